This is an optimization exercise on Yosys and OpenROAD, whose aim is small area, not a production implementation.
Where RTL was checked, it was by simulation tests only, not by an equivalence proof against the original.
Runs are listed by start time; runs that overlapped did not see each other's results, and the first one shown may already differ from the original design.
Some runs may be left out. An edit can pass the tests and still lose a function that they never use.
Function not checked in runs 1, 2, 5, 6, 17, 21 and 24: the RTL went through the layout flow alone.
Power is estimated from default activity; no workload was simulated.

### flow/run.sh
#!/bin/bash
# synth_recipe.tcl (not shown) runs the flow's synth.tcl, then flattens the netlist and writes it again
# the make line also repeats each setting of config.mk as NAME=value (left out here)
make -C /OpenROAD-flow-scripts/flow DESIGN_CONFIG=/design/flow/config.mk WORK_HOME=/design/flow/orfs CLKGATE_MAP_FILE= SYNTH_SCRIPT=/design/flow/synth_recipe.tcl finish
### flow/config.mk
export PLATFORM = sky130hd
export DESIGN_NAME = Segway
export DESIGN_NICKNAME = Segway
export VERILOG_FILES = /design/flow/design.v
export SDC_FILE = /design/flow/constraint.sdc
export NUM_CORES = 4
export LEC_CHECK = 0
export CAP_MARGIN = 20
export CORE_MARGIN = 2
export CORE_UTILIZATION = 40
export PLACE_DENSITY = 0.6
export SLEW_MARGIN = 20
### flow/constraint.sdc
create_clock -name core_clock -period 16.0 [get_ports {clk}]
set_input_delay 3.2000 -clock core_clock [delete_from_list [all_inputs] [get_ports {clk}]]
set_output_delay 3.2000 -clock core_clock [all_outputs]
set_load 0.01 [all_outputs]
### flow/design.v
module UART_rcv(clk,rst_n,RX,rdy,rx_data,clr_rdy);
input clk,rst_n;			 
input RX;					 
input clr_rdy;			 
output rdy;				 
output [7:0] rx_data;		 
typedef enum reg {IDLE, RX_STATE} state_t;
state_t state, nxt_state;
reg [8:0] shift_reg;		 
reg [3:0] bit_cnt;			 
reg [11:0] baud_cnt;			 
reg rdy;					 
reg rx_ff1, rx_ff2;			 
logic start, set_rdy, receiving;		 
wire shift;
always_ff @(posedge clk or negedge rst_n)
  if (!rst_n)
    state <= IDLE;
  else
    state <= nxt_state;
always_ff @(posedge clk or negedge rst_n)
  if (!rst_n)
    bit_cnt <= 4'b0000;
  else if (start)
    bit_cnt <= 4'b0000;
  else if (shift)
    bit_cnt <= bit_cnt+1;
always_ff @(posedge clk or negedge rst_n)
  if (!rst_n)
    baud_cnt <= 1302;			 
  else if (start)
    baud_cnt <= 1302;			 
  else if (shift)
    baud_cnt <= 2604;			 
  else if (receiving)
    baud_cnt <= baud_cnt-1;		 
always_ff @(posedge clk)
  if (shift)
    shift_reg <= {rx_ff2,shift_reg[8:1]};    
always @(posedge clk or negedge rst_n)
  if (!rst_n)
    rdy <= 1'b0;
  else if (start || clr_rdy)
    rdy <= 1'b0;			 
  else if (set_rdy)
    rdy <= 1'b1;
always_ff @(posedge clk or negedge rst_n)
  if (!rst_n)
    begin
      rx_ff1 <= 1'b1;			 
      rx_ff2 <= 1'b1;
    end
  else
    begin
      rx_ff1 <= RX;
      rx_ff2 <= rx_ff1;
    end
always_comb
  begin
    start         = 0;
    set_rdy    = 0;
    receiving     = 0;
    nxt_state     = IDLE;	 
    case (state)
      IDLE : begin
        if (!rx_ff2)		 
          begin
            nxt_state = RX_STATE;
            start = 1;
          end
        else nxt_state = IDLE;
      end
      default : begin		 
        if (bit_cnt==4'b1010)
          begin
            set_rdy = 1;
            nxt_state = IDLE;
          end
        else
          nxt_state = RX_STATE;
        receiving = 1;
      end
    endcase
  end
assign shift = ~|baud_cnt; 						 
assign rx_data = shift_reg[7:0];				 
endmodule
module Auth_blk (clk,rst_n,RX,rider_off,pwr_up);
  input rider_off;
  input RX;
  input clk;
  input rst_n;
  output logic pwr_up;
  logic [7:0] rx_data;
  logic rx_rdy;
  logic clr_rx_rdy;
	UART_rcv receiver(.clk(clk), .rst_n(rst_n), .RX(RX), .rdy(rx_rdy), .rx_data(rx_data), .clr_rdy(clr_rx_rdy));
typedef enum reg [1:0] {OFF, PWR1, PWR2} state_t;
  state_t state, nxt_state;
always_ff @(posedge clk, negedge rst_n) 
  if (!rst_n)    
    state <= OFF;
  else    
    state <= nxt_state;
always_comb  begin 
  pwr_up = 0;
  clr_rx_rdy = 0;
  nxt_state = OFF; 
  case(state)
    OFF: if (rx_data == 8'h67 && rx_rdy) begin 
	   clr_rx_rdy = 1; 
           nxt_state = PWR1;
         end 
    PWR1: begin 
 	pwr_up = 1;
	if (rider_off) begin
            clr_rx_rdy = 1; 
            nxt_state = OFF;
        end
        else if (!rider_off && rx_data == 8'h73 && rx_rdy) begin  
          clr_rx_rdy = 1; 
          nxt_state = PWR2;
        end
	else nxt_state = PWR1;
        end         
  PWR2: begin 
 	pwr_up = 1;
	if (!rider_off && rx_data == 8'h67 && rx_rdy) begin
            clr_rx_rdy = 1; 
            nxt_state = PWR1;
        end 
        else if (rider_off) begin 
                clr_rx_rdy = 1; 
                nxt_state = OFF;
        end
	else nxt_state = PWR2;         
        end 
 default : begin        
  nxt_state = OFF;
 end 
 endcase
end
endmodule 
module SPI_mstr16(rst_n,clk,SS_n,SCLK,MOSI,MISO,cmd,done,rd_data,wrt);
input clk, rst_n, wrt, MISO;
input [15:0] cmd;
output logic done, SS_n, MOSI;
output SCLK;
output [15:0] rd_data;
logic [4:0] sclk_div; 
logic smpl, MISO_smpl, shft; 
logic [15:0] shft_reg;
logic rst_cnt; 
logic set_done, clr_done; 
logic [4:0]count; 
logic add;  
logic init;  
typedef enum logic[1:0]{IDLE, FRONT, SHIFT, BACK} state_t; 
state_t state, nxt_state;
always_ff@(posedge clk)
if(rst_cnt)
  sclk_div <= 5'b10111; 
else
  sclk_div <= sclk_div + 1'b1; 
assign SCLK = sclk_div[4]; 
always_ff@(posedge clk)
  if(smpl) 
    MISO_smpl <= MISO;
always_ff@(posedge clk)
  if(wrt)
    shft_reg <= cmd; 
  else if(shft)
    shft_reg <= {shft_reg[14:0], MISO_smpl}; 
assign MOSI = shft_reg[15]; 
assign rd_data = shft_reg;
always_ff@(posedge clk, negedge rst_n)
  if(!rst_n)
    state <= IDLE;
  else
    state <= nxt_state;
always_comb begin
  nxt_state = IDLE;
  rst_cnt = 0;
  smpl = 0;
  shft = 0;
  add = 0;
  init = 0;
  set_done = 0;
  clr_done = 0;
  case(state)
    IDLE: 
      begin
	rst_cnt = 1;
	if(wrt) begin 
	  nxt_state = FRONT;
	  clr_done = 1;  
	end
      end
    FRONT:  
      begin
	if(sclk_div == 5'b11111)begin
	  nxt_state = SHIFT;
	  init = 1; 
        end
        else
          nxt_state = FRONT;
      end
    SHIFT: 
      begin
        if(count == 16)
          nxt_state = BACK;
        else if(sclk_div == 5'b11111)begin 
	  nxt_state = SHIFT;
	  shft = 1; 
   	end
	else if(sclk_div == 5'b01111)begin 
	  nxt_state = SHIFT;
	  add = 1;
	  smpl = 1;  
 	end
        else
          nxt_state = SHIFT;
      end
    BACK: 
      begin
	if(sclk_div == 5'b11111)begin
	  nxt_state = IDLE;
	  shft = 1; 
	  set_done = 1;
	end
	else
	  nxt_state = BACK;
      end
    default:
	nxt_state = IDLE;
  endcase
end
always_ff@(posedge clk, negedge rst_n)
  if(!rst_n)
    count <= 1'b0;
  else if(init)
    count <= 1'b0; 
  else if(add)
    count <= count + 1; 
always_ff@(posedge clk, negedge rst_n)
  if(!rst_n)begin
    SS_n <= 1'b1; 
    done <= 1'b0; 
  end
  else if(set_done)
    begin
    SS_n <= 1'b1;
    done <= 1'b1;
  end
  else if(clr_done)
    begin
    SS_n <= 1'b0;
    done <= 1'b0;
  end
endmodule
module inertial_integrator(clk,rst_n,vld,ptch_rt,AZ,ptch);
  input clk,rst_n,vld;
  input logic signed [15:0] ptch_rt, AZ;
  output logic signed [15:0] ptch;
  logic signed [26:0] ptch_int;
  logic signed [15:0] ptch_rt_comp;
  logic signed [15:0] AZ_comp;
  logic signed [25:0] ptch_acc_product;
  logic signed [15:0] ptch_acc;
  logic signed [26:0] fusion_ptch_offset;
  localparam signed PTCH_RT_OFFSET = 16'h03C2;
  localparam signed AZ_OFFSET = 16'hFE80; 
  assign AZ_comp = AZ - AZ_OFFSET;
  assign ptch = ptch_int[26:11];
  assign ptch_rt_comp = ptch_rt - PTCH_RT_OFFSET;
  assign ptch_acc_product = AZ_comp*$signed(327);
  assign ptch_acc = {{3{ptch_acc_product[25]}},ptch_acc_product[25:13]};
  assign fusion_ptch_offset = (ptch_acc > ptch) ? 512: -512;  
  always_ff @(posedge clk, negedge rst_n) begin
    if(!rst_n) 
      ptch_int <= 27'h0000000;
    else if(vld)
      ptch_int <= ptch_int - {{11{ptch_rt_comp[15]}},ptch_rt_comp} + fusion_ptch_offset;
  end
endmodule 
module inert_intf(clk,rst_n,vld,ptch,SS_n,SCLK,MOSI,MISO,INT);
  input clk,rst_n;
  input MISO,INT;
  output logic vld;
  output SS_n,SCLK,MOSI;
  output [15:0] ptch;
  logic [7:0] hold_pitchL;
  logic [7:0] hold_pitchH;
  logic [7:0] hold_AZL;
  logic [7:0] hold_AZH;
  logic INT_ff1;
  logic INT_ff2;
  logic [15:0] timer;  
  logic [15:0] cmd;  
  logic wrt;
  logic done;
  logic [7:0] rd_data; 
  logic [15:0] AZ;
  logic [15:0] ptch_rt;
  logic clr_tmr;  
  logic rd_ptchL;
  logic rd_ptchH;
  logic rd_AZL;
  logic rd_AZH;
  typedef enum logic [3:0] {INIT1,INIT2,INIT3,INIT4,WAIT,READ1,READ2,READ3,READ4} state_t;
  state_t state, nextState;
  always_ff @(posedge clk) begin
    INT_ff1 <= INT;
    INT_ff2 <= INT_ff1;
  end
  always_ff @(posedge clk,negedge rst_n) begin
    if(!rst_n) begin
      hold_pitchL <= 8'h00;
      hold_pitchH <= 8'h00;
      hold_AZL <= 8'h00;
      hold_AZH <= 8'h00;
    end
    else if(rd_ptchL) hold_pitchL <= rd_data;
    else if(rd_ptchH) hold_pitchH <= rd_data;
    else if(rd_AZL) hold_AZL <= rd_data;
    else if(rd_AZH) hold_AZH <= rd_data;
  end
  always_ff @(posedge clk, negedge rst_n) begin
    if(!rst_n)
      timer <= 16'h0000;
    else if(clr_tmr)
      timer <= 16'h0000;
    else
      timer <= timer + 1;
  end
  always_ff @(posedge clk, negedge rst_n) begin
    if(!rst_n)
      state <= INIT1;
    else
      state <= nextState;
  end
  always_comb begin
    wrt = 0;
    cmd = 16'h0000;
    vld = 0;
    rd_ptchL = 0;
    rd_ptchH = 0;
    rd_AZL = 0;
    rd_AZH = 0;
    clr_tmr = 0;
	 nextState = INIT1;
    case (state)
      INIT1: begin
        cmd = 16'h0D02;
	if(&timer) begin
	  nextState = INIT2;
	  clr_tmr = 1;
	  wrt = 1;
	end
      end
      INIT2: begin
	cmd = 16'h1053;
	if(&timer[9:0]) begin 
          nextState = INIT3;
	  clr_tmr = 1;
	  wrt = 1;
	end
	else nextState = INIT2;
      end
      INIT3: begin
	cmd = 16'h1150;
	if(&timer[9:0]) begin
	  nextState = INIT4;
	  clr_tmr = 1;
	  wrt = 1;
	end
	else nextState = INIT3;
      end
      INIT4: begin
	cmd = 16'h1460;
	if(&timer[9:0]) begin
	  nextState = WAIT;
	  clr_tmr = 1;
	  wrt = 1;
	end
	else nextState = INIT4;
      end
      WAIT: begin
	if(INT_ff2) begin
	  nextState = READ1;
	  cmd = 16'hA200;
	  wrt = 1;
	end
	else
	  nextState = WAIT;
      end
      READ1: begin
	if(done) begin
	  rd_ptchL = 1;
	  cmd = 16'hA300;
	  wrt = 1;
	  nextState = READ2;
	end
	else nextState = READ1;
      end
      READ2: begin
	if(done) begin
	  cmd = 16'hAC00;
	  wrt = 1;
	  rd_ptchH = 1;
	  nextState = READ3;
	end
	else nextState = READ2;
      end
      READ3: begin
	if(done) begin
	  wrt = 1;
 	  cmd = 16'hAD00;
	  rd_AZL = 1;
	  nextState = READ4;
	end
	else nextState = READ3;
      end
      READ4: begin
	if(done) begin
	  rd_AZH = 1;
	  nextState = WAIT;
	  vld = 1;
	end
	else nextState = READ4;
      end
      default: nextState = INIT1;
    endcase
  end
  assign ptch_rt = {hold_pitchH,hold_pitchL};
  assign AZ = {hold_AZH,hold_AZL};
  SPI_mstr16 SPI_DUT(.clk(clk),.rst_n(rst_n),.SS_n(SS_n),.SCLK(SCLK),.MOSI(MOSI),.MISO(MISO),.wrt(wrt),.cmd(cmd),.done(done),.rd_data(rd_data));
  inertial_integrator integrator_DUT(.clk(clk),.rst_n(rst_n),.vld(vld),.ptch_rt(ptch_rt),.AZ(AZ),.ptch(ptch));  
endmodule
module balance_cntrl(clk,rst_n,vld,ptch,ld_cell_diff,lft_spd,lft_rev,
                     rght_spd,rght_rev,rider_off, en_steer,pwr_up,too_fast);
  input clk,rst_n;
  input vld;						 
  input signed [15:0] ptch;			 
  input signed [11:0] ld_cell_diff;	 
  input rider_off;					 
  input en_steer;
  input pwr_up;
  output too_fast;
  output [10:0] lft_spd;			 
  output lft_rev;					 
  output [10:0] rght_spd;			 
  output rght_rev;					 
  parameter fast_sim = 0;
  logic signed [14:0] ptch_P_term;
  logic signed [17:0] integrator;
  logic signed [12:0] ptch_D_term;
  logic signed [15:0] lft_torque;
  logic signed [15:0] rght_torque;
  logic signed [9:0] ptch_err_sat;
  logic signed [17:0] ptch_err_sat_SE;
  logic signed [17:0] sum_intgtr_ptcherr;
  logic signed [9:0] prev_ptch_err;
  logic signed [9:0] tempI;
  logic signed [9:0] ptch_D_diff;
  logic signed [6:0] ptch_D_diff_SE;
  logic signed [15:0] PID_cntrl;
  logic unsigned [15:0] lft_torque_abs;
  logic unsigned [15:0] rght_torque_abs;
  logic signed [15:0] leftSum;
  logic signed [15:0] rightSum; 
  logic compareLeft;
  logic compareRight;
  logic signed [15:0] lft_shaped;
  logic unsigned [15:0] lft_shaped_abs;
  logic signed [15:0] rght_shaped;
  logic unsigned [15:0] rght_shaped_abs;
  logic ov;
  localparam P_COEFF = 5'h0E;
  localparam D_COEFF = 6'h14;				 
  localparam LOW_TORQUE_BAND = 8'h46;	 
  localparam GAIN_MULTIPLIER = 6'h0F;	 
  localparam MIN_DUTY = 15'h03D4;		 
  always_comb begin
    ptch_err_sat = ptch[15] ? (&ptch[15:9] ? ptch[9:0] : 10'b1000000000) : (|ptch[15:9] ? 10'b0111111111 : ptch[9:0]);
    ptch_P_term = ptch_err_sat * ($signed(P_COEFF));
    ptch_err_sat_SE = {{8{ptch_err_sat[9]}},ptch_err_sat};
    sum_intgtr_ptcherr = ptch_err_sat_SE + integrator;
    ov = ((ptch_err_sat_SE[17] == integrator[17]) && (ptch_err_sat_SE[17] !== sum_intgtr_ptcherr[17]));
  end
  always_ff @(posedge clk, negedge rst_n) begin
    if(!rst_n)
      integrator <= 18'h00000;
    else begin
      if(rider_off)
        integrator <= 18'h00000;
			else if(!pwr_up)
				integrator <= 18'h00000;
      else begin
        if(vld && !ov)
   	  integrator <= sum_intgtr_ptcherr;
	else
	  integrator <= integrator;
      end
    end
  end
  always_ff @(posedge clk, negedge rst_n) begin
    if(!rst_n) begin
      tempI <= 10'h000; 
      prev_ptch_err <= 10'h000;
    end
    else begin
      if(vld) begin
        tempI <= ptch_err_sat;
	prev_ptch_err <= tempI;
      end
    end
  end
  assign ptch_D_diff = ptch_err_sat - prev_ptch_err;
  assign ptch_D_diff_SE = (ptch_D_diff[9] && ~&ptch_D_diff[8:6]) ? 7'h40 : (~ptch_D_diff[9] && |ptch_D_diff[8:6]) ? 7'h3F : ptch_D_diff[6:0];
  assign ptch_D_term = ($signed(D_COEFF)) * ptch_D_diff_SE;
  assign PID_cntrl = (fast_sim) ? {ptch_P_term[14],ptch_P_term} + integrator[17:2] + {{3{ptch_D_term[12]}},ptch_D_term} : {{1{ptch_P_term[14]}},ptch_P_term[14:0]} + {{3{ptch_D_term[12]}},ptch_D_term[12:0]} + {{4{integrator[17]}},integrator[17:6]};
  assign lft_torque = en_steer ? (PID_cntrl - {{7{ld_cell_diff[11]}}, ld_cell_diff[11:3]}) : PID_cntrl;
  assign rght_torque = en_steer ? (PID_cntrl + {{7{ld_cell_diff[11]}}, ld_cell_diff[11:3]}) : PID_cntrl;
  assign leftSum = lft_torque[15] ? lft_torque -($signed(MIN_DUTY)) : lft_torque + ($signed(MIN_DUTY));
  assign rightSum = rght_torque[15] ? rght_torque - ($signed(MIN_DUTY)) : rght_torque + ($signed(MIN_DUTY));
  assign lft_torque_abs = lft_torque[15] ? ~lft_torque + 1 : lft_torque;
  assign rght_torque_abs = rght_torque[15] ? -rght_torque : rght_torque;
  assign compareLeft = (lft_torque_abs >= LOW_TORQUE_BAND);
  assign compareRight = (rght_torque_abs >= LOW_TORQUE_BAND);
  assign lft_shaped = compareLeft ? leftSum : lft_torque * ($signed(GAIN_MULTIPLIER));
  assign lft_shaped_abs = lft_shaped[15] ? -lft_shaped : lft_shaped;
  assign lft_spd = (pwr_up) ? ((|lft_shaped_abs[15:11]) ? 11'h7FF : lft_shaped_abs[10:0]) : 11'h000;
  assign lft_rev = lft_shaped[15];
  assign rght_shaped = compareRight ? rightSum : rght_torque * ($signed(GAIN_MULTIPLIER));
  assign rght_shaped_abs = rght_shaped[15] ? -rght_shaped : rght_shaped;
  assign rght_spd = (pwr_up) ? ((|rght_shaped_abs[15:11]) ? 11'h7FF : rght_shaped_abs[10:0]) : 11'h000;
  assign rght_rev = rght_shaped[15];
  assign too_fast = (lft_spd > 1536 || rght_spd > 1536);
endmodule 
module steer_en(clk,rst_n,en_steer,rider_off,lft_ld,rght_ld,ld_cell_diff);
  input clk;				 
	input rst_n;				 
	input [11:0] lft_ld;
	input [11:0] rght_ld;
	output logic en_steer;	 
	output logic rider_off;	 
	output [11:0] ld_cell_diff;  
	localparam MIN_RIDER_WEIGHT	 = 12'h200;
	logic sum_gt_min; 
	logic diff_gt_15_16;  
	logic diff_gt_1_4;  
  logic clr_tmr;		 
	logic tmr_full; 
	logic [26:0] timer;
	parameter fast_sim = 0;  
	typedef enum logic [1:0] {IDLE, WAIT, STEER} state_t;
		state_t state, nextState;
	always_ff @(posedge clk, negedge rst_n) begin
		if(!rst_n)
			timer <= 26'h0000000;
		else if(clr_tmr)
			timer <= 26'h0000000;
		else
			timer <= timer + 1;
	end
	always_ff @(posedge clk, negedge rst_n) begin
		if(!rst_n)
			state <= IDLE;
		else
			state <= nextState;
	end
	assign sum_gt_min = ((lft_ld + rght_ld) >= MIN_RIDER_WEIGHT);
	assign diff_gt_15_16 = (lft_ld - rght_ld < 0) ? -(lft_ld-rght_ld) > 15*(lft_ld+ rght_ld)/16 : (lft_ld-rght_ld) > 15*(lft_ld+ rght_ld)/16;
	assign diff_gt_1_4 = (lft_ld - rght_ld < 0) ? -(lft_ld - rght_ld) < (lft_ld + rght_ld)/4 : (lft_ld - rght_ld) < (lft_ld + rght_ld)/4;
	assign tmr_full = (fast_sim)? &timer[14:0]: &timer;
	assign ld_cell_diff = lft_ld - rght_ld;
	always_comb begin
		clr_tmr = 0;
		en_steer = 0;
		rider_off = 0;
		nextState = IDLE;
		unique case(state)
			IDLE: 
				if(sum_gt_min) begin
					nextState = WAIT;
					clr_tmr = 1;
					end
			WAIT: begin 
				if(!sum_gt_min) begin
					nextState = IDLE;
					rider_off = 1;
				end
				else if(diff_gt_1_4) begin
					nextState = WAIT;
					clr_tmr = 1;
				end
				else if(tmr_full)
						nextState = STEER;
				else
						nextState = WAIT;
			end
			STEER: begin
				en_steer = 1;
				if(!sum_gt_min) begin
					nextState = IDLE;
					rider_off = 1;
				end
				else if(diff_gt_15_16) begin
					clr_tmr = 1;
					nextState = WAIT;
				end
				else
					nextState = STEER;
			end
			default:
				nextState = IDLE;
		endcase
	end
endmodule
module PWM11(PWM_sig, duty, clk, rst_n);
input clk, rst_n;
input [10:0] duty;
output reg PWM_sig;
reg[10:0] count;
wire set, reset;
reg Q;
always@(posedge clk or negedge rst_n) begin
	if(!rst_n)
		count <= 11'h000;
	else 
		count <= count + 1'b1;
end
always@(posedge clk) begin
	if(reset)
		Q <= 1'b0;
	else if(set)
		Q <= 1'b1;
end
always@(posedge clk or negedge rst_n) begin
	if(!rst_n)
		PWM_sig <= 10'h000;
	else
		PWM_sig <= Q;
end
assign set = (count < duty);
assign reset = (count >= duty);
endmodule
module mtr_drv(input clk,rst_n,lft_rev,rght_rev, input [10:0] lft_spd, input [10:0] rght_spd, output logic PWM_rev_lft,PWM_frwrd_lft,PWM_rev_rght,PWM_frwrd_rght);
  logic PWM_sig_left;  
  logic PWM_sig_right;
    PWM11 pwm_left(.clk(clk), .rst_n(rst_n), .duty(lft_spd), .PWM_sig(PWM_sig_left));
    PWM11 pwm_right(.clk(clk), .rst_n(rst_n) ,.duty(rght_spd), .PWM_sig(PWM_sig_right));
  assign PWM_rev_lft = (lft_rev & PWM_sig_left);
  assign PWM_rev_rght = (rght_rev & PWM_sig_right);
  assign PWM_frwrd_lft = (~lft_rev & PWM_sig_left);
  assign PWM_frwrd_rght = (~rght_rev & PWM_sig_right);
endmodule
module A2D_intf(clk, rst_n, nxt, lft_ld, rght_ld, batt, SS_n, SCLK, MOSI, MISO);
input clk, rst_n, nxt;
input MISO;
output logic [11:0] lft_ld, rght_ld, batt;
output logic SS_n, SCLK, MOSI;
logic wrt, done;
logic [15:0] cmd, rd_data;
logic [1:0] counter;
logic update;
typedef enum logic [1:0]{IDLE, TELL, READ}state_t;
state_t state, nxt_state;
SPI_mstr16 spi(.rst_n(rst_n),.clk(clk),.SS_n(SS_n),.SCLK(SCLK),.MOSI(MOSI),.MISO(MISO),.cmd(cmd),.done(done),.rd_data(rd_data),.wrt(wrt));
always_ff@(posedge clk, negedge rst_n)
	if(!rst_n)
		state <= IDLE;
	else
		state <= nxt_state; 
always_comb begin
	wrt = 0;
	update = 0;
	nxt_state = IDLE;
	case(state)
	IDLE: begin
		if(nxt)begin
			wrt = 1;
			nxt_state = TELL;
		end
	end
	TELL: begin
		if(done)begin
			wrt = 1;
			nxt_state = READ;
		end
		else
			nxt_state = TELL;
	end
	READ: begin
		if(done)begin
			update = 1;
			nxt_state = IDLE;
		end
		else
			nxt_state = READ;
	end
	default:
		nxt_state = IDLE;
	endcase
end
always_ff@(posedge clk, negedge rst_n)
	if(!rst_n)begin
		lft_ld <= 0;
		rght_ld <= 0;
		batt <= 0;
	end
	else if((counter == 2'b00) && update)
		lft_ld <= rd_data[11:0];
	else if((counter == 2'b01) && update)
		rght_ld <= rd_data[11:0];
	else if((counter == 2'b10) && update)
		batt <= rd_data[11:0];
assign cmd = (counter == 2'b00)? 0 : (counter == 2'b01)? 16'h2000 : 16'h2800;
always_ff@(posedge clk, negedge rst_n)
	if(!rst_n)
		counter <= 1'b0;
	else if(update)begin
		counter <= counter + 1;
		if(counter == 2)
			counter <= 1'b0;
        end
endmodule
module reset_synch(RST_n, clk, rst_n);
input RST_n, clk;
output reg rst_n;
reg int_rst;
always @(negedge clk or negedge RST_n) begin
	if(!RST_n)
		int_rst <= 1'b0;
	else
		int_rst <= 1'b1;
end
always @(negedge clk or negedge RST_n) begin
	if(!RST_n)
		rst_n <= 1'b0;
	else
		rst_n <= int_rst;
end
endmodule
module Segway(clk,RST_n,INERT_SS_n,INERT_MOSI,
              INERT_SCLK,INERT_MISO,A2D_SS_n,A2D_MOSI,A2D_SCLK,
			  A2D_MISO,PWM_rev_rght,PWM_frwrd_rght,PWM_rev_lft,
			  PWM_frwrd_lft,INT,RX);
  input clk,RST_n;
  input INERT_MISO;						 
  input A2D_MISO;						 
  input INT;							 
  input RX;								 
  output A2D_SS_n, INERT_SS_n;			 
  output A2D_MOSI, INERT_MOSI;			 
  output A2D_SCLK, INERT_SCLK;			 
  output PWM_rev_rght, PWM_frwrd_rght;   
  output PWM_rev_lft, PWM_frwrd_lft;	 
  localparam fast_sim = 1;	 
  wire rst_n;                            
  wire [11:0] lft_ld;
  wire [11:0] rght_ld;
  wire moving;
  wire ovr_spd;
  wire batt_low;
  wire [10:0] lft_spd;
  wire [10:0] rght_spd;
  wire lft_rev;
  wire rght_rev;
  wire rider_off;
  wire pwr_up;
  wire vld;
  wire [15:0] ptch;
  wire [11:0] ld_cell_diff;
  wire en_steer;
  wire [11:0] batt;
  Auth_blk auth (.RX(RX), .rider_off(rider_off), .pwr_up(pwr_up), .clk(clk), .rst_n(rst_n));
  inert_intf inert(.clk(clk), .rst_n(rst_n), .vld(vld), .ptch(ptch), .SS_n(INERT_SS_n), .SCLK(INERT_SCLK), .MOSI(INERT_MOSI), .MISO(INERT_MISO), .INT(INT));
  balance_cntrl #(fast_sim) blctrl (.clk(clk), .rst_n(rst_n), .ptch(ptch), .ld_cell_diff(ld_cell_diff), .lft_spd(lft_spd), .rght_spd(rght_spd), 
 	.lft_rev(lft_rev), .rght_rev(rght_rev), .rider_off(rider_off), .en_steer(en_steer), .pwr_up(pwr_up), .too_fast(ovr_spd), .vld(vld));
  steer_en #(fast_sim) steer (.clk(clk), .rst_n(rst_n), .en_steer(en_steer), .rider_off(rider_off), .lft_ld(lft_ld), .rght_ld(rght_ld), .ld_cell_diff(ld_cell_diff));
  mtr_drv mtr(.clk(clk), .rst_n(rst_n), .lft_spd(lft_spd), .lft_rev(lft_rev), .PWM_rev_rght(PWM_rev_rght), .PWM_rev_lft(PWM_rev_lft), .PWM_frwrd_lft(PWM_frwrd_lft), .PWM_frwrd_rght(PWM_frwrd_rght), .rght_spd(rght_spd), .rght_rev(rght_rev));
  A2D_intf A2D(.clk(clk), .rst_n(rst_n), .nxt(vld), .lft_ld(lft_ld), .rght_ld(rght_ld), .batt(batt), .SS_n(A2D_SS_n), .SCLK(A2D_SCLK), .MOSI(A2D_MOSI), .MISO(A2D_MISO));
  reset_synch iRST(.clk(clk),.RST_n(RST_n),.rst_n(rst_n));
endmodule
==> metrics.md, run 1 <==
| Metric | Value |
|---|---|
| IO buf count | 15 |
| Max-Cap Viols | 0 |
| Critical path type | reg -> out |
| CP Max Fanout | 9 |
| Via count | 24,300 |
| Status | finished clean |
| Worst Max-Slew Pin Slew | 1110 ps |
| WP data required | 12,800 ps |
| Detail Route Antenna Nets | 0 |
| Post-route insts no fill | 4,701 |
| Clk pwr share | 0.489 |
| Std-Cell Core Area | 0.0787 mm² |
| Yosys warns | 11 |
| GP Congestion | 0.862 |
| Pwr dens | 46.8 mW/mm² |
| Total gr overflow | 0 |
| Logic pwr share | 0.036 |
| Max-slew violations | 0 |
| Fin crit share | 0.951 |
| Max reg flops | 27 |
| Sequential share of the synthesized area | 0.230 |
| Peak supply drop | 0.0000645 V |
| H-tree lvl count | 2 |
| CTS tree | done |
| Syn_area_per_cell | 8.79 µm² |
| Setup-failing EPs final | 0 |
| Cts bufs inserted | 34 |
| Post-synthesis cell type count | 108 |
| WHS | 296 ps |
| Diode count | 0 |
| Synth top area cells | ha_1, dfrtp_1, fa_1 |
| Most common cell in the netlist | inv_1 |
| Worst Hold Class | reg -> reg |
| Total power | 1.63 mW |
| Total wire length | 68.1 mm |
| Net Sw Power | 380 µW |
| Most common cell on crit path | inv_1 |
| CTS Hold Buffers Added | 0 |
| Commonest cells in the netlist | inv_1, ha_1, nor2_1 |
| Die X | 286 µm |
| Worst Path Buf+Inv | 9 |
| Placed cells | 4,635 |
| Critical Path Max Stage Delay | 550 ps |
| Slowest CP cell | clkdlybuf4s50_1 |
| Most used DFF post-synth | dfrtp_1 |
| Post-synth EDFFs | 43 |
| Share of layout cells above drive strength 1 | 0.0748 |
| Largest registers | inert.integrator_DUT.ptch_int x27, blctrl.integrator x18 |
| Biggest area consumer among synthesized cells | ha_1 |
| Leakage power | 17.4 nW |
| Drt initial violations | 1,187 |
| Top reg by flops | inert.integrator_DUT.ptch_int |
| Die area | 0.0815 mm² |
| Initial antenna violation count | 0 |
| Nets | 4,243 |
| Post-synthesis register bit count | 285 |
| Vias per inst | 5.17 |
| Final Hold Viols | 0 |
| WL/cell | 14.5 µm |
| Crit start category | flop |
| P&R area growth vs syn | 9.51% |
| Pin count of the biggest net entering global routing | 159 |
| Internal Power | 1.25 mW |
| Aggregate global-route resource usage | 0.168 |
| Worst rel slew slack | 0.260 |
| Seq pwr share | 0.475 |
| Starting density of the core | 0.403 |
| Syn Nets | 4,221 |
| Filler instances | 7,751 |
| Cell Area, Synth | 0.0317 mm² |
| Detailed placement HPWL | 53.3 mm |
| Worst EP arrival | 12,020 ps |
| Min Tclk post-route | 15,220 ps |
| Crit. End Element | primary output |
| Die Y | 286 µm |
| Family with the most delay on the worst path | adder cells |
| IO Count | 16 |
| FP Rows | 103 |
| Cells after Synth | 3,606 |
| Clk_skew | 36.0 ps |
| Top-area cell type share of the netlist area | 0.178 |
| Final WS setup | 776 ps |
| Reg clk slew, reported paths | 50 ps |
| First-pass GRT wire length | 117 mm |
| CTS root buffer | clkbuf_16 |
| Vias in the first global route | 23,900 |
| Achievable Freq | 65.7 MHz |
| Clock latency on the worst-skew pair | 560 ps |
| CTS Sinks | 285 |
| Async SR Flop Fraction | 0.800 |
| Longest Clk Path Bufs | 3 |
| DRC viols | 0 |
| Number of detailed-route iterations in the first pass | 5 |
| Dpl ws | -30.4 ps |
| Sw frac | 0.234 |
metrics by stage:
| stage | setup TNS, ps | utilization | cell area, µm² |
|---|---|---|---|
| floorplan | 0 | - | 31700 |
| global placement | 0 | 0.422 | 33200 |
| detailed placement | -30.4 | 0.422 | 33200 |
| CTS | 0 | 0.437 | 34400 |
| global route | -110 | 0.441 | 34700 |
| finish | 0 | 0.441 | 34700 |
logic make-up (layout without fill, tap and decap cells):
family,after synthesis,in the layout,share of synthesized area
simple gates,1008,1008,0.156
compound gates,758,758,0.154
fa+ha+maj,609,609,0.278
buf+inv,559,604,0.0670
xor+xnor,295,295,0.0847
flops,285,285,0.230
mux,91,91,0.0308
other cells,1,1,0.000118
worst paths after layout:
check | from | to | slack, ps | depth (start not counted)
max reg2reg | inert.integrator_DUT.ptch_int[21] | mtr.pwm_right.Q | 2150 | 67
min in group asynchronous | iRST.rst_n | inert.SPI_DUT.count[1] | 8490 | 1
max | inert.integrator_DUT.ptch_int[21] | PWM_rev_rght | 780 | 48
min | iRST.int_rst | iRST.rst_n | 300 | 0
max in group asynchronous | RST_n | iRST.rst_n | 5140 | 1
min reg2reg | iRST.int_rst | iRST.rst_n | 300 | 0
cells in the final DEF (no fill, tap or decap), types with 20 or more instances in the layout:
master	instances
fa_1	158
nor2b_1	45
nand3_1	85
nand2_1	234
a211oi_1	28
xor2_1	91
edfxtp_1	43
inv_1	473
mux2_2	53
o21bai_1	33
o211ai_1	22
and3_1	49
nand4_1	31
o21ai_1	31
nor3_1	75
o21a_1	40
xnor2_1	192
clkbuf_16	34
o21ai_0	182
nor4_1	20
o31ai_1	23
nor2_1	281
nand2b_1	36
mux2i_1	37
and2_1	41
buf_4	48
dfrtp_1	217
a21o_1	60
ha_1	445
a21oi_1	168
routing by layer:
metal / vias up / part of all wire / GRT usage
met5: - / 0 / 0
met2: 267 / 0.46 / 0.281
li1: 12400 / - / -
met1: 11500 / 0.49 / 0.236
met3: 63 / 0.028 / 0.0191
met4: 0 / 0.016 / 0.0338
what timing repair did:
action | in CTS | in global routing
setup endpoints to repair | 4 | 5
buffers inserted | 1 | 6
gates resized for setup | 16 | 56
pin swaps | 1 | 10
power groups by stage:
stage / registers, mW / logic [mW] / clock network, mW
6_report: 0.772 / 0.0582 / 0.795
5_1_grt: 0.775 / 0.0696 / 0.850
4_1_cts: 0.772 / 0.0599 / 0.824
3_5_place_dp: 0.785 / 0.0601 / 0
3_3_place_gp: 0.785 / 0.0587 / 0
2_1_floorplan: 0.789 / 0.0401 / 0
final cells by class:
class	count	area [µm²]	share of cell area
Multi-Input combinational cell	2762	22700	0.652
Sequential cell	285	7290	0.210
Inverter	481	1810	0.0522
Tap cell	1050	1310	0.0378
Clock buffer	47	950	0.0274
Timing Repair Buffer	64	531	0.0153
Clock inverter	12	174	0.00501
==> run 2: changes to the inputs <==
--- a/flow/config.mk
+++ b/flow/config.mk
@@ -7,2 +7,3 @@
 export LEC_CHECK = 0
+export ABC_AREA = 1
 export CAP_MARGIN = 20
==> metrics.md, run 2 <==
| Metric | Value |
|---|---|
| Status | finished clean |
| Initial antenna violation count | 0 |
| Async SR Flop Fraction | 0.800 |
| Max reg flops | 27 |
| CTS Hold Buffers Added | 0 |
| WP data required | 12,800 ps |
| Worst Path Buf+Inv | 15 |
| Top-area cell type share of the netlist area | 0.182 |
| Dpl ws | 693 ps |
| Achievable Freq | 67.3 MHz |
| Cts bufs inserted | 35 |
| Die X | 283 µm |
| Min Tclk post-route | 14,850 ps |
| Via count | 24,400 |
| Max-Cap Viols | 0 |
| Most common cell on crit path | inv_1 |
| Post-synth EDFFs | 43 |
| Final core utilization | 0.438 |
| Hold path depth | 0 |
| Detail Route Antenna Nets | 0 |
| GP Congestion | 0.907 |
| P&R area growth vs syn | 8.69% |
| FP Rows | 102 |
| Leakage power | 18.4 nW |
| Total wire length | 64.9 mm |
| Post-synthesis cell type count | 67 |
| Most used DFF post-synth | dfrtp_1 |
| Commonest non-fill, non-tap cells in the layout | inv_1, nand2_1, ha_1 |
| Sequential share of the synthesized area | 0.234 |
| Biggest area consumer among synthesized cells | ha_1 |
| Top reg by flops | inert.integrator_DUT.ptch_int |
| Total gr overflow | 0 |
| WL/cell | 12.7 µm |
| Drt initial violations | 1,009 |
| Longest Clk Path Bufs | 3 |
| Commonest cells in the netlist | inv_1, nand2_1, ha_1 |
| Worst Hold Class | reg -> reg |
| Syn_area_per_cell | 7.78 µm² |
| Aggregate global-route resource usage | 0.168 |
| Post-DP Area | 0.0324 mm² |
| Final WS setup | 1150 ps |
| Synth top area cells | ha_1, dfrtp_1, fa_1 |
| Most common cell after layout, fill and taps aside | inv_1 |
| IO Count | 16 |
| Placed cells | 5,018 |
| Die area | 0.0800 mm² |
| Max-slew violations | 0 |
| WHS | 296 ps |
| Vias per inst | 4.78 |
| Pwr dens | 49.1 mW/mm² |
| Worst EP arrival | 11,650 ps |
| Largest registers | inert.integrator_DUT.ptch_int x27, blctrl.integrator x18 |
| Nets | 4,644 |
| Syn Nets | 4,613 |
| Die Y | 283 µm |
| Cell Area, Synth | 0.0311 mm² |
| CP Max Fanout | 8 |
| Setup-failing EPs final | 0 |
| Post-route insts no fill | 5,096 |
| Family with the most delay on the worst path | adder cells |
| CTS root buffer | clkbuf_16 |
| Clock latency on the worst-skew pair | 570 ps |
| Pin count of the biggest net entering global routing | 161 |
| Post-synthesis register bit count | 285 |
| Number of detailed-route iterations in the first pass | 5 |
| Worst-case reg-to-reg path depth | 82 |
| Detailed placement HPWL | 52.1 mm |
| Final Hold Viols | 0 |
| DRC viols | 0 |
| Crit. End Element | primary output |
| Std-Cell Core Area | 0.0772 mm² |
| Crit start category | flop |
| Final TNS setup | 0 ps |
| Worst Max-Slew Pin Slew | 1030 ps |
| RSZ-0062 raised after global routing | no |
| Clk_skew | 24.9 ps |
| Vias in the first global route | 24,000 |
| CTS Sinks | 285 |
| Share of layout cells above drive strength 1 | 0.0488 |
| First-pass GRT wire length | 113 mm |
| Diode count | 0 |
| CTS tree | done |
| Starting density of the core | 0.403 |
| H-tree lvl count | 2 |
| Fin crit share | 0.928 |
| Critical Path Max Stage Delay | 540 ps |
| Critical path type | reg -> out |
| Number of cells on the critical path | 60 |
| Yosys warns | 11 |
| Reg clk slew, reported paths | 60 ps |
| Worst rel slew slack | 0.307 |
| Total power | 1.66 mW |
| IO buf count | 15 |
| Most common cell in the netlist | inv_1 |
| Cells after Synth | 3,998 |
| Slowest CP cell | fa_1 |
| Peak supply drop | 0.0000667 V |
| Design Area, Final | 0.0338 mm² |
[run 2: cell count changes after synthesis, sizes merged, moves of 54 or more]
cell   delta
nand2   +486
inv     +341
xnor2   -128
xor2    +106
nand3    +90
a21oi    +54
o21ai    +54
[run 2: timing repair]
action | in CTS | in global routing
resized for setup | 0 | 21
buffers inserted | 0 | 13
endpoints found under the setup margin | 0 | 4
[run 2: layer usage]
metal | wire (µm) | vias up | GRT usage | part of all wire
li1 | - | 12800 | - | -
met1 | 30700 | 11200 | 0.220 | 0.47
met3 | 1750 | 74 | 0.0181 | 0.027
met2 | 31300 | 234 | 0.299 | 0.48
met4 | 1080 | 0 | 0.0353 | 0.017
met5 | 0 | - | 0 | 0
[run 2: cell type report]
class                      instances  area [µm²]
clock buffer                      40         915
timing repair buffer              48         418
sequential                       285        7290
multi-input combinational       2835       20500
tap                             1040        1300
inverter                         824        3100
clock inverter                    24         262
fill                            7766       43400
[run 2: worst paths after layout]
kind	to	slack [ps]	from
max	PWM_rev_lft	1150	inert.integrator_DUT.ptch_int[22]
min	iRST.rst_n	300	iRST.int_rst
max reg2reg	mtr.pwm_right.Q	3010	inert.integrator_DUT.ptch_int[22]
min reg2reg	iRST.rst_n	300	iRST.int_rst
max in group asynchronous	iRST.rst_n	5160	RST_n
min in group asynchronous	A2D.spi.count[1]	8500	iRST.rst_n
[run 2: power breakdown]
group	switching [mW]	internal, mW
sequential	0.0158	0.756
combinational	0.0468	0.0223
clock	0.348	0.469
[run 2: cell families (layout without fill, tap and decap cells)]
group	Yosys count	count (layout)	synth area share
buf+inv	878	936	0.109
flops	285	285	0.234
fa+ha+maj	609	609	0.283
compound gates	634	634	0.113
other cells	1	1	0.000121
xor+xnor	270	270	0.0763
simple gates	1321	1321	0.183
[run 2: worst reg2reg max path, delay by kind of cell (launching register included)]
kind,cells,cell delay (ps)
AO/OA/AOI/OAI,18,2520
adder cells (fa/ha/maj),12,4540
flip-flops,1,410
buffers and inverters,17,1370
AND/OR/NAND/NOR,31,3440
XOR/XNOR,4,680
==> run 3: changes to the inputs <==
==> flow/design.v (replaced) <==
module UART_rcv(clk,rst_n,RX,clr_rdy,rdy,is_g,is_s);
  input clk,rst_n;
  input RX;
  input clr_rdy;
  output reg rdy;
  output reg is_g, is_s;
  localparam [11:0] B_HALF = 12'hCEE;    
  localparam [11:0] B_FULL = 12'h000;    
  localparam [11:0] B_ZERO = 12'h1B1;
  localparam [7:0] CH_G = 8'h67, CH_S = 8'h73;
  reg rx_ff1, rx_ff2;
  reg [3:0] bit_cnt;       
  reg [11:0] baud;
  wire idle  = bit_cnt[3] & bit_cnt[1] & bit_cnt[0];
  wire last  = bit_cnt[3] & bit_cnt[1] & ~bit_cnt[0];
  wire recv  = ~(bit_cnt[3] & bit_cnt[1]);
  wire start = idle & ~rx_ff2;
  wire shift = recv & (baud == B_ZERO);
  wire [3:0] bit_inc;
  rc_inc #(4) ibc(.a(bit_cnt), .ci(1'b1), .s(bit_inc), .co());
  always_ff @(posedge clk or negedge rst_n)
    if (!rst_n) begin
      rx_ff1 <= 1'b1;
      rx_ff2 <= 1'b1;
    end else begin
      rx_ff1 <= RX;
      rx_ff2 <= rx_ff1;
    end
  always_ff @(posedge clk or negedge rst_n)
    if (!rst_n)
      bit_cnt <= 4'd11;
    else if (start)
      bit_cnt <= 4'd0;
    else if (shift)
      bit_cnt <= bit_inc;
    else if (last)
      bit_cnt <= 4'd11;
  always_ff @(posedge clk)
    if (start)
      baud <= B_HALF;
    else if (shift)
      baud <= B_FULL;
    else
      baud <= {baud[10:0], ~(baud[11] ^ baud[5] ^ baud[3] ^ baud[0])};
  reg eg, es;
  always_comb
    case (bit_cnt)
      4'd1: begin eg = CH_G[0]; es = CH_S[0]; end
      4'd2: begin eg = CH_G[1]; es = CH_S[1]; end
      4'd3: begin eg = CH_G[2]; es = CH_S[2]; end
      4'd4: begin eg = CH_G[3]; es = CH_S[3]; end
      4'd5: begin eg = CH_G[4]; es = CH_S[4]; end
      4'd6: begin eg = CH_G[5]; es = CH_S[5]; end
      4'd7: begin eg = CH_G[6]; es = CH_S[6]; end
      4'd8: begin eg = CH_G[7]; es = CH_S[7]; end
      default: begin eg = rx_ff2; es = rx_ff2; end    
    endcase
  always_ff @(posedge clk)
    if (start) begin
      is_g <= 1'b1;
      is_s <= 1'b1;
    end else if (shift) begin
      is_g <= is_g & (rx_ff2 == eg);
      is_s <= is_s & (rx_ff2 == es);
    end
  always_ff @(posedge clk or negedge rst_n)
    if (!rst_n)
      rdy <= 1'b0;
    else if (start || clr_rdy)
      rdy <= 1'b0;
    else if (last)
      rdy <= 1'b1;
endmodule
module Auth_blk (clk,rst_n,RX,rider_off,pwr_up);
  input rider_off;
  input RX;
  input clk;
  input rst_n;
  output logic pwr_up;
  logic rx_rdy, is_g, is_s;
  logic clr_rx_rdy;
  UART_rcv receiver(.clk(clk), .rst_n(rst_n), .RX(RX), .clr_rdy(clr_rx_rdy), .rdy(rx_rdy),
                    .is_g(is_g), .is_s(is_s));
  typedef enum reg [1:0] {OFF, PWR1, PWR2} state_t;
  state_t state, nxt_state;
  wire got_g = is_g & rx_rdy;
  wire got_s = is_s & rx_rdy;
  always_ff @(posedge clk, negedge rst_n)
    if (!rst_n)
      state <= OFF;
    else
      state <= nxt_state;
  always_comb begin
    pwr_up = 0;
    clr_rx_rdy = 0;
    nxt_state = OFF;
    case (state)
      OFF: if (got_g) begin
             clr_rx_rdy = 1;
             nxt_state = PWR1;
           end
      PWR1: begin
        pwr_up = 1;
        if (rider_off) begin
          clr_rx_rdy = 1;
          nxt_state = OFF;
        end else if (got_s) begin
          clr_rx_rdy = 1;
          nxt_state = PWR2;
        end else
          nxt_state = PWR1;
      end
      PWR2: begin
        pwr_up = 1;
        if (!rider_off && got_g) begin
          clr_rx_rdy = 1;
          nxt_state = PWR1;
        end else if (rider_off) begin
          clr_rx_rdy = 1;
          nxt_state = OFF;
        end else
          nxt_state = PWR2;
      end
      default: nxt_state = OFF;
    endcase
  end
endmodule
module SPI_mstr16(clk,rst_n,wrt,SS_n,SCLK,p,sc,smpl,shft);
  input clk, rst_n, wrt;
  output logic SS_n;
  output SCLK;
  output [4:0] p, sc;
  output smpl, shft;
  logic [9:0] cnt;
  wire [9:0] cnt_inc;
  rc_inc #(10) inc(.a(cnt), .ci(1'b1), .s(cnt_inc), .co());
  assign SCLK = cnt[4];
  assign p = cnt[9:5];
  assign sc = cnt[4:0];
  wire run = ~SS_n & ~cnt[9];                   
  assign smpl = run & (cnt[4:0] == 5'd15);      
  assign shft = run & (&cnt[4:0]);              
  wire last = ~SS_n & (cnt == 10'h1FF);
  always_ff @(posedge clk)
    if (SS_n)
      cnt <= 10'h3F7;
    else
      cnt <= cnt_inc;
  always_ff @(posedge clk, negedge rst_n)
    if (!rst_n)
      SS_n <= 1'b1;
    else if (SS_n) begin
      if (wrt) SS_n <= 1'b0;
    end else if (last)
      SS_n <= 1'b1;
endmodule
module inertial_integrator(clk,rst_n,vld,ptch_rt,AZ,p,j,fus_go,ptch);
  input clk,rst_n,vld;
  input [15:0] ptch_rt, AZ;
  input [4:0] p, j;
  input fus_go;
  output [15:0] ptch;
  logic [26:0] ptch_int;
  assign ptch = ptch_int[26:11];
  logic [7:0] dl;           
  logic [2:0] cy;           
  logic cx;                 
  logic fus;
  wire init = p[4];                          
  wire az = AZ[j[3:0]];
  wire kb = (j == 5'd7) | (j == 5'd8);
  wire xj = j[4] ? dl[0] : (az ^ kb ^ cx);   
  wire cxn = (az & kb) | (cx & (az ^ kb));
  reg yb;                                    
  always_comb
    if (j < 5'd13)
      yb = 1'b0;
    else if (j > 5'd28)
      yb = ~ptch[15];
    else
      yb = ~ptch[j[3:0] + 4'd3];
  wire s1 = xj ^ dl[0] ^ dl[1];
  wire k1 = (xj & dl[0]) | (dl[1] & (xj ^ dl[0]));
  wire s2 = dl[5] ^ dl[7] ^ yb;
  wire k2 = (dl[5] & dl[7]) | (yb & (dl[5] ^ dl[7]));
  wire ob = s1 ^ s2 ^ cy[0];
  wire k3 = (s1 & s2) | (cy[0] & (s1 ^ s2));
  wire s4 = k1 ^ k2 ^ k3;
  wire k4 = (k1 & k2) | (k3 & (k1 ^ k2));
  wire h0 = s4 ^ cy[1];
  wire k5 = s4 & cy[1];
  wire f1 = k4 ^ k5 ^ cy[2];
  wire k6 = (k4 & k5) | (cy[2] & (k4 ^ k5));
  always_ff @(posedge clk)
    if (init) begin
      dl <= 8'h0;
      cy <= 3'h0;
      cx <= 1'b0;
    end else begin
      dl <= {dl[6:0], xj};
      cy <= {k6, f1, h0};
      cx <= cxn;
    end
  always_ff @(posedge clk)
    if (fus_go & (p == 5'd0) & (&j))
      fus <= ~ob;
  wire [15:0] c;
  rc_add #(16) a5(.a(ptch_rt), .b(16'hFC3E), .ci(1'b0), .s(c), .co());
  wire [16:0] e;
  rc_add #(17) a6(.a(~{c[15], c}), .b(fus ? 17'h00201 : 17'h1FE01), .ci(1'b0), .s(e), .co());
  wire [26:0] nxt;
  rc_add #(27) a7(.a(ptch_int), .b({{10{e[16]}}, e}), .ci(1'b0), .s(nxt), .co());
  always_ff @(posedge clk, negedge rst_n)
    if (!rst_n)
      ptch_int <= 27'h0;
    else if (vld)
      ptch_int <= nxt;
endmodule
module inert_intf(clk,rst_n,tmr,vld,ptch,SS_n,SCLK,MOSI,MISO,INT);
  input clk,rst_n;
  input [15:0] tmr;                
  input MISO,INT;
  output logic vld;
  output SS_n,SCLK,MOSI;
  output [15:0] ptch;
  logic [7:0] hold_pitchL, hold_pitchH, hold_AZH;
  logic INT_ff1, INT_ff2;
  logic wrt, done;
  logic rd_ptchL, rd_ptchH, rd_AZL, rd_AZH;
  logic MISO_smpl;
  logic [7:0] rx;                  
  logic [3:0] txi;                 
  logic smpl, shft;
  logic [15:0] cmd;
  typedef enum logic [3:0] {INIT1,INIT2,INIT3,INIT4,WAIT,READ1,READ2,READ3,READ4} state_t;
  state_t state, nextState;
  always_ff @(posedge clk) begin
    INT_ff1 <= INT;
    INT_ff2 <= INT_ff1;
  end
  logic [4:0] p, sc;
  SPI_mstr16 spi(.clk(clk), .rst_n(rst_n), .wrt(wrt), .SS_n(SS_n), .SCLK(SCLK), .p(p), .sc(sc),
                 .smpl(smpl), .shft(shft));
  assign done = SS_n;
  always_ff @(posedge clk)
    if (smpl) MISO_smpl <= MISO;
  wire [3:0] txi_inc;
  rc_inc #(4) itx(.a(txi), .ci(1'b1), .s(txi_inc), .co());
  always_ff @(posedge clk)
    if (wrt & ~SS_n)
      rx <= 8'h00;
    else if (shft)
      rx <= {rx[6:0], MISO_smpl};
  always_ff @(posedge clk)
    if (wrt)
      txi <= 4'h0;
    else if (shft)
      txi <= txi_inc;
  always_comb
    case (state)
      INIT2: cmd = 16'h0D02;
      INIT3: cmd = 16'h1053;
      INIT4: cmd = 16'h1150;
      WAIT:  cmd = 16'h1460;
      READ1: cmd = 16'hA200;
      READ2: cmd = 16'hA300;
      READ3: cmd = 16'hAC00;
      default: cmd = 16'hAD00;
    endcase
  assign MOSI = cmd[~txi];
  always_ff @(posedge clk) begin
    if (rd_ptchL) hold_pitchL <= rx;
    if (rd_ptchH) hold_pitchH <= rx;
  end
  always_ff @(posedge clk, negedge rst_n)
    if (!rst_n)
      hold_AZH <= 8'h00;
    else if (rd_AZH)
      hold_AZH <= rx;
  always_ff @(posedge clk, negedge rst_n)
    if (!rst_n)
      state <= INIT1;
    else
      state <= nextState;
  wire t10 = &tmr[9:0];
  always_comb begin
    wrt = 0;
    vld = 0;
    rd_ptchL = 0;
    rd_ptchH = 0;
    rd_AZL = 0;
    rd_AZH = 0;
    nextState = state;
    case (state)
      INIT1: if (&tmr[15:10] & t10) begin nextState = INIT2; wrt = 1; end
      INIT2: if (t10) begin nextState = INIT3; wrt = 1; end
      INIT3: if (t10) begin nextState = INIT4; wrt = 1; end
      INIT4: if (t10) begin nextState = WAIT; wrt = 1; end
      WAIT:  if (INT_ff2) begin nextState = READ1; wrt = 1; end
      READ1: if (done) begin rd_ptchL = 1; wrt = 1; nextState = READ2; end
      READ2: if (done) begin rd_ptchH = 1; wrt = 1; nextState = READ3; end
      READ3: if (done) begin rd_AZL = 1; wrt = 1; nextState = READ4; end
      READ4: if (done) begin rd_AZH = 1; vld = 1; nextState = WAIT; end
      default: nextState = INIT1;
    endcase
  end
  wire fus_go = (state == READ4) & ~SS_n;
  inertial_integrator integrator_DUT(.clk(clk), .rst_n(rst_n), .vld(vld),
      .ptch_rt({hold_pitchH,hold_pitchL}), .AZ({hold_AZH,rx}), .p(p), .j(sc), .fus_go(fus_go),
      .ptch(ptch));
endmodule
module balance_cntrl(clk,rst_n,vld,ptch,ld_cell_diff,lft_spd,lft_rev,
                     rght_spd,rght_rev,rider_off,en_steer,pwr_up);
  input clk,rst_n;
  input vld;
  input [15:0] ptch;
  input [8:0] ld_cell_diff;       
  input rider_off;
  input en_steer;
  input pwr_up;
  output [10:0] lft_spd;
  output lft_rev;
  output [10:0] rght_spd;
  output rght_rev;
  logic [17:0] integrator;
  logic [9:0] tempI, prev_ptch_err;
  wire [9:0] err = ptch[15] ? (&ptch[14:9] ? ptch[9:0] : 10'h200)
                            : (|ptch[14:9] ? 10'h1FF : ptch[9:0]);
  wire [17:0] isum;
  rc_add #(18) ai(.a(integrator), .b({{8{err[9]}}, err}), .ci(1'b0), .s(isum), .co());
  wire ov = (err[9] == integrator[17]) & (err[9] != isum[17]);
  always_ff @(posedge clk, negedge rst_n)
    if (!rst_n)
      integrator <= 18'h0;
    else if (rider_off | ~pwr_up)
      integrator <= 18'h0;
    else if (vld & ~ov)
      integrator <= isum;
  always_ff @(posedge clk, negedge rst_n)
    if (!rst_n) begin
      tempI <= 10'h0;
      prev_ptch_err <= 10'h0;
    end else if (vld) begin
      tempI <= err;
      prev_ptch_err <= tempI;
    end
  wire [9:0] dd;
  rc_add #(10) ad(.a(err), .b(~prev_ptch_err), .ci(1'b1), .s(dd), .co());
  wire [6:0] dsat = (dd[9] & ~&dd[8:6]) ? 7'h40 : (~dd[9] & |dd[8:6]) ? 7'h3F : dd[6:0];
  wire [15:0] ds = {{9{dsat[6]}}, dsat};
  wire [15:0] es = {{6{err[9]}}, err};
  wire [15:0] p14, d20, pd, pid;
  rc_add #(16) ap(.a(es << 4), .b(~(es << 1)), .ci(1'b1), .s(p14), .co());
  rc_add #(16) aq(.a(ds << 4), .b(ds << 2), .ci(1'b0), .s(d20), .co());
  rc_add #(16) ar(.a(p14), .b(d20), .ci(1'b0), .s(pd), .co());
  rc_add #(16) as(.a(pd), .b(integrator[17:2]), .ci(1'b0), .s(pid), .co());
  wire [15:0] st = en_steer ? {{7{ld_cell_diff[8]}}, ld_cell_diff} : 16'h0;
  wire [15:0] lt, rt;
  rc_add #(16) al(.a(pid), .b(~st), .ci(1'b1), .s(lt), .co());
  rc_add #(16) ab(.a(pid), .b(st), .ci(1'b0), .s(rt), .co());
  shape shl(.t(lt), .pwr_up(pwr_up), .spd(lft_spd), .rev(lft_rev));
  shape shr(.t(rt), .pwr_up(pwr_up), .spd(rght_spd), .rev(rght_rev));
endmodule
module shape(input [15:0] t, input pwr_up, output [10:0] spd, output rev);
  wire neg = t[15];
  wire [15:0] x = t ^ {16{neg}};
  wire [10:0] a;
  wire co;
  rc_inc #(11) ia(.a(x[10:0]), .ci(neg), .s(a), .co(co));
  wire big = (|x[15:11]) | co;                        
  wire ge70, ge1068, rv_n, rv_p;
  rc_ge #(7) c1(.a(a[6:0]), .b(7'd70), .ge(ge70));
  rc_ge #(11) c2(.a(a), .b(11'd1068), .ge(ge1068));
  rc_ge #(15) c3(.a(t[14:0]), .b(15'h03D4), .ge(rv_n));
  rc_ge #(15) c4(.a(t[14:0]), .b(15'h7C2C), .ge(rv_p));
  wire sml = ~big & ~|a[10:7] & ~ge70;
  wire sat = big | ge1068;
  wire [10:0] m15, m980;
  rc_add #(11) am(.a({a[6:0], 4'h0}), .b(~{4'h0, a[6:0]}), .ci(1'b1), .s(m15), .co());
  rc_add #(11) an(.a(a), .b(11'd980), .ci(1'b0), .s(m980), .co());
  wire [10:0] raw = sat ? 11'h7FF : sml ? m15 : m980;
  assign spd = pwr_up ? raw : 11'h0;
  assign rev = neg ? rv_n : rv_p;
endmodule
module steer_en(clk,rst_n,lft_ld,rght_ld,en_steer,rider_off,ld_cell_diff);
  input clk;
  input rst_n;
  input [11:0] lft_ld;
  input [11:0] rght_ld;
  output logic en_steer;
  output logic rider_off;
  output [8:0] ld_cell_diff;       
  wire [11:0] dif, sum;
  wire nb, sc;
  rc_add #(12) ad(.a(lft_ld), .b(~rght_ld), .ci(1'b1), .s(dif), .co(nb));    
  rc_add #(12) as(.a(lft_ld), .b(rght_ld), .ci(1'b0), .s(sum), .co(sc));
  assign ld_cell_diff = dif[11:3];
  wire sum_gt_min = |sum[11:9];
  wire s_le_32r;
  rc_ge #(13) g1(.a({rght_ld[7:0], 5'h0}), .b({sc, sum}), .ge(s_le_32r));
  wire diff_gt_15_16 = ~nb | (~|rght_ld[11:8] & ~s_le_32r);
  wire d_ge;
  rc_ge #(12) g2(.a(dif), .b({1'b0, sc, sum[11:2]}), .ge(d_ge));
  wire diff_lt_1_4 = nb & ~d_ge;
  localparam [15:0] T_FULL = 16'hD577;
  logic [15:0] timer;
  logic clr_tmr;
  wire tmr_full = (timer == T_FULL);
  always_ff @(posedge clk)
    if (clr_tmr)
      timer <= 16'h0;
    else
      timer <= {timer[14:0], ~(timer[15] ^ timer[14] ^ timer[12] ^ timer[3])};
  typedef enum logic [1:0] {IDLE, WAIT, STEER} state_t;
  state_t state, nextState;
  always_ff @(posedge clk, negedge rst_n)
    if (!rst_n)
      state <= IDLE;
    else
      state <= nextState;
  always_comb begin
    clr_tmr = 0;
    en_steer = 0;
    rider_off = 0;
    nextState = IDLE;
    case (state)
      IDLE:
        if (sum_gt_min) begin
          nextState = WAIT;
          clr_tmr = 1;
        end
      WAIT:
        if (!sum_gt_min) begin
          nextState = IDLE;
          rider_off = 1;
        end else if (diff_lt_1_4) begin
          nextState = WAIT;
          clr_tmr = 1;
        end else if (tmr_full)
          nextState = STEER;
        else
          nextState = WAIT;
      STEER: begin
        en_steer = 1;
        if (!sum_gt_min) begin
          nextState = IDLE;
          rider_off = 1;
        end else if (diff_gt_15_16) begin
          clr_tmr = 1;
          nextState = WAIT;
        end else
          nextState = STEER;
      end
      default:
        nextState = IDLE;
    endcase
  end
endmodule
module PWM11(PWM_sig, duty, cnt, clk, rst_n);
  input clk, rst_n;
  input [10:0] duty;
  input [10:0] cnt;
  output reg PWM_sig;
  reg Q;
  wire ge;
  rc_ge #(11) cmp(.a(cnt), .b(duty), .ge(ge));
  always @(posedge clk)
    Q <= ~ge;
  always @(posedge clk or negedge rst_n)
    if (!rst_n)
      PWM_sig <= 1'b0;
    else
      PWM_sig <= Q;
endmodule
module mtr_drv(input clk, rst_n, lft_rev, rght_rev, input [10:0] lft_spd, input [10:0] rght_spd,
               output [15:0] tmr,
               output logic PWM_rev_lft, PWM_frwrd_lft, PWM_rev_rght, PWM_frwrd_rght);
  logic [15:0] cnt;
  wire [15:0] cnt_inc;
  rc_inc #(16) inc(.a(cnt), .ci(1'b1), .s(cnt_inc), .co());
  always_ff @(posedge clk, negedge rst_n)
    if (!rst_n)
      cnt <= 16'h0;
    else
      cnt <= cnt_inc;
  assign tmr = cnt;
  logic PWM_sig_left, PWM_sig_right;
  PWM11 pwm_left(.clk(clk), .rst_n(rst_n), .duty(lft_spd), .cnt(cnt[10:0]), .PWM_sig(PWM_sig_left));
  PWM11 pwm_right(.clk(clk), .rst_n(rst_n), .duty(rght_spd), .cnt(cnt[10:0]), .PWM_sig(PWM_sig_right));
  assign PWM_rev_lft = lft_rev & PWM_sig_left;
  assign PWM_rev_rght = rght_rev & PWM_sig_right;
  assign PWM_frwrd_lft = ~lft_rev & PWM_sig_left;
  assign PWM_frwrd_rght = ~rght_rev & PWM_sig_right;
endmodule
module A2D_intf(clk, rst_n, nxt, lft_ld, rght_ld, SS_n, SCLK, MOSI, MISO);
  input clk, rst_n, nxt;
  input MISO;
  output logic [11:0] lft_ld, rght_ld;
  output SS_n, SCLK, MOSI;
  logic wrt, done, update;
  logic [1:0] counter;
  logic [11:0] rx;
  logic [4:0] p;
  logic smpl;
  typedef enum logic [1:0] {IDLE, TELL, READ} state_t;
  state_t state, nxt_state;
  SPI_mstr16 spi(.clk(clk), .rst_n(rst_n), .wrt(wrt), .SS_n(SS_n), .SCLK(SCLK), .p(p), .sc(),
                 .smpl(smpl), .shft());
  assign done = SS_n;
  always_ff @(posedge clk)
    if (smpl) rx <= {rx[10:0], MISO};
  assign MOSI = (p == 5'd2) & (counter != 2'd0) | (p == 5'd4) & (counter == 2'd2);
  always_ff @(posedge clk, negedge rst_n)
    if (!rst_n)
      state <= IDLE;
    else
      state <= nxt_state;
  always_comb begin
    wrt = 0;
    update = 0;
    nxt_state = state;
    case (state)
      IDLE: if (nxt) begin wrt = 1; nxt_state = TELL; end
      TELL: if (done) begin wrt = 1; nxt_state = READ; end
      READ: if (done) begin update = 1; nxt_state = IDLE; end
      default: nxt_state = IDLE;
    endcase
  end
  always_ff @(posedge clk, negedge rst_n)
    if (!rst_n) begin
      lft_ld <= 12'h0;
      rght_ld <= 12'h0;
    end else if (update) begin
      if (counter == 2'd0) lft_ld <= rx;
      if (counter == 2'd1) rght_ld <= rx;
    end
  always_ff @(posedge clk, negedge rst_n)
    if (!rst_n)
      counter <= 2'd0;
    else if (update)
      counter <= (counter == 2'd2) ? 2'd0 : {counter[0], ~counter[0] & ~counter[1]};
endmodule
module reset_synch(RST_n, clk, rst_n);
input RST_n, clk;
output reg rst_n;
reg int_rst;
always @(negedge clk or negedge RST_n) begin
	if(!RST_n)
		int_rst <= 1'b0;
	else
		int_rst <= 1'b1;
end
always @(negedge clk or negedge RST_n) begin
	if(!RST_n)
		rst_n <= 1'b0;
	else
		rst_n <= int_rst;
end
endmodule
module Segway(clk,RST_n,INERT_SS_n,INERT_MOSI,
              INERT_SCLK,INERT_MISO,A2D_SS_n,A2D_MOSI,A2D_SCLK,
              A2D_MISO,PWM_rev_rght,PWM_frwrd_rght,PWM_rev_lft,
              PWM_frwrd_lft,INT,RX);
  input clk,RST_n;
  input INERT_MISO;
  input A2D_MISO;
  input INT;
  input RX;
  output A2D_SS_n, INERT_SS_n;
  output A2D_MOSI, INERT_MOSI;
  output A2D_SCLK, INERT_SCLK;
  output PWM_rev_rght, PWM_frwrd_rght;
  output PWM_rev_lft, PWM_frwrd_lft;
  wire rst_n;
  wire [11:0] lft_ld, rght_ld;
  wire [10:0] lft_spd, rght_spd;
  wire lft_rev, rght_rev;
  wire rider_off, pwr_up, en_steer;
  wire vld;
  wire [15:0] ptch;
  wire [8:0] ld_cell_diff;
  wire [15:0] tmr;                       
  reset_synch iRST(.clk(clk),.RST_n(RST_n),.rst_n(rst_n));
  Auth_blk auth(.clk(clk), .rst_n(rst_n), .RX(RX), .rider_off(rider_off), .pwr_up(pwr_up));
  inert_intf inert(.clk(clk), .rst_n(rst_n), .tmr(tmr), .vld(vld), .ptch(ptch),
                   .SS_n(INERT_SS_n), .SCLK(INERT_SCLK), .MOSI(INERT_MOSI), .MISO(INERT_MISO), .INT(INT));
  balance_cntrl blctrl(.clk(clk), .rst_n(rst_n), .vld(vld), .ptch(ptch), .ld_cell_diff(ld_cell_diff),
                       .lft_spd(lft_spd), .lft_rev(lft_rev), .rght_spd(rght_spd), .rght_rev(rght_rev),
                       .rider_off(rider_off), .en_steer(en_steer), .pwr_up(pwr_up));
  steer_en steer(.clk(clk), .rst_n(rst_n), .lft_ld(lft_ld), .rght_ld(rght_ld),
                 .en_steer(en_steer), .rider_off(rider_off), .ld_cell_diff(ld_cell_diff));
  mtr_drv mtr(.clk(clk), .rst_n(rst_n), .tmr(tmr), .lft_spd(lft_spd), .lft_rev(lft_rev),
              .rght_spd(rght_spd), .rght_rev(rght_rev),
              .PWM_rev_lft(PWM_rev_lft), .PWM_frwrd_lft(PWM_frwrd_lft),
              .PWM_rev_rght(PWM_rev_rght), .PWM_frwrd_rght(PWM_frwrd_rght));
  A2D_intf A2D(.clk(clk), .rst_n(rst_n), .nxt(vld), .lft_ld(lft_ld), .rght_ld(rght_ld),
               .SS_n(A2D_SS_n), .SCLK(A2D_SCLK), .MOSI(A2D_MOSI), .MISO(A2D_MISO));
endmodule
module rc_add #(parameter N = 8) (input [N-1:0] a, input [N-1:0] b, input ci,
                                  output [N-1:0] s, output co);
  wire [N:0] c;
  assign c[0] = ci;
  genvar i;
  generate for (i = 0; i < N; i = i + 1) begin : g
    assign s[i] = a[i] ^ b[i] ^ c[i];
    assign c[i+1] = (a[i] & b[i]) | (c[i] & (a[i] ^ b[i]));
  end endgenerate
  assign co = c[N];
endmodule
module rc_inc #(parameter N = 8) (input [N-1:0] a, input ci, output [N-1:0] s, output co);
  wire [N:0] c;
  assign c[0] = ci;
  genvar i;
  generate for (i = 0; i < N; i = i + 1) begin : g
    assign s[i] = a[i] ^ c[i];
    assign c[i+1] = a[i] & c[i];
  end endgenerate
  assign co = c[N];
endmodule
module rc_ge #(parameter N = 8) (input [N-1:0] a, input [N-1:0] b, output ge);
  wire [N:0] c;
  assign c[0] = 1'b1;
  genvar i;
  generate for (i = 0; i < N; i = i + 1) begin : g
    assign c[i+1] = (a[i] & ~b[i]) | (c[i] & ~(a[i] ^ b[i]));
  end endgenerate
  assign ge = c[N];
endmodule
--- a/flow/config.mk
+++ b/flow/config.mk
@@ -7,3 +7,2 @@
 export LEC_CHECK = 0
-export ABC_AREA = 1
 export CAP_MARGIN = 20
==> metrics.md, run 3 <==
| Metric | Value |
|---|---|
| Cell Area, Synth | 0.0165 mm² |
| Setup-failing EPs final | 0 |
| Yosys warns | 11 |
| Biggest area consumer among synthesized cells | dfrtp_1 |
| Post-synth EDFFs | 30 |
| Final TNS setup | 0 ps |
| Crit. End Element | primary output |
| Total gr overflow | 0 |
| Diode count | 0 |
| Critical path type | reg -> out |
| Syn Nets | 1,865 |
| Max reg flops | 27 |
| Number of detailed-route iterations in the first pass | 5 |
| Share of layout cells above drive strength 1 | 0.122 |
| Pin count of the biggest net entering global routing | 71 |
| CTS root buffer | clkbuf_16 |
| FP Rows | 74 |
| Most common cell in the netlist | inv_1 |
| Worst EP arrival | 12,150 ps |
| Total wire length | 31.6 mm |
| Most common cell after layout, fill and taps aside | inv_1 |
| Std-Cell Core Area | 0.0408 mm² |
| Commonest non-fill, non-tap cells in the layout | inv_1, ha_1, nand2_1 |
| Clk_skew | 38.6 ps |
| CTS tree | done |
| Post-route insts no fill | 2,128 |
| Min Tclk post-route | 15,350 ps |
| Die area | 0.0430 mm² |
| Most common cell on crit path | fa_1 |
| H-tree lvl count | 1 |
| Die Y | 207 µm |
| Vias per inst | 5.00 |
| RSZ-0062 raised after global routing | no |
| Commonest cells in the netlist | inv_1, ha_1, fa_1 |
| Clock latency on the worst-skew pair | 590 ps |
| Post-synthesis cell type count | 72 |
| Top reg by flops | inert.integrator_DUT.ptch_int |
| Drt initial violations | 416 |
| Reg clk slew, reported paths | 60 ps |
| Critical Path Max Stage Delay | 570 ps |
| Sequential share of the synthesized area | 0.358 |
| Status | finished clean |
| Longest Clk Path Bufs | 3 |
| CTS Sinks | 246 |
| Via count | 10,600 |
| Async SR Flop Fraction | 0.561 |
| Vias in the first global route | 11,200 |
| Worst rel slew slack | 0.344 |
| Aggregate global-route resource usage | 0.153 |
| DRC viols | 0 |
| First-pass GRT wire length | 55.0 mm |
| Initial antenna violation count | 0 |
| Achievable Freq | 65.1 MHz |
| Largest registers | inert.integrator_DUT.ptch_int x27, blctrl.integrator x18 |
| Placed cells | 2,056 |
| Cts bufs inserted | 29 |
| Cells after Synth | 1,535 |
| Nets | 1,903 |
| CTS Hold Buffers Added | 0 |
| Most used DFF post-synth | dfrtp_1 |
| WP data required | 12,800 ps |
| IO buf count | 15 |
| IO Count | 16 |
| Die X | 207 µm |
| WL/cell | 14.9 µm |
| CP Max Fanout | 4 |
| Syn_area_per_cell | 10.8 µm² |
| Max-slew violations | 0 |
| Synth top area cells | dfrtp_1, fa_1, ha_1 |
| Detailed placement HPWL | 23.6 mm |
| Detail Route Antenna Nets | 0 |
| Top-area cell type share of the netlist area | 0.195 |
| P&R area growth vs syn | 13.1% |
| Fin crit share | 0.959 |
| Post-synthesis register bit count | 246 |
| Worst Max-Slew Pin Slew | 978 ps |
| Crit start category | flop |
| Final Hold Viols | 0 |
| GP Congestion | 0.853 |
| Worst Hold Class | reg -> reg |
| Starting density of the core | 0.405 |
| Slowest CP cell | or4_4 |
| Max-Cap Viols | 0 |
-- run 3: changes by cell type after synthesis, sizes merged, moves of 168 or more --
cell	before	now
a21oi	230	43
ha	451	169
inv	821	216
nand2	723	151
nand3	179	11
nor2	287	72
o21ai	272	104
xor2	202	22
-- run 3: routing by layer --
| layer | track usage | vias to the layer above | wire (µm) |
|---|---|---|---|
| met5 | 0 | - | 0 |
| met4 | 0.0431 | 0 | 788 |
| met3 | 0.0183 | 52 | 846 |
| met2 | 0.261 | 127 | 15300 |
| met1 | 0.205 | 5268 | 14700 |
| li1 | - | 5190 | - |
-- run 3: per-stage QoR --
stage	utilization	setup slack (ps)	hold WS (ps)	instance area, µm²
after detailed placement	0.425	161	297	17300
after floorplan	-	537	292	16500
after global placement	0.425	307	292	17300
after CTS	0.455	-4.80	297	18600
after global routing	0.458	16.1	301	18700
final	0.458	650	295	18700
-- run 3: cells by family (layout without fill, tap and decap cells) --
| group | after synthesis | count (layout) | synth area share |
|---|---|---|---|
| other cells | 1 | 1 | 0.000227 |
| fa+ha+maj | 324 | 324 | 0.315 |
| simple gates | 347 | 347 | 0.0996 |
| buf+inv | 266 | 327 | 0.0619 |
| flops | 246 | 246 | 0.358 |
| xor+xnor | 44 | 44 | 0.0250 |
| compound gates | 242 | 242 | 0.0916 |
| mux | 65 | 65 | 0.0483 |
-- run 3: layout make-up --
cell class,count,area (µm²)
inverters,216,811
multi-input cells,1023,9740
clock inverters,15,210
well taps,532,666
repair buffers,57,472
clock buffers,39,888
flip-flops and latches,246,5920
fillers,3739,22100
-- run 3: critical path, delay by kind of cell, from the launching register on --
family,cells,cell delay [ps]
simple gates,4,1200
fa+ha+maj,23,8310
buf+inv,6,540
compound gates,4,760
flops,1,390
xor+xnor,2,370
-- run 3: repair_timing --
item	4_1_cts	5_1_grt
resized for setup	17	32
pin swaps	10	6
endpoints found under the setup margin	4	6
buffers inserted	10	8
-- run 3: final timing paths --
path / startpoint / end / slack [ps] / depth (start not counted)
max: inert.integrator_DUT.ptch_int[24] / PWM_frwrd_rght / 650 / 39
min reg2reg: iRST.int_rst / iRST.rst_n / 300 / 0
max reg2reg: inert.integrator_DUT.ptch_int[24] / mtr.pwm_right.Q / 750 / 64
min in group asynchronous: iRST.rst_n / inert.integrator_DUT.ptch_int[19] / 8500 / 1
min: iRST.int_rst / iRST.rst_n / 300 / 0
max in group asynchronous: RST_n / iRST.rst_n / 5150 / 1
Power of run 3 is not shown: the default activity estimate is doubtful for this run.
==> run 4: changes to the inputs <==
--- a/flow/config.mk
+++ b/flow/config.mk
@@ -9,4 +9,5 @@
 export CORE_MARGIN = 2
-export CORE_UTILIZATION = 40
-export PLACE_DENSITY = 0.6
+export CORE_UTILIZATION = 60
+export CTS_BUF_LIST = sky130_fd_sc_hd__clkbuf_4
+export PLACE_DENSITY = 0.75
 export SLEW_MARGIN = 20
==> metrics.md, run 4 <==
| Metric | Value |
|---|---|
| Clock latency on the worst-skew pair | 660 ps |
| Biggest area consumer among synthesized cells | dfrtp_1 |
| GP Congestion | 0.858 |
| Die Y | 170 µm |
| First-pass GRT wire length | 54.5 mm |
| FP Rows | 60 |
| DRC viols | 0 |
| Critical path type | reg -> out |
| Most common cell on crit path | fa_1 |
| CTS Hold Buffers Added | 0 |
| P&R area growth vs syn | 11.1% |
| Detail Route Antenna Nets | 0 |
| Cells after Synth | 1,535 |
| Commonest non-fill, non-tap cells in the layout | inv_1, ha_1, nand2_1 |
| Status | finished clean |
| Crit. End Element | primary output |
| Final Hold Viols | 0 |
| Worst Hold Class | reg -> reg |
| Longest Clk Path Bufs | 3 |
| Achievable Freq | 64.3 MHz |
| Total gr overflow | 0 |
| Top reg by flops | inert.integrator_DUT.ptch_int |
| CP Max Fanout | 3 |
| Sequential share of the synthesized area | 0.358 |
| Dpl ws | -93.2 ps |
| Largest registers | inert.integrator_DUT.ptch_int x27, blctrl.integrator x18 |
| Starting density of the core | 0.612 |
| Share of layout cells above drive strength 1 | 0.157 |
| IO Count | 16 |
| Most common cell after layout, fill and taps aside | inv_1 |
| Post-synthesis register bit count | 246 |
| CTS tree | done |
| Worst Max-Slew Pin Slew | 945 ps |
| Post-synthesis cell type count | 72 |
| Std-Cell Core Area | 0.0270 mm² |
| Number of detailed-route iterations in the first pass | 5 |
| Final WS setup | 454 ps |
| Fin crit share | 0.972 |
| Async SR Flop Fraction | 0.561 |
| Vias in the first global route | 11,700 |
| Total wire length | 31.6 mm |
| Detailed placement HPWL | 23.1 mm |
| Filler instances | 2,004 |
| H-tree lvl count | 3 |
| Crit start category | flop |
| Syn Nets | 1,865 |
| Die X | 170 µm |
| Synth top area cells | dfrtp_1, fa_1, ha_1 |
| Cell Area, Synth | 0.0165 mm² |
| WL/cell | 15.7 µm |
| Critical Path Max Stage Delay | 590 ps |
| Pin count of the biggest net entering global routing | 73 |
| Max reg flops | 27 |
| Clk_skew | 85.7 ps |
| Slowest CP cell | or4_4 |
| Cts bufs inserted | 68 |
| Aggregate global-route resource usage | 0.232 |
| Yosys warns | 11 |
| Syn_area_per_cell | 10.8 µm² |
| Min Tclk post-route | 15,550 ps |
| CTS Sinks | 246 |
| Vias per inst | 5.44 |
| Commonest cells in the netlist | inv_1, ha_1, fa_1 |
| IO buf count | 15 |
| Max-Cap Viols | 0 |
| Worst EP arrival | 12,350 ps |
| Via count | 10,900 |
| Reg clk slew, reported paths | 70 ps |
| Initial antenna violation count | 1 |
| Top-area cell type share of the netlist area | 0.195 |
| WP data required | 12,800 ps |
| Post-synth EDFFs | 30 |
| Nets | 1,944 |
| Most common cell in the netlist | inv_1 |
| Die area | 0.0289 mm² |
| Drt initial violations | 678 |
| Setup-failing EPs final | 0 |
| Max-slew violations | 0 |
| Most used DFF post-synth | dfrtp_1 |
| Worst rel slew slack | 0.370 |
| CTS root buffer | clkbuf_4 |
run 4: per-stage QoR:
step                      cells  cell area [µm²]  TNS, ps  hold WS (ps)   util
after floorplan            1535            16500        0           292      -
after global placement     1864            17100        0           296  0.632
after detailed placement   1864            17100    -93.2           301  0.632
after CTS                  2002            18200    -10.7           315  0.674
after global routing       2011            18400     -370           317  0.681
final                      2011            18400        0           315  0.681
run 4: worst paths after layout:
check,start,end,slack [ps],depth (start not counted)
hold / removal,iRST.int_rst,iRST.rst_n,320,0
setup / recovery,inert.integrator_DUT.ptch_int[24],PWM_frwrd_rght,450,39
setup reg to reg,inert.integrator_DUT.ptch_int[24],mtr.pwm_left.Q,610,66
min in group asynchronous,iRST.rst_n,A2D.state[1],8460,1
hold reg to reg,iRST.int_rst,iRST.rst_n,320,0
max in group asynchronous,RST_n,iRST.rst_n,5180,1
run 4: layer usage:
metal	track usage	vias up	wire [µm]
met5	0	-	0
met3	0.0428	46	1270
met2	0.399	187	16100
met1	0.301	5404	13700
li1	-	5306	-
met4	0.0725	0	569
run 4: layout make-up:
| class | instances | area (µm²) | share of cell area |
|---|---|---|---|
| Multi-Input combinational cell | 1023 | 9790 | 0.532 |
| Sequential cell | 246 | 5920 | 0.322 |
| Inverter | 216 | 811 | 0.0441 |
| Clock buffer | 107 | 803 | 0.0437 |
| Timing Repair Buffer | 59 | 483 | 0.0263 |
| Tap cell | 341 | 427 | 0.0232 |
| Clock inverter | 18 | 150 | 0.00816 |
| Antenna cell | 1 | 2.50 | 0.000136 |
run 4: worst max-delay path, delay by kind of cell, from the launching register on:
kind	cells	cell delay [ps]
adders and majority gates	23	8450
xor gates and xnor gates	2	370
DFF	1	380
and+or+nand+nor	4	1240
AOI/OAI and AO/OA	4	760
buffers and inverters	6	510
run 4: cell families after synthesis:
kind of cell | Yosys count | share of synthesized area
buf+inv | 266 | 0.0619
other cells | 1 | 0.000227
simple gates | 347 | 0.0996
fa+ha+maj | 324 | 0.315
compound gates | 242 | 0.0916
flops | 246 | 0.358
xor+xnor | 44 | 0.0250
mux | 65 | 0.0483
run 4: what timing repair did:
item	CTS	global route
gates resized for setup	18	34
pin swaps	11	7
endpoints found under the hold margin	0	0
setup endpoints to repair	5	6
buffers inserted	13	8
Power of run 4 is not shown: the default activity estimate is doubtful for this run.
==> run 5: changes to the inputs <==
--- a/flow/design.v
+++ b/flow/design.v
@@ -156,5 +156,6 @@
 endmodule
-module inertial_integrator(clk,rst_n,vld,ptch_rt,AZ,p,j,fus_go,ptch);
-  input clk,rst_n,vld;
-  input [15:0] ptch_rt, AZ;
+module inertial_integrator(clk,rst_n,vld,rd_lo,n_rt_lo,n_rt_hi,n_AZ,p,j,fus_go,ptch);
+  input clk,rst_n,vld,rd_lo;
+  input [7:0] n_rt_lo, n_rt_hi;
+  input [15:0] n_AZ;
   input [4:0] p, j;
@@ -164,2 +165,17 @@
   assign ptch = ptch_int[26:11];
+  logic k1, k2;
+  wire [7:0] lo, lsum;
+  wire lc, lk;
+  rc_add #(8) a0(.a(n_rt_lo), .b(8'hC2), .ci(1'b0), .s(lo), .co(lc));
+  rc_add #(8) a1(.a(ptch_int[7:0]), .b(lo), .ci(1'b1), .s(lsum), .co(lk));
+  always_ff @(posedge clk)
+    if (rd_lo) begin
+      k1 <= lc;
+      k2 <= lk;
+    end
+  always_ff @(posedge clk, negedge rst_n)
+    if (!rst_n)
+      ptch_int[7:0] <= 8'h0;
+    else if (rd_lo)
+      ptch_int[7:0] <= lsum;
   logic [7:0] dl;           
@@ -169,3 +185,3 @@
   wire init = p[4];                          
-  wire az = AZ[j[3:0]];
+  wire az = ~n_AZ[j[3:0]];
   wire kb = (j == 5'd7) | (j == 5'd8);
@@ -182,9 +198,9 @@
   wire s1 = xj ^ dl[0] ^ dl[1];
-  wire k1 = (xj & dl[0]) | (dl[1] & (xj ^ dl[0]));
+  wire k1s = (xj & dl[0]) | (dl[1] & (xj ^ dl[0]));
   wire s2 = dl[5] ^ dl[7] ^ yb;
-  wire k2 = (dl[5] & dl[7]) | (yb & (dl[5] ^ dl[7]));
+  wire k2s = (dl[5] & dl[7]) | (yb & (dl[5] ^ dl[7]));
   wire ob = s1 ^ s2 ^ cy[0];
   wire k3 = (s1 & s2) | (cy[0] & (s1 ^ s2));
-  wire s4 = k1 ^ k2 ^ k3;
-  wire k4 = (k1 & k2) | (k3 & (k1 ^ k2));
+  wire s4 = k1s ^ k2s ^ k3;
+  wire k4 = (k1s & k2s) | (k3 & (k1s ^ k2s));
   wire h0 = s4 ^ cy[1];
@@ -206,13 +222,13 @@
       fus <= ~ob;
-  wire [15:0] c;
-  rc_add #(16) a5(.a(ptch_rt), .b(16'hFC3E), .ci(1'b0), .s(c), .co());
-  wire [16:0] e;
-  rc_add #(17) a6(.a(~{c[15], c}), .b(fus ? 17'h00201 : 17'h1FE01), .ci(1'b0), .s(e), .co());
-  wire [26:0] nxt;
-  rc_add #(27) a7(.a(ptch_int), .b({{10{e[16]}}, e}), .ci(1'b0), .s(nxt), .co());
+  wire [7:0] nh;
+  rc_add #(8) a5(.a(n_rt_hi), .b(8'h03), .ci(k1), .s(nh), .co());
+  wire [8:0] e;
+  rc_add #(9) a6(.a({nh[7], nh}), .b(fus ? 9'h002 : 9'h1FE), .ci(1'b0), .s(e), .co());
+  wire [18:0] nxt;
+  rc_add #(19) a7(.a(ptch_int[26:8]), .b({{10{e[8]}}, e}), .ci(k2), .s(nxt), .co());
   always_ff @(posedge clk, negedge rst_n)
     if (!rst_n)
-      ptch_int <= 27'h0;
+      ptch_int[26:8] <= 19'h0;
     else if (vld)
-      ptch_int <= nxt;
+      ptch_int[26:8] <= nxt;
 endmodule
@@ -225,3 +241,3 @@
   output [15:0] ptch;
-  logic [7:0] hold_pitchL, hold_pitchH, hold_AZH;
+  logic [7:0] hold_pitchH, hold_AZH;      
   logic INT_ff1, INT_ff2;
@@ -250,5 +266,5 @@
     if (wrt & ~SS_n)
-      rx <= 8'h00;
+      rx <= 8'hFF;
     else if (shft)
-      rx <= {rx[6:0], MISO_smpl};
+      rx <= {rx[6:0], ~MISO_smpl};
   always_ff @(posedge clk)
@@ -270,9 +286,7 @@
   assign MOSI = cmd[~txi];
-  always_ff @(posedge clk) begin
-    if (rd_ptchL) hold_pitchL <= rx;
+  always_ff @(posedge clk)
     if (rd_ptchH) hold_pitchH <= rx;
-  end
   always_ff @(posedge clk, negedge rst_n)
     if (!rst_n)
-      hold_AZH <= 8'h00;
+      hold_AZH <= 8'hFF;
     else if (rd_AZH)
@@ -307,4 +321,4 @@
   wire fus_go = (state == READ4) & ~SS_n;
-  inertial_integrator integrator_DUT(.clk(clk), .rst_n(rst_n), .vld(vld),
-      .ptch_rt({hold_pitchH,hold_pitchL}), .AZ({hold_AZH,rx}), .p(p), .j(sc), .fus_go(fus_go),
+  inertial_integrator integrator_DUT(.clk(clk), .rst_n(rst_n), .vld(vld), .rd_lo(rd_ptchL),
+      .n_rt_lo(rx), .n_rt_hi(hold_pitchH), .n_AZ({hold_AZH,rx}), .p(p), .j(sc), .fus_go(fus_go),
       .ptch(ptch));
--- a/flow/config.mk
+++ b/flow/config.mk
@@ -10,3 +10,4 @@
 export CORE_UTILIZATION = 60
-export CTS_BUF_LIST = sky130_fd_sc_hd__clkbuf_4
+export CTS_BUF_LIST = sky130_fd_sc_hd__clkbuf_8
+export GPL_TIMING_DRIVEN = 0
 export PLACE_DENSITY = 0.75
==> metrics.md, run 5 <==
| Metric | Value |
|---|---|
| Status | finished clean |
| Async SR Flop Fraction | 0.575 |
| Max reg flops | 27 |
| Total wire length | 32.4 mm |
| Most common cell after layout, fill and taps aside | inv_1 |
| Hold EP | iRST.rst_n |
| Total gr overflow | 0 |
| Post-synth EDFFs | 24 |
| Worst Path Buf+Inv | 7 |
| H-tree lvl count | 2 |
| Family with the most delay on the worst path | adder cells |
| IO Count | 16 |
| Diode count | 0 |
| Crit start category | flop |
| Nets | 1,920 |
| Worst rel slew slack | 0.433 |
| Reg2reg end | mtr.pwm_right.Q |
| Achievable Freq | 64.5 MHz |
| Detail Route Antenna Nets | 0 |
| Area share of and/or/nand/nor cells after synthesis | 0.115 |
| Reg clk slew, reported paths | 60 ps |
| Synth Area in Adders | 0.317 |
| P&R area growth vs syn | 12.6% |
| Sequential share of the synthesized area | 0.357 |
| Post-synthesis cell type count | 74 |
| Clock latency on the worst-skew pair | 560 ps |
| Final Hold Viols | 0 |
| Filler instances | 1,939 |
| CTS root buffer | clkbuf_8 |
| Min Tclk post-route | 15,500 ps |
| Xor and xnor area share after synthesis | 0.0269 |
| Worst EP arrival | 12,300 ps |
| Setup-failing EPs final | 0 |
| Yosys warns | 11 |
| Vias per inst | 5.54 |
| Number of detailed-route iterations in the first pass | 5 |
| Pin count of the biggest net entering global routing | 19 |
| Top reg by flops | inert.integrator_DUT.ptch_int |
| Crit. End Element | primary output |
| Std-Cell Core Area | 0.0262 mm² |
| Biggest area consumer among synthesized cells | fa_1 |
| IO buf count | 15 |
| CTS Sinks | 240 |
| Compound-gate portion of the synthesized area | 0.0888 |
| DRC viols | 0 |
| Clk_skew | 39.5 ps |
| Commonest cells in the netlist | inv_1, nand2_1, ha_1 |
| Cells after Synth | 1,502 |
| Worst-case reg-to-reg path depth | 63 |
| Via count | 10,900 |
| Syn_area_per_cell | 10.7 µm² |
| Slowest CP cell | fa_1 |
| Fin crit share | 0.969 |
| Worst Max-Slew Pin Slew | 829 ps |
| Largest registers | inert.integrator_DUT.ptch_int x27, blctrl.integrator x18 |
| Worst Hold Class | reg -> reg |
| Cts bufs inserted | 42 |
| GP Congestion | 0.844 |
| Initial antenna violation count | 0 |
| Max-Cap Viols | 0 |
| Worst R2R Setup Slack | 570 ps |
| Die Y | 168 µm |
| First-pass GRT wire length | 54.7 mm |
| Most common cell on crit path | fa_1 |
| Post-synthesis register bit count | 240 |
| Reg2reg start | inert.integrator_DUT.ptch_int[25] |
| Longest Clk Path Bufs | 3 |
| Most common cell in the netlist | inv_1 |
| Synth top area cells | fa_1, dfrtp_1, ha_1 |
| Top-area cell type share of the netlist area | 0.193 |
| Aggregate global-route resource usage | 0.237 |
| CP Launch Point | inert.integrator_DUT.ptch_int[25] |
| Starting density of the core | 0.615 |
| Critical path type | reg -> out |
| Max-slew violations | 0 |
| WL/cell | 16.5 µm |
| FP Rows | 59 |
| WP data required | 12,800 ps |
| Critical Path Max Stage Delay | 570 ps |
| Cell Area, Synth | 0.0161 mm² |
| Commonest non-fill, non-tap cells in the layout | inv_1, nand2_1, ha_1 |
| Detailed placement HPWL | 24.2 mm |
| Drt initial violations | 518 |
| Share of layout cells above drive strength 1 | 0.138 |
| Most used DFF post-synth | dfrtp_1 |
| Die X | 168 µm |
| Largest family of logic cells by synthesized area | adder cells |
| CTS tree | done |
| Syn Nets | 1,823 |
| Hold path depth | 0 |
| CP Max Fanout | 4 |
| Die area | 0.0282 mm² |
| Vias in the first global route | 11,400 |
| Hold path startpoint | iRST.int_rst |
| Final TNS setup | 0 ps |
| Post-synthesis mux area share | 0.0353 |
[run 5: changes by cell type after synthesis, sizes merged, moves of 9 or more]
cell and change:
mux2i -23, a21boi -17, ha -9, inv -12
nand2 +15, and2 +18, a22o +15, nor2 -18
[run 5: per-stage QoR]
stage                      util  cell area, µm²  instances  hold WS, ps  setup slack (ps)
after floorplan               -           16100       1502          292               673
after global placement    0.637           16700       1852          296              -583
after detailed placement  0.643           16900       1861          307              -861
after CTS                 0.682           17900       1949          308              47.9
after global routing      0.693           18100       1967          311              -114
final                     0.693           18100       1967          309               502
[run 5: logic make-up (layout without fill, tap and decap cells)]
kind of cell,Yosys count,in the layout
compound gates,230,230
xor+xnor,46,46
fa+ha+maj,315,315
buf+inv,251,381
flops,240,240
mux,43,43
other cells,1,1
simple gates,376,376
[run 5: per-layer routing]
metal / global-route usage / up-vias / share of wire
met1: 0.314 / 5458 / 0.44
met3: 0.0336 / 54 / 0.035
li1: - / 5197 / -
met2: 0.409 / 195 / 0.51
met4: 0.0684 / 0 / 0.019
met5: 0 / - / 0
[run 5: worst register-to-register path: cells and delay by family (launching register included)]
kind / cells / cell delay, ps
AO/OA/AOI/OAI: 9 / 1210
multiplexers: 1 / 340
flip-flops: 1 / 400
AND/OR/NAND/NOR: 4 / 680
buffers and inverters: 9 / 930
adder cells (fa/ha/maj): 36 / 11010
XOR/XNOR: 4 / 740
[run 5: timing repair]
action                     4_1_cts  5_1_grt
resized for setup               20       40
cloned                           0        1
setup endpoints to repair        6        6
pin swaps                        3       20
hold buffers                     0        0
buffers inserted                12       17
[run 5: how the worst max path moves through the flow]
stage | end | slack, ps | cells after the start
floorplan | mtr.pwm_right.Q | 670 | 65
global placement | mtr.pwm_right.Q | -580 | 63
detailed placement | mtr.pwm_right.Q | -860 | 65
CTS | PWM_frwrd_rght | 50 | 41
global route | mtr.pwm_right.Q | -110 | 65
finish | PWM_rev_lft | 500 | 42
[run 5: area by class of cell]
| type | count | area (µm²) | share of cell area |
|---|---|---|---|
| timing repair buffer | 54 | 547 | 0.0301 |
| tap | 335 | 419 | 0.0231 |
| clock inverter | 26 | 149 | 0.00820 |
| sequential | 240 | 5750 | 0.317 |
| clock buffer | 51 | 702 | 0.0387 |
| multi-input combinational | 1011 | 9600 | 0.529 |
| buffer | 46 | 208 | 0.0114 |
| inverter | 204 | 766 | 0.0422 |
Power of run 5 is not shown: the default activity estimate is doubtful for this run.
==> run 6: changes to the inputs <==
--- a/flow/config.mk
+++ b/flow/config.mk
@@ -10,3 +10,4 @@
 export CORE_UTILIZATION = 60
-export CTS_BUF_LIST = sky130_fd_sc_hd__clkbuf_8
+export CTS_CLUSTER_DIAMETER = 60
+export CTS_CLUSTER_SIZE = 24
 export GPL_TIMING_DRIVEN = 0
==> metrics.md, run 6 <==
| Metric | Value |
|---|---|
| Status | finished clean |
| Max-Cap Viols | 0 |
| Post-synthesis register bit count | 240 |
| Top reg by flops | inert.integrator_DUT.ptch_int |
| Die Y | 168 µm |
| Family with the most delay on the worst path | adder cells |
| Setup-failing EPs final | 0 |
| Number of detailed-route iterations in the first pass | 5 |
| Cts bufs inserted | 22 |
| Drt initial violations | 608 |
| Worst EP arrival | 12,400 ps |
| Yosys warns | 11 |
| WL/cell | 16.9 µm |
| Total gr overflow | 0 |
| WP data required | 12,800 ps |
| Vias per inst | 5.60 |
| Reg2reg end | mtr.pwm_right.Q |
| Top-area cell type share of the netlist area | 0.193 |
| Aggregate global-route resource usage | 0.236 |
| Worst Hold Class | reg -> reg |
| First-pass GRT wire length | 54.7 mm |
| Vias in the first global route | 11,300 |
| Commonest cells in the netlist | inv_1, nand2_1, ha_1 |
| Critical path type | reg -> out |
| WHS | 306 ps |
| CP Max Fanout | 4 |
| Fin crit share | 0.975 |
| Detailed placement HPWL | 24.2 mm |
| Post-route insts no fill | 1,939 |
| Syn_area_per_cell | 10.7 µm² |
| Hold EP | iRST.rst_n |
| Commonest non-fill, non-tap cells in the layout | inv_1, nand2_1, ha_1 |
| Worst R2R Setup Slack | 620 ps |
| Placed cells | 1,861 |
| CTS root buffer | clkbuf_16 |
| Syn Nets | 1,823 |
| Starting density of the core | 0.615 |
| Die X | 168 µm |
| Most common cell after layout, fill and taps aside | inv_1 |
| Hold path startpoint | iRST.int_rst |
| Via count | 10,900 |
| Slowest CP cell | fa_1 |
| Pin count of the biggest net entering global routing | 25 |
| Post-DP Area | 0.0169 mm² |
| Clock latency on the worst-skew pair | 540 ps |
| Total wire length | 32.7 mm |
| Most used DFF post-synth | dfrtp_1 |
| Nets | 1,909 |
| Final Hold Viols | 0 |
| CTS tree | done |
| Async SR Flop Fraction | 0.575 |
| Detail Route Antenna Nets | 0 |
| Most common cell on crit path | fa_1 |
| DRC viols | 0 |
| Hold path depth | 0 |
| Achievable Freq | 64.1 MHz |
| Sequential share of the synthesized area | 0.357 |
| Min Tclk post-route | 15,600 ps |
| Critical Path Max Stage Delay | 590 ps |
| FP Rows | 59 |
| Crit start category | flop |
| Die area | 0.0282 mm² |
| CTS Sinks | 240 |
| GP Congestion | 0.844 |
| IO Count | 16 |
| Diode count | 0 |
| Max-slew violations | 0 |
| Worst Path Buf+Inv | 7 |
| Post-synthesis cell type count | 74 |
| Biggest area consumer among synthesized cells | fa_1 |
| Synth top area cells | fa_1, dfrtp_1, ha_1 |
| Crit. End Element | primary output |
| H-tree lvl count | 1 |
| Clk_skew | 31.8 ps |
| Cells after Synth | 1,502 |
| Share of layout cells above drive strength 1 | 0.137 |
| Reg2reg start | inert.integrator_DUT.ptch_int[22] |
| IO buf count | 15 |
| Design Area, Final | 0.0182 mm² |
| Worst-case reg-to-reg path depth | 63 |
| Largest registers | inert.integrator_DUT.ptch_int x27, blctrl.integrator x18 |
| Std-Cell Core Area | 0.0262 mm² |
| Initial antenna violation count | 0 |
| P&R area growth vs syn | 12.6% |
| Longest Clk Path Bufs | 3 |
| Worst Max-Slew Pin Slew | 795 ps |
| Worst rel slew slack | 0.466 |
| Cell Area, Synth | 0.0161 mm² |
| Post-synth EDFFs | 24 |
| Reg clk slew, reported paths | 70 ps |
| Most common cell in the netlist | inv_1 |
| Max reg flops | 27 |
[run 6: cell counts after synthesis]
Identical to the previous run, type by type.
[run 6: worst register-to-register path: cells and delay by family (launching register included)]
family                     cells  cell delay (ps)
muxes                          1              340
adders and majority gates     36            10980
buffers and inverters          9              900
xor gates and xnor gates       4              730
AOI/OAI and AO/OA              9             1180
DFF                            1              410
and+or+nand+nor                4              690
[run 6: final cells by class]
class                   instances  area (µm²)
clock inverters                16         190
repair buffers                 63         614
plain buffers                  46         211
inverters                     204         766
fillers                      1921        8060
well taps                     335         419
clock buffers                  24         568
multi-input cells            1011        9630
flip-flops and latches        240        5750
[run 6: layer usage]
metal	vias to the layer above	global-route usage	part of all wire
met1	5471	0.316	0.44
met5	-	0	0
met3	60	0.0268	0.029
li1	5166	-	-
met4	0	0.0567	0.024
met2	168	0.415	0.51
[run 6: cells by family after synthesis]
group | after synthesis | synth area share
adders and majority gates | 315 | 0.317
DFF | 240 | 0.357
and+or+nand+nor | 376 | 0.115
muxes | 43 | 0.0353
buffers and inverters | 251 | 0.0595
AOI/OAI and AO/OA | 230 | 0.0888
xor gates and xnor gates | 46 | 0.0269
other | 1 | 0.000233
[run 6: worst max-delay path by stage]
stage,from,endpoint,slack [ps],cells after the start
after floorplan,inert.integrator_DUT.ptch_int[26],mtr.pwm_right.Q,670,65
after global placement,inert.integrator_DUT.ptch_int[26],mtr.pwm_right.Q,-580,63
after detailed placement,inert.integrator_DUT.ptch_int[26],mtr.pwm_right.Q,-860,65
after CTS,inert.integrator_DUT.ptch_int[24],PWM_frwrd_rght,4,41
after global routing,inert.integrator_DUT.ptch_int[24],PWM_frwrd_lft,-40,42
final,inert.integrator_DUT.ptch_int[22],PWM_frwrd_lft,400,42
[run 6: metrics by stage]
stage,worst slack (ps),util,setup TNS (ps)
2_1_floorplan,673,-,0
3_3_place_gp,-583,0.637,-1330
3_5_place_dp,-861,0.643,-2430
4_1_cts,3.98,0.678,0
5_1_grt,-42.1,0.693,-46.3
6_report,399,0.693,0
[run 6: repair_timing]
item | CTS | global route
setup endpoints to repair | 6 | 6
resized for setup | 19 | 49
gates cloned | 0 | 2
hold buffers | 0 | 0
pin swaps | 4 | 18
buffers inserted | 13 | 24
Power of run 6 is not shown: the default activity estimate is doubtful for this run.
==> run 7: changes to the inputs <==
--- a/flow/design.v
+++ b/flow/design.v
@@ -638,3 +638,3 @@
   generate for (i = 0; i < N; i = i + 1) begin : g
-    assign c[i+1] = (a[i] & ~b[i]) | (c[i] & ~(a[i] ^ b[i]));
+    assign c[i+1] = (a[i] & ~b[i]) | (c[i] & (a[i] | ~b[i]));
   end endgenerate
--- a/flow/config.mk
+++ b/flow/config.mk
@@ -10,4 +10,3 @@
 export CORE_UTILIZATION = 60
-export CTS_CLUSTER_DIAMETER = 60
-export CTS_CLUSTER_SIZE = 24
+export CTS_BUF_LIST = sky130_fd_sc_hd__clkbuf_8
 export GPL_TIMING_DRIVEN = 0
==> metrics.md, run 7 <==
| Metric | Value |
|---|---|
| H-tree lvl count | 2 |
| Final core utilization | 0.691 |
| FP Rows | 60 |
| First-pass GRT wire length | 57.5 mm |
| Critical Path Max Stage Delay | 560 ps |
| Std-Cell Core Area | 0.0267 mm² |
| Vias in the first global route | 11,900 |
| Clk_skew | 56.6 ps |
| Worst Max-Slew Pin Slew | 1130 ps |
| Status | finished clean |
| Sequential share of the synthesized area | 0.355 |
| Commonest cells in the netlist | inv_1, nand2_1, fa_1 |
| Synth top area cells | fa_1, dfrtp_1, dfxtp_1 |
| Number of detailed-route iterations in the first pass | 5 |
| Most common cell on crit path | fa_2 |
| Final TNS setup | 0 ps |
| IO Count | 16 |
| Aggregate global-route resource usage | 0.249 |
| Largest registers | inert.integrator_DUT.ptch_int x27, blctrl.integrator x18 |
| Worst Hold Class | reg -> reg |
| Vias per inst | 5.63 |
| Syn_area_per_cell | 10.4 µm² |
| Worst rel slew slack | 0.241 |
| Worst-case reg-to-reg path depth | 57 |
| Top reg by flops | inert.integrator_DUT.ptch_int |
| Cell Area, Synth | 0.0162 mm² |
| Most used DFF post-synth | dfrtp_1 |
| Clock latency on the worst-skew pair | 570 ps |
| Fin crit share | 0.973 |
| Yosys warns | 11 |
| Min Tclk post-route | 15,570 ps |
| Initial antenna violation count | 0 |
| Diode count | 0 |
| P&R area growth vs syn | 14.0% |
| Post-synthesis cell type count | 85 |
| Most common cell in the netlist | inv_1 |
| Pin count of the biggest net entering global routing | 19 |
| Worst EP arrival | 12,370 ps |
| Post-synthesis register bit count | 240 |
| Topmost layer with routed signal wires | met4 |
| Total gr overflow | 0 |
| Hold EP | iRST.rst_n |
| Achievable Freq | 64.2 MHz |
| Die area | 0.0284 mm² |
| Crit. End Element | primary output |
| Critical path type | reg -> out |
| Reg2reg start | inert.integrator_DUT.ptch_int[23] |
| Final Hold Viols | 0 |
| Detailed placement HPWL | 25.1 mm |
| Worst R2R Setup Slack | 510 ps |
| WL met3 | 1.41 mm |
| CTS tree | done |
| CTS Sinks | 240 |
| IO buf count | 15 |
| Hold path startpoint | iRST.int_rst |
| Design Area, Final | 0.0185 mm² |
| Slowest CP cell | fa_2 |
| Metal2 WL | 16.9 mm |
| Crit start category | flop |
| Cells after Synth | 1,554 |
| Syn Nets | 1,837 |
| CP Launch Point | inert.integrator_DUT.ptch_int[23] |
| Drt initial violations | 605 |
| Most common cell after layout, fill and taps aside | inv_1 |
| Max-Cap Viols | 0 |
| CP Max Fanout | 4 |
| Cts bufs inserted | 42 |
| WL/cell | 16.7 µm |
| Hold path depth | 0 |
| Post-DP Area | 0.0170 mm² |
| CTS root buffer | clkbuf_8 |
| GP Congestion | 0.866 |
| Reg2reg end | mtr.pwm_right.Q |
| Total wire length | 33.9 mm |
| Setup-failing EPs final | 0 |
| Async SR Flop Fraction | 0.575 |
| Share of layout cells above drive strength 1 | 0.146 |
| Starting density of the core | 0.607 |
| DRC viols | 0 |
| Nets | 1,935 |
| Max-slew violations | 0 |
| Die Y | 168 µm |
| Die X | 168 µm |
| Met1 wire length | 14.7 mm |
| Top-area cell type share of the netlist area | 0.191 |
| Commonest non-fill, non-tap cells in the layout | inv_1, nand2_1, fa_1 |
| Post-synth EDFFs | 24 |
| Max reg flops | 27 |
| WP data required | 12,800 ps |
| Detail Route Antenna Nets | 0 |
| Reg clk slew, reported paths | 60 ps |
| Longest Clk Path Bufs | 3 |
| Via count | 11,400 |
| Biggest area consumer among synthesized cells | fa_1 |
-- run 7: cell types whose count changed after synthesis, sizes merged, moves of 15 or more --
cell   change
a21oi     +28
a22o      -15
and2      -17
ha        -38
mux2i     +19
nor2      +42
nor2b     +17
o21ai     -39
-- run 7: critical path: cells and delay by family (launching register included) --
family	cells	cell delay (ps)
compound gates	5	1030
xor+xnor	2	370
fa+ha+maj	23	8360
buf+inv	6	620
flops	1	370
simple gates	3	1010
-- run 7: stage by stage --
step                worst slack, ps  hold WS, ps  cells
floorplan                      95.8          292   1554
global placement              -1030          296   1910
detailed placement            -1320          297   1919
CTS                            21.9          297   2015
global route                  -55.7          302   2026
finish                          427          294   2026
-- run 7: cells by family (layout without fill, tap and decap cells) --
kind of cell,Yosys count,count (layout),share of synthesized area
and+or+nand+nor,429,429,0.128
adders and majority gates,280,280,0.287
buffers and inverters,256,387,0.0599
DFF,240,240,0.355
AOI/OAI and AO/OA,238,238,0.0939
muxes,63,63,0.0483
xor gates and xnor gates,47,47,0.0275
other,1,1,0.000231
-- run 7: worst max-delay path by stage --
stage | endpoint | slack, ps | cells after the start
2_1_floorplan | mtr.pwm_right.Q | 100 | 58
4_1_cts | mtr.pwm_right.Q | 20 | 58
3_5_place_dp | mtr.pwm_right.Q | -1320 | 58
5_1_grt | mtr.pwm_right.Q | -60 | 57
3_3_place_gp | mtr.pwm_left.Q | -1030 | 59
6_report | PWM_rev_rght | 430 | 39
-- run 7: metal layers --
metal,vias to the layer above,global-route usage
met3,78,0.0378
met1,5713,0.333
met2,234,0.425
met5,-,0
li1,5387,-
met4,0,0.0761
-- run 7: repair_timing --
action / CTS / global route
setup endpoints to repair: 6 / 6
setup buffers: 20 / 11
hold endpoints to repair: 0 / 0
pin swaps: 9 / 22
hold buffers: 0 / 0
gates resized for setup: 34 / 53
-- run 7: cell type report --
type                       instances  area [µm²]
multi-input combinational       1058        9850
buffer                            44         193
clock buffer                      52         716
fill                            1957        8250
clock inverter                    25         206
tap                              341         427
inverter                         211         792
timing repair buffer              55         538
sequential                       240        5750
Power of run 7 is not shown: the default activity estimate is doubtful for this run.
==> run 8: changes to the inputs <==
==> flow/flow/run.sh (new file) <==
#!/bin/bash
# Standard layout flow; only the clock tree options differ: no dummy loads
# are added to balance the clock tree, and leaf buffers are clkbuf_8.
set -e
export CTS_ARGS="-sink_clustering_enable -repair_clock_nets -dont_use_dummy_load -buf_list sky130_fd_sc_hd__clkbuf_8"
bash standard.sh > standard.log 2>&1
==> flow/standard.sh (new file) <==
#!/bin/bash
# synth_recipe.tcl (not shown) runs the flow's synth.tcl, then flattens the netlist and writes it again
# the make line also repeats each setting of config.mk as NAME=value (left out here)
make -C /OpenROAD-flow-scripts/flow DESIGN_CONFIG=/design/flow/config.mk WORK_HOME=/design/flow/orfs CLKGATE_MAP_FILE= SYNTH_SCRIPT=/design/flow/synth_recipe.tcl "${@:-finish}"
removed: flow/run.sh
==> metrics.md, run 8 <==
| Metric | Value |
|---|---|
| Drt initial violations | 560 |
| Topmost layer with routed signal wires | met4 |
| Crit. End Element | primary output |
| Commonest non-fill, non-tap cells in the layout | inv_1, nand2_1, fa_1 |
| Diode count | 0 |
| Min Tclk post-route | 15,530 ps |
| Vias per inst | 5.68 |
| Nets | 1,932 |
| WL/cell | 16.6 µm |
| Number of detailed-route iterations in the first pass | 5 |
| Post-synthesis register bit count | 240 |
| Sequential share of the synthesized area | 0.355 |
| Worst rel slew slack | 0.334 |
| Post-route insts no fill | 1,988 |
| Top-area cell type share of the netlist area | 0.191 |
| Die X | 168 µm |
| Starting density of the core | 0.607 |
| FP Rows | 60 |
| Post-synth EDFFs | 24 |
| Std-Cell Core Area | 0.0267 mm² |
| Share of layout cells above drive strength 1 | 0.131 |
| WHS | 294 ps |
| Clock latency on the worst-skew pair | 560 ps |
| Worst Hold Class | reg -> reg |
| Vias in the first global route | 11,800 |
| Longest Clk Path Bufs | 3 |
| Setup-failing EPs final | 0 |
| Crit start category | flop |
| Max-Cap Viols | 0 |
| Largest registers | inert.integrator_DUT.ptch_int x27, blctrl.integrator x18 |
| Metal2 WL | 16.3 mm |
| Die area | 0.0284 mm² |
| Synth top area cells | fa_1, dfrtp_1, dfxtp_1 |
| Max reg flops | 27 |
| IO buf count | 15 |
| Worst Max-Slew Pin Slew | 996 ps |
| Total gr overflow | 0 |
| Cell Area, Synth | 0.0162 mm² |
| Most common cell in the netlist | inv_1 |
| Slowest CP cell | fa_2 |
| Via count | 11,300 |
| Syn_area_per_cell | 10.4 µm² |
| Pin count of the biggest net entering global routing | 19 |
| Reg clk slew, reported paths | 50 ps |
| Fin crit share | 0.971 |
| Clk_skew | 79.1 ps |
| Critical path type | reg -> out |
| Placed cells | 1,919 |
| CTS tree | done |
| Detailed placement HPWL | 25.1 mm |
| WP data required | 12,800 ps |
| Total wire length | 33.1 mm |
| IO Count | 16 |
| Aggregate global-route resource usage | 0.245 |
| Biggest area consumer among synthesized cells | fa_1 |
| Max-slew violations | 0 |
| Initial antenna violation count | 0 |
| Yosys warns | 11 |
| Achievable Freq | 64.4 MHz |
| Most common cell on crit path | fa_1 |
| H-tree lvl count | 2 |
| Most common cell after layout, fill and taps aside | inv_1 |
| Cells after Synth | 1,554 |
| CP Max Fanout | 4 |
| Critical Path Max Stage Delay | 610 ps |
| Status | finished clean |
| Met1 wire length | 14.7 mm |
| CTS Hold Buffers Added | 0 |
| Most used DFF post-synth | dfrtp_1 |
| WL met3 | 1.28 mm |
| GP Congestion | 0.866 |
| CTS root buffer | clkbuf_8 |
| Detail Route Antenna Nets | 0 |
| Post-synthesis cell type count | 85 |
| Final Hold Viols | 0 |
| Syn Nets | 1,837 |
| DRC viols | 0 |
| Top reg by flops | inert.integrator_DUT.ptch_int |
| Worst EP arrival | 12,330 ps |
| Async SR Flop Fraction | 0.575 |
| First-pass GRT wire length | 56.6 mm |
| CTS Sinks | 240 |
| Cts bufs inserted | 42 |
| Die Y | 168 µm |
| Commonest cells in the netlist | inv_1, nand2_1, fa_1 |
| P&R area growth vs syn | 11.6% |
==> run 8: metal layers <==
metal  GRT usage  vias up
li1            -     5346
met4      0.0757        0
met3      0.0371       84
met5           0        -
met1       0.328     5614
met2       0.417      250
==> run 8: metrics by stage <==
stage          worst slack, ps   util  instance area [µm²]  TNS [ps]
3_3_place_gp             -1030  0.629                16800     -3710
5_1_grt                  -29.8  0.677                18100     -45.2
6_report                   466  0.677                18100         0
2_1_floorplan             95.8      -                16200         0
3_5_place_dp             -1320  0.635                17000     -4690
4_1_cts                   25.4  0.666                17800         0
==> run 8: cells by family (layout without fill, tap and decap cells) <==
| kind of cell | Yosys count | after routing | synth area share |
|---|---|---|---|
| AOI/OAI and AO/OA | 238 | 238 | 0.0939 |
| xor gates and xnor gates | 47 | 47 | 0.0275 |
| other | 1 | 1 | 0.000231 |
| and+or+nand+nor | 429 | 429 | 0.128 |
| adders and majority gates | 280 | 280 | 0.287 |
| DFF | 240 | 240 | 0.355 |
| muxes | 63 | 63 | 0.0483 |
| buffers and inverters | 256 | 349 | 0.0599 |
==> run 8: final cells by class <==
class | count | area, µm²
fillers | 2008 | 8630
repair buffers | 52 | 505
plain buffers | 44 | 189
flip-flops and latches | 240 | 5750
clock buffers | 42 | 578
inverters | 211 | 792
multi-input cells | 1058 | 9850
well taps | 341 | 427
==> run 8: critical path, delay by kind of cell (launching register included) <==
kind	cells	cell delay (ps)
AO/OA/AOI/OAI	4	980
flip-flops	1	370
AND/OR/NAND/NOR	4	790
adder cells (fa/ha/maj)	22	8210
buffers and inverters	8	1120
XOR/XNOR	2	360
==> run 8: what timing repair did <==
item | 4_1_cts | 5_1_grt
setup endpoints to repair | 6 | 6
gates resized for setup | 33 | 49
buffers inserted | 17 | 11
pin swaps | 8 | 19
cloned | 0 | 0
==> run 8: final timing paths <==
kind                                                   start                           endpoint  slack (ps)  cells after the start
min                                             iRST.int_rst                         iRST.rst_n         290                      0
max                        inert.integrator_DUT.ptch_int[23]                      PWM_frwrd_lft         470                     40
max in group asynchronous                              RST_n                         iRST.rst_n        5080                      1
min reg2reg                                     iRST.int_rst                         iRST.rst_n         290                      0
min in group asynchronous                         iRST.rst_n  inert.integrator_DUT.ptch_int[17]        8280                      0
max reg2reg                inert.integrator_DUT.ptch_int[23]                    mtr.pwm_right.Q         630                     57
Power of run 8 is not shown: the default activity estimate is doubtful for this run.
==> run 9: changes to the inputs <==
==> flow/flow/run.sh (replaced) <==
#!/bin/bash
# Standard layout flow; only the clock tree options differ: no dummy loads
# are added to balance the clock tree, and leaf buffers are clkbuf_8.
set -e
export CTS_ARGS="-sink_clustering_enable -repair_clock_nets -dont_use_dummy_load -buf_list sky130_fd_sc_hd__clkbuf_8 -sink_clustering_size 16 -sink_clustering_max_diameter 60"
bash standard.sh > standard.log 2>&1
==> metrics.md, run 9 <==
| Metric | Value |
|---|---|
| Pin count of the biggest net entering global routing | 19 |
| Die X | 168 µm |
| Share of layout cells above drive strength 1 | 0.119 |
| Clock latency on the worst-skew pair | 610 ps |
| Detail Route Antenna Nets | 0 |
| DRC viols | 0 |
| Hold path startpoint | iRST.int_rst |
| Critical Path Max Stage Delay | 580 ps |
| Worst Path Buf+Inv | 7 |
| Reg2reg start | inert.integrator_DUT.ptch_int[23] |
| Worst EP arrival | 12,430 ps |
| Std-Cell Core Area | 0.0267 mm² |
| Worst rel slew slack | 0.327 |
| Fin crit share | 0.977 |
| Most common cell on crit path | fa_1 |
| Global-route met1 utilization | 0.325 |
| P&R area growth vs syn | 10.1% |
| Slowest CP cell | fa_2 |
| Critical path type | reg -> out |
| Final TNS setup | 0 ps |
| Async SR Flop Fraction | 0.575 |
| Initial antenna violation count | 1 |
| Worst-case reg-to-reg path depth | 57 |
| Reg2reg end | mtr.pwm_right.Q |
| Cells after Synth | 1,554 |
| CTS tree | done |
| Most common cell in the netlist | inv_1 |
| M3 GR Usage | 0.0357 |
| Worst Max-Slew Pin Slew | 1010 ps |
| CTS Hold Buffers Added | 0 |
| Min Tclk post-route | 15,630 ps |
| GP Congestion | 0.866 |
| Worst Hold Class | reg -> reg |
| Largest registers | inert.integrator_DUT.ptch_int x27, blctrl.integrator x18 |
| H-tree lvl count | 1 |
| Setup-failing EPs final | 0 |
| Starting density of the core | 0.607 |
| Commonest non-fill, non-tap cells in the layout | inv_1, nand2_1, fa_1 |
| Final core utilization | 0.668 |
| Yosys warns | 11 |
| Filler instances | 2,052 |
| Post-synth EDFFs | 24 |
| Most used DFF post-synth | dfrtp_1 |
| Status | finished clean |
| Aggregate global-route resource usage | 0.244 |
| CP Max Fanout | 4 |
| Most common cell after layout, fill and taps aside | inv_1 |
| Max-slew violations | 0 |
| Biggest area consumer among synthesized cells | fa_1 |
| Max-Cap Viols | 0 |
| Max reg flops | 27 |
| Post-synthesis cell type count | 85 |
| IO Count | 16 |
| Critical path endpoint | PWM_rev_rght |
| Vias in the first global route | 11,700 |
| Number of cells on the critical path | 39 |
| Die Y | 168 µm |
| Die area | 0.0284 mm² |
| Crit start category | flop |
| Commonest cells in the netlist | inv_1, nand2_1, fa_1 |
| Total gr overflow | 0 |
| Via count | 11,300 |
| FP Rows | 60 |
| Total wire length | 33.2 mm |
| Worst R2R Setup Slack | 470 ps |
| Placed cells | 1,919 |
| Detailed placement HPWL | 25.1 mm |
| Reg clk slew, reported paths | 100 ps |
| Cell Area, Synth | 0.0162 mm² |
| Top-area cell type share of the netlist area | 0.191 |
| Met2 track utilization from global routing | 0.419 |
| Top reg by flops | inert.integrator_DUT.ptch_int |
| Sequential share of the synthesized area | 0.355 |
| Final Hold Viols | 0 |
| Family with the most delay on the worst path | adder cells |
| Drt initial violations | 626 |
| WL/cell | 16.8 µm |
| CP Launch Point | inert.integrator_DUT.ptch_int[23] |
| Busiest grt layer | met2 |
| Number of detailed-route iterations in the first pass | 5 |
| Vias per inst | 5.71 |
| Nets | 1,916 |
| IO buf count | 15 |
| CTS root buffer | clkbuf_8 |
| Post-route insts no fill | 1,973 |
| Synth top area cells | fa_1, dfrtp_1, dfxtp_1 |
| Post-synthesis register bit count | 240 |
| First-pass GRT wire length | 56.5 mm |
| Cts bufs inserted | 25 |
| Longest Clk Path Bufs | 3 |
| CTS Sinks | 240 |
| Clk_skew | 109 ps |
| WP data required | 12,800 ps |
| Syn Nets | 1,837 |
| Syn_area_per_cell | 10.4 µm² |
| Achievable Freq | 64.0 MHz |
| Crit. End Element | primary output |
run 9: logic make-up after synthesis:
group / after synthesis / synth area share
flip-flops: 240 / 0.355
AND/OR/NAND/NOR: 429 / 0.128
XOR/XNOR: 47 / 0.0275
multiplexers: 63 / 0.0483
buffers and inverters: 256 / 0.0599
AO/OA/AOI/OAI: 238 / 0.0939
adder cells (fa/ha/maj): 280 / 0.287
other: 1 / 0.000231
run 9: per-stage QoR:
step                hold slack (ps)  setup slack, ps  instance area, µm²
global route                    303            -57.0               17800
detailed placement              297            -1320               17000
CTS                             297            -6.12               17600
finish                          294              365               17900
global placement                296            -1030               16800
floorplan                       292             95.8               16200
run 9: worst min path at each step:
stage | to | slack, ps | depth (start not counted)
detailed placement | iRST.rst_n | 300 | 0
floorplan | iRST.rst_n | 290 | 0
finish | iRST.rst_n | 290 | 0
global placement | iRST.rst_n | 300 | 0
global route | iRST.rst_n | 300 | 0
CTS | iRST.rst_n | 300 | 0
run 9: final cells by class:
cell class,instances,area (µm²),area share
inverters,211,792,0.0444
plain buffers,44,185,0.0104
repair buffers,53,524,0.0294
flip-flops and latches,240,5750,0.322
multi-input cells,1058,9820,0.550
well taps,341,427,0.0239
diodes,1,2.50,0.000140
clock buffers,25,344,0.0193
run 9: what timing repair did:
action / in CTS / in global routing
endpoints found under the setup margin: 6 / 6
pin swaps: 9 / 15
resized for setup: 38 / 39
setup buffers: 19 / 10
run 9: layer usage:
metal	part of all wire	vias to the layer above	wire, µm
met5	0	-	0
met4	0.026	0	850
met3	0.044	74	1450
met2	0.50	248	16500
met1	0.43	5620	14400
li1	-	5318	-
Power of run 9 is not shown: the default activity estimate is doubtful for this run.
==> run 10: changes to the inputs <==
==> flow/flow/run.sh (replaced) <==
#!/bin/bash
# Standard layout flow; only the clock tree options differ: no dummy loads
# are added to balance the clock tree, and leaf buffers are clkbuf_8.
set -e
export CTS_ARGS="-sink_clustering_enable -repair_clock_nets -dont_use_dummy_load -buf_list sky130_fd_sc_hd__clkbuf_8 -sink_clustering_size 12 -sink_clustering_max_diameter 60"
bash standard.sh > standard.log 2>&1
==> metrics.md, run 10 <==
| Metric | Value |
|---|---|
| H-tree lvl count | 1 |
| Most used DFF post-synth | dfrtp_1 |
| Final core utilization | 0.669 |
| GP Congestion | 0.866 |
| Total wire length | 33.0 mm |
| Die X | 168 µm |
| Initial antenna violation count | 1 |
| Top-area cell type share of the netlist area | 0.191 |
| Crit start category | flop |
| Crit. End Element | primary output |
| Longest Clk Path Bufs | 3 |
| Max-slew violations | 0 |
| Yosys warns | 11 |
| Syn Nets | 1,837 |
| Final Hold Viols | 0 |
| Clock latency on the worst-skew pair | 580 ps |
| Hold path startpoint | iRST.int_rst |
| Cts bufs inserted | 27 |
| CTS tree | done |
| Slowest CP cell | fa_2 |
| Worst rel slew slack | 0.323 |
| Std-Cell Core Area | 0.0267 mm² |
| Starting density of the core | 0.607 |
| Die area | 0.0284 mm² |
| CTS Sinks | 240 |
| Vias per inst | 5.68 |
| P&R area growth vs syn | 10.2% |
| Status | finished clean |
| Post-synthesis cell type count | 85 |
| Die Y | 168 µm |
| Achievable Freq | 64.1 MHz |
| Reg2reg end | mtr.pwm_right.Q |
| Synth top area cells | fa_1, dfrtp_1, dfxtp_1 |
| DRC viols | 0 |
| CP Max Fanout | 6 |
| Dpl ws | -1320 ps |
| Most common cell in the netlist | inv_1 |
| IO Count | 16 |
| Post-synth EDFFs | 24 |
| Hold EP | iRST.rst_n |
| Worst Max-Slew Pin Slew | 1010 ps |
| Drt initial violations | 604 |
| Min Tclk post-route | 15,610 ps |
| WP data required | 12,800 ps |
| Reg clk slew, reported paths | 90 ps |
| Hold path depth | 0 |
| WL/cell | 16.7 µm |
| Share of layout cells above drive strength 1 | 0.120 |
| RSZ-0062 raised after global routing | yes |
| Commonest non-fill, non-tap cells in the layout | inv_1, nand2_1, fa_1 |
| Total gr overflow | 0 |
| Post-DP Area | 0.0170 mm² |
| CTS root buffer | clkbuf_8 |
| Max-Cap Viols | 0 |
| Nets | 1,917 |
| Top reg by flops | inert.integrator_DUT.ptch_int |
| Worst R2R Setup Slack | 500 ps |
| Async SR Flop Fraction | 0.575 |
| Sequential share of the synthesized area | 0.355 |
| Syn_area_per_cell | 10.4 µm² |
| Detail Route Antenna Nets | 0 |
| Worst-case reg-to-reg path depth | 58 |
| Post-synthesis register bit count | 240 |
| Via count | 11,200 |
| Biggest area consumer among synthesized cells | fa_1 |
| IO buf count | 15 |
| Final TNS setup | 0 ps |
| Worst Hold Class | reg -> reg |
| Critical path type | reg -> out |
| Detailed placement HPWL | 25.1 mm |
| Worst EP arrival | 12,410 ps |
| Cells after Synth | 1,554 |
| First-pass GRT wire length | 56.4 mm |
| Most common cell after layout, fill and taps aside | inv_1 |
| Fin crit share | 0.976 |
| Final WS setup | 389 ps |
| Cell Area, Synth | 0.0162 mm² |
| Reg2reg start | inert.integrator_DUT.ptch_int[20] |
| Most common cell on crit path | fa_1 |
| Clk_skew | 56.6 ps |
| Pin count of the biggest net entering global routing | 19 |
| Largest registers | inert.integrator_DUT.ptch_int x27, blctrl.integrator x18 |
| Max reg flops | 27 |
| Aggregate global-route resource usage | 0.243 |
| Commonest cells in the netlist | inv_1, nand2_1, fa_1 |
| Design Area, Final | 0.0179 mm² |
| Critical Path Max Stage Delay | 490 ps |
| Setup-failing EPs final | 0 |
| Vias in the first global route | 11,700 |
| Number of detailed-route iterations in the first pass | 5 |
| FP Rows | 60 |
-- run 10: metrics by stage --
stage               hold WS [ps]  cells
finish                       294   1974
global route                 303   1973
CTS                          297   1964
detailed placement           297   1919
global placement             296   1910
floorplan                    292   1554
-- run 10: repair_timing --
action	4_1_cts	5_1_grt
cloned	0	0
setup endpoints to repair	6	6
resized for setup	36	43
hold buffers	0	0
pin swaps	8	14
setup buffers	19	9
-- run 10: worst max path at each step --
stage	startpoint	endpoint	slack, ps	cells after the start
finish	inert.integrator_DUT.ptch_int[20]	PWM_frwrd_rght	390	40
global route	inert.integrator_DUT.ptch_int[23]	mtr.pwm_left.Q	-90	59
CTS	inert.integrator_DUT.ptch_int[22]	mtr.pwm_right.Q	10	58
detailed placement	inert.integrator_DUT.ptch_int[24]	mtr.pwm_right.Q	-1320	58
global placement	inert.integrator_DUT.ptch_int[22]	mtr.pwm_left.Q	-1030	59
floorplan	inert.integrator_DUT.ptch_int[24]	mtr.pwm_right.Q	100	58
-- run 10: final cells by class --
class | instances | area (µm²)
Multi-Input combinational cell | 1058 | 9830
Fill cell | 2038 | 8860
Sequential cell | 240 | 5750
Inverter | 211 | 792
Timing Repair Buffer | 52 | 508
Tap cell | 341 | 427
Clock buffer | 27 | 372
Buffer | 44 | 185
Antenna cell | 1 | 2.50
-- run 10: routing by layer --
layer,track usage,up-vias,share of wire
met2,0.414,218,0.49
met1,0.327,5602,0.44
met4,0.0712,0,0.025
met3,0.0346,72,0.041
li1,-,5315,-
met5,0,-,0
-- run 10: logic make-up after synthesis --
family,Yosys count,synth area share
compound gates,238,0.0939
xor+xnor,47,0.0275
fa+ha+maj,280,0.287
buf+inv,256,0.0599
flops,240,0.355
mux,63,0.0483
other cells,1,0.000231
simple gates,429,0.128
-- run 10: critical path, delay by kind of cell, from the launching register on --
family                     cells  cell delay [ps]
adders and majority gates     23             8370
AOI/OAI and AO/OA              5             1040
buffers and inverters          8             1010
and+or+nand+nor                2              660
DFF                            1              420
xor gates and xnor gates       2              330
Power of run 10 is not shown: the default activity estimate is doubtful for this run.
==> run 11: changes to the inputs <==
--- a/flow/design.v
+++ b/flow/design.v
@@ -379,20 +379,18 @@
   wire neg = t[15];
-  wire [15:0] x = t ^ {16{neg}};
-  wire [10:0] a;
-  wire co;
-  rc_inc #(11) ia(.a(x[10:0]), .ci(neg), .s(a), .co(co));
-  wire big = (|x[15:11]) | co;                        
-  wire ge70, ge1068, rv_n, rv_p;
-  rc_ge #(7) c1(.a(a[6:0]), .b(7'd70), .ge(ge70));
-  rc_ge #(11) c2(.a(a), .b(11'd1068), .ge(ge1068));
-  rc_ge #(15) c3(.a(t[14:0]), .b(15'h03D4), .ge(rv_n));
-  rc_ge #(15) c4(.a(t[14:0]), .b(15'h7C2C), .ge(rv_p));
-  wire sml = ~big & ~|a[10:7] & ~ge70;
-  wire sat = big | ge1068;
-  wire [10:0] m15, m980;
-  rc_add #(11) am(.a({a[6:0], 4'h0}), .b(~{4'h0, a[6:0]}), .ci(1'b1), .s(m15), .co());
-  rc_add #(11) an(.a(a), .b(11'd980), .ci(1'b0), .s(m980), .co());
-  wire [10:0] raw = sat ? 11'h7FF : sml ? m15 : m980;
-  assign spd = pwr_up ? raw : 11'h0;
-  assign rev = neg ? rv_n : rv_p;
+  wire [15:0] x = t ^ {16{neg}};                      
+  wire big = |x[15:11];
+  wire ge_sat, ge_lo, rv_x;
+  rc_ge #(11) c1(.a(x[10:0]), .b(neg ? 11'd1067 : 11'd1068), .ge(ge_sat));
+  rc_ge #(7) c2(.a(x[6:0]), .b(neg ? 7'd69 : 7'd70), .ge(ge_lo));
+  rc_ge #(15) c3(.a(x[14:0]), .b(15'd31788), .ge(rv_x));     
+  wire sat = big | ge_sat;                            
+  wire sml = ~big & ~|x[10:7] & ~ge_lo;               
+  wire [6:0] a7;
+  rc_inc #(7) ia(.a(x[6:0]), .ci(neg), .s(a7), .co());
+  wire [10:0] opa = sml ? {a7, 4'h0} : x[10:0];
+  wire [10:0] opb = sml ? ~{4'h0, a7} : 11'd980;
+  wire [10:0] sum;
+  rc_add #(11) am(.a(opa), .b(opb), .ci(sml | neg), .s(sum), .co());
+  assign spd = pwr_up ? (sum | {11{sat}}) : 11'h0;
+  assign rev = neg ^ rv_x;
 endmodule
==> flow/flow/run.sh (replaced) <==
#!/bin/bash
# Standard layout flow; only the clock tree options differ: no dummy loads
# are added to balance the clock tree, and leaf buffers are clkbuf_8.
set -e
export CTS_ARGS="-sink_clustering_enable -repair_clock_nets -dont_use_dummy_load -buf_list sky130_fd_sc_hd__clkbuf_8 -sink_clustering_size 16 -sink_clustering_max_diameter 60"
bash standard.sh > standard.log 2>&1
==> metrics.md, run 11 <==
| Metric | Value |
|---|---|
| Detailed placement HPWL | 24.1 mm |
| Slowest CP cell | fa_2 |
| Hold path depth | 0 |
| Hold path startpoint | mtr.pwm_left.Q |
| Worst R2R Setup Slack | 60 ps |
| First-pass GRT wire length | 53.9 mm |
| Hold EP | mtr.pwm_left.PWM_sig |
| WP data required | 12,800 ps |
| Pin count of the biggest net entering global routing | 19 |
| IO Count | 16 |
| Worst rel slew slack | 0.307 |
| Worst Max-Slew Pin Slew | 1030 ps |
| Reg2reg start | inert.integrator_DUT.ptch_int[20] |
| Vias per inst | 5.60 |
| Placed cells | 1,859 |
| Sequential share of the synthesized area | 0.365 |
| Post-synthesis cell type count | 77 |
| Max reg flops | 27 |
| Die area | 0.0276 mm² |
| IO buf count | 15 |
| Die X | 166 µm |
| Vias in the first global route | 11,200 |
| Async SR Flop Fraction | 0.575 |
| RSZ-0062 raised after global routing | yes |
| Total wire length | 32.1 mm |
| Status | complete, but fails checks |
| Syn Nets | 1,764 |
| CP Max Fanout | 5 |
| Worst-case reg-to-reg path depth | 65 |
| Max-Cap Viols | 0 |
| Share of layout cells above drive strength 1 | 0.178 |
| Top-area cell type share of the netlist area | 0.199 |
| Worst Hold Class | reg -> reg |
| CTS tree | done |
| Most used DFF post-synth | dfrtp_1 |
| Syn_area_per_cell | 10.5 µm² |
| Clk_skew | 88.7 ps |
| Aggregate global-route resource usage | 0.237 |
| P&R area growth vs syn | 12.5% |
| H-tree lvl count | 1 |
| Initial antenna violation count | 0 |
| Longest Clk Path Bufs | 3 |
| Fin crit share | 1.01 |
| Synth top area cells | fa_1, dfrtp_1, dfxtp_1 |
| Via count | 10,800 |
| Most common cell on crit path | fa_2 |
| DRC viols | 0 |
| Critical Path Max Stage Delay | 500 ps |
| Largest registers | inert.integrator_DUT.ptch_int x27, blctrl.integrator x18 |
| Drt initial violations | 611 |
| Post-route insts no fill | 1,921 |
| Die Y | 166 µm |
| Yosys warns | 11 |
| Crit. End Element | primary output |
| CTS root buffer | clkbuf_8 |
| Critical path type | reg -> out |
| CTS Sinks | 240 |
| Detail Route Antenna Nets | 0 |
| Final Hold Viols | 0 |
| Final WS setup | -164 ps |
| Commonest non-fill, non-tap cells in the layout | inv_1, nand2_1, dfrtp_1 |
| Cts bufs inserted | 22 |
| Std-Cell Core Area | 0.0259 mm² |
| Nets | 1,853 |
| Worst EP arrival | 12,960 ps |
| Post-synthesis register bit count | 240 |
| Max-slew violations | 0 |
| Starting density of the core | 0.609 |
| Biggest area consumer among synthesized cells | fa_1 |
| Post-synth EDFFs | 24 |
| Min Tclk post-route | 16,160 ps |
| Filler instances | 1,898 |
| Total gr overflow | 0 |
| Crit start category | flop |
| Top reg by flops | inert.integrator_DUT.ptch_int |
| Most common cell in the netlist | inv_1 |
| Clock latency on the worst-skew pair | 580 ps |
| Reg2reg end | mtr.pwm_left.Q |
| Setup-failing EPs final | 4 |
| Violated Checks | negative setup slack |
| Most common cell after layout, fill and taps aside | inv_1 |
| Achievable Freq | 61.9 MHz |
| Commonest cells in the netlist | inv_1, fa_1, nand2_1 |
| Number of detailed-route iterations in the first pass | 5 |
| Cell Area, Synth | 0.0158 mm² |
| Diode count | 0 |
| Reg clk slew, reported paths | 90 ps |
| CP Launch Point | inert.integrator_DUT.ptch_int[20] |
| FP Rows | 59 |
| WL/cell | 16.7 µm |
| GP Congestion | 0.862 |
| Cells after Synth | 1,499 |
## run 11: changes by cell type in the layout (fill, tap and decap cells not counted), moves of 7 or more
cell and change:
nand2_1 -21, fa_1 -29, ha_4 +7, inv_2 +16, ha_1 -32, buf_4 +10
fa_2 +31, inv_1 -28
## run 11: final cells by class
cell class                      instances  area [µm²]  share of cell area
Timing Repair Buffer                   68         626              0.0353
Tap cell                              335         419              0.0236
Inverter                              201         759              0.0428
Multi-Input combinational cell       1012        9700               0.546
Sequential cell                       240        5760               0.324
Clock buffer                           22         303              0.0171
Buffer                                 43         184              0.0104
## run 11: worst max-delay path by stage
stage	to	slack [ps]	cells past startpoint
after detailed placement	mtr.pwm_left.Q	-1270	65
after global placement	mtr.pwm_left.Q	-1050	65
after floorplan	mtr.pwm_left.Q	20	67
after CTS	mtr.pwm_right.Q	20	66
final	PWM_frwrd_rght	-160	47
after global routing	PWM_frwrd_rght	-620	47
## run 11: worst max-delay path: cells and delay by family (launching register included)
family / cells / cell delay, ps
AO/OA/AOI/OAI: 8 / 1240
XOR/XNOR: 4 / 960
adder cells (fa/ha/maj): 23 / 8300
buffers and inverters: 10 / 960
flip-flops: 1 / 440
AND/OR/NAND/NOR: 2 / 490
## run 11: cells by family after synthesis
kind of cell    Yosys count  share of synthesized area
simple gates            403                      0.125
xor+xnor                 50                     0.0291
mux                      59                     0.0463
compound gates          231                     0.0897
fa+ha+maj               268                      0.286
other cells               1                   0.000238
buf+inv                 247                     0.0592
flops                   240                      0.365
## run 11: routing by layer
| layer | up-vias | GRT usage | share of wire |
|---|---|---|---|
| li1 | 5106 | - | - |
| met1 | 5403 | 0.305 | 0.42 |
| met2 | 176 | 0.422 | 0.52 |
| met3 | 67 | 0.0279 | 0.037 |
| met4 | 0 | 0.0707 | 0.027 |
| met5 | - | 0 | 0 |
## run 11: metrics by stage
step	cell area, µm²	setup TNS [ps]	utilization	worst slack [ps]	hold slack (ps)
6_report	17700	-433	0.685	-164	310
5_1_grt	17700	-3190	0.685	-617	290
4_1_cts	17400	0	0.672	16.9	290
3_5_place_dp	16600	-6820	0.642	-1270	314
3_3_place_gp	16500	-5570	0.636	-1050	297
2_1_floorplan	15900	0	-	18.6	292
## run 11: what timing repair did
item / CTS / global route
pin swaps: 39 / 68
setup endpoints to repair: 6 / 6
gates resized for setup: 73 / 78
hold buffers: 0 / 0
buffers inserted: 33 / 11
Power of run 11 is not shown: the default activity estimate is doubtful for this run.
==> run 12: changes to the inputs <==
--- a/flow/config.mk
+++ b/flow/config.mk
@@ -9,6 +9,6 @@
 export CORE_MARGIN = 2
-export CORE_UTILIZATION = 60
+export CORE_UTILIZATION = 75
 export CTS_BUF_LIST = sky130_fd_sc_hd__clkbuf_8
 export GPL_TIMING_DRIVEN = 0
-export PLACE_DENSITY = 0.75
+export PLACE_DENSITY = 0.88
 export SLEW_MARGIN = 20
==> metrics.md, run 12 <==
| Metric | Value |
|---|---|
| Status | complete, but fails checks |
| Violated Checks | negative setup slack |
| Detailed placement HPWL | 25.7 mm |
| CP Max Fanout | 10 |
| Post-synthesis mux area share | 0.0463 |
| Syn_area_per_cell | 10.5 µm² |
| Syn Nets | 1,764 |
| Area share of and/or/nand/nor cells after synthesis | 0.125 |
| Synth top area cells | fa_1, dfrtp_1, dfxtp_1 |
| Worst EP arrival | 13,170 ps |
| FP Rows | 53 |
| Vias per inst | 6.28 |
| Drt initial violations | 832 |
| Most common cell on crit path | fa_2 |
| Via count | 11,800 |
| Post-DP Area | 0.0166 mm² |
| CTS root buffer | clkbuf_8 |
| Std-Cell Core Area | 0.0208 mm² |
| Placed cells | 1,798 |
| Largest family of logic cells by synthesized area | adder cells |
| Starting density of the core | 0.758 |
| Die X | 149 µm |
| Aggregate global-route resource usage | 0.355 |
| M3 GR Usage | 0.0560 |
| Worst Hold Class | reg -> reg |
| Max-slew violations | 0 |
| Slowest CP cell | fa_2 |
| Worst Path Buf+Inv | 11 |
| Min Tclk post-route | 16,370 ps |
| CTS tree | done |
| Most common cell after layout, fill and taps aside | inv_1 |
| Commonest cells in the netlist | inv_1, fa_1, nand2_1 |
| Global-route met1 utilization | 0.429 |
| Xor and xnor area share after synthesis | 0.0291 |
| Post-synthesis cell type count | 77 |
| Critical Path Max Stage Delay | 610 ps |
| Multi-input gate area | 0.00977 mm² |
| Initial antenna violation count | 0 |
| Pin count of the biggest net entering global routing | 20 |
| Total gr overflow | 0 |
| DRC viols | 0 |
| Largest registers | inert.integrator_DUT.ptch_int x27, blctrl.integrator x18 |
| Filler instances | 1,009 |
| Diode count | 0 |
| Total wire length | 39.4 mm |
| Reg clk slew, reported paths | 90 ps |
| Cts bufs inserted | 21 |
| Final Hold Viols | 0 |
| Async SR Flop Fraction | 0.575 |
| RSZ-0062 raised after global routing | yes |
| Clk_skew | 64.0 ps |
| Number of detailed-route iterations in the first pass | 6 |
| Die Y | 149 µm |
| Clock latency on the worst-skew pair | 560 ps |
| Post-route insts no fill | 1,874 |
| Max-Cap Viols | 0 |
| Family with the most delay on the worst path | adder cells |
| Most common cell in the netlist | inv_1 |
| Share of layout cells above drive strength 1 | 0.198 |
| Vias in the first global route | 12,400 |
| CTS Sinks | 240 |
| P&R area growth vs syn | 13.5% |
| Max reg flops | 27 |
| Top-area cell type share of the netlist area | 0.199 |
| Sequential Area | 0.00576 mm² |
| Yosys warns | 11 |
| Setup-failing EPs final | 5 |
| Biggest area consumer among synthesized cells | fa_1 |
| Top reg by flops | inert.integrator_DUT.ptch_int |
| Busiest grt layer | met2 |
| Fin crit share | 1.02 |
| Nets | 1,866 |
| IO Count | 16 |
| Synth Area in Adders | 0.286 |
| Die area | 0.0222 mm² |
| Longest Clk Path Bufs | 3 |
| Sequential share of the synthesized area | 0.365 |
| Final core utilization | 0.860 |
| Commonest non-fill, non-tap cells in the layout | inv_1, nand2_1, dfrtp_1 |
| H-tree lvl count | 1 |
| Met2 track utilization from global routing | 0.611 |
| Design Area, Final | 0.0179 mm² |
| Critical path type | reg -> out |
| First-pass GRT wire length | 61.6 mm |
| WP data required | 12,800 ps |
| Worst Max-Slew Pin Slew | 1070 ps |
| GP Congestion | 0.932 |
| Worst rel slew slack | 0.286 |
| Crit start category | flop |
| Post-synth EDFFs | 24 |
| Compound-gate portion of the synthesized area | 0.0897 |
| IO buf count | 15 |
| Achievable Freq | 61.1 MHz |
| Cell Area, Synth | 0.0158 mm² |
| CTS Hold Buffers Added | 0 |
| Post-synthesis register bit count | 240 |
| Most used DFF post-synth | dfrtp_1 |
| WL/cell | 21.0 µm |
| Final WS setup | -373 ps |
| Cells after Synth | 1,499 |
| Detail Route Antenna Nets | 0 |
| Crit. End Element | primary output |
-- run 12: logic make-up after synthesis --
group           count (synthesis)
compound gates                231
xor+xnor                       50
fa+ha+maj                     268
buf+inv                       247
flops                         240
mux                            59
other cells                     1
simple gates                  403
-- run 12: final timing paths --
| check | start | to | slack [ps] | cells past startpoint |
|---|---|---|---|---|
| min in group asynchronous | iRST.rst_n | A2D.rght_ld[4] | 8190 | 0 |
| max in group asynchronous | RST_n | iRST.rst_n | 5110 | 1 |
| hold reg to reg | iRST.int_rst | iRST.rst_n | 300 | 0 |
| hold / removal | iRST.int_rst | iRST.rst_n | 300 | 0 |
| setup reg to reg | inert.integrator_DUT.ptch_int[23] | mtr.pwm_left.Q | -250 | 68 |
| setup / recovery | inert.integrator_DUT.ptch_int[23] | PWM_rev_lft | -370 | 48 |
-- run 12: layer usage --
metal  part of all wire  routed length (µm)  vias to the layer above
li1                   -                   -                     5140
met1               0.36               14100                     5855
met2               0.51               20100                      582
met3              0.071                2810                      185
met4              0.059                2330                        0
met5                  0                   0                        -
-- run 12: area by class of cell --
type	instances	area share
Inverter	201	0.0424
Buffer	39	0.00985
Sequential cell	240	0.322
Timing Repair Buffer	86	0.0449
Tap cell	275	0.0192
Clock buffer	21	0.0161
Multi-Input combinational cell	1012	0.546
-- run 12: repair_timing --
| item | CTS | global route |
|---|---|---|
| buffers inserted | 49 | 13 |
| cloned | 0 | 1 |
| gates resized for setup | 130 | 45 |
| setup endpoints to repair | 6 | 6 |
| pin swaps | 80 | 81 |
-- run 12: worst reg2reg max path: cells and delay by family, from the launching register on --
family,cells,cell delay [ps]
fa+ha+maj,31,10210
xor+xnor,3,650
simple gates,5,1080
flops,1,450
buf+inv,16,1310
compound gates,13,2470
-- run 12: metrics by stage --
stage          setup slack (ps)  hold slack [ps]  setup TNS [ps]
6_report                   -373              299           -1090
5_1_grt                    -804              314           -2880
4_1_cts                    -246              301            -890
3_5_place_dp              -1670              301           -6880
3_3_place_gp              -1280              297           -5370
2_1_floorplan              18.6              292               0
Power of run 12 is not shown: the default activity estimate is doubtful for this run.
==> run 13: changes to the inputs <==
--- a/flow/design.v
+++ b/flow/design.v
@@ -365,7 +365,9 @@
   wire [15:0] es = {{6{err[9]}}, err};
-  wire [15:0] p14, d20, pd, pid;
+  wire [15:0] p14, pi, cs_s, cs_c, pid;
   rc_add #(16) ap(.a(es << 4), .b(~(es << 1)), .ci(1'b1), .s(p14), .co());
-  rc_add #(16) aq(.a(ds << 4), .b(ds << 2), .ci(1'b0), .s(d20), .co());
-  rc_add #(16) ar(.a(p14), .b(d20), .ci(1'b0), .s(pd), .co());
-  rc_add #(16) as(.a(pd), .b(integrator[17:2]), .ci(1'b0), .s(pid), .co());
+  rc_add #(16) aq(.a(p14), .b(integrator[17:2]), .ci(1'b0), .s(pi), .co());
+  wire [15:0] d4 = ds << 2, d16 = ds << 4;
+  assign cs_s = pi ^ d4 ^ d16;
+  assign cs_c = (pi & d4) | (d16 & (pi ^ d4));
+  rc_add #(16) ar(.a(cs_s), .b({cs_c[14:0], 1'b0}), .ci(1'b0), .s(pid), .co());
   wire [15:0] st = en_steer ? {{7{ld_cell_diff[8]}}, ld_cell_diff} : 16'h0;
--- a/flow/config.mk
+++ b/flow/config.mk
@@ -9,6 +9,6 @@
 export CORE_MARGIN = 2
-export CORE_UTILIZATION = 75
+export CORE_UTILIZATION = 60
 export CTS_BUF_LIST = sky130_fd_sc_hd__clkbuf_8
 export GPL_TIMING_DRIVEN = 0
-export PLACE_DENSITY = 0.88
+export PLACE_DENSITY = 0.75
 export SLEW_MARGIN = 20
==> metrics.md, run 13 <==
| Metric | Value |
|---|---|
| Status | finished clean |
| Total gr overflow | 0 |
| Detail Route Antenna Nets | 0 |
| Syn Nets | 1,820 |
| Cells after Synth | 1,555 |
| Min Tclk post-route | 15,620 ps |
| Critical path type | reg -> reg |
| CTS Sinks | 240 |
| Std-Cell Core Area | 0.0262 mm² |
| Cell Area, Synth | 0.0161 mm² |
| Total wire length | 33.0 mm |
| Sequential share of the synthesized area | 0.357 |
| Worst Path Buf+Inv | 18 |
| Worst-case reg-to-reg path depth | 71 |
| Post-DP Area | 0.0169 mm² |
| Aggregate global-route resource usage | 0.246 |
| Die Y | 168 µm |
| Critical path endpoint | mtr.pwm_left.Q |
| Synth top area cells | fa_1, dfrtp_1, dfxtp_1 |
| Most common cell on crit path | fa_2 |
| Detailed placement HPWL | 25.2 mm |
| Post-synthesis cell type count | 80 |
| Drt initial violations | 780 |
| Die area | 0.0282 mm² |
| Top-area cell type share of the netlist area | 0.194 |
| Worst Max-Slew Pin Slew | 1060 ps |
| Via count | 11,100 |
| Yosys warns | 11 |
| GP Congestion | 0.876 |
| Worst R2R Setup Slack | 380 ps |
| Final Hold Viols | 0 |
| Diode count | 0 |
| Initial antenna violation count | 0 |
| Syn_area_per_cell | 10.4 µm² |
| WP data required | 16,430 ps |
| Max-slew violations | 0 |
| Starting density of the core | 0.614 |
| Met2 track utilization from global routing | 0.422 |
| FP Rows | 59 |
| Post-synth EDFFs | 24 |
| Largest registers | inert.integrator_DUT.ptch_int x27, blctrl.integrator x18 |
| Worst EP arrival | 16,040 ps |
| Design Area, Final | 0.0179 mm² |
| Longest Clk Path Bufs | 3 |
| Hold path startpoint | iRST.int_rst |
| CTS root buffer | clkbuf_8 |
| Share of layout cells above drive strength 1 | 0.148 |
| M3 GR Usage | 0.0291 |
| Number of cells on the critical path | 71 |
| Fin crit share | 0.976 |
| Max reg flops | 27 |
| DRC viols | 0 |
| Most used DFF post-synth | dfrtp_1 |
| Area share of and/or/nand/nor cells after synthesis | 0.129 |
| H-tree lvl count | 1 |
| Most common cell in the netlist | inv_1 |
| First-pass GRT wire length | 56.6 mm |
| Synth Area in Adders | 0.279 |
| Worst rel slew slack | 0.287 |
| Critical Path Max Stage Delay | 510 ps |
| WL/cell | 16.7 µm |
| Setup-failing EPs final | 0 |
| Xor and xnor area share after synthesis | 0.0322 |
| Reg2reg start | inert.integrator_DUT.ptch_int[22] |
| P&R area growth vs syn | 11.0% |
| CP Launch Point | inert.integrator_DUT.ptch_int[22] |
| Cts bufs inserted | 23 |
| Largest family of logic cells by synthesized area | adder cells |
| Busiest grt layer | met2 |
| Clk_skew | 102 ps |
| Top reg by flops | inert.integrator_DUT.ptch_int |
| Vias in the first global route | 11,500 |
| Async SR Flop Fraction | 0.575 |
| Die X | 168 µm |
| Crit. End Element | flop |
| Reg clk slew, reported paths | 70 ps |
| Reg2reg end | mtr.pwm_left.Q |
| Post-synthesis register bit count | 240 |
| Most common cell after layout, fill and taps aside | inv_1 |
| Family with the most delay on the worst path | adder cells |
| Nets | 1,907 |
| Post-synthesis mux area share | 0.0448 |
| Pin count of the biggest net entering global routing | 18 |
| Crit start category | flop |
| Max-Cap Viols | 0 |
| Vias per inst | 5.63 |
| WHS | 302 ps |
| Slowest CP cell | fa_1 |
| CTS Hold Buffers Added | 0 |
| IO Count | 16 |
| Global-route met1 utilization | 0.339 |
| RSZ-0062 raised after global routing | yes |
| Clock latency on the worst-skew pair | 600 ps |
| Commonest non-fill, non-tap cells in the layout | inv_1, nand2_1, dfrtp_1 |
| Number of detailed-route iterations in the first pass | 5 |
| Achievable Freq | 64.0 MHz |
| Commonest cells in the netlist | inv_1, nand2_1, fa_1 |
| CTS tree | done |
| CP Max Fanout | 7 |
| Compound-gate portion of the synthesized area | 0.0964 |
| IO buf count | 15 |
| Worst Hold Class | reg -> reg |
| Biggest area consumer among synthesized cells | fa_1 |
[run 13: cell count changes after synthesis, moves of 8 or more]
cell	previous run	this run
nand2_1	143	173
nor2b_1	34	20
xor2_1	11	19
and2_1	9	26
nor2_1	91	70
o21ai_0	71	108
a21oi_1	74	53
xnor2_1	37	28
[run 13: worst min path at each step]
stage | cells after the start | end
floorplan | 0 | iRST.rst_n
global placement | 0 | iRST.rst_n
detailed placement | 0 | iRST.rst_n
CTS | 0 | iRST.rst_n
global route | 0 | iRST.rst_n
finish | 0 | iRST.rst_n
[run 13: logic make-up after synthesis]
| kind of cell | Yosys count |
|---|---|
| mux | 57 |
| simple gates | 426 |
| xor+xnor | 52 |
| buf+inv | 259 |
| fa+ha+maj | 266 |
| other cells | 1 |
| flops | 240 |
| compound gates | 254 |
[run 13: metal layers]
| layer | routed length [µm] | vias up | share of wire |
|---|---|---|---|
| met3 | 1240 | 71 | 0.038 |
| met5 | 0 | - | 0 |
| li1 | - | 5318 | - |
| met1 | 14500 | 5521 | 0.44 |
| met4 | 818 | 0 | 0.025 |
| met2 | 16400 | 218 | 0.50 |
[run 13: through the flow]
stage	setup slack, ps	util	TNS (ps)	cells
after global routing	-270	0.682	-450	1975
after CTS	0.295	0.667	0	1954
after global placement	-1080	0.639	-2660	1905
final	384	0.682	0	1975
after floorplan	19.0	-	0	1555
after detailed placement	-1350	0.645	-3730	1915
[run 13: timing repair]
item,CTS,global route
pin swaps,14,42
resized for setup,34,62
setup endpoints to repair,6,6
gates cloned,0,1
setup buffers,17,20
[run 13: cell type report]
class	instances	area, µm²
timing repair buffer	63	601
fill	1951	8350
inverter	198	743
tap	335	419
multi-input combinational	1056	9730
sequential	240	5760
clock buffer	23	317
buffer	60	292
Power of run 13 is not shown: the default activity estimate is doubtful for this run.
==> run 14: changes to the inputs <==
--- a/flow/design.v
+++ b/flow/design.v
@@ -325,4 +325,4 @@
 endmodule
-module balance_cntrl(clk,rst_n,vld,ptch,ld_cell_diff,lft_spd,lft_rev,
-                     rght_spd,rght_rev,rider_off,en_steer,pwr_up);
+module balance_cntrl(clk,rst_n,vld,ptch,ld_cell_diff,cnt,lft_pwm,lft_rev,
+                     rght_pwm,rght_rev,rider_off,en_steer,pwr_up);
   input clk,rst_n;
@@ -334,5 +334,6 @@
   input pwr_up;
-  output [10:0] lft_spd;
+  input [10:0] cnt;               
+  output lft_pwm;                  
   output lft_rev;
-  output [10:0] rght_spd;
+  output rght_pwm;                 
   output rght_rev;
@@ -376,6 +377,6 @@
   rc_add #(16) ab(.a(pid), .b(st), .ci(1'b0), .s(rt), .co());
-  shape shl(.t(lt), .pwr_up(pwr_up), .spd(lft_spd), .rev(lft_rev));
-  shape shr(.t(rt), .pwr_up(pwr_up), .spd(rght_spd), .rev(rght_rev));
+  shape shl(.t(lt), .pwr_up(pwr_up), .cnt(cnt), .pwm(lft_pwm), .rev(lft_rev));
+  shape shr(.t(rt), .pwr_up(pwr_up), .cnt(cnt), .pwm(rght_pwm), .rev(rght_rev));
 endmodule
-module shape(input [15:0] t, input pwr_up, output [10:0] spd, output rev);
+module shape(input [15:0] t, input pwr_up, input [10:0] cnt, output pwm, output rev);
   wire neg = t[15];
@@ -393,5 +394,15 @@
   wire [10:0] opb = sml ? ~{4'h0, a7} : 11'd980;
-  wire [10:0] sum;
-  rc_add #(11) am(.a(opa), .b(opb), .ci(sml | neg), .s(sum), .co());
-  assign spd = pwr_up ? (sum | {11{sat}}) : 11'h0;
+  wire ci = sml | neg;
+  wire [10:0] nc = ~cnt;
+  wire [10:0] cs_s = opa ^ opb ^ nc;
+  wire [10:0] cs_c = (opa & opb) | (nc & (opa ^ opb));
+  wire [10:0] cb = {cs_c[9:0], ci};
+  wire [11:0] cc;
+  assign cc[0] = 1'b0;
+  genvar i;
+  generate for (i = 0; i < 11; i = i + 1) begin : g
+    assign cc[i+1] = (cs_s[i] & cb[i]) | (cc[i] & (cs_s[i] | cb[i]));
+  end endgenerate
+  wire hi = cc[11];
+  assign pwm = pwr_up & (sat ? ~&cnt : sml ? (hi & cs_c[10]) : (hi | cs_c[10]));
   assign rev = neg ^ rv_x;
@@ -472,12 +483,9 @@
 endmodule
-module PWM11(PWM_sig, duty, cnt, clk, rst_n);
+module PWM11(PWM_sig, on, clk, rst_n);
   input clk, rst_n;
-  input [10:0] duty;
-  input [10:0] cnt;
+  input on;                        
   output reg PWM_sig;
   reg Q;
-  wire ge;
-  rc_ge #(11) cmp(.a(cnt), .b(duty), .ge(ge));
   always @(posedge clk)
-    Q <= ~ge;
+    Q <= on;
   always @(posedge clk or negedge rst_n)
@@ -488,3 +496,3 @@
 endmodule
-module mtr_drv(input clk, rst_n, lft_rev, rght_rev, input [10:0] lft_spd, input [10:0] rght_spd,
+module mtr_drv(input clk, rst_n, lft_rev, rght_rev, input lft_on, input rght_on,
                output [15:0] tmr,
@@ -501,4 +509,4 @@
   logic PWM_sig_left, PWM_sig_right;
-  PWM11 pwm_left(.clk(clk), .rst_n(rst_n), .duty(lft_spd), .cnt(cnt[10:0]), .PWM_sig(PWM_sig_left));
-  PWM11 pwm_right(.clk(clk), .rst_n(rst_n), .duty(rght_spd), .cnt(cnt[10:0]), .PWM_sig(PWM_sig_right));
+  PWM11 pwm_left(.clk(clk), .rst_n(rst_n), .on(lft_on), .PWM_sig(PWM_sig_left));
+  PWM11 pwm_right(.clk(clk), .rst_n(rst_n), .on(rght_on), .PWM_sig(PWM_sig_right));
   assign PWM_rev_lft = lft_rev & PWM_sig_left;
@@ -589,3 +597,3 @@
   wire [11:0] lft_ld, rght_ld;
-  wire [10:0] lft_spd, rght_spd;
+  wire lft_on, rght_on;
   wire lft_rev, rght_rev;
@@ -601,3 +609,3 @@
   balance_cntrl blctrl(.clk(clk), .rst_n(rst_n), .vld(vld), .ptch(ptch), .ld_cell_diff(ld_cell_diff),
-                       .lft_spd(lft_spd), .lft_rev(lft_rev), .rght_spd(rght_spd), .rght_rev(rght_rev),
+                       .cnt(tmr[10:0]), .lft_pwm(lft_on), .lft_rev(lft_rev), .rght_pwm(rght_on), .rght_rev(rght_rev),
                        .rider_off(rider_off), .en_steer(en_steer), .pwr_up(pwr_up));
@@ -605,4 +613,4 @@
                  .en_steer(en_steer), .rider_off(rider_off), .ld_cell_diff(ld_cell_diff));
-  mtr_drv mtr(.clk(clk), .rst_n(rst_n), .tmr(tmr), .lft_spd(lft_spd), .lft_rev(lft_rev),
-              .rght_spd(rght_spd), .rght_rev(rght_rev),
+  mtr_drv mtr(.clk(clk), .rst_n(rst_n), .tmr(tmr), .lft_on(lft_on), .lft_rev(lft_rev),
+              .rght_on(rght_on), .rght_rev(rght_rev),
               .PWM_rev_lft(PWM_rev_lft), .PWM_frwrd_lft(PWM_frwrd_lft),
==> metrics.md, run 14 <==
| Metric | Value |
|---|---|
| Hold path depth | 0 |
| Post-synthesis register bit count | 240 |
| Critical Path Max Stage Delay | 460 ps |
| Filler instances | 2,075 |
| CTS root buffer | clkbuf_8 |
| CP Max Fanout | 8 |
| Largest registers | inert.integrator_DUT.ptch_int x27, blctrl.integrator x18 |
| Clk_skew | 90.6 ps |
| Starting density of the core | 0.614 |
| Post-route insts no fill | 1,939 |
| Status | finished clean |
| Worst R2R Setup Slack | 910 ps |
| Largest family of logic cells by synthesized area | adder cells |
| Drt initial violations | 638 |
| Async SR Flop Fraction | 0.575 |
| Top-area cell type share of the netlist area | 0.197 |
| Crit. End Element | primary output |
| IO Count | 16 |
| Syn Nets | 1,808 |
| Achievable Freq | 64.5 MHz |
| Setup-failing EPs final | 0 |
| Nets | 1,873 |
| RSZ-0062 raised after global routing | no |
| Vias per inst | 5.61 |
| Post-synth EDFFs | 24 |
| Vias in the first global route | 11,300 |
| Worst EP arrival | 12,310 ps |
| Most common cell in the netlist | inv_1 |
| Die area | 0.0281 mm² |
| Longest Clk Path Bufs | 3 |
| Worst rel slew slack | 0.446 |
| Xor and xnor area share after synthesis | 0.0289 |
| DRC viols | 0 |
| Worst-case reg-to-reg path depth | 59 |
| Detail Route Antenna Nets | 0 |
| H-tree lvl count | 1 |
| P&R area growth vs syn | 8.50% |
| Post-synthesis mux area share | 0.0504 |
| Synth top area cells | fa_1, dfrtp_1, dfxtp_1 |
| Commonest non-fill, non-tap cells in the layout | inv_1, nand2_1, fa_1 |
| Post-synthesis cell type count | 76 |
| Via count | 10,900 |
| CTS Sinks | 240 |
| Slowest CP cell | fa_1 |
| Synth Area in Adders | 0.281 |
| Crit start category | flop |
| Top reg by flops | inert.integrator_DUT.ptch_int |
| Die Y | 168 µm |
| Sequential Area | 0.00575 mm² |
| CTS tree | done |
| Area share of and/or/nand/nor cells after synthesis | 0.130 |
| IO buf count | 15 |
| Cts bufs inserted | 25 |
| Max-slew violations | 0 |
| Sequential share of the synthesized area | 0.359 |
| Compound-gate portion of the synthesized area | 0.0905 |
| Aggregate global-route resource usage | 0.238 |
| GP Congestion | 0.863 |
| First-pass GRT wire length | 54.7 mm |
| Final Hold Viols | 0 |
| Number of detailed-route iterations in the first pass | 7 |
| Std-Cell Core Area | 0.0261 mm² |
| Total gr overflow | 0 |
| Share of layout cells above drive strength 1 | 0.103 |
| Commonest cells in the netlist | inv_1, nand2_1, fa_1 |
| Worst Max-Slew Pin Slew | 831 ps |
| Cell Area, Synth | 0.0160 mm² |
| Reg clk slew, reported paths | 60 ps |
| Fin crit share | 0.970 |
| FP Rows | 59 |
| WP data required | 12,800 ps |
| Detailed placement HPWL | 25.1 mm |
| Placed cells | 1,900 |
| Pin count of the biggest net entering global routing | 20 |
| Max reg flops | 27 |
| Yosys warns | 11 |
| Most common cell on crit path | fa_2 |
| Max-Cap Viols | 0 |
| Critical path type | reg -> out |
| Diode count | 0 |
| Biggest area consumer among synthesized cells | fa_1 |
| Die X | 168 µm |
| Syn_area_per_cell | 10.4 µm² |
| Multi-input gate area | 0.00950 mm² |
| Clock latency on the worst-skew pair | 590 ps |
| Total wire length | 32.0 mm |
| Min Tclk post-route | 15,510 ps |
| Worst Hold Class | reg -> reg |
| Most used DFF post-synth | dfrtp_1 |
| Cells after Synth | 1,541 |
| WL/cell | 16.5 µm |
| Most common cell after layout, fill and taps aside | inv_1 |
| Initial antenna violation count | 1 |
[run 14: cell count changes after synthesis, moves of 6 or more]
cell | before | now
clkbuf_1 | 49 | 37
and3_1 | 11 | 4
xnor2_1 | 28 | 20
a21oi_1 | 53 | 60
mux2_2 | 20 | 26
nor2_1 | 70 | 88
nand2_1 | 173 | 166
o21ai_0 | 108 | 89
or2_2 | 21 | 15
inv_1 | 196 | 209
nand3b_1 | 13 | 7
[run 14: cell type report]
type	instances	share of cell area
multi-input cells	1047	0.546
flip-flops and latches	240	0.331
inverters	209	0.0451
well taps	335	0.0241
repair buffers	39	0.0235
clock buffers	25	0.0198
plain buffers	44	0.0111
[run 14: cell families (layout without fill, tap and decap cells)]
group	Yosys count	in the layout
simple gates	431	431
fa+ha+maj	266	266
buf+inv	254	317
compound gates	240	240
flops	240	240
mux	65	65
xor+xnor	44	44
other cells	1	1
[run 14: worst max-delay path: cells and delay by family, from the launching register on]
kind                     cells  cell delay [ps]
AO/OA/AOI/OAI                8             1430
flip-flops                   1              410
XOR/XNOR                     4             1020
adder cells (fa/ha/maj)     23             7330
AND/OR/NAND/NOR              2              380
buffers and inverters       11             1140
[run 14: final timing paths]
check | startpoint | end
max | inert.integrator_DUT.ptch_int[24] | PWM_rev_lft
min | iRST.int_rst | iRST.rst_n
max reg2reg | inert.integrator_DUT.ptch_int[24] | mtr.pwm_right.Q
min reg2reg | iRST.int_rst | iRST.rst_n
max in group asynchronous | RST_n | iRST.int_rst
min in group asynchronous | iRST.rst_n | blctrl.integrator[8]
[run 14: per-layer routing]
| layer | GRT usage | share of wire | up-vias |
|---|---|---|---|
| met5 | 0 | 0.00034 | - |
| li1 | - | - | 5223 |
| met2 | 0.422 | 0.51 | 172 |
| met4 | 0.0518 | 0.020 | 2 |
| met3 | 0.0305 | 0.032 | 48 |
| met1 | 0.315 | 0.44 | 5436 |
[run 14: through the flow]
step / TNS [ps] / hold slack, ps / instance area (µm²) / utilization / worst slack, ps
2_1_floorplan: 0 / 292 / 16000 / - / 399
3_3_place_gp: -4370 / 297 / 16600 / 0.636 / -1130
3_5_place_dp: -6320 / 295 / 16800 / 0.642 / -1460
4_1_cts: 0 / 279 / 17300 / 0.662 / 11.6
5_1_grt: 0 / 292 / 17400 / 0.666 / 1.86
6_report: 0 / 273 / 17400 / 0.666 / 487
[run 14: what timing repair did]
| item | CTS | global route |
|---|---|---|
| pin swaps | 8 | 7 |
| resized for setup | 30 | 25 |
| setup buffers | 13 | 2 |
| endpoints found under the setup margin | 6 | 5 |
| hold buffers | 0 | 0 |
Power of run 14 is not shown: the default activity estimate is doubtful for this run.
==> run 15: changes to the inputs <==
--- a/flow/design.v
+++ b/flow/design.v
@@ -156,3 +156,3 @@
 endmodule
-module inertial_integrator(clk,rst_n,vld,rd_lo,n_rt_lo,n_rt_hi,n_AZ,p,j,fus_go,ptch);
+module inertial_integrator(clk,rst_n,vld,rd_lo,n_rt_lo,n_rt_hi,n_AZ,p,j,fus_go,ptch,ptch_nxt);
   input clk,rst_n,vld,rd_lo;
@@ -163,2 +163,3 @@
   output [15:0] ptch;
+  output [15:0] ptch_nxt;         
   logic [26:0] ptch_int;
@@ -228,2 +229,3 @@
   rc_add #(19) a7(.a(ptch_int[26:8]), .b({{10{e[8]}}, e}), .ci(k2), .s(nxt), .co());
+  assign ptch_nxt = nxt[18:3];
   always_ff @(posedge clk, negedge rst_n)
@@ -234,3 +236,3 @@
 endmodule
-module inert_intf(clk,rst_n,tmr,vld,ptch,SS_n,SCLK,MOSI,MISO,INT);
+module inert_intf(clk,rst_n,tmr,vld,ptch,ptch_nxt,SS_n,SCLK,MOSI,MISO,INT);
   input clk,rst_n;
@@ -241,2 +243,3 @@
   output [15:0] ptch;
+  output [15:0] ptch_nxt;
   logic [7:0] hold_pitchH, hold_AZH;      
@@ -323,5 +326,5 @@
       .n_rt_lo(rx), .n_rt_hi(hold_pitchH), .n_AZ({hold_AZH,rx}), .p(p), .j(sc), .fus_go(fus_go),
-      .ptch(ptch));
+      .ptch(ptch), .ptch_nxt(ptch_nxt));
 endmodule
-module balance_cntrl(clk,rst_n,vld,ptch,ld_cell_diff,cnt,lft_pwm,lft_rev,
+module balance_cntrl(clk,rst_n,vld,ptch,ptch_nxt,ld_cell_diff,cnt,lft_pwm,lft_rev,
                      rght_pwm,rght_rev,rider_off,en_steer,pwr_up);
@@ -330,2 +333,3 @@
   input [15:0] ptch;
+  input [15:0] ptch_nxt;           
   input [8:0] ld_cell_diff;       
@@ -340,5 +344,8 @@
   logic [17:0] integrator;
-  logic [9:0] tempI, prev_ptch_err;
+  logic [9:0] tempI;
+  logic [6:0] dsat;                
   wire [9:0] err = ptch[15] ? (&ptch[14:9] ? ptch[9:0] : 10'h200)
                             : (|ptch[14:9] ? 10'h1FF : ptch[9:0]);
+  wire [9:0] err_nxt = ptch_nxt[15] ? (&ptch_nxt[14:9] ? ptch_nxt[9:0] : 10'h200)
+                                    : (|ptch_nxt[14:9] ? 10'h1FF : ptch_nxt[9:0]);
   wire [17:0] isum;
@@ -353,2 +360,5 @@
       integrator <= isum;
+  wire [9:0] dd;
+  rc_add #(10) ad(.a(err_nxt), .b(~tempI), .ci(1'b1), .s(dd), .co());
+  wire [6:0] dsat_nxt = (dd[9] & ~&dd[8:6]) ? 7'h40 : (~dd[9] & |dd[8:6]) ? 7'h3F : dd[6:0];
   always_ff @(posedge clk, negedge rst_n)
@@ -356,10 +366,7 @@
       tempI <= 10'h0;
-      prev_ptch_err <= 10'h0;
+      dsat <= 7'h0;
     end else if (vld) begin
       tempI <= err;
-      prev_ptch_err <= tempI;
+      dsat <= dsat_nxt;
     end
-  wire [9:0] dd;
-  rc_add #(10) ad(.a(err), .b(~prev_ptch_err), .ci(1'b1), .s(dd), .co());
-  wire [6:0] dsat = (dd[9] & ~&dd[8:6]) ? 7'h40 : (~dd[9] & |dd[8:6]) ? 7'h3F : dd[6:0];
   wire [15:0] ds = {{9{dsat[6]}}, dsat};
@@ -601,3 +608,3 @@
   wire vld;
-  wire [15:0] ptch;
+  wire [15:0] ptch, ptch_nxt;
   wire [8:0] ld_cell_diff;
@@ -606,5 +613,5 @@
   Auth_blk auth(.clk(clk), .rst_n(rst_n), .RX(RX), .rider_off(rider_off), .pwr_up(pwr_up));
-  inert_intf inert(.clk(clk), .rst_n(rst_n), .tmr(tmr), .vld(vld), .ptch(ptch),
+  inert_intf inert(.clk(clk), .rst_n(rst_n), .tmr(tmr), .vld(vld), .ptch(ptch), .ptch_nxt(ptch_nxt),
                    .SS_n(INERT_SS_n), .SCLK(INERT_SCLK), .MOSI(INERT_MOSI), .MISO(INERT_MISO), .INT(INT));
-  balance_cntrl blctrl(.clk(clk), .rst_n(rst_n), .vld(vld), .ptch(ptch), .ld_cell_diff(ld_cell_diff),
+  balance_cntrl blctrl(.clk(clk), .rst_n(rst_n), .vld(vld), .ptch(ptch), .ptch_nxt(ptch_nxt), .ld_cell_diff(ld_cell_diff),
                        .cnt(tmr[10:0]), .lft_pwm(lft_on), .lft_rev(lft_rev), .rght_pwm(rght_on), .rght_rev(rght_rev),
==> metrics.md, run 15 <==
| Metric | Value |
|---|---|
| Post-synthesis cell type count | 85 |
| FP Rows | 59 |
| Pin count of the biggest net entering global routing | 18 |
| Initial antenna violation count | 0 |
| Syn Nets | 1,818 |
| Setup-failing EPs final | 0 |
| Most used DFF post-synth | dfrtp_1 |
| Number of detailed-route iterations in the first pass | 16 |
| Commonest cells in the netlist | nand2_1, inv_1, fa_1 |
| Clk_skew | 89.3 ps |
| Drt initial violations | 729 |
| Final Hold Viols | 0 |
| CTS root buffer | clkbuf_8 |
| Vias in the first global route | 11,300 |
| Reg clk slew, reported paths | 60 ps |
| Yosys warns | 11 |
| First-pass GRT wire length | 55.0 mm |
| Via count | 11,000 |
| CTS Hold Buffers Added | 0 |
| Sequential share of the synthesized area | 0.356 |
| Synth top area cells | fa_1, dfrtp_1, dfxtp_1 |
| CP Max Fanout | 11 |
| Std-Cell Core Area | 0.0261 mm² |
| Critical path type | reg -> out |
| Max-slew violations | 0 |
| Crit start category | flop |
| Share of layout cells above drive strength 1 | 0.0728 |
| Aggregate global-route resource usage | 0.239 |
| Cell Area, Synth | 0.0160 mm² |
| Worst Path Buf+Inv | 6 |
| Worst Max-Slew Pin Slew | 1040 ps |
| IO buf count | 15 |
| Crit. End Element | primary output |
| Max reg flops | 27 |
| CTS tree | done |
| Status | finished clean |
| Worst EP arrival | 11,950 ps |
| Top reg by flops | inert.integrator_DUT.ptch_int |
| Async SR Flop Fraction | 0.570 |
| Die area | 0.0279 mm² |
| Longest Clk Path Bufs | 3 |
| Most common cell on crit path | fa_1 |
| Starting density of the core | 0.611 |
| Largest registers | inert.integrator_DUT.ptch_int x27, blctrl.integrator x18 |
| Syn_area_per_cell | 10.3 µm² |
| Final TNS setup | 0 ps |
| CTS Sinks | 237 |
| Detail Route Antenna Nets | 0 |
| RSZ-0062 raised after global routing | no |
| Top-area cell type share of the netlist area | 0.190 |
| Min Tclk post-route | 15,150 ps |
| Most common cell after layout, fill and taps aside | nand2_1 |
| Family with the most delay on the worst path | adder cells |
| Diode count | 0 |
| Cts bufs inserted | 24 |
| Commonest non-fill, non-tap cells in the layout | nand2_1, inv_1, fa_1 |
| H-tree lvl count | 1 |
| Worst Hold Class | reg -> reg |
| Most common cell in the netlist | nand2_1 |
| Die X | 167 µm |
| WHS | 290 ps |
| GP Congestion | 0.855 |
| Critical Path Max Stage Delay | 600 ps |
| Clock latency on the worst-skew pair | 580 ps |
| Post-synthesis register bit count | 237 |
| Dpl ws | 1070 ps |
| Slowest CP cell | clkdlybuf4s50_1 |
| Biggest area consumer among synthesized cells | fa_1 |
| P&R area growth vs syn | 6.65% |
| IO Count | 16 |
| Worst rel slew slack | 0.303 |
| Filler instances | 2,081 |
| Final WS setup | 853 ps |
| Cells after Synth | 1,546 |
| WP data required | 12,800 ps |
| DRC viols | 0 |
| Vias per inst | 5.68 |
| Die Y | 167 µm |
| WL/cell | 16.5 µm |
| Total gr overflow | 0 |
| Detailed placement HPWL | 25.3 mm |
| Total wire length | 31.9 mm |
| Achievable Freq | 66.0 MHz |
| Post-synth EDFFs | 24 |
| Fin crit share | 0.947 |
| Max-Cap Viols | 0 |
| Nets | 1,868 |
==> run 15: cell count changes after synthesis, moves of 7 or more <==
cell     before  now
a21oi_1      60   46
and3_1        4   12
nor2_1       88   98
inv_1       209  180
nand3_1      22   15
ha_1        103  114
and2_1       26   14
nand2_1     166  218
==> run 15: layout make-up <==
class | instances | area, µm² | share of cell area
clock buffers | 24 | 330 | 0.0194
multi-input cells | 1084 | 9440 | 0.554
repair buffers | 24 | 310 | 0.0182
flip-flops and latches | 237 | 5680 | 0.333
plain buffers | 43 | 176 | 0.0104
well taps | 335 | 419 | 0.0246
inverters | 182 | 683 | 0.0401
==> run 15: layer usage <==
metal,routed length [µm],GRT usage,vias up,share of wire
met4,471,0.0590,0,0.015
met5,0,0,-,0
li1,-,-,5230,-
met3,1240,0.0262,44,0.039
met1,14700,0.339,5460,0.46
met2,15500,0.402,222,0.49
==> run 15: logic make-up (layout without fill, tap and decap cells) <==
group                      after synthesis  count (layout)  share of synthesized area
muxes                                   58              58                     0.0450
and+or+nand+nor                        482             482                      0.141
other                                    1               1                   0.000235
AOI/OAI and AO/OA                      224             224                     0.0877
DFF                                    237             237                      0.356
adders and majority gates              275             275                      0.286
buffers and inverters                  225             273                     0.0538
xor gates and xnor gates                44              44                     0.0310
==> run 15: final timing paths <==
path                       slack, ps  cells after the start                                end                  from
hold reg to reg                  290                      0               mtr.pwm_left.PWM_sig        mtr.pwm_left.Q
min in group asynchronous       8290                      0  inert.integrator_DUT.ptch_int[13]            iRST.rst_n
hold / removal                   290                      0               mtr.pwm_left.PWM_sig        mtr.pwm_left.Q
max in group asynchronous       5130                      1                         iRST.rst_n                 RST_n
setup / recovery                 850                     35                       PWM_rev_rght        A2D.rght_ld[0]
setup reg to reg                1630                     43                     blctrl.dsat[2]  inert.hold_pitchH[0]
==> run 15: worst reg2reg max path, delay by kind of cell (launching register included) <==
family                     cells  cell delay [ps]
adders and majority gates     29            11230
buffers and inverters          6              390
and+or+nand+nor                3              700
DFF                            1              380
xor gates and xnor gates       2              500
AOI/OAI and AO/OA              3              980
==> run 15: through the flow <==
stage / util / area (µm²) / std cells
after detailed placement: 0.639 / 16700 / 1905
after floorplan: - / 16000 / 1546
final: 0.652 / 17000 / 1929
after global placement: 0.633 / 16500 / 1896
after global routing: 0.652 / 17000 / 1929
after CTS: 0.652 / 17000 / 1929
==> run 15: what timing repair did <==
item,4_1_cts,5_1_grt
setup buffers,0,0
gates resized for setup,0,1
setup endpoints to repair,0,1
Power of run 15 is not shown: the default activity estimate is doubtful for this run.
==> run 16: changes to the inputs <==
--- a/flow/config.mk
+++ b/flow/config.mk
@@ -9,6 +9,6 @@
 export CORE_MARGIN = 2
-export CORE_UTILIZATION = 60
+export CORE_UTILIZATION = 70
 export CTS_BUF_LIST = sky130_fd_sc_hd__clkbuf_8
 export GPL_TIMING_DRIVEN = 0
-export PLACE_DENSITY = 0.75
+export PLACE_DENSITY = 0.85
 export SLEW_MARGIN = 20
==> metrics.md, run 16 <==
| Metric | Value |
|---|---|
| Status | finished clean |
| Worst Max-Slew Pin Slew | 822 ps |
| Dpl ws | 1130 ps |
| Top-area cell type share of the netlist area | 0.190 |
| Setup-failing EPs final | 0 |
| Family with the most delay on the worst path | adder cells |
| Biggest area consumer among synthesized cells | fa_1 |
| Cts bufs inserted | 23 |
| Yosys warns | 11 |
| Final WS setup | 727 ps |
| Cells after Synth | 1,546 |
| Via count | 11,200 |
| Number of cells on the critical path | 34 |
| Critical path type | reg -> out |
| Die Y | 155 µm |
| Crit start category | flop |
| Max-Cap Viols | 0 |
| Reg2reg start | inert.integrator_DUT.k1 |
| Global-route met1 utilization | 0.395 |
| Met2 track utilization from global routing | 0.513 |
| IO buf count | 15 |
| Busiest grt layer | met2 |
| Share of layout cells above drive strength 1 | 0.0728 |
| Synth top area cells | fa_1, dfrtp_1, dfxtp_1 |
| CP Max Fanout | 11 |
| RSZ-0062 raised after global routing | no |
| Syn_area_per_cell | 10.3 µm² |
| Async SR Flop Fraction | 0.570 |
| Starting density of the core | 0.710 |
| CTS tree | done |
| IO Count | 16 |
| Number of detailed-route iterations in the first pass | 5 |
| Post-synthesis cell type count | 85 |
| Most common cell in the netlist | nand2_1 |
| CP Launch Point | A2D.rght_ld[0] |
| Sequential share of the synthesized area | 0.356 |
| P&R area growth vs syn | 6.11% |
| WL/cell | 18.1 µm |
| Reg clk slew, reported paths | 100 ps |
| Post-synthesis register bit count | 237 |
| Clk_skew | 46.3 ps |
| Post-synth EDFFs | 24 |
| Commonest cells in the netlist | nand2_1, inv_1, fa_1 |
| Slowest CP cell | clkdlybuf4s50_1 |
| H-tree lvl count | 1 |
| Detail Route Antenna Nets | 0 |
| Crit. End Element | primary output |
| Filler instances | 1,486 |
| Max-slew violations | 0 |
| Top reg by flops | inert.integrator_DUT.ptch_int |
| Most common cell after layout, fill and taps aside | nand2_1 |
| Achievable Freq | 65.5 MHz |
| Critical path endpoint | PWM_rev_rght |
| Total wire length | 33.9 mm |
| Final TNS setup | 0 ps |
| CTS Sinks | 237 |
| Critical Path Max Stage Delay | 610 ps |
| Worst Path Buf+Inv | 5 |
| Clock latency on the worst-skew pair | 560 ps |
| Syn Nets | 1,818 |
| Worst R2R Setup Slack | 1510 ps |
| WP data required | 12,800 ps |
| Final Hold Viols | 0 |
| Vias in the first global route | 11,900 |
| Die X | 155 µm |
| Cell Area, Synth | 0.0160 mm² |
| Worst EP arrival | 12,070 ps |
| Min Tclk post-route | 15,270 ps |
| Aggregate global-route resource usage | 0.298 |
| Worst rel slew slack | 0.448 |
| Fin crit share | 0.955 |
| Reg2reg end | blctrl.dsat[0] |
| Worst-case reg-to-reg path depth | 43 |
| M3 GR Usage | 0.0432 |
| Vias per inst | 5.96 |
| First-pass GRT wire length | 57.6 mm |
| Diode count | 0 |
| Largest registers | inert.integrator_DUT.ptch_int x27, blctrl.integrator x18 |
| Std-Cell Core Area | 0.0225 mm² |
| CTS root buffer | clkbuf_8 |
| Longest Clk Path Bufs | 3 |
| Drt initial violations | 787 |
| DRC viols | 0 |
| Total gr overflow | 0 |
| Most common cell on crit path | fa_1 |
| GP Congestion | 0.913 |
| Detailed placement HPWL | 26.2 mm |
| Commonest non-fill, non-tap cells in the layout | nand2_1, inv_1, fa_1 |
| Max reg flops | 27 |
| Initial antenna violation count | 0 |
| Nets | 1,867 |
| FP Rows | 55 |
| Pin count of the biggest net entering global routing | 19 |
| Most used DFF post-synth | dfrtp_1 |
| Die area | 0.0240 mm² |
| Worst Hold Class | reg -> reg |
run 16: cell families after synthesis:
kind of cell | share of synthesized area
AO/OA/AOI/OAI | 0.0877
XOR/XNOR | 0.0310
adder cells (fa/ha/maj) | 0.286
buffers and inverters | 0.0538
flip-flops | 0.356
multiplexers | 0.0450
other | 0.000235
AND/OR/NAND/NOR | 0.141
run 16: repair_timing:
item	4_1_cts	5_1_grt
resized for setup	0	1
hold buffers	0	0
endpoints found under the setup margin	0	1
buffers inserted	0	0
run 16: area by class of cell:
type	count	area [µm²]	share of cell area
clock buffers	23	317	0.0187
inverters	182	683	0.0403
well taps	285	357	0.0210
multi-input cells	1084	9440	0.557
plain buffers	43	176	0.0104
repair buffers	24	298	0.0176
flip-flops and latches	237	5680	0.335
run 16: metrics by stage:
| step | hold WS, ps | utilization | std cells | instance area [µm²] |
|---|---|---|---|---|
| after global placement | 297 | 0.732 | 1846 | 16500 |
| after global routing | 304 | 0.753 | 1878 | 17000 |
| after floorplan | 292 | - | 1546 | 16000 |
| final | 301 | 0.753 | 1878 | 17000 |
| after detailed placement | 301 | 0.739 | 1855 | 16600 |
| after CTS | 302 | 0.753 | 1878 | 16900 |
run 16: worst min-delay path by stage:
stage,slack (ps),startpoint,depth (start not counted),to
after floorplan,290,iRST.int_rst,0,iRST.rst_n
after global placement,300,iRST.int_rst,0,iRST.rst_n
after detailed placement,300,iRST.int_rst,0,iRST.rst_n
after CTS,300,iRST.int_rst,0,iRST.rst_n
after global routing,300,iRST.int_rst,0,iRST.rst_n
final,300,iRST.int_rst,0,iRST.rst_n
run 16: worst register-to-register path: cells and delay by family, from the launching register on:
family,cells,cell delay (ps)
xor+xnor,2,490
flops,1,400
simple gates,3,690
fa+ha+maj,29,11240
compound gates,3,1180
buf+inv,6,370
run 16: metal layers:
| metal | wire, µm | part of all wire |
|---|---|---|
| met5 | 0 | 0 |
| met4 | 893 | 0.026 |
| met3 | 1870 | 0.055 |
| met2 | 16900 | 0.50 |
| met1 | 14200 | 0.42 |
Power of run 16 is not shown: the default activity estimate is doubtful for this run.
==> run 17: changes to the inputs <==
--- a/flow/design.v
+++ b/flow/design.v
@@ -373,9 +373,7 @@
   wire [15:0] es = {{6{err[9]}}, err};
-  wire [15:0] p14, pi, cs_s, cs_c, pid;
+  wire [15:0] p14, d20, pd, pid;
   rc_add #(16) ap(.a(es << 4), .b(~(es << 1)), .ci(1'b1), .s(p14), .co());
-  rc_add #(16) aq(.a(p14), .b(integrator[17:2]), .ci(1'b0), .s(pi), .co());
-  wire [15:0] d4 = ds << 2, d16 = ds << 4;
-  assign cs_s = pi ^ d4 ^ d16;
-  assign cs_c = (pi & d4) | (d16 & (pi ^ d4));
-  rc_add #(16) ar(.a(cs_s), .b({cs_c[14:0], 1'b0}), .ci(1'b0), .s(pid), .co());
+  rc_add #(16) aq(.a(ds << 4), .b(ds << 2), .ci(1'b0), .s(d20), .co());
+  rc_add #(16) ar(.a(p14), .b(d20), .ci(1'b0), .s(pd), .co());
+  rc_add #(16) as(.a(pd), .b(integrator[17:2]), .ci(1'b0), .s(pid), .co());
   wire [15:0] st = en_steer ? {{7{ld_cell_diff[8]}}, ld_cell_diff} : 16'h0;
--- a/flow/config.mk
+++ b/flow/config.mk
@@ -9,6 +9,6 @@
 export CORE_MARGIN = 2
-export CORE_UTILIZATION = 70
+export CORE_UTILIZATION = 60
 export CTS_BUF_LIST = sky130_fd_sc_hd__clkbuf_8
 export GPL_TIMING_DRIVEN = 0
-export PLACE_DENSITY = 0.85
+export PLACE_DENSITY = 0.75
 export SLEW_MARGIN = 20
==> metrics.md, run 17 <==
| Metric | Value |
|---|---|
| Status | finished clean |
| Cts bufs inserted | 25 |
| Commonest non-fill, non-tap cells in the layout | inv_1, nand2_1, fa_1 |
| Most used DFF post-synth | dfrtp_1 |
| Detailed placement HPWL | 25.0 mm |
| Post-synthesis mux area share | 0.0421 |
| Synth Area in Adders | 0.287 |
| Most common cell after layout, fill and taps aside | inv_1 |
| Share of layout cells above drive strength 1 | 0.0729 |
| Die area | 0.0280 mm² |
| Diode count | 0 |
| Max reg flops | 27 |
| Clock latency on the worst-skew pair | 600 ps |
| Post-synthesis cell type count | 86 |
| Fin crit share | 0.953 |
| Cells after Synth | 1,543 |
| P&R area growth vs syn | 6.53% |
| Max-Cap Viols | 0 |
| IO buf count | 15 |
| Post-synth EDFFs | 24 |
| CTS Sinks | 237 |
| Vias in the first global route | 11,200 |
| H-tree lvl count | 1 |
| Cell Area, Synth | 0.0160 mm² |
| Max-slew violations | 0 |
| Xor and xnor area share after synthesis | 0.0295 |
| Slowest CP cell | fa_1 |
| Top-area cell type share of the netlist area | 0.193 |
| Drt initial violations | 791 |
| Compound-gate portion of the synthesized area | 0.0922 |
| Post-synthesis register bit count | 237 |
| Busiest grt layer | met2 |
| Worst Hold Class | reg -> reg |
| Synth top area cells | fa_1, dfrtp_1, dfxtp_1 |
| Worst EP arrival | 12,050 ps |
| Area share of and/or/nand/nor cells after synthesis | 0.137 |
| Async SR Flop Fraction | 0.570 |
| FP Rows | 59 |
| Largest registers | inert.integrator_DUT.ptch_int x27, blctrl.integrator x18 |
| Die X | 167 µm |
| Postcts setup bufs | 0 |
| M3 GR Usage | 0.0326 |
| Syn_area_per_cell | 10.4 µm² |
| Via count | 10,800 |
| Min Tclk post-route | 15,250 ps |
| CTS Hold Buffers Added | 0 |
| Crit start category | flop |
| DRC viols | 0 |
| Sequential share of the synthesized area | 0.355 |
| Final Hold Viols | 0 |
| Yosys warns | 11 |
| Crit. End Element | primary output |
| Achievable Freq | 65.6 MHz |
| Filler instances | 2,097 |
| Number of detailed-route iterations in the first pass | 5 |
| Vias per inst | 5.62 |
| Number of gates resized after CTS | 0 |
| Longest Clk Path Bufs | 3 |
| Critical Path Max Stage Delay | 560 ps |
| Std-Cell Core Area | 0.0261 mm² |
| Die Y | 167 µm |
| IO Count | 16 |
| Biggest area consumer among synthesized cells | fa_1 |
| Total wire length | 31.5 mm |
| Detail Route Antenna Nets | 0 |
| Initial antenna violation count | 0 |
| Most common cell on crit path | fa_1 |
| Clk_skew | 106 ps |
| Final TNS setup | 0 ps |
| GP Congestion | 0.868 |
| CTS root buffer | clkbuf_8 |
| Worst Max-Slew Pin Slew | 1030 ps |
| Syn Nets | 1,816 |
| Setup-failing EPs final | 0 |
| WP data required | 12,800 ps |
| Reg clk slew, reported paths | 100 ps |
| Aggregate global-route resource usage | 0.237 |
| Met2 track utilization from global routing | 0.385 |
| CTS tree | done |
| RSZ-0062 raised after global routing | no |
| CP Max Fanout | 10 |
| Worst rel slew slack | 0.310 |
| Commonest cells in the netlist | inv_1, nand2_1, fa_1 |
| WL/cell | 16.4 µm |
| Pin count of the biggest net entering global routing | 18 |
| Critical path type | reg -> out |
| Nets | 1,866 |
| Top reg by flops | inert.integrator_DUT.ptch_int |
| Largest family of logic cells by synthesized area | adder cells |
| First-pass GRT wire length | 54.6 mm |
| Starting density of the core | 0.613 |
| Global-route met1 utilization | 0.341 |
| Total gr overflow | 0 |
| Most common cell in the netlist | inv_1 |
[run 17: changes by cell type after synthesis, sizes merged, moves of 6 or more]
cell / previous run / this run
a21oi: 46 / 59
nor2: 98 / 82
nand2: 218 / 189
xor2: 15 / 9
inv: 181 / 200
nor2b: 21 / 36
xnor2: 24 / 30
[run 17: worst paths after layout]
kind / slack, ps / endpoint / from / depth (start not counted)
setup reg to reg: 1700 / blctrl.dsat[5] / inert.hold_pitchH[0] / 43
max in group asynchronous: 5160 / iRST.rst_n / RST_n / 1
setup / recovery: 750 / PWM_rev_rght / A2D.rght_ld[0] / 32
min in group asynchronous: 8330 / blctrl.tempI[6] / iRST.rst_n / 0
hold reg to reg: 300 / iRST.rst_n / iRST.int_rst / 0
hold / removal: 300 / iRST.rst_n / iRST.int_rst / 0
[run 17: routing by layer]
layer	part of all wire	vias up
met5	0	-
met4	0.021	0
met3	0.041	53
met2	0.47	205
met1	0.47	5351
li1	-	5206
[run 17: layout make-up]
cell class | count | area (µm²) | share of cell area
plain buffers | 42 | 160 | 0.00939
clock buffers | 25 | 344 | 0.0202
well taps | 335 | 419 | 0.0246
multi-input cells | 1064 | 9410 | 0.552
flip-flops and latches | 237 | 5680 | 0.333
repair buffers | 23 | 283 | 0.0166
inverters | 200 | 753 | 0.0442
[run 17: metrics by stage]
| stage | area (µm²) | setup slack (ps) | instances | hold slack [ps] | utilization |
|---|---|---|---|---|---|
| after floorplan | 16000 | 2520 | 1543 | 292 | - |
| after global placement | 16600 | 1470 | 1893 | 300 | 0.634 |
| after detailed placement | 16700 | 1350 | 1901 | 298 | 0.639 |
| after CTS | 17100 | 674 | 1926 | 305 | 0.653 |
| after global routing | 17100 | 75.9 | 1926 | 324 | 0.653 |
| final | 17100 | 754 | 1926 | 300 | 0.653 |
[run 17: worst max-delay path, delay by kind of cell (launching register included)]
| kind | cells | cell delay, ps |
|---|---|---|
| buf+inv | 4 | 810 |
| xor+xnor | 2 | 740 |
| fa+ha+maj | 19 | 7710 |
| simple gates | 5 | 1360 |
| flops | 1 | 460 |
| compound gates | 2 | 380 |
[run 17: logic make-up after synthesis]
logic type / after synthesis
buffers and inverters: 242
other: 1
muxes: 52
xor gates and xnor gates: 43
adders and majority gates: 276
DFF: 237
AOI/OAI and AO/OA: 238
and+or+nand+nor: 454
Power of run 17 is not shown: the default activity estimate is doubtful for this run.
==> run 18: changes to the inputs <==
--- a/flow/design.v
+++ b/flow/design.v
@@ -373,7 +373,9 @@
   wire [15:0] es = {{6{err[9]}}, err};
-  wire [15:0] p14, d20, pd, pid;
+  wire [15:0] p14, pi, cs_s, cs_c, pid;
   rc_add #(16) ap(.a(es << 4), .b(~(es << 1)), .ci(1'b1), .s(p14), .co());
-  rc_add #(16) aq(.a(ds << 4), .b(ds << 2), .ci(1'b0), .s(d20), .co());
-  rc_add #(16) ar(.a(p14), .b(d20), .ci(1'b0), .s(pd), .co());
-  rc_add #(16) as(.a(pd), .b(integrator[17:2]), .ci(1'b0), .s(pid), .co());
+  rc_add #(16) aq(.a(p14), .b(integrator[17:2]), .ci(1'b0), .s(pi), .co());
+  wire [15:0] d4 = ds << 2, d16 = ds << 4;
+  assign cs_s = pi ^ d4 ^ d16;
+  assign cs_c = (pi & d4) | (d16 & (pi ^ d4));
+  rc_add #(16) ar(.a(cs_s), .b({cs_c[14:0], 1'b0}), .ci(1'b0), .s(pid), .co());
   wire [15:0] st = en_steer ? {{7{ld_cell_diff[8]}}, ld_cell_diff} : 16'h0;
==> flow/flow/run.sh (replaced) <==
#!/bin/bash
# Standard layout flow; only the clock tree options differ: no dummy loads
# are added to balance the clock tree, and leaf buffers are clkbuf_8.
set -e
export CTS_ARGS="-sink_clustering_enable -repair_clock_nets -dont_use_dummy_load -buf_list sky130_fd_sc_hd__clkbuf_16 -sink_clustering_size 25 -sink_clustering_max_diameter 60"
bash standard.sh > standard.log 2>&1
==> metrics.md, run 18 <==
| Metric | Value |
|---|---|
| Most common cell in the netlist | nand2_1 |
| WL/cell | 16.7 µm |
| Sequential Area | 0.00568 mm² |
| Yosys warns | 11 |
| Post-synthesis cell type count | 85 |
| Pin count of the biggest net entering global routing | 26 |
| Worst Path Buf+Inv | 6 |
| Detailed placement HPWL | 25.3 mm |
| Die X | 167 µm |
| Final Hold Viols | 0 |
| RSZ-0062 raised after global routing | no |
| Reg2reg start | inert.hold_pitchH[0] |
| Min Tclk post-route | 15,230 ps |
| Critical path type | reg -> out |
| Crit. End Element | primary output |
| Max-slew violations | 0 |
| Number of cells on the critical path | 35 |
| Cells after Synth | 1,546 |
| Biggest area consumer among synthesized cells | fa_1 |
| Max reg flops | 27 |
| Post-synthesis register bit count | 237 |
| CP Launch Point | A2D.rght_ld[0] |
| FP Rows | 59 |
| GP Congestion | 0.855 |
| Top-area cell type share of the netlist area | 0.190 |
| P&R area growth vs syn | 8.19% |
| CP Max Fanout | 11 |
| Final TNS setup | 0 ps |
| Max-Cap Viols | 0 |
| CTS tree | done |
| Total wire length | 32.1 mm |
| Crit start category | flop |
| Critical Path Max Stage Delay | 610 ps |
| Die area | 0.0279 mm² |
| Drt initial violations | 644 |
| Largest registers | inert.integrator_DUT.ptch_int x27, blctrl.integrator x18 |
| Top reg by flops | inert.integrator_DUT.ptch_int |
| Clock latency on the worst-skew pair | 540 ps |
| Post-synth EDFFs | 24 |
| Worst-case reg-to-reg path depth | 43 |
| Longest Clk Path Bufs | 3 |
| Syn Nets | 1,818 |
| Worst rel slew slack | 0.304 |
| Fin crit share | 0.952 |
| IO buf count | 15 |
| Number of detailed-route iterations in the first pass | 16 |
| Commonest cells in the netlist | nand2_1, inv_1, fa_1 |
| Postcts setup bufs | 0 |
| Most common cell on crit path | fa_1 |
| Hold path depth | 0 |
| Most common cell after layout, fill and taps aside | nand2_1 |
| Share of layout cells above drive strength 1 | 0.0722 |
| DRC viols | 0 |
| Diode count | 0 |
| Reg2reg end | blctrl.dsat[0] |
| Total gr overflow | 0 |
| Critical path endpoint | PWM_rev_rght |
| IO Count | 16 |
| Worst R2R Setup Slack | 1670 ps |
| Vias in the first global route | 11,400 |
| Sequential share of the synthesized area | 0.356 |
| Filler instances | 2,048 |
| Most used DFF post-synth | dfrtp_1 |
| H-tree lvl count | 1 |
| Commonest non-fill, non-tap cells in the layout | nand2_1, inv_1, fa_1 |
| WP data required | 12,800 ps |
| Aggregate global-route resource usage | 0.242 |
| Worst EP arrival | 12,030 ps |
| Async SR Flop Fraction | 0.570 |
| Worst Hold Class | reg -> reg |
| Detail Route Antenna Nets | 0 |
| Vias per inst | 5.69 |
| Reg clk slew, reported paths | 80 ps |
| Worst Max-Slew Pin Slew | 1040 ps |
| Std-Cell Core Area | 0.0261 mm² |
| Nets | 1,867 |
| Setup-failing EPs final | 0 |
| Starting density of the core | 0.611 |
| Synth top area cells | fa_1, dfrtp_1, dfxtp_1 |
| Syn_area_per_cell | 10.3 µm² |
| Achievable Freq | 65.7 MHz |
| Via count | 11,000 |
| First-pass GRT wire length | 55.5 mm |
| Multi-input gate area | 0.00944 mm² |
| Status | finished clean |
| Initial antenna violation count | 0 |
| Clk_skew | 62.4 ps |
| Family with the most delay on the worst path | adder cells |
| CTS Sinks | 237 |
| Cts bufs inserted | 23 |
| Slowest CP cell | clkdlybuf4s50_1 |
| CTS root buffer | clkbuf_16 |
| Cell Area, Synth | 0.0160 mm² |
| Die Y | 167 µm |
-- run 18: cell count changes after synthesis, sizes merged, moves of 5 or more --
| cell | before | now |
|---|---|---|
| nand2 | 189 | 218 |
| nor2 | 82 | 98 |
| inv | 200 | 181 |
| mux2i | 24 | 29 |
| a21oi | 59 | 46 |
| and3 | 8 | 13 |
| xor2 | 9 | 15 |
| xnor2 | 30 | 24 |
| buf | 4 | 9 |
| nor2b | 36 | 21 |
-- run 18: metal layers --
| layer | share of wire | global-route usage |
|---|---|---|
| met3 | 0.041 | 0.0286 |
| met5 | 0 | 0 |
| met2 | 0.48 | 0.407 |
| met4 | 0.021 | 0.0654 |
| met1 | 0.46 | 0.337 |
-- run 18: timing repair --
| action | 4_1_cts | 5_1_grt |
|---|---|---|
| gates resized for setup | 0 | 1 |
| setup endpoints to repair | 0 | 1 |
| hold buffers | 0 | 0 |
-- run 18: worst min-delay path by stage --
stage,from,to,slack (ps)
global placement,iRST.int_rst,iRST.rst_n,300
CTS,iRST.int_rst,iRST.rst_n,300
floorplan,iRST.int_rst,iRST.rst_n,290
global route,iRST.int_rst,iRST.rst_n,300
finish,iRST.int_rst,iRST.rst_n,300
detailed placement,iRST.int_rst,iRST.rst_n,300
-- run 18: per-stage QoR --
stage               hold WS, ps  utilization  cells  setup WS (ps)  cell area (µm²)
global placement            298        0.633   1896           1230            16500
detailed placement          298        0.639   1905           1070            16700
global route                302        0.661   1928            176            17300
floorplan                   292            -   1546           2430            16000
finish                      296        0.661   1928            772            17300
CTS                         298        0.661   1928            503            17300
-- run 18: cells by family after synthesis --
group | Yosys count | synth area share
mux | 58 | 0.0450
xor+xnor | 44 | 0.0310
simple gates | 482 | 0.141
fa+ha+maj | 275 | 0.286
flops | 237 | 0.356
compound gates | 224 | 0.0877
other cells | 1 | 0.000235
buf+inv | 225 | 0.0538
-- run 18: worst reg2reg max path: cells and delay by family, from the launching register on --
family	cells	cell delay [ps]
compound gates	3	960
xor+xnor	2	520
fa+ha+maj	29	11240
flops	1	370
simple gates	3	700
buf+inv	6	390
-- run 18: cell type report --
class	count	area share
multi-input combinational	1084	0.546
tap	335	0.0243
sequential	237	0.329
inverter	182	0.0395
timing repair buffer	24	0.0180
buffer	43	0.0102
clock buffer	23	0.0333
Power of run 18 is not shown: the default activity estimate is doubtful for this run.
==> run 19: changes to the inputs <==
--- a/flow/design.v
+++ b/flow/design.v
@@ -238,3 +238,3 @@
   input clk,rst_n;
-  input [15:0] tmr;                
+  input [11:0] tmr;                
   input MISO,INT;
@@ -272,6 +272,8 @@
       rx <= {rx[6:0], ~MISO_smpl};
-  always_ff @(posedge clk)
-    if (wrt)
+  always_ff @(posedge clk, negedge rst_n)
+    if (!rst_n)
       txi <= 4'h0;
-    else if (shft)
+    else if (wrt)
+      txi <= 4'h0;
+    else if (shft | ((state == INIT1) & (&tmr)))
       txi <= txi_inc;
@@ -311,3 +313,3 @@
     case (state)
-      INIT1: if (&tmr[15:10] & t10) begin nextState = INIT2; wrt = 1; end
+      INIT1: if ((&txi) & (&tmr[11:10]) & t10) begin nextState = INIT2; wrt = 1; end
       INIT2: if (t10) begin nextState = INIT3; wrt = 1; end
@@ -504,10 +506,10 @@
 module mtr_drv(input clk, rst_n, lft_rev, rght_rev, input lft_on, input rght_on,
-               output [15:0] tmr,
+               output [11:0] tmr,
                output logic PWM_rev_lft, PWM_frwrd_lft, PWM_rev_rght, PWM_frwrd_rght);
-  logic [15:0] cnt;
-  wire [15:0] cnt_inc;
-  rc_inc #(16) inc(.a(cnt), .ci(1'b1), .s(cnt_inc), .co());
+  logic [11:0] cnt;
+  wire [11:0] cnt_inc;
+  rc_inc #(12) inc(.a(cnt), .ci(1'b1), .s(cnt_inc), .co());
   always_ff @(posedge clk, negedge rst_n)
     if (!rst_n)
-      cnt <= 16'h0;
+      cnt <= 12'h0;
     else
@@ -610,3 +612,3 @@
   wire [8:0] ld_cell_diff;
-  wire [15:0] tmr;                       
+  wire [11:0] tmr;                       
   reset_synch iRST(.clk(clk),.RST_n(RST_n),.rst_n(rst_n));
==> flow/flow/run.sh (replaced) <==
#!/bin/bash
# Standard layout flow; only the clock tree options differ: no dummy loads
# are added to balance the clock tree, and leaf buffers are clkbuf_8.
set -e
export CTS_ARGS="-sink_clustering_enable -repair_clock_nets -dont_use_dummy_load -buf_list sky130_fd_sc_hd__clkbuf_8 -sink_clustering_size 16 -sink_clustering_max_diameter 60"
bash standard.sh > standard.log 2>&1
==> metrics.md, run 19 <==
| Metric | Value |
|---|---|
| Crit start category | flop |
| Crit. End Element | primary output |
| Cts bufs inserted | 23 |
| Post-synth EDFFs | 24 |
| Commonest non-fill, non-tap cells in the layout | nand2_1, inv_1, fa_1 |
| Number of detailed-route iterations in the first pass | 5 |
| Cells after Synth | 1,533 |
| Reg clk slew, reported paths | 90 ps |
| Slowest CP cell | fa_1 |
| Post-synthesis mux area share | 0.0381 |
| Yosys warns | 11 |
| Min Tclk post-route | 15,320 ps |
| Share of layout cells above drive strength 1 | 0.0716 |
| Syn_area_per_cell | 10.3 µm² |
| Worst Max-Slew Pin Slew | 1050 ps |
| Number of gates resized after CTS | 0 |
| CP Max Fanout | 10 |
| Cell Area, Synth | 0.0157 mm² |
| Die Y | 166 µm |
| Xor and xnor area share after synthesis | 0.0286 |
| Via count | 10,800 |
| Hold EP | iRST.rst_n |
| Syn Nets | 1,801 |
| Most common cell on crit path | fa_1 |
| Pin count of the biggest net entering global routing | 18 |
| Starting density of the core | 0.607 |
| Reg2reg start | inert.integrator_DUT.k1 |
| Commonest cells in the netlist | nand2_1, inv_1, fa_1 |
| Die area | 0.0275 mm² |
| Fin crit share | 0.957 |
| WL/cell | 16.5 µm |
| Nets | 1,849 |
| Postcts setup bufs | 0 |
| Worst-case reg-to-reg path depth | 42 |
| Detail Route Antenna Nets | 0 |
| IO buf count | 15 |
| Achievable Freq | 65.3 MHz |
| Hold path startpoint | iRST.int_rst |
| Reg2reg end | blctrl.dsat[3] |
| Hold path depth | 0 |
| Status | finished clean |
| Final TNS setup | 0 ps |
| CTS root buffer | clkbuf_8 |
| First-pass GRT wire length | 55.1 mm |
| Worst EP arrival | 12,120 ps |
| Die X | 166 µm |
| Total gr overflow | 0 |
| Vias per inst | 5.66 |
| Critical path type | reg -> out |
| Initial antenna violation count | 0 |
| Aggregate global-route resource usage | 0.240 |
| GP Congestion | 0.849 |
| Most common cell after layout, fill and taps aside | nand2_1 |
| Synth top area cells | fa_1, dfrtp_1, dfxtp_1 |
| Std-Cell Core Area | 0.0259 mm² |
| Synth Area in Adders | 0.284 |
| Async SR Flop Fraction | 0.579 |
| Worst Hold Class | reg -> reg |
| Compound-gate portion of the synthesized area | 0.0977 |
| DRC viols | 0 |
| Area share of and/or/nand/nor cells after synthesis | 0.140 |
| Post-synthesis cell type count | 79 |
| Worst R2R Setup Slack | 1340 ps |
| Largest family of logic cells by synthesized area | adder cells |
| IO Count | 16 |
| Most used DFF post-synth | dfrtp_1 |
| Most common cell in the netlist | nand2_1 |
| Sequential share of the synthesized area | 0.356 |
| Setup-failing EPs final | 0 |
| FP Rows | 59 |
| Vias in the first global route | 11,400 |
| Worst rel slew slack | 0.299 |
| Clk_skew | 57.0 ps |
| Top reg by flops | inert.integrator_DUT.ptch_int |
| CTS tree | done |
| Total wire length | 31.6 mm |
| CTS Sinks | 233 |
| Max-slew violations | 0 |
| Top-area cell type share of the netlist area | 0.194 |
| Drt initial violations | 607 |
| Clock latency on the worst-skew pair | 570 ps |
| Post-synthesis register bit count | 233 |
| P&R area growth vs syn | 6.57% |
| Biggest area consumer among synthesized cells | fa_1 |
| Diode count | 0 |
| Detailed placement HPWL | 24.9 mm |
| Final Hold Viols | 0 |
| Largest registers | inert.integrator_DUT.ptch_int x27, blctrl.integrator x18, steer.timer x16 |
| Max reg flops | 27 |
| Max-Cap Viols | 0 |
| H-tree lvl count | 1 |
| WP data required | 12,800 ps |
| CTS Hold Buffers Added | 0 |
| Critical Path Max Stage Delay | 570 ps |
| Longest Clk Path Bufs | 3 |
| RSZ-0062 raised after global routing | no |
-- run 19: changes by cell type after synthesis, moves of 4 or more --
cell	before	now
nor2_1	98	65
a21oi_1	46	66
mux2i_1	29	10
and2_1	14	24
o31ai_1	1	8
nand2_1	218	223
a21o_1	7	3
dfxtp_1	78	74
ha_1	114	110
maj3_1	8	4
nand2b_1	18	22
o21a_1	3	7
xnor2_1	24	28
-- run 19: how the worst max path moves through the flow --
stage / from / endpoint / slack [ps] / depth (start not counted)
5_1_grt: inert.integrator_DUT.ptch_int[26] / PWM_rev_rght / 80 / 40
6_report: A2D.rght_ld[0] / PWM_rev_rght / 680 / 33
4_1_cts: A2D.rght_ld[0] / PWM_rev_rght / 550 / 34
2_1_floorplan: A2D.lft_ld[0] / PWM_rev_rght / 2430 / 34
3_3_place_gp: A2D.rght_ld[0] / PWM_rev_rght / 1290 / 34
3_5_place_dp: A2D.rght_ld[0] / PWM_rev_rght / 1130 / 34
-- run 19: through the flow --
step | utilization | setup WS, ps | std cells | instance area [µm²] | hold slack, ps
floorplan | - | 2430 | 1533 | 15700 | 292
global placement | 0.629 | 1290 | 1883 | 16300 | 297
detailed placement | 0.634 | 1130 | 1891 | 16400 | 305
CTS | 0.647 | 549 | 1914 | 16800 | 305
global route | 0.647 | 75.4 | 1914 | 16800 | 320
finish | 0.647 | 682 | 1914 | 16800 | 300
-- run 19: kinds of logic (layout without fill, tap and decap cells) --
kind of cell,Yosys count,after routing
compound gates,252,252
xor+xnor,47,47
fa+ha+maj,267,267
buf+inv,226,272
flops,233,233
mux,43,43
other cells,1,1
simple gates,464,464
-- run 19: layout make-up --
cell class / instances / area, µm²
clock buffers: 23 / 317
multi-input cells: 1074 / 9260
inverters: 185 / 697
fillers: 2075 / 9160
repair buffers: 23 / 295
well taps: 335 / 419
flip-flops and latches: 233 / 5600
plain buffers: 41 / 164
-- run 19: routing by layer --
metal / global-route usage / part of all wire / vias up
met4: 0.0491 / 0.012 / 0
met1: 0.325 / 0.44 / 5432
met3: 0.0276 / 0.037 / 33
li1: - / - / 5173
met2: 0.421 / 0.51 / 193
met5: 0 / 0 / -
-- run 19: critical path: cells and delay by family, from the launching register on --
family / cells / cell delay (ps)
flops: 1 / 470
fa+ha+maj: 19 / 7760
simple gates: 5 / 950
compound gates: 4 / 970
buf+inv: 4 / 870
xor+xnor: 1 / 530
Power of run 19 is not shown: the default activity estimate is doubtful for this run.
==> run 20: changes to the inputs <==
--- a/flow/config.mk
+++ b/flow/config.mk
@@ -9,6 +9,6 @@
 export CORE_MARGIN = 2
-export CORE_UTILIZATION = 60
+export CORE_UTILIZATION = 70
 export CTS_BUF_LIST = sky130_fd_sc_hd__clkbuf_8
 export GPL_TIMING_DRIVEN = 0
-export PLACE_DENSITY = 0.75
+export PLACE_DENSITY = 0.85
 export SLEW_MARGIN = 20
==> metrics.md, run 20 <==
| Metric | Value |
|---|---|
| Worst Hold Class | reg -> reg |
| Crit start category | flop |
| Pin count of the biggest net entering global routing | 20 |
| Number of gates resized after CTS | 0 |
| CTS tree | done |
| Cell Area, Synth | 0.0157 mm² |
| Most common cell after layout, fill and taps aside | nand2_1 |
| Reg2reg end | blctrl.dsat[0] |
| RSZ-0062 raised after global routing | no |
| Critical path endpoint | PWM_rev_rght |
| Reg clk slew, reported paths | 80 ps |
| Crit. End Element | primary output |
| Detailed placement HPWL | 25.9 mm |
| IO Count | 16 |
| Most common cell on crit path | fa_1 |
| CP Max Fanout | 10 |
| Top reg by flops | inert.integrator_DUT.ptch_int |
| Drt initial violations | 649 |
| Worst R2R Setup Slack | 1170 ps |
| Commonest cells in the netlist | nand2_1, inv_1, fa_1 |
| Final Hold Viols | 0 |
| Final WS setup | 606 ps |
| Diode count | 0 |
| DRC viols | 0 |
| Aggregate global-route resource usage | 0.296 |
| Via count | 11,200 |
| Syn_area_per_cell | 10.3 µm² |
| P&R area growth vs syn | 6.12% |
| Final TNS setup | 0 ps |
| Worst rel slew slack | 0.420 |
| Filler instances | 1,383 |
| Max-Cap Viols | 0 |
| IO buf count | 15 |
| GP Congestion | 0.878 |
| Critical Path Max Stage Delay | 750 ps |
| Nets | 1,849 |
| First-pass GRT wire length | 56.6 mm |
| WP data required | 12,800 ps |
| Worst EP arrival | 12,190 ps |
| Status | finished clean |
| H-tree lvl count | 1 |
| Critical path type | reg -> out |
| Post-synthesis register bit count | 233 |
| Most used DFF post-synth | dfrtp_1 |
| Top-area cell type share of the netlist area | 0.194 |
| Sequential share of the synthesized area | 0.356 |
| Die Y | 154 µm |
| Longest Clk Path Bufs | 3 |
| Initial antenna violation count | 0 |
| Post-route insts no fill | 1,859 |
| CTS root buffer | clkbuf_8 |
| Die area | 0.0237 mm² |
| Commonest non-fill, non-tap cells in the layout | nand2_1, inv_1, fa_1 |
| Total gr overflow | 0 |
| Number of detailed-route iterations in the first pass | 6 |
| Worst Max-Slew Pin Slew | 870 ps |
| Synth top area cells | fa_1, dfrtp_1, dfxtp_1 |
| Multi-input gate area | 0.00926 mm² |
| Worst-case reg-to-reg path depth | 42 |
| Post-synthesis cell type count | 79 |
| Fin crit share | 0.962 |
| Postcts setup bufs | 0 |
| Reg2reg start | inert.integrator_DUT.k1 |
| CTS Hold Buffers Added | 0 |
| CTS Sinks | 233 |
| Slowest CP cell | a21oi_1 |
| Achievable Freq | 65.0 MHz |
| CP Launch Point | inert.integrator_DUT.ptch_int[26] |
| Max-slew violations | 0 |
| Clk_skew | 109 ps |
| Cts bufs inserted | 22 |
| Starting density of the core | 0.716 |
| WL/cell | 17.9 µm |
| Vias per inst | 6.01 |
| Total wire length | 33.3 mm |
| Vias in the first global route | 11,700 |
| Post-synth EDFFs | 24 |
| Max reg flops | 27 |
| Yosys warns | 11 |
| Placed cells | 1,837 |
| Most common cell in the netlist | nand2_1 |
| Detail Route Antenna Nets | 0 |
| Setup-failing EPs final | 0 |
| Std-Cell Core Area | 0.0220 mm² |
| Cells after Synth | 1,533 |
| Largest registers | inert.integrator_DUT.ptch_int x27, blctrl.integrator x18, steer.timer x16 |
| Dpl ws | 1170 ps |
| FP Rows | 54 |
| Min Tclk post-route | 15,390 ps |
| Biggest area consumer among synthesized cells | fa_1 |
| Clock latency on the worst-skew pair | 590 ps |
| Syn Nets | 1,801 |
| Die X | 154 µm |
| Sequential Area | 0.00560 mm² |
| Share of layout cells above drive strength 1 | 0.0716 |
| Async SR Flop Fraction | 0.579 |
run 20: cell count changes in the layout (fill, tap and decap cells not counted):
cell,delta
buf_6,+1
clkbuf_8,-1
nand2b_2,-1
nor2_2,+1
nand2b_1,+1
nor2_1,-1
run 20: logic make-up (layout without fill, tap and decap cells):
family,count (synthesis),after routing,synth area share
simple gates,464,464,0.140
fa+ha+maj,267,267,0.284
compound gates,252,252,0.0977
flops,233,233,0.356
buf+inv,226,272,0.0548
xor+xnor,47,47,0.0286
mux,43,43,0.0381
other cells,1,1,0.000239
run 20: how the worst min path moves through the flow:
| stage | start | to | slack, ps | cells past startpoint |
|---|---|---|---|---|
| 2_1_floorplan | iRST.int_rst | iRST.rst_n | 290 | 0 |
| 3_3_place_gp | iRST.int_rst | iRST.rst_n | 300 | 0 |
| 3_5_place_dp | iRST.int_rst | iRST.rst_n | 300 | 0 |
| 4_1_cts | iRST.int_rst | iRST.rst_n | 300 | 0 |
| 5_1_grt | iRST.int_rst | iRST.rst_n | 310 | 0 |
| 6_report | iRST.int_rst | iRST.rst_n | 300 | 0 |
run 20: cell type report:
type | instances | share of cell area
inverters | 185 | 0.0418
repair buffers | 24 | 0.0184
clock buffers | 22 | 0.0181
plain buffers | 41 | 0.00982
flip-flops and latches | 233 | 0.336
multi-input cells | 1074 | 0.555
well taps | 280 | 0.0210
run 20: per-layer routing:
| metal | part of all wire | GRT usage | up-vias |
|---|---|---|---|
| met5 | 0 | 0 | - |
| met4 | 0.030 | 0.103 | 0 |
| met3 | 0.049 | 0.0364 | 79 |
| met2 | 0.51 | 0.520 | 330 |
| met1 | 0.41 | 0.386 | 5600 |
| li1 | - | - | 5168 |
run 20: worst max-delay path: cells and delay by family, from the launching register on:
kind / cells / cell delay [ps]
xor+xnor: 1 / 520
buf+inv: 10 / 1470
flops: 1 / 370
compound gates: 6 / 1790
simple gates: 6 / 1330
fa+ha+maj: 17 / 6140
run 20: per-stage QoR:
step	hold slack [ps]	utilization	cell area [µm²]
floorplan	292	-	15700
detailed placement	304	0.746	16400
CTS	304	0.760	16700
global placement	296	0.739	16200
finish	301	0.760	16700
global route	308	0.760	16700
Power of run 20 is not shown: the default activity estimate is doubtful for this run.
==> run 21: changes to the inputs <==
--- a/flow/design.v
+++ b/flow/design.v
@@ -236,3 +236,3 @@
 endmodule
-module inert_intf(clk,rst_n,tmr,vld,ptch,ptch_nxt,SS_n,SCLK,MOSI,MISO,INT);
+module inert_intf(clk,rst_n,tmr,vld,ptch,ptch_nxt,SS_n,SCLK,MOSI,MISO,INT,pH_ld,pH_d,pH_q);
   input clk,rst_n;
@@ -244,3 +244,6 @@
   output [15:0] ptch_nxt;
-  logic [7:0] hold_pitchH, hold_AZH;      
+  output pH_ld;
+  output [7:0] pH_d;
+  input [7:0] pH_q;
+  logic [7:0] hold_AZH;            
   logic INT_ff1, INT_ff2;
@@ -291,4 +294,4 @@
   assign MOSI = cmd[~txi];
-  always_ff @(posedge clk)
-    if (rd_ptchH) hold_pitchH <= rx;
+  assign pH_ld = rd_ptchH;
+  assign pH_d = rx;
   always_ff @(posedge clk, negedge rst_n)
@@ -327,3 +330,3 @@
   inertial_integrator integrator_DUT(.clk(clk), .rst_n(rst_n), .vld(vld), .rd_lo(rd_ptchL),
-      .n_rt_lo(rx), .n_rt_hi(hold_pitchH), .n_AZ({hold_AZH,rx}), .p(p), .j(sc), .fus_go(fus_go),
+      .n_rt_lo(rx), .n_rt_hi(pH_q), .n_AZ({hold_AZH,rx}), .p(p), .j(sc), .fus_go(fus_go),
       .ptch(ptch), .ptch_nxt(ptch_nxt));
@@ -525,3 +528,3 @@
 endmodule
-module A2D_intf(clk, rst_n, nxt, lft_ld, rght_ld, SS_n, SCLK, MOSI, MISO);
+module A2D_intf(clk, rst_n, nxt, lft_ld, rght_ld, SS_n, SCLK, MOSI, MISO, ld_x, x_d, x_q);
   input clk, rst_n, nxt;
@@ -530,2 +533,5 @@
   output SS_n, SCLK, MOSI;
+  input ld_x;                      
+  input [7:0] x_d;
+  output [7:0] x_q;
   logic wrt, done, update;
@@ -541,3 +547,7 @@
   always_ff @(posedge clk)
-    if (smpl) rx <= {rx[10:0], MISO};
+    if (smpl)
+      rx <= {rx[10:0], MISO};
+    else if (ld_x)
+      rx[7:0] <= x_d;
+  assign x_q = rx[7:0];
   assign MOSI = (p == 5'd2) & (counter != 2'd0) | (p == 5'd4) & (counter == 2'd2);
@@ -612,2 +622,4 @@
   wire [8:0] ld_cell_diff;
+  wire pH_ld;
+  wire [7:0] pH_d, pH_q;
   wire [11:0] tmr;                       
@@ -616,3 +628,4 @@
   inert_intf inert(.clk(clk), .rst_n(rst_n), .tmr(tmr), .vld(vld), .ptch(ptch), .ptch_nxt(ptch_nxt),
-                   .SS_n(INERT_SS_n), .SCLK(INERT_SCLK), .MOSI(INERT_MOSI), .MISO(INERT_MISO), .INT(INT));
+                   .SS_n(INERT_SS_n), .SCLK(INERT_SCLK), .MOSI(INERT_MOSI), .MISO(INERT_MISO), .INT(INT),
+                   .pH_ld(pH_ld), .pH_d(pH_d), .pH_q(pH_q));
   balance_cntrl blctrl(.clk(clk), .rst_n(rst_n), .vld(vld), .ptch(ptch), .ptch_nxt(ptch_nxt), .ld_cell_diff(ld_cell_diff),
@@ -627,3 +640,4 @@
   A2D_intf A2D(.clk(clk), .rst_n(rst_n), .nxt(vld), .lft_ld(lft_ld), .rght_ld(rght_ld),
-               .SS_n(A2D_SS_n), .SCLK(A2D_SCLK), .MOSI(A2D_MOSI), .MISO(A2D_MISO));
+               .SS_n(A2D_SS_n), .SCLK(A2D_SCLK), .MOSI(A2D_MOSI), .MISO(A2D_MISO),
+               .ld_x(pH_ld), .x_d(pH_d), .x_q(pH_q));
 endmodule
--- a/flow/config.mk
+++ b/flow/config.mk
@@ -9,6 +9,6 @@
 export CORE_MARGIN = 2
-export CORE_UTILIZATION = 70
+export CORE_UTILIZATION = 60
 export CTS_BUF_LIST = sky130_fd_sc_hd__clkbuf_8
 export GPL_TIMING_DRIVEN = 0
-export PLACE_DENSITY = 0.85
+export PLACE_DENSITY = 0.75
 export SLEW_MARGIN = 20
==> metrics.md, run 21 <==
| Metric | Value |
|---|---|
| CTS tree | done |
| Worst rel slew slack | 0.234 |
| GP Congestion | 0.904 |
| Std-Cell Core Area | 0.0258 mm² |
| Async SR Flop Fraction | 0.600 |
| Sequential share of the synthesized area | 0.342 |
| Most common cell in the netlist | nand2_1 |
| Cts bufs inserted | 23 |
| Longest Clk Path Bufs | 3 |
| Final Hold Viols | 0 |
| IO buf count | 15 |
| FP Rows | 59 |
| Achievable Freq | 65.2 MHz |
| RSZ-0062 raised after global routing | no |
| Most used DFF post-synth | dfrtp_1 |
| Max-Cap Viols | 0 |
| Vias per inst | 5.68 |
| Synth top area cells | fa_1, dfrtp_1, dfxtp_1 |
| Aggregate global-route resource usage | 0.246 |
| Clk_skew | 87.0 ps |
| Top-area cell type share of the netlist area | 0.194 |
| Max reg flops | 27 |
| Initial antenna violation count | 0 |
| Total gr overflow | 0 |
| Commonest cells in the netlist | nand2_1, inv_1, fa_1 |
| CP Max Fanout | 10 |
| Top reg by flops | inert.integrator_DUT.ptch_int |
| CTS root buffer | clkbuf_8 |
| Via count | 10,900 |
| IO Count | 16 |
| Vias in the first global route | 11,700 |
| Starting density of the core | 0.607 |
| Slowest CP cell | fa_1 |
| Critical path type | reg -> out |
| Crit. End Element | primary output |
| Detailed placement HPWL | 25.6 mm |
| CTS Sinks | 225 |
| Worst EP arrival | 12,130 ps |
| Drt initial violations | 574 |
| Min Tclk post-route | 15,330 ps |
| Commonest non-fill, non-tap cells in the layout | nand2_1, inv_1, fa_1 |
| Post-synthesis cell type count | 82 |
| Largest registers | inert.integrator_DUT.ptch_int x27, blctrl.integrator x18, steer.timer x16 |
| Most common cell on crit path | fa_1 |
| Status | finished clean |
| Share of layout cells above drive strength 1 | 0.0801 |
| Die area | 0.0274 mm² |
| Reg clk slew, reported paths | 100 ps |
| Placed cells | 1,897 |
| Critical Path Max Stage Delay | 580 ps |
| WP data required | 12,800 ps |
| Max-slew violations | 0 |
| Number of detailed-route iterations in the first pass | 5 |
| WHS | 294 ps |
| Total wire length | 32.2 mm |
| Postcts setup bufs | 0 |
| Fin crit share | 0.958 |
| Cells after Synth | 1,538 |
| Setup-failing EPs final | 0 |
| Die X | 166 µm |
| Post-route insts no fill | 1,920 |
| CTS Hold Buffers Added | 0 |
| Die Y | 166 µm |
| Worst Hold Class | reg -> reg |
| H-tree lvl count | 1 |
| Nets | 1,855 |
| Syn Nets | 1,806 |
| Pin count of the biggest net entering global routing | 19 |
| Number of gates resized after CTS | 0 |
| Cell Area, Synth | 0.0157 mm² |
| Post-synth EDFFs | 16 |
| First-pass GRT wire length | 56.0 mm |
| WL/cell | 16.8 µm |
| Post-synthesis register bit count | 225 |
| Clock latency on the worst-skew pair | 580 ps |
| Worst Max-Slew Pin Slew | 1140 ps |
| Diode count | 0 |
| P&R area growth vs syn | 6.80% |
| DRC viols | 0 |
| Syn_area_per_cell | 10.2 µm² |
| Yosys warns | 11 |
| Biggest area consumer among synthesized cells | fa_1 |
| Final TNS setup | 0 ps |
| Most common cell after layout, fill and taps aside | nand2_1 |
| Crit start category | flop |
| Detail Route Antenna Nets | 0 |
==> run 21: final cells by class <==
type	count	area, µm²
fillers	2092	9100
inverters	185	694
flip-flops and latches	225	5360
plain buffers	48	190
well taps	335	419
clock buffers	23	317
multi-input cells	1080	9440
repair buffers	24	323
==> run 21: path summary, 6_finish.rpt <==
check                              start                               end  slack (ps)  cells after the start
max reg2reg                    A2D.rx[0]                    blctrl.dsat[0]        1670                     43
min in group asynchronous     iRST.rst_n  inert.integrator_DUT.ptch_int[5]        8110                      0
max in group asynchronous          RST_n                        iRST.rst_n        5150                      1
max                        A2D.lft_ld[0]                    PWM_frwrd_rght         670                     33
min reg2reg                 iRST.int_rst                        iRST.rst_n         290                      0
min                         iRST.int_rst                        iRST.rst_n         290                      0
==> run 21: worst max-delay path: cells and delay by family, from the launching register on <==
kind | cells | cell delay, ps
xor gates and xnor gates | 1 | 550
adders and majority gates | 19 | 7720
and+or+nand+nor | 5 | 1060
buffers and inverters | 5 | 980
AOI/OAI and AO/OA | 3 | 850
DFF | 1 | 390
==> run 21: per-stage QoR <==
stage / setup WS (ps) / instance area, µm² / util
after global routing: 10.7 / 16700 / 0.648
after global placement: 1300 / 16200 / 0.629
after floorplan: 2450 / 15700 / -
after detailed placement: 1220 / 16400 / 0.635
after CTS: 584 / 16700 / 0.648
final: 667 / 16700 / 0.648
==> run 21: metal layers <==
metal / vias to the layer above / track usage / routed length [µm]
met4: 0 / 0.0881 / 1160
met5: - / 0 / 0
met2: 244 / 0.431 / 16100
met3: 75 / 0.0289 / 1200
li1: 5193 / - / -
met1: 5384 / 0.316 / 13800
==> run 21: logic make-up (layout without fill, tap and decap cells) <==
group                      after synthesis  count (layout)  share of synthesized area
muxes                                   60              60                     0.0477
DFF                                    225             225                      0.342
buffers and inverters                  233             280                     0.0564
and+or+nand+nor                        458             458                      0.140
other                                    1               1                   0.000239
adders and majority gates              271             271                      0.288
AOI/OAI and AO/OA                      243             243                     0.0967
xor gates and xnor gates                47              47                     0.0292
Power of run 21 is not shown: the default activity estimate is doubtful for this run.
==> run 22: changes to the inputs <==
==> flow/design.v: back to that of run 19 <==
==> flow/flow/run.sh (replaced) <==
#!/bin/bash
# Standard layout flow; only the clock tree options differ: no dummy loads
# are added to balance the clock tree, and leaf buffers are clkbuf_8.
set -e
export CTS_ARGS="-sink_clustering_enable -repair_clock_nets -dont_use_dummy_load -buf_list sky130_fd_sc_hd__clkbuf_4 -sink_clustering_size 8 -sink_clustering_max_diameter 40"
bash standard.sh > standard.log 2>&1
==> metrics.md, run 22 <==
| Metric | Value |
|---|---|
| Status | finished clean |
| Largest registers | inert.integrator_DUT.ptch_int x27, blctrl.integrator x18, steer.timer x16 |
| Cells after Synth | 1,533 |
| WP data required | 12,800 ps |
| Number of cells on the critical path | 33 |
| Commonest non-fill, non-tap cells in the layout | nand2_1, inv_1, fa_1 |
| Global-route met1 utilization | 0.325 |
| Total gr overflow | 0 |
| Syn_area_per_cell | 10.3 µm² |
| Placed cells | 1,891 |
| Final TNS setup | 0 ps |
| Post-synthesis register bit count | 233 |
| IO buf count | 15 |
| Reg clk slew, reported paths | 80 ps |
| Worst-case reg-to-reg path depth | 43 |
| IO Count | 16 |
| Clk_skew | 128 ps |
| WHS | 300 ps |
| WL/cell | 16.5 µm |
| Top-area cell type share of the netlist area | 0.194 |
| CTS tree | done |
| Most common cell after layout, fill and taps aside | nand2_1 |
| Most common cell on crit path | fa_1 |
| Cell Area, Synth | 0.0157 mm² |
| Yosys warns | 11 |
| Vias per inst | 5.65 |
| Std-Cell Core Area | 0.0259 mm² |
| Share of layout cells above drive strength 1 | 0.0821 |
| Total wire length | 31.8 mm |
| Via count | 10,900 |
| RSZ-0062 raised after global routing | no |
| Most used DFF post-synth | dfrtp_1 |
| Detailed placement HPWL | 24.9 mm |
| Busiest grt layer | met2 |
| Critical Path Max Stage Delay | 570 ps |
| Biggest area consumer among synthesized cells | fa_1 |
| Hold EP | iRST.rst_n |
| Fin crit share | 0.961 |
| Reg2reg start | inert.integrator_DUT.k1 |
| Die area | 0.0275 mm² |
| Max-slew violations | 0 |
| Longest Clk Path Bufs | 3 |
| GP Congestion | 0.849 |
| H-tree lvl count | 2 |
| Critical path type | reg -> out |
| Worst Hold Class | reg -> reg |
| Top reg by flops | inert.integrator_DUT.ptch_int |
| Worst EP arrival | 12,170 ps |
| Commonest cells in the netlist | nand2_1, inv_1, fa_1 |
| Final Hold Viols | 0 |
| P&R area growth vs syn | 6.51% |
| Worst Path Buf+Inv | 4 |
| Hold path startpoint | iRST.int_rst |
| Family with the most delay on the worst path | adder cells |
| Starting density of the core | 0.607 |
| Die Y | 166 µm |
| Initial antenna violation count | 1 |
| Post-synth EDFFs | 24 |
| Sequential share of the synthesized area | 0.356 |
| CP Max Fanout | 10 |
| Met2 track utilization from global routing | 0.422 |
| M3 GR Usage | 0.0324 |
| Max reg flops | 27 |
| Reg2reg end | blctrl.dsat[0] |
| CTS Sinks | 233 |
| CTS root buffer | clkbuf_4 |
| FP Rows | 59 |
| Drt initial violations | 516 |
| Achievable Freq | 65.1 MHz |
| Async SR Flop Fraction | 0.579 |
| Post-route insts no fill | 1,932 |
| Most common cell in the netlist | nand2_1 |
| Postcts setup bufs | 0 |
| Vias in the first global route | 11,600 |
| Post-synthesis cell type count | 79 |
| Aggregate global-route resource usage | 0.243 |
| Hold path depth | 0 |
| Min Tclk post-route | 15,370 ps |
| Syn Nets | 1,801 |
| Pin count of the biggest net entering global routing | 18 |
| Setup-failing EPs final | 0 |
| Synth top area cells | fa_1, dfrtp_1, dfxtp_1 |
| Number of detailed-route iterations in the first pass | 5 |
| Detail Route Antenna Nets | 0 |
| Worst R2R Setup Slack | 1250 ps |
| Worst rel slew slack | 0.292 |
| Slowest CP cell | fa_1 |
| Worst Max-Slew Pin Slew | 1060 ps |
| Crit. End Element | primary output |
| Clock latency on the worst-skew pair | 670 ps |
| Max-Cap Viols | 0 |
| Crit start category | flop |
| DRC viols | 0 |
| Die X | 166 µm |
| Cts bufs inserted | 40 |
| Nets | 1,866 |
| First-pass GRT wire length | 55.6 mm |
| CTS Hold Buffers Added | 0 |
-- run 22: cell types whose count changed after synthesis, moves of 6 or more --
cell      before  now
nor2b_1       39   22
clkbuf_1      40   34
and2_1        13   24
mux2i_1       26   10
nor2_1        88   65
nand2_1      187  223
a21oi_1       52   66
nand2b_1      12   22
edfxtp_1      16   24
-- run 22: metrics by stage --
stage	cell area, µm²	util	worst slack [ps]
floorplan	15700	-	2430
global placement	16300	0.629	1290
detailed placement	16400	0.634	1130
CTS	16700	0.646	500
global route	16700	0.646	15.5
finish	16700	0.646	628
-- run 22: logic make-up (layout without fill, tap and decap cells) --
logic type | after synthesis | after routing | share of synthesized area
XOR/XNOR | 47 | 47 | 0.0286
flip-flops | 233 | 233 | 0.356
adder cells (fa/ha/maj) | 267 | 267 | 0.284
buffers and inverters | 226 | 289 | 0.0548
AO/OA/AOI/OAI | 252 | 252 | 0.0977
AND/OR/NAND/NOR | 464 | 464 | 0.140
other | 1 | 2 | 0.000239
multiplexers | 43 | 43 | 0.0381
-- run 22: worst max-delay path by stage --
| stage | slack [ps] | endpoint | start |
|---|---|---|---|
| 6_report | 630 | PWM_rev_rght | A2D.rght_ld[0] |
| 3_5_place_dp | 1130 | PWM_rev_rght | A2D.rght_ld[0] |
| 5_1_grt | 20 | PWM_rev_rght | inert.integrator_DUT.ptch_int[24] |
| 4_1_cts | 500 | PWM_rev_rght | A2D.rght_ld[0] |
| 3_3_place_gp | 1290 | PWM_rev_rght | A2D.rght_ld[0] |
| 2_1_floorplan | 2430 | PWM_rev_rght | A2D.lft_ld[0] |
-- run 22: cell type report --
class	instances	area, µm²
flip-flops and latches	233	5600
fillers	2084	9170
multi-input cells	1074	9270
well taps	335	419
plain buffers	41	164
repair buffers	23	295
inverters	185	697
diodes	1	2.50
clock buffers	40	300
-- run 22: metal layers --
metal	wire (µm)	vias to the layer above	share of wire
met1	14000	5440	0.44
met4	641	0	0.020
met5	0	-	0
met3	1170	59	0.037
met2	16000	195	0.50
li1	-	5221	-
-- run 22: repair_timing --
action / 4_1_cts / 5_1_grt
endpoints found under the hold margin: 0 / 0
gates resized for setup: 0 / 2
setup endpoints to repair: 0 / 1
Power of run 22 is not shown: the default activity estimate is doubtful for this run.
==> run 23: changes to the inputs <==
==> flow/flow/run.sh (replaced) <==
#!/bin/bash
# Standard layout flow; only the clock tree options differ: no dummy loads
# are added to balance the clock tree, and leaf buffers are clkbuf_8.
set -e
export CTS_ARGS="-sink_clustering_enable -repair_clock_nets -dont_use_dummy_load -buf_list sky130_fd_sc_hd__clkbuf_8 -sink_clustering_size 20 -sink_clustering_max_diameter 60"
bash standard.sh > standard.log 2>&1
==> metrics.md, run 23 <==
| Metric | Value |
|---|---|
| Top-area cell type share of the netlist area | 0.194 |
| Reg2reg start | inert.integrator_DUT.k1 |
| Most common cell on crit path | fa_1 |
| Top reg by flops | inert.integrator_DUT.ptch_int |
| Worst Max-Slew Pin Slew | 1050 ps |
| Biggest area consumer among synthesized cells | fa_1 |
| Fin crit share | 0.958 |
| Slowest CP cell | fa_1 |
| Syn_area_per_cell | 10.3 µm² |
| WL/cell | 16.4 µm |
| IO buf count | 15 |
| Total gr overflow | 0 |
| Total wire length | 31.5 mm |
| P&R area growth vs syn | 6.49% |
| Share of layout cells above drive strength 1 | 0.0710 |
| Std-Cell Core Area | 0.0259 mm² |
| Clock latency on the worst-skew pair | 560 ps |
| Worst rel slew slack | 0.296 |
| RSZ-0062 raised after global routing | no |
| Post-synthesis register bit count | 233 |
| Most common cell in the netlist | nand2_1 |
| Max-Cap Viols | 0 |
| Starting density of the core | 0.607 |
| Clk_skew | 58.4 ps |
| Yosys warns | 11 |
| Max reg flops | 27 |
| Max-slew violations | 0 |
| Nets | 1,848 |
| Most used DFF post-synth | dfrtp_1 |
| Cts bufs inserted | 22 |
| Drt initial violations | 578 |
| Crit. End Element | primary output |
| Die Y | 166 µm |
| First-pass GRT wire length | 54.9 mm |
| Largest registers | inert.integrator_DUT.ptch_int x27, blctrl.integrator x18, steer.timer x16 |
| Sequential share of the synthesized area | 0.356 |
| CTS root buffer | clkbuf_8 |
| CP Max Fanout | 10 |
| Commonest cells in the netlist | nand2_1, inv_1, fa_1 |
| Reg clk slew, reported paths | 100 ps |
| Worst Hold Class | reg -> reg |
| Status | finished clean |
| Initial antenna violation count | 0 |
| Die area | 0.0275 mm² |
| Critical path type | reg -> out |
| Most common cell after layout, fill and taps aside | nand2_1 |
| GP Congestion | 0.849 |
| Die X | 166 µm |
| Commonest non-fill, non-tap cells in the layout | nand2_1, inv_1, fa_1 |
| Filler instances | 2,069 |
| Worst EP arrival | 12,120 ps |
| Vias in the first global route | 11,400 |
| Detail Route Antenna Nets | 0 |
| IO Count | 16 |
| FP Rows | 59 |
| Syn Nets | 1,801 |
| Crit start category | flop |
| Diode count | 0 |
| Post-synthesis cell type count | 79 |
| CTS Sinks | 233 |
| Achievable Freq | 65.3 MHz |
| WP data required | 12,800 ps |
| Hold path startpoint | iRST.int_rst |
| Cell Area, Synth | 0.0157 mm² |
| Detailed placement HPWL | 24.9 mm |
| Aggregate global-route resource usage | 0.239 |
| DRC viols | 0 |
| Critical Path Max Stage Delay | 570 ps |
| CTS Hold Buffers Added | 0 |
| Async SR Flop Fraction | 0.579 |
| Longest Clk Path Bufs | 3 |
| Vias per inst | 5.66 |
| Via count | 10,800 |
| Number of detailed-route iterations in the first pass | 5 |
| Min Tclk post-route | 15,320 ps |
| CTS tree | done |
| Synth top area cells | fa_1, dfrtp_1, dfxtp_1 |
| Pin count of the biggest net entering global routing | 21 |
| Postcts setup bufs | 0 |
| Final Hold Viols | 0 |
| Final TNS setup | 0 ps |
| CP Launch Point | A2D.rght_ld[0] |
| Post-synth EDFFs | 24 |
| H-tree lvl count | 1 |
| Number of gates resized after CTS | 0 |
| Cells after Synth | 1,533 |
| Setup-failing EPs final | 0 |
run 23: kinds of logic after synthesis:
family	count (synthesis)	synth area share
AND/OR/NAND/NOR	464	0.140
adder cells (fa/ha/maj)	267	0.284
AO/OA/AOI/OAI	252	0.0977
flip-flops	233	0.356
buffers and inverters	226	0.0548
XOR/XNOR	47	0.0286
multiplexers	43	0.0381
other	1	0.000239
run 23: cell type report:
class | count | area (µm²) | share of cell area
plain buffers | 41 | 164 | 0.00979
clock buffers | 22 | 303 | 0.0181
inverters | 185 | 697 | 0.0416
multi-input cells | 1074 | 9260 | 0.553
flip-flops and latches | 233 | 5600 | 0.334
well taps | 335 | 419 | 0.0250
repair buffers | 23 | 295 | 0.0176
run 23: final timing paths:
path	to	slack (ps)	cells past startpoint
max in group asynchronous	iRST.rst_n	5120	1
worst min-delay path	iRST.rst_n	300	0
worst min register to register	iRST.rst_n	300	0
worst max-delay path	PWM_rev_rght	680	33
worst max register to register	blctrl.dsat[3]	1310	42
min in group asynchronous	blctrl.integrator[9]	8320	0
run 23: worst max-delay path: cells and delay by family (launching register included):
family / cells / cell delay, ps
adder cells (fa/ha/maj): 19 / 7760
XOR/XNOR: 1 / 530
AND/OR/NAND/NOR: 5 / 950
flip-flops: 1 / 470
AO/OA/AOI/OAI: 4 / 980
buffers and inverters: 4 / 870
run 23: through the flow:
| step | worst slack [ps] | util | hold slack [ps] | std cells | instance area [µm²] |
|---|---|---|---|---|---|
| detailed placement | 1130 | 0.634 | 305 | 1891 | 16400 |
| CTS | 544 | 0.646 | 305 | 1913 | 16700 |
| global placement | 1290 | 0.629 | 297 | 1883 | 16300 |
| global route | 78.7 | 0.646 | 320 | 1913 | 16700 |
| floorplan | 2430 | - | 292 | 1533 | 15700 |
| finish | 678 | 0.646 | 300 | 1913 | 16700 |
run 23: routing by layer:
metal	vias to the layer above	wire length (µm)	global-route usage
met4	0	355	0.0495
li1	5168	-	-
met1	5421	14000	0.324
met3	30	1160	0.0296
met2	210	16000	0.420
met5	-	0	0
Power of run 23 is not shown: the default activity estimate is doubtful for this run.
==> run 24: changes to the inputs <==
==> flow/design.v: back to that of run 21 <==
==> metrics.md, run 24 <==
| Metric | Value |
|---|---|
| Status | finished clean |
| Detailed placement HPWL | 25.6 mm |
| Max reg flops | 27 |
| Crit start category | flop |
| Reg clk slew, reported paths | 120 ps |
| Vias per inst | 5.68 |
| Via count | 10,900 |
| Max-slew violations | 0 |
| Nets | 1,854 |
| Post-synthesis register bit count | 225 |
| First-pass GRT wire length | 55.9 mm |
| Cts bufs inserted | 22 |
| Longest Clk Path Bufs | 3 |
| Number of detailed-route iterations in the first pass | 5 |
| Achievable Freq | 65.4 MHz |
| Critical path type | reg -> out |
| Sequential Area | 0.00536 mm² |
| Async SR Flop Fraction | 0.600 |
| Multi-input gate area | 0.00944 mm² |
| Starting density of the core | 0.607 |
| Most used DFF post-synth | dfrtp_1 |
| Post-synth EDFFs | 16 |
| Critical Path Max Stage Delay | 590 ps |
| Xor and xnor area share after synthesis | 0.0292 |
| Worst rel slew slack | 0.245 |
| Synth top area cells | fa_1, dfrtp_1, dfxtp_1 |
| Aggregate global-route resource usage | 0.245 |
| CTS root buffer | clkbuf_8 |
| Syn Nets | 1,806 |
| Initial antenna violation count | 0 |
| H-tree lvl count | 1 |
| Post-synthesis cell type count | 82 |
| Die Y | 166 µm |
| Max-Cap Viols | 0 |
| WP data required | 12,800 ps |
| Std-Cell Core Area | 0.0258 mm² |
| Fin crit share | 0.955 |
| Most common cell after layout, fill and taps aside | nand2_1 |
| Largest registers | inert.integrator_DUT.ptch_int x27, blctrl.integrator x18, steer.timer x16 |
| Hold path depth | 0 |
| WL/cell | 16.8 µm |
| IO Count | 16 |
| Biggest area consumer among synthesized cells | fa_1 |
| Setup-failing EPs final | 0 |
| Yosys warns | 11 |
| Die X | 166 µm |
| DRC viols | 0 |
| IO buf count | 15 |
| Share of layout cells above drive strength 1 | 0.0802 |
| Total gr overflow | 0 |
| Commonest non-fill, non-tap cells in the layout | nand2_1, inv_1, fa_1 |
| Sequential share of the synthesized area | 0.342 |
| Most common cell on crit path | fa_1 |
| Die area | 0.0274 mm² |
| Worst Hold Class | reg -> reg |
| Worst R2R Setup Slack | 1610 ps |
| Slowest CP cell | fa_1 |
| Commonest cells in the netlist | nand2_1, inv_1, fa_1 |
| Final TNS setup | 0 ps |
| GP Congestion | 0.904 |
| Clock latency on the worst-skew pair | 590 ps |
| Worst Max-Slew Pin Slew | 1120 ps |
| Syn_area_per_cell | 10.2 µm² |
| Drt initial violations | 559 |
| P&R area growth vs syn | 6.74% |
| FP Rows | 59 |
| Total wire length | 32.2 mm |
| Cells after Synth | 1,538 |
| RSZ-0062 raised after global routing | no |
| CP Max Fanout | 10 |
| Diode count | 0 |
| Final Hold Viols | 0 |
| Area share of and/or/nand/nor cells after synthesis | 0.140 |
| Compound-gate portion of the synthesized area | 0.0967 |
| CTS tree | done |
| Pin count of the biggest net entering global routing | 21 |
| Worst EP arrival | 12,080 ps |
| Most common cell in the netlist | nand2_1 |
| Largest family of logic cells by synthesized area | adder cells |
| Vias in the first global route | 11,600 |
| Crit. End Element | primary output |
| Min Tclk post-route | 15,280 ps |
| Filler instances | 2,102 |
| Worst-case reg-to-reg path depth | 43 |
| Top-area cell type share of the netlist area | 0.194 |
| Clk_skew | 117 ps |
| Top reg by flops | inert.integrator_DUT.ptch_int |
| Synth Area in Adders | 0.288 |
| CTS Sinks | 225 |
| Post-synthesis mux area share | 0.0477 |
| Detail Route Antenna Nets | 0 |
| Cell Area, Synth | 0.0157 mm² |
[run 24: changes by cell type after synthesis, sizes merged, moves of 6 or more]
cell	before	now
mux2i	11	27
nor2b	22	39
nand2b	22	12
edfxtp	24	16
or2	20	26
and2	24	13
a21oi	67	52
clkbuf	34	40
nor2	65	88
nand2	224	187
[run 24: area by class of cell]
class | instances | area share
flip-flops and latches | 225 | 0.320
well taps | 335 | 0.0251
multi-input cells | 1080 | 0.564
clock buffers | 22 | 0.0181
repair buffers | 24 | 0.0193
plain buffers | 48 | 0.0114
inverters | 185 | 0.0415
[run 24: logic make-up after synthesis]
family          after synthesis
simple gates                458
fa+ha+maj                   271
compound gates              243
buf+inv                     233
flops                       225
mux                          60
xor+xnor                     47
other cells                   1
[run 24: worst paths after layout]
check	start	end
worst max-delay path	A2D.rght_ld[0]	PWM_frwrd_rght
worst max register to register	A2D.rx[0]	blctrl.dsat[0]
worst min-delay path	iRST.int_rst	iRST.rst_n
min in group asynchronous	iRST.rst_n	inert.integrator_DUT.ptch_int[5]
max in group asynchronous	RST_n	iRST.int_rst
worst min register to register	iRST.int_rst	iRST.rst_n
[run 24: what timing repair did]
item | in CTS | in global routing
hold buffers | 0 | 0
buffers inserted | 0 | 0
endpoints found under the setup margin | 0 | 1
gates resized for setup | 0 | 1
[run 24: worst max-delay path, delay by kind of cell (launching register included)]
family          cells  cell delay, ps
simple gates        5            1060
xor+xnor            1             550
fa+ha+maj          19            7780
flops               1             470
compound gates      3             750
buf+inv             4             880
[run 24: stage by stage]
| step | setup slack, ps | std cells | hold WS, ps | instance area (µm²) | util |
|---|---|---|---|---|---|
| final | 720 | 1919 | 295 | 16700 | 0.648 |
| after global routing | 155 | 1919 | 303 | 16700 | 0.648 |
| after CTS | 572 | 1919 | 296 | 16700 | 0.647 |
| after detailed placement | 1220 | 1897 | 295 | 16400 | 0.635 |
| after global placement | 1300 | 1888 | 298 | 16200 | 0.629 |
| after floorplan | 2450 | 1538 | 292 | 15700 | - |
[run 24: layer usage]
layer / share of wire / GRT usage / up-vias
met1: 0.44 / 0.316 / 5429
met3: 0.031 / 0.0277 / 70
met4: 0.033 / 0.0817 / 0
li1: - / - / 5187
met5: 0 / 0 / -
met2: 0.50 / 0.432 / 206
Power of run 24 is not shown: the default activity estimate is doubtful for this run.
==> run 25: changes to the inputs <==
--- a/flow/design.v
+++ b/flow/design.v
@@ -156,3 +156,3 @@
 endmodule
-module inertial_integrator(clk,rst_n,vld,rd_lo,n_rt_lo,n_rt_hi,n_AZ,p,j,fus_go,ptch,ptch_nxt);
+module inertial_integrator(clk,rst_n,vld,rd_lo,n_rt_lo,n_rt_hi,n_AZ,p,j,fus_go,ptch,ptch_nxt,eng_en,eng_d,eng_q);
   input clk,rst_n,vld,rd_lo;
@@ -162,2 +162,5 @@
   input fus_go;
+  output eng_en;
+  output [11:0] eng_d;
+  input [11:0] eng_q;
   output [15:0] ptch;
@@ -181,5 +184,5 @@
       ptch_int[7:0] <= lsum;
-  logic [7:0] dl;           
-  logic [2:0] cy;           
-  logic cx;                 
+  wire [7:0] dl = eng_q[7:0];      
+  wire [2:0] cy = eng_q[10:8];     
+  wire cx = eng_q[11];             
   logic fus;
@@ -210,12 +213,4 @@
   wire k6 = (k4 & k5) | (cy[2] & (k4 ^ k5));
-  always_ff @(posedge clk)
-    if (init) begin
-      dl <= 8'h0;
-      cy <= 3'h0;
-      cx <= 1'b0;
-    end else begin
-      dl <= {dl[6:0], xj};
-      cy <= {k6, f1, h0};
-      cx <= cxn;
-    end
+  assign eng_en = fus_go;
+  assign eng_d = init ? 12'h0 : {cxn, k6, f1, h0, dl[6:0], xj};
   always_ff @(posedge clk)
@@ -236,3 +231,3 @@
 endmodule
-module inert_intf(clk,rst_n,tmr,vld,ptch,ptch_nxt,SS_n,SCLK,MOSI,MISO,INT,pH_ld,pH_d,pH_q);
+module inert_intf(clk,rst_n,tmr,vld,ptch,ptch_nxt,SS_n,SCLK,MOSI,MISO,INT,eng_en,eng_d,eng_q);
   input clk,rst_n;
@@ -244,6 +239,6 @@
   output [15:0] ptch_nxt;
-  output pH_ld;
-  output [7:0] pH_d;
-  input [7:0] pH_q;
-  logic [7:0] hold_AZH;            
+  output eng_en;
+  output [11:0] eng_d;
+  input [11:0] eng_q;
+  logic [7:0] hold_pitchH, hold_AZH;      
   logic INT_ff1, INT_ff2;
@@ -294,4 +289,4 @@
   assign MOSI = cmd[~txi];
-  assign pH_ld = rd_ptchH;
-  assign pH_d = rx;
+  always_ff @(posedge clk)
+    if (rd_ptchH) hold_pitchH <= rx;
   always_ff @(posedge clk, negedge rst_n)
@@ -330,4 +325,5 @@
   inertial_integrator integrator_DUT(.clk(clk), .rst_n(rst_n), .vld(vld), .rd_lo(rd_ptchL),
-      .n_rt_lo(rx), .n_rt_hi(pH_q), .n_AZ({hold_AZH,rx}), .p(p), .j(sc), .fus_go(fus_go),
-      .ptch(ptch), .ptch_nxt(ptch_nxt));
+      .n_rt_lo(rx), .n_rt_hi(hold_pitchH), .n_AZ({hold_AZH,rx}), .p(p), .j(sc), .fus_go(fus_go),
+      .ptch(ptch), .ptch_nxt(ptch_nxt),
+      .eng_en(eng_en), .eng_d(eng_d), .eng_q(eng_q));
 endmodule
@@ -528,3 +524,3 @@
 endmodule
-module A2D_intf(clk, rst_n, nxt, lft_ld, rght_ld, SS_n, SCLK, MOSI, MISO, ld_x, x_d, x_q);
+module A2D_intf(clk, rst_n, nxt, lft_ld, rght_ld, SS_n, SCLK, MOSI, MISO, x_en, x_d, x_q);
   input clk, rst_n, nxt;
@@ -533,5 +529,5 @@
   output SS_n, SCLK, MOSI;
-  input ld_x;                      
-  input [7:0] x_d;
-  output [7:0] x_q;
+  input x_en;                      
+  input [11:0] x_d;                
+  output [11:0] x_q;
   logic wrt, done, update;
@@ -547,7 +543,7 @@
   always_ff @(posedge clk)
-    if (smpl)
+    if (x_en)
+      rx <= x_d;
+    else if (smpl)
       rx <= {rx[10:0], MISO};
-    else if (ld_x)
-      rx[7:0] <= x_d;
-  assign x_q = rx[7:0];
+  assign x_q = rx;
   assign MOSI = (p == 5'd2) & (counter != 2'd0) | (p == 5'd4) & (counter == 2'd2);
@@ -622,4 +618,4 @@
   wire [8:0] ld_cell_diff;
-  wire pH_ld;
-  wire [7:0] pH_d, pH_q;
+  wire eng_en;
+  wire [11:0] eng_d, eng_q;
   wire [11:0] tmr;                       
@@ -629,3 +625,3 @@
                    .SS_n(INERT_SS_n), .SCLK(INERT_SCLK), .MOSI(INERT_MOSI), .MISO(INERT_MISO), .INT(INT),
-                   .pH_ld(pH_ld), .pH_d(pH_d), .pH_q(pH_q));
+                   .eng_en(eng_en), .eng_d(eng_d), .eng_q(eng_q));
   balance_cntrl blctrl(.clk(clk), .rst_n(rst_n), .vld(vld), .ptch(ptch), .ptch_nxt(ptch_nxt), .ld_cell_diff(ld_cell_diff),
@@ -641,3 +637,3 @@
                .SS_n(A2D_SS_n), .SCLK(A2D_SCLK), .MOSI(A2D_MOSI), .MISO(A2D_MISO),
-               .ld_x(pH_ld), .x_d(pH_d), .x_q(pH_q));
+               .x_en(eng_en), .x_d(eng_d), .x_q(eng_q));
 endmodule
==> flow/flow/run.sh (replaced) <==
#!/bin/bash
# Standard layout flow; only the clock tree options differ: no dummy loads
# are added to balance the clock tree, and leaf buffers are clkbuf_8.
set -e
export CTS_ARGS="-sink_clustering_enable -repair_clock_nets -dont_use_dummy_load -buf_list sky130_fd_sc_hd__clkbuf_8 -sink_clustering_size 16 -sink_clustering_max_diameter 60"
bash standard.sh > standard.log 2>&1
==> metrics.md, run 25 <==
| Metric | Value |
|---|---|
| Detailed placement HPWL | 25.6 mm |
| Postcts setup bufs | 0 |
| Critical Path Max Stage Delay | 560 ps |
| Most common cell after layout, fill and taps aside | nand2_1 |
| Top-area cell type share of the netlist area | 0.194 |
| Vias in the first global route | 11,200 |
| Most common cell in the netlist | nand2_1 |
| Clock latency on the worst-skew pair | 580 ps |
| Most common cell on crit path | fa_1 |
| Starting density of the core | 0.606 |
| IO Count | 16 |
| Pin count of the biggest net entering global routing | 19 |
| Worst rel slew slack | 0.280 |
| Crit start category | flop |
| Filler instances | 2,082 |
| Number of gates resized after CTS | 0 |
| Sequential share of the synthesized area | 0.342 |
| Post-DP Area | 0.0164 mm² |
| Min Tclk post-route | 14,960 ps |
| Number of detailed-route iterations in the first pass | 7 |
| Yosys warns | 11 |
| Clk_skew | 65.9 ps |
| IO buf count | 15 |
| Share of layout cells above drive strength 1 | 0.0805 |
| GP Congestion | 0.905 |
| Drt initial violations | 692 |
| First-pass GRT wire length | 54.6 mm |
| RSZ-0062 raised after global routing | no |
| Syn_area_per_cell | 10.3 µm² |
| Critical path type | reg -> out |
| Detail Route Antenna Nets | 0 |
| Largest registers | inert.integrator_DUT.ptch_int x27, blctrl.integrator x18, steer.timer x16 |
| Max-slew violations | 0 |
| DRC viols | 0 |
| Std-Cell Core Area | 0.0258 mm² |
| Vias per inst | 5.68 |
| Synth top area cells | fa_1, dfrtp_1, ha_1 |
| CTS tree | done |
| Cell Area, Synth | 0.0157 mm² |
| Reg clk slew, reported paths | 90 ps |
| Achievable Freq | 66.9 MHz |
| Cells after Synth | 1,528 |
| CTS root buffer | clkbuf_8 |
| Commonest non-fill, non-tap cells in the layout | nand2_1, inv_1, fa_1 |
| Aggregate global-route resource usage | 0.250 |
| Cts bufs inserted | 24 |
| Fin crit share | 0.935 |
| Slowest CP cell | fa_1 |
| WP data required | 12,800 ps |
| Post-synth EDFFs | 24 |
| Async SR Flop Fraction | 0.611 |
| Die X | 166 µm |
| Biggest area consumer among synthesized cells | fa_1 |
| Setup-failing EPs final | 0 |
| Total gr overflow | 0 |
| P&R area growth vs syn | 6.86% |
| FP Rows | 59 |
| Diode count | 0 |
| Die Y | 166 µm |
| Final TNS setup | 0 ps |
| Post-synthesis register bit count | 221 |
| CP Max Fanout | 10 |
| Status | finished clean |
| Commonest cells in the netlist | nand2_1, inv_1, fa_1 |
| Max-Cap Viols | 0 |
| WHS | 297 ps |
| Crit. End Element | primary output |
| Nets | 1,848 |
| Syn Nets | 1,796 |
| WL/cell | 16.8 µm |
| Max reg flops | 27 |
| CTS Sinks | 221 |
| Total wire length | 32.2 mm |
| Longest Clk Path Bufs | 3 |
| Worst Max-Slew Pin Slew | 1070 ps |
| Worst Hold Class | reg -> reg |
| Initial antenna violation count | 0 |
| Via count | 10,900 |
| CTS Hold Buffers Added | 0 |
| Post-synthesis cell type count | 86 |
| Top reg by flops | inert.integrator_DUT.ptch_int |
| H-tree lvl count | 1 |
| Design Area, Final | 0.0167 mm² |
| Final Hold Viols | 0 |
| Most used DFF post-synth | dfrtp_1 |
| Worst EP arrival | 11,760 ps |
| Die area | 0.0274 mm² |
-- run 25: area by class of cell --
class | count | area (µm²) | area share
Buffer | 47 | 194 | 0.0116
Clock buffer | 24 | 330 | 0.0197
Inverter | 183 | 687 | 0.0410
Multi-Input combinational cell | 1077 | 9420 | 0.563
Sequential cell | 221 | 5360 | 0.320
Tap cell | 335 | 419 | 0.0250
Timing Repair Buffer | 26 | 325 | 0.0194
-- run 25: cells by family after synthesis --
| logic type | count (synthesis) | synth area share |
|---|---|---|
| DFF | 221 | 0.342 |
| other | 1 | 0.000239 |
| buffers and inverters | 230 | 0.0562 |
| AOI/OAI and AO/OA | 242 | 0.0966 |
| muxes | 60 | 0.0481 |
| and+or+nand+nor | 460 | 0.142 |
| xor gates and xnor gates | 46 | 0.0285 |
| adders and majority gates | 268 | 0.286 |
-- run 25: final timing paths --
check	start	to	slack [ps]	cells after the start
setup reg to reg	inert.integrator_DUT.k1	blctrl.dsat[0]	1670	43
hold reg to reg	iRST.int_rst	iRST.rst_n	300	0
min in group asynchronous	iRST.rst_n	inert.integrator_DUT.ptch_int[5]	8110	0
max in group asynchronous	RST_n	iRST.rst_n	5130	1
setup / recovery	A2D.rght_ld[0]	PWM_frwrd_rght	1040	33
hold / removal	iRST.int_rst	iRST.rst_n	300	0
-- run 25: per-layer routing --
metal,GRT usage,routed length [µm],up-vias
li1,-,-,5219
met1,0.336,14500,5393
met2,0.433,15800,202
met3,0.0235,989,52
met4,0.0713,873,0
met5,0,0,-
-- run 25: metrics by stage --
| stage | utilization | setup slack, ps | std cells |
|---|---|---|---|
| after floorplan | - | 2750 | 1528 |
| after global placement | 0.628 | 1630 | 1878 |
| after detailed placement | 0.635 | 1570 | 1888 |
| after CTS | 0.648 | 968 | 1912 |
| after global routing | 0.648 | 482 | 1913 |
| final | 0.648 | 1040 | 1913 |
-- run 25: worst max-delay path, delay by kind of cell (launching register included) --
family | cells | cell delay [ps]
compound gates | 2 | 330
fa+ha+maj | 19 | 7610
buf+inv | 5 | 1170
simple gates | 5 | 1030
mux | 1 | 340
flops | 1 | 430
xor+xnor | 1 | 250
Power of run 25 is not shown: the default activity estimate is doubtful for this run.
==> run 26: changes to the inputs <==
--- a/flow/config.mk
+++ b/flow/config.mk
@@ -7,3 +7,3 @@
 export LEC_CHECK = 0
-export CAP_MARGIN = 20
+export CAP_MARGIN = 0
 export CORE_MARGIN = 2
@@ -13,2 +13,2 @@
 export PLACE_DENSITY = 0.75
-export SLEW_MARGIN = 20
+export SLEW_MARGIN = 0
==> metrics.md, run 26 <==
| Metric | Value |
|---|---|
| Postcts setup bufs | 0 |
| Drt initial violations | 595 |
| DRC viols | 0 |
| Std-Cell Core Area | 0.0258 mm² |
| Max-Cap Viols | 0 |
| Synth top area cells | fa_1, dfrtp_1, ha_1 |
| Post-synthesis register bit count | 221 |
| Crit start category | flop |
| Compound-gate portion of the synthesized area | 0.0966 |
| Share of layout cells above drive strength 1 | 0.0793 |
| Most used DFF post-synth | dfrtp_1 |
| Initial antenna violation count | 1 |
| Most common cell on crit path | fa_1 |
| Reg2reg end | blctrl.dsat[0] |
| IO buf count | 15 |
| Starting density of the core | 0.606 |
| Cells after Synth | 1,528 |
| Commonest non-fill, non-tap cells in the layout | nand2_1, inv_1, fa_1 |
| First-pass GRT wire length | 55.1 mm |
| Top-area cell type share of the netlist area | 0.194 |
| Worst Max-Slew Pin Slew | 1170 ps |
| Worst Hold Class | reg -> reg |
| CTS Sinks | 221 |
| CP Launch Point | A2D.lft_ld[0] |
| Aggregate global-route resource usage | 0.252 |
| Worst-case reg-to-reg path depth | 43 |
| Total wire length | 32.5 mm |
| Final TNS setup | 0 ps |
| Xor and xnor area share after synthesis | 0.0285 |
| CTS Hold Buffers Added | 0 |
| Filler instances | 2,050 |
| Setup-failing EPs final | 0 |
| Dpl ws | 1570 ps |
| Die Y | 166 µm |
| Syn_area_per_cell | 10.3 µm² |
| Cell Area, Synth | 0.0157 mm² |
| Async SR Flop Fraction | 0.611 |
| Critical Path Max Stage Delay | 550 ps |
| Die X | 166 µm |
| FP Rows | 59 |
| Via count | 10,900 |
| WL/cell | 17.0 µm |
| WP data required | 12,800 ps |
| Min Tclk post-route | 14,990 ps |
| Critical path endpoint | PWM_frwrd_rght |
| Longest Clk Path Bufs | 3 |
| Vias in the first global route | 11,400 |
| Number of gates resized after CTS | 0 |
| Vias per inst | 5.71 |
| Reg2reg start | inert.integrator_DUT.k1 |
| Largest family of logic cells by synthesized area | adder cells |
| Detailed placement HPWL | 25.6 mm |
| Most common cell after layout, fill and taps aside | nand2_1 |
| Sequential share of the synthesized area | 0.342 |
| Nets | 1,846 |
| RSZ-0062 raised after global routing | no |
| Critical path type | reg -> out |
| GP Congestion | 0.905 |
| P&R area growth vs syn | 7.03% |
| Commonest cells in the netlist | nand2_1, inv_1, fa_1 |
| Most common cell in the netlist | nand2_1 |
| Hold path startpoint | mtr.pwm_left.Q |
| Reg clk slew, reported paths | 60 ps |
| Diode count | 0 |
| Max-slew violations | 0 |
| Worst rel slew slack | 0.215 |
| Clock latency on the worst-skew pair | 610 ps |
| Slowest CP cell | fa_1 |
| Post-synthesis mux area share | 0.0481 |
| CP Max Fanout | 10 |
| Yosys warns | 11 |
| CTS tree | done |
| Detail Route Antenna Nets | 0 |
| Achievable Freq | 66.7 MHz |
| Final WS setup | 1010 ps |
| Total gr overflow | 0 |
| Synth Area in Adders | 0.286 |
| Post-synth EDFFs | 24 |
| Max reg flops | 27 |
| H-tree lvl count | 1 |
| Fin crit share | 0.937 |
| Die area | 0.0274 mm² |
| Largest registers | inert.integrator_DUT.ptch_int x27, blctrl.integrator x18, steer.timer x16 |
| Biggest area consumer among synthesized cells | fa_1 |
| Number of detailed-route iterations in the first pass | 6 |
| Top reg by flops | inert.integrator_DUT.ptch_int |
| Crit. End Element | primary output |
| CTS root buffer | clkbuf_8 |
| Status | finished clean |
| Worst EP arrival | 11,790 ps |
| IO Count | 16 |
| Final Hold Viols | 0 |
| Area share of and/or/nand/nor cells after synthesis | 0.142 |
| Syn Nets | 1,796 |
| Worst R2R Setup Slack | 1560 ps |
| Pin count of the biggest net entering global routing | 22 |
| Cts bufs inserted | 25 |
| Post-synthesis cell type count | 86 |
| Clk_skew | 110 ps |
==> run 26: cell counts after synthesis <==
No cell type changed its count.
==> run 26: worst min path at each step <==
| stage | endpoint | slack [ps] | cells after the start |
|---|---|---|---|
| after floorplan | iRST.rst_n | 290 | 0 |
| after global placement | iRST.rst_n | 300 | 0 |
| after detailed placement | iRST.rst_n | 300 | 0 |
| after CTS | mtr.pwm_left.PWM_sig | 330 | 0 |
| after global routing | mtr.pwm_left.PWM_sig | 340 | 0 |
| final | mtr.pwm_left.PWM_sig | 330 | 0 |
==> run 26: layout make-up <==
type | count | area (µm²) | share of cell area
plain buffers | 47 | 194 | 0.0116
clock buffers | 25 | 344 | 0.0205
inverters | 183 | 687 | 0.0410
multi-input cells | 1077 | 9420 | 0.562
flip-flops and latches | 221 | 5360 | 0.320
well taps | 335 | 419 | 0.0250
repair buffers | 23 | 338 | 0.0202
==> run 26: logic make-up after synthesis <==
logic type      Yosys count
fa+ha+maj               268
compound gates          242
xor+xnor                 46
flops                   221
mux                      60
other cells               1
simple gates            460
buf+inv                 230
==> run 26: critical path, delay by kind of cell, from the launching register on <==
family	cells	cell delay (ps)
AO/OA/AOI/OAI	2	330
multiplexers	1	330
buffers and inverters	6	1250
AND/OR/NAND/NOR	5	1030
XOR/XNOR	1	240
adder cells (fa/ha/maj)	19	7610
flip-flops	1	380
==> run 26: stage by stage <==
step | hold WS (ps) | util | area, µm² | instances
detailed placement | 305 | 0.636 | 16400 | 1886
finish | 328 | 0.649 | 16800 | 1911
floorplan | 292 | - | 15700 | 1528
CTS | 330 | 0.649 | 16800 | 1911
global route | 337 | 0.649 | 16800 | 1911
global placement | 297 | 0.628 | 16200 | 1878
==> run 26: metal layers <==
layer	global-route usage	part of all wire	vias to the layer above
li1	-	-	5192
met1	0.332	0.44	5417
met2	0.436	0.49	233
met3	0.0297	0.040	74
met4	0.0831	0.032	2
met5	0	0.00040	-
Power of run 26 is not shown: the default activity estimate is doubtful for this run.
==> run 27: changes to the inputs <==
--- a/flow/config.mk
+++ b/flow/config.mk
@@ -7,3 +7,3 @@
 export LEC_CHECK = 0
-export CAP_MARGIN = 0
+export CAP_MARGIN = 10
 export CORE_MARGIN = 2
@@ -13,2 +13,2 @@
 export PLACE_DENSITY = 0.75
-export SLEW_MARGIN = 0
+export SLEW_MARGIN = 10
==> metrics.md, run 27 <==
| Metric | Value |
|---|---|
| Status | finished clean |
| Crit. End Element | primary output |
| Final core utilization | 0.649 |
| Biggest area consumer among synthesized cells | fa_1 |
| CTS Sinks | 221 |
| CTS root buffer | clkbuf_8 |
| IO Count | 16 |
| Met1 wire length | 14.4 mm |
| Final TNS setup | 0 ps |
| Max reg flops | 27 |
| WP data required | 12,800 ps |
| Number of gates resized after CTS | 0 |
| Post-synthesis register bit count | 221 |
| Achievable Freq | 66.6 MHz |
| CTS Hold Buffers Added | 0 |
| First-pass GRT wire length | 55.1 mm |
| Fin crit share | 0.938 |
| Starting density of the core | 0.606 |
| Cts bufs inserted | 24 |
| IO buf count | 15 |
| Drt initial violations | 569 |
| Most common cell after layout, fill and taps aside | nand2_1 |
| Critical Path Max Stage Delay | 560 ps |
| Detail Route Antenna Nets | 0 |
| Total wire length | 32.5 mm |
| Post-synthesis cell type count | 86 |
| Most common cell on crit path | fa_1 |
| CP Launch Point | inert.integrator_DUT.ptch_int[26] |
| CP Max Fanout | 10 |
| Setup-failing EPs final | 0 |
| RSZ-0062 raised after global routing | no |
| Final Hold Viols | 0 |
| Max-Cap Viols | 0 |
| Reg clk slew, reported paths | 90 ps |
| Design Area, Final | 0.0168 mm² |
| Syn Nets | 1,796 |
| Cells after Synth | 1,528 |
| Post-DP Area | 0.0164 mm² |
| Metal2 WL | 15.9 mm |
| Most used DFF post-synth | dfrtp_1 |
| Synth top area cells | fa_1, dfrtp_1, ha_1 |
| Commonest non-fill, non-tap cells in the layout | nand2_1, inv_1, fa_1 |
| Top-area cell type share of the netlist area | 0.194 |
| Cell Area, Synth | 0.0157 mm² |
| Vias in the first global route | 11,400 |
| Hold EP | iRST.rst_n |
| Aggregate global-route resource usage | 0.253 |
| GP Congestion | 0.905 |
| Longest Clk Path Bufs | 3 |
| CTS tree | done |
| Postcts setup bufs | 0 |
| FP Rows | 59 |
| Critical path type | reg -> out |
| Dpl ws | 1540 ps |
| Total gr overflow | 0 |
| Initial antenna violation count | 1 |
| Most common cell in the netlist | nand2_1 |
| Slowest CP cell | a21oi_1 |
| Async SR Flop Fraction | 0.611 |
| Worst rel slew slack | 0.234 |
| Sequential share of the synthesized area | 0.342 |
| Worst R2R Setup Slack | 1680 ps |
| Worst EP arrival | 11,810 ps |
| Nets | 1,847 |
| Crit start category | flop |
| Vias per inst | 5.69 |
| Worst Max-Slew Pin Slew | 1150 ps |
| DRC viols | 0 |
| Clock latency on the worst-skew pair | 580 ps |
| Die X | 166 µm |
| Pin count of the biggest net entering global routing | 21 |
| Number of detailed-route iterations in the first pass | 5 |
| Die Y | 166 µm |
| Reg2reg end | blctrl.dsat[0] |
| Detailed placement HPWL | 25.8 mm |
| Min Tclk post-route | 15,010 ps |
| Syn_area_per_cell | 10.3 µm² |
| Via count | 10,900 |
| Reg2reg start | inert.integrator_DUT.k1 |
| Yosys warns | 11 |
| Clk_skew | 73.7 ps |
| Topmost layer with routed signal wires | met5 |
| Worst Hold Class | reg -> reg |
| Final WS setup | 994 ps |
| Die area | 0.0274 mm² |
| Diode count | 0 |
| Share of layout cells above drive strength 1 | 0.0799 |
| Commonest cells in the netlist | nand2_1, inv_1, fa_1 |
| Largest registers | inert.integrator_DUT.ptch_int x27, blctrl.integrator x18, steer.timer x16 |
| Std-Cell Core Area | 0.0258 mm² |
| Hold path startpoint | iRST.int_rst |
| WL met3 | 1.30 mm |
| P&R area growth vs syn | 7.05% |
| Hold path depth | 0 |
| Top reg by flops | inert.integrator_DUT.ptch_int |
| WL/cell | 17.0 µm |
| Max-slew violations | 0 |
| Post-synth EDFFs | 24 |
| Worst-case reg-to-reg path depth | 43 |
| H-tree lvl count | 1 |
==> run 27: cell counts after synthesis <==
Identical to the previous run, type by type.
==> run 27: stage by stage <==
| stage | hold slack, ps | cells |
|---|---|---|
| 2_1_floorplan | 292 | 1528 |
| 3_3_place_gp | 297 | 1878 |
| 3_5_place_dp | 305 | 1888 |
| 4_1_cts | 305 | 1912 |
| 5_1_grt | 307 | 1912 |
| 6_report | 302 | 1912 |
==> run 27: cell type report <==
class                      count  area, µm²
clock buffer                  24        330
sequential                   221       5360
multi-input combinational   1077       9420
timing repair buffer          25        355
fill                        2071       9070
buffer                        47        194
tap                          335        419
inverter                     183        687
==> run 27: critical path, delay by kind of cell (launching register included) <==
| kind | cells | cell delay, ps |
|---|---|---|
| fa+ha+maj | 16 | 6400 |
| flops | 1 | 330 |
| mux | 1 | 350 |
| simple gates | 4 | 860 |
| compound gates | 4 | 1190 |
| buf+inv | 7 | 1860 |
| xor+xnor | 1 | 250 |
==> run 27: logic make-up after synthesis <==
family,Yosys count,share of synthesized area
flip-flops,221,0.342
XOR/XNOR,46,0.0285
AND/OR/NAND/NOR,460,0.142
adder cells (fa/ha/maj),268,0.286
other,1,0.000239
AO/OA/AOI/OAI,242,0.0966
multiplexers,60,0.0481
buffers and inverters,230,0.0562
==> run 27: worst max-delay path by stage <==
stage                           to  slack (ps)
floorplan           PWM_frwrd_rght        2750
CTS                 PWM_frwrd_rght         920
global placement    PWM_frwrd_rght        1630
detailed placement  PWM_frwrd_rght        1540
finish              PWM_frwrd_rght         990
global route        PWM_frwrd_rght         430
==> run 27: metal layers <==
| metal | up-vias | GRT usage |
|---|---|---|
| li1 | 5217 | - |
| met1 | 5359 | 0.331 |
| met2 | 233 | 0.438 |
| met3 | 67 | 0.0355 |
| met4 | 2 | 0.0772 |
| met5 | - | 0 |
Power of run 27 is not shown: the default activity estimate is doubtful for this run.
